This design comes from an exercise in tuning for small area and a short achievable clock period on the open sky130 flow, not from production work. RTL that was checked went through simulation tests only; none was proved equivalent to the original. The runs stand in the order in which they began. Some may have run side by side, so a run need not build on the results above it, and the first need not be the original design. The series may have gaps, and a smaller design here may also do less where the tests do not look. Only the layout flow was run in runs 5, 6, 9 to 13, 19, 20, 29, 30 and 33; the RTL was not checked for function there.

**flow/run.sh**
```bash
#!/bin/bash
# synth_recipe.tcl (not shown) runs the flow's synth.tcl, then flattens the netlist and writes it again
# the make line also repeats each setting of config.mk as NAME=value (left out here)
make -C /OpenROAD-flow-scripts/flow DESIGN_CONFIG=/design/flow/config.mk WORK_HOME=/design/flow/orfs CLKGATE_MAP_FILE= SYNTH_SCRIPT=/design/flow/synth_recipe.tcl finish
```
**flow/config.mk**
```make
export PLATFORM = sky130hd
export DESIGN_NAME = fp_logarithm
export DESIGN_NICKNAME = fp_logarithm
export VERILOG_FILES = /design/flow/design.v
export SDC_FILE = /design/flow/constraint.sdc
export NUM_CORES = 4
export LEC_CHECK = 0
export CAP_MARGIN = 20
export CORE_MARGIN = 2
export CORE_UTILIZATION = 40
export SLEW_MARGIN = 20
```
**flow/constraint.sdc**
```tcl
create_clock -name core_clock -period 16.0 [get_ports {clk}]
set_input_delay 3.2000 -clock core_clock [delete_from_list [all_inputs] [get_ports {clk}]]
set_output_delay 3.2000 -clock core_clock [all_outputs]
set_load 0.01 [all_outputs]
```
**flow/design.v**
```verilog
`timescale 1ns / 1ps
	module int_to_float(output [31:0] flt_value,  input [31:0] int_value);
    integer i;
    reg [7:0] exp;
    reg [22:0] mantissa;
    assign flt_value = {int_value[31], exp, mantissa};
    always @* begin
        exp = 0;
        mantissa = 0;
        if(int_value != 32'b0) begin
            for(i = 0; i < 32; i = i + 1)
                if(int_value[i]) exp = i;
            if(exp > 23)
                mantissa = int_value >> (exp - 23);
            else if(exp < 23)
                mantissa = int_value << (23 - exp);
            else
                mantissa = int_value;
            exp = exp + 127;
        end
    end
endmodule
`timescale 1ns / 1ps
module fp_multiplier(input [32-1:0]  fp_input1,
            input [32-1:0]  fp_input2,
            input 			 clock,
            input 	  		 enable,
            output [32-1:0] fp_output,
            output 		    fp_exception
    );
wire [2*32+-2*8-1:0]result_man;
main_multiplier_fpu_test m1(.a({1'b1,fp_input1[32-2-8:0]}),.b({1'b1,fp_input2[32-2-8:0]}),.clk(clock),.c_reg(result_man));
wire overflow_exception;
wire underflow_exception;
reg [8-1:0]result_exp;
reg [8-1:0]out_exp;
reg [32-8-2:0] out_man;
reg [32-2:0] out_res;
reg out_inf;
reg out_zero;
reg out_nan;
reg out_inf_fw_1;
reg out_zero_fw_1;
reg out_nan_fw_1;
reg out_inf_fw_2;
reg out_zero_fw_2;
reg out_nan_fw_2;
reg do_norm;
reg overflow_exception_1;
reg underflow_exception_1;
reg overflow_exception_1_fw;
reg underflow_exception_1_fw;
reg overflow_exception_2;
reg norm_done;
reg exp_adj_done;
reg output_sign;
reg output_sign_fw_1;
reg output_sign_fw_2;
always @(posedge clock)
begin	
  if (enable)
  begin
    output_sign <= fp_input1[32-1] ^ fp_input2[32-1];   
    if (fp_input1[32-2:0] == 31'h7f800000 && fp_input2[32-2:0] == 31'b0)
    begin
      out_nan  <= 1;   
      out_zero <= 0; 
      out_inf  <= 0; 
      do_norm	<= 0;
    end	
    else if(fp_input2[32-2:0] == 31'h7f800000 && fp_input1[32-2:0] == 31'b0)
    begin
      out_nan  <= 1;   
      out_zero <= 0; 
      out_inf  <= 0; 
      do_norm	<= 0;
    end
    else if(fp_input1[32-2:0] == 31'h7f800000 || fp_input2[32-2:0] == 31'h7f800000)
    begin
      out_inf  <= 1;   
      out_zero <= 0;
      out_nan  <= 0;
      do_norm	<= 0;
    end			
    else if(fp_input1[32-2:0] == 31'b0 || fp_input2[32-2:0] == 31'b0)
    begin
      out_zero <= 1;   
      out_inf  <= 0;  
      out_nan  <= 0;
      do_norm	<= 0;
    end	
    else
    begin		
      out_inf  	<= 0;  
      out_zero 	<= 0;
      out_nan		<= 0;
      do_norm		<= 1;
      result_exp  <= fp_input1[32-2:32-1-8] + fp_input2[32-2:32-1-8] - 7'd127;						
    end
  end
  else
  begin
    out_zero      <= out_zero;
    out_nan		  <= out_nan;
    out_inf		  <= out_inf;
    result_exp	  <= result_exp;
    output_sign	  <= output_sign;		
    do_norm 		  <= do_norm;
  end
end
always @(posedge clock)
begin
  norm_done  	  			 <= 0;
  out_man	     			 <= 0;
  overflow_exception_1  <= 0;
  underflow_exception_1 <= 0;
  out_zero_fw_1 			 <= out_zero;
  out_nan_fw_1  			 <= out_nan;
  out_inf_fw_1  			 <= out_inf;
  output_sign_fw_1		 <= output_sign;
  if(do_norm)
  begin
    if (result_exp > 254)
    begin
      overflow_exception_1 	<= 1;   
      underflow_exception_1 	<= 0;
    end
    else if (result_exp < 1)
    begin
      underflow_exception_1 	<= 1;
      overflow_exception_1 	<= 0;
    end
    else
    begin
      if(result_man[2*32+-2*8-1])
      begin
        out_exp <= result_exp + 1'b1;  
        out_man <= result_man [2*32+-2*8-2 : 2*32+-2*8-2 -(32-8-2)];  
        norm_done  <= 1;
      end
      else if (result_man[2*32+-2*8-2])
      begin
        out_exp <= result_exp;  
        out_man <= result_man [2*32+-2*8-3 : 2*32+-2*8-3 -(32-8-2)];
        norm_done  <= 1;
      end		
      else
        out_man <= 23'b0;
    end
  end
end
always @(posedge clock)
begin
  exp_adj_done 				 <= 0;
  overflow_exception_2 	 <= 0;
  out_res						 <= 0;
  overflow_exception_1_fw  <= overflow_exception_1;
  underflow_exception_1_fw <= underflow_exception_1;
  out_zero_fw_2 			 	 <= out_zero_fw_1;
  out_nan_fw_2  			 	 <= out_nan_fw_1;
  out_inf_fw_2  			 	 <= out_inf_fw_1;
  output_sign_fw_2		 	 <= output_sign_fw_1;
  if(norm_done)
  begin		
    if (out_exp > 254)
      overflow_exception_2 <= 1;
    else
    begin
      exp_adj_done <= 1;
      out_res      <= {out_exp,out_man};
    end
  end
end
assign fp_output[32-1]     = output_sign_fw_2;
assign fp_output[32-2:0]   = exp_adj_done ? out_res : underflow_exception ? 31'b0: overflow_exception ? 31'h7f800000 : out_nan_fw_2 ? 31'h7f800001 : 31'b0;
assign overflow_exception  = overflow_exception_1_fw || overflow_exception_2 || out_inf_fw_2;
assign underflow_exception = underflow_exception_1_fw || out_zero_fw_2;
assign fp_exception        = overflow_exception || underflow_exception;
endmodule
module main_multiplier_fpu_test(
 input [23:0]	a,
 input [23:0] 	b,
 input 			clk,
 input 			en,
 output reg [47:0] 	c_reg
    );
  reg [23:0]  a_reg;
  reg [23:0]  b_reg;
  wire [47:0] c ; 
  always @(posedge clk) begin
    a_reg <= a ; 
    b_reg <= b ; 
    c_reg <= c ; 
    end 
  multiplier_fpu_test mul(
            .a(a_reg), 
            .b(b_reg), 
            .c(c),
            .clk(clk)
            );
endmodule
module multiplier_fpu_test(
 input [23:0] 	a,
 input [23:0]	b,
 input 			clk,
 output reg [47:0] 	c
    );
   wire [47:0]	c0;
   wire [47:0]	c1;
   wire [47:0]	c2;
   wire [47:0]	c3;
   wire [47:0]	c4;
   wire [47:0]	c5;
   wire [47:0]	c6;
   wire [47:0]	c7;
   wire [47:0]	c8;
   wire [47:0]	c9;
   wire [47:0]	c10;
   wire [47:0]	c11;
   wire [47:0]	c12;
   reg [47:0]	d0;
   reg [47:0]	d1;
   reg [47:0]	d2;
   reg [47:0]	d3;
   reg [47:0]	d4;
   reg [47:0]	d5;
   reg [47:0]	d6;
   reg [47:0]	d7;
   reg [47:0]	d8;
   reg [47:0]	d9;
   reg [47:0]	d10;
   reg [47:0]	d11;
   reg [47:0]	d12;
   mini_multiplier_fpu_test mmul0(
                .a(a),
                .b({b[1:0],1'b0}),
                .c(c0)
                );
   mini_multiplier_fpu_test mmul1(
                .a(a),
                .b(b[3:1]),
                .c(c1)
                );
   mini_multiplier_fpu_test mmul2(
                .a(a),
                .b(b[5:3]),
                .c(c2)
                );							
   mini_multiplier_fpu_test mmul3(
                .a(a),
                .b(b[7:5]),
                .c(c3)
                );
   mini_multiplier_fpu_test mmul4(
                .a(a),
                .b(b[9:7]),
                .c(c4)
                );
   mini_multiplier_fpu_test mmul5(
                .a(a),
                .b(b[11:9]),
                .c(c5)
                );
    mini_multiplier_fpu_test mmul6(
                .a(a),
                .b(b[13:11]),
                .c(c6)
                );
    mini_multiplier_fpu_test mmul7(
                .a(a),
                .b(b[15:13]),
                .c(c7)
                );
    mini_multiplier_fpu_test mmul8(
                .a(a),
                .b(b[17:15]),
                .c(c8)
                );
    mini_multiplier_fpu_test mmul9(
                .a(a),
                .b(b[19:17]),
                .c(c9)
                );
    mini_multiplier_fpu_test mmul10(
                .a(a),
                .b(b[21:19]),
                .c(c10)
                );
    mini_multiplier_fpu_test mmul11(
                .a(a),
                .b(b[23:21]),
                .c(c11)
                );
   mini_multiplier_fpu_test mmul12(
                .a(a),
                .b({2'b0,b[23]}),
                .c(c12)
                );
   always @( posedge clk) begin
    d0 <= c0 ;
    d1 <= {c1[45:0],2'b0} ;
    d2 <= {c2[43:0],4'b0} ;
    d3 <= {c3[41:0],6'b0} ;
    d4 <= {c4[39:0],8'b0} ;
    d5 <= {c5[37:0],10'b0} ;
    d6 <= {c6[35:0],12'b0} ;
    d7 <= {c7[33:0],14'b0} ;
    d8 <= {c8[31:0],16'b0} ;
    d9 <= {c9[29:0],18'b0} ;
    d10 <= {c10[27:0],20'b0} ;
    d11 <= {c11[25:0],22'b0} ;	
    d12 <= {c12[23:0],24'b0} ;	
   end
   reg [47:0] c_temp1, c_temp2, c_temp3, c_temp4, c_temp5, c_temp6, c_temp7, c_temp9, c_temp10, c_temp11, c_temp12; 
   always @(*) begin
    c_temp1 = d0 + d1 ; 
    c_temp2 = d2 + d3 ; 
    c_temp3 = d4 + d5 ; 
    c_temp4 = d6 + d7 ;
    c_temp5 = d8 + d9 ; 
    c_temp6 = d10 + d11 ; 		
    c_temp9 = c_temp1 + c_temp2 ;
    c_temp10 = c_temp3 + c_temp4 ;
    c_temp11 = c_temp5 + c_temp6 ;		
    c_temp12 = c_temp9 + c_temp10;
    c_temp7 = d12 + c_temp11;
    c = c_temp12 + c_temp7;
   end
endmodule
module mini_multiplier_fpu_test(
  input [23:0]	a,
  input [2:0] 	b,
  output reg [47:0] 		c
    );
  always @(*) begin
    case (b)
      3'b000 : c <= 1'b0 ; 
      3'b010 : c <= {{24{1'b0}},a} ; 
      3'b100 : c <= ~{{23{1'b0}},a,1'b0} + 48'b1 ;
      3'b110 : c <= ~{{24{1'b0}},a} + 48'b1 ; 
      3'b001 : c <= {{24{1'b0}},a} ;
      3'b011 : c <= {{23{1'b0}},a,1'b0} ; 
      3'b101 : c <= ~{{24{1'b0}},a} + 48'b1 ;
      3'b111 : c <= 1'b0 ;  			
    endcase
  end 
endmodule
`timescale 1ns / 1ps
module fp_adder(a,b,clk,out);
input[31:0]a,b;
input clk;
output [31:0]out;
wire [7:0]e1,e2,ex,ey,exy,ex1,ey1,ex2,ex3;
wire s1,s2,s,s3,sr,sn,s4,sx1,sy1,sn1,sn2,sn3,sn4,sr1,sr2,sn5,sn6;
wire [23:0]m1,m2,mx,my,mxy,mx1,my1;
wire [24:0]mxy1,mxy2;
assign s1=a[31];
assign s2=b[31];
assign e1=a[30:23];
assign e2=b[30:23];
assign m1[23]=1'b1;
assign m2[23]=1'b1;
assign m1[22:0]=a[22:0];
assign m2[22:0]=b[22:0];
cmpshift as(e1[7:0],e2[7:0],s1,s2,m1[23:0],m2[23:0],clk,ex,ey,mx,my,s,sx1,sy1);
buffer1 buff1(ex,ey,sx1,sy1,mx,my,s,clk,ex1,ey1,mx1,my1,sn,sn1,sn2);
faddsub as1(mx1,my1,sn1,sn2,sn,ex1,clk,mxy1,ex2,sn3,sn4,s3,sr1);
buffer2 buff2(mxy1,s3,sr1,ex2,sn3,sn4,clk,mxy2,ex3,sn5,sn6,s4,sr2);
normalized as2(mxy2,sr2,sn5,sn6,s4,clk,ex3,sr,exy,mxy);
assign out={sr,exy,mxy[22:0]};
endmodule
module buffer2(mxy1,s3,sr1,ex,sn3,sn4,clk,mxy2,ex3,sn5,sn6,s4,sr2);
input [24:0]mxy1;
input s3,clk,sr1,sn3,sn4;
input [7:0]ex;
output reg[24:0]mxy2;
output reg[7:0]ex3;
output reg s4,sn5,sn6,sr2;
always@(posedge clk)
begin
sr2<=sr1;
sn5<=sn3;
sn6<=sn4;
ex3<=ex;
mxy2<=mxy1;
s4<=s3;
end
endmodule
module buffer1(ex,ey,sx1,sy1,mx,my,s,clk,ex1,ey1,mx1,my1,sn,sn1,sn2);
input [7:0]ex,ey;
input [23:0]mx,my;
input s,clk,sx1,sy1;
output reg [7:0]ex1,ey1;
output reg [23:0]mx1,my1;
output reg sn,sn1,sn2;
always@(posedge clk)
begin
sn1<=sx1;
sn2<=sy1;
ex1<=ex;
ey1<=ey;
mx1<=mx;
my1<=my;
sn<=s;
end
endmodule
module normalized(mxy1,s,s1,s2,s3,clk,ex,sr,exy,mxy);
input[24:0]mxy1;
input s,s1,s2,s3,clk;
input[7:0]ex;
output reg sr;
output reg[7:0]exy;
output reg[23:0]mxy;
reg [24:0]mxy2;
reg [23:0]mxy_t;
reg [7:0]exy_t;
always@(posedge clk)
begin
sr<=s?s1^(mxy1[24]&s3):s2^(mxy1[24]&s3);
mxy2=(mxy1[24]&s3)?~mxy1+25'b1:mxy1;
mxy_t=mxy2[24:1];
exy_t=ex;
repeat(24)
begin
if(mxy_t[23]==1'b0)
begin
mxy_t=mxy_t<<1'b1;
exy_t=exy_t-8'b1;
end
end
mxy<=mxy_t;
exy<=exy_t;
end
endmodule
module faddsub(a,b,s1,s2,sn,ex1,clk,out,ex2,sn3,sn4,s,sr1);  
input [23:0]a,b;
input[7:0]ex1;
input s1,s2,clk,sn;
output reg [23:0]ex2;
output reg[24:0]out;
output reg s,sn3,sn4,sr1;
always@(posedge clk)
begin
ex2<=ex1;
sr1<=sn;
sn3<=s1;
sn4<=s2;
s<=s1^s2;
if(s1^s2)
begin
out<=a-b;
end
else
begin
out<=a+b;
end
end
endmodule
module cmpshift(e1,e2,s1,s2,m1,m2,clk,ex,ey,mx,my,s,sx1,sy1);  
input [7:0]e1,e2;
input [23:0]m1,m2;
input clk,s1,s2;
output reg[7:0]ex,ey;
output reg[23:0]mx,my;
output reg s,sx1,sy1;
reg [7:0]diff;
always@(posedge clk)
begin
sx1<=s1;
sy1<=s2;
if(e1==e2)
begin
ex<=e1+8'b1;
ey<=e2+8'b1;
mx<=m1;
my<=m2;
s<=1'b1;
end
else if(e1>e2)
begin
diff=e1-e2;
ex<=e1+8'b1;
ey<=e1+8'b1;
mx<=m1;
my<=m2>>diff;
s<=1'b1;
end
else
begin
diff=e2-e1;
ex<=e2+8'b1;
ey<=e2+8'b1;
mx<=m2;
my<=m1>>diff;
s<=1'b0;
end
end
endmodule
`timescale 1ns / 1ps
module fp_logarithm(in_val, clk, ln_output,rst);
input[31:0] in_val;
input clk,rst;
output[31:0] ln_output;
wire[31:0] frac, frac_by_2, add_1,log_mant,exp_ln2, mant_flt, exp_flt;
reg[31:0] frac_pipe1,frac_by_2_pipe1, add_pipe1, log_mant_pipe1, exp_ext, exp_ln2_pipe1,mant_ext,exp_flt_val;
reg[22:0] mant;
reg[7:0] exp,exp_val;
reg s;
int_to_float itf1(.int_value(mant_ext), .flt_value(mant_flt));
int_to_float itf2(.int_value(exp_ext), .flt_value(exp_flt));
fp_multiplier 	fpm1(.fp_input1(mant_flt), 		.fp_input2(32'h34000000),  .clock(clk), .enable(1'b1), .fp_output(frac)		);
fp_multiplier 	fpm2(.fp_input1(frac_pipe1), 		.fp_input2(32'hbf000000),  .clock(clk), .enable(1'b1), .fp_output(frac_by_2));
fp_adder 		fpa1(.a(frac_by_2_pipe1),.b(32'h3f800000),  .clk(clk), .out(add_1)	);
fp_multiplier 	fpm3(.fp_input1(frac_pipe1), 		.fp_input2(add_pipe1),	   .clock(clk), .enable(1'b1), .fp_output(log_mant)	);
fp_multiplier	fpm4(.fp_input1(exp_flt_val),			.fp_input2(32'h3f317218),  .clock(clk), .enable(1'b1),.fp_output(exp_ln2));
fp_adder			fpa2(.a(exp_ln2_pipe1),	.b(log_mant_pipe1),.clk(clk),.out(ln_output));
always@(posedge clk)
begin
mant<=in_val[22:0];
exp <=in_val[30:23] -127;
if(exp[7]==1'b1)
begin
exp_val<=-exp;
s=1'b1;end
else
begin
exp_val<=exp;
s=1'b0;
end
exp_ext[7:0]<= exp_val;
exp_ext[31:8]<={24{exp_val[7]}};
exp_flt_val<={s,exp_flt[30:0]};
mant_ext<={8'h00,mant};
frac_pipe1<=frac;
frac_by_2_pipe1<=frac_by_2;
add_pipe1<=add_1;
log_mant_pipe1<=log_mant;
exp_ln2_pipe1<=exp_ln2;
end
endmodule
```
==> results.cfg, run 1 <==
[timing]
hold_violations = 0
finalSetupViolCount = 0
worst_pin_slew_ns = 1.28
timing.fmax_ghz = 0.0663
maxSlewViolCount = 0
post-route-min-period_ns = 15.08
fin_skew_ns = 0.0784
relSlewSlack_pct = 14.1
min_period_over_period_pct = 94.3

[finish]
top_regs = add_pipe1: 32 flops, exp_ln2_pipe1: 32 flops, log_mant_pipe1: 32 flops
regArea_um2 = 33800
multi_input_area_um2 = 54300
fin_nets = 11000
area_growth_syn_to_layout_pct = 11.4
final_cell_mix = dfxtp_1 (1573), nor2_1 (807), inv_1 (781), nand2_1 (781), a21oi_1 (566)
fillers = 22060
stdcell_area_um2 = 104000
layout_commonest_cell = dfxtp_1
drive_gt1_share_pct = 8.37

[cts]
numCtsBuffers = 174
cts_max_path_buffers = 3
root_buffer = clkbuf_16
tritoncts = yes
clock_latency_ns = 0.88
htree_levels = 4
cts_sinks = 1655
clk_pin_slew_ns = 0.06

[floorplanning]
die_w_um = 486
start_util_pct = 40.3
fp-row-count = 176
die_area_um2 = 236000
io_pins = 66
fp.coreArea_um2 = 231000
die_h_um = 486

[yosys]
synth_cell_types = 128
synth_nets = 11116
synthArstFlopShare_pct = 0
ys_seq_elements = 1655
yosysWarnings = 12
synthesis.area_um2 = 93000
synth-edff-count = 64
syn_inst = 10183
avgSynthCellArea_um2 = 9.13
synthTopCellsByArea = dfxtp_1 (34%), fa_1 (9.9%), ha_1 (5.9%)
synth_top_area_share_pct = 34.3
yosysSeqAreaShare_pct = 36.3
synth_top_flop_cell = dfxtp_1
yosysTopAreaCell = dfxtp_1

[critical_path]
end_kind = register
crit_type = register to register
crit_slowest_cell = or4_1
worstPathRequired_ns = 16.68
critPathLaunchType = register
cpPeakStageDelay_ns = 0.53
path_max_fanout = 5
cp-startpoint = fpa1.buff2.mxy2[0]
critPathMostFrequentCell = ha_1
r2r-start = fpa1.buff2.mxy2[0]
crit_arrival_ns = 15.76

[placed_design]
hpwl_mm = 207
numPortBuffers = 63
placed_area_um2 = 97100
gp_congestion = 0.934

[drt]
viasPerCell = 5.64
drtIter0Drc = 7279
drc = 0
routedWlPerCell_um = 21.3
drt-total-wl_mm = 283
dr.pass1.iters = 8
dr_total_vias = 74713
ant_nets = 0

[grt]
grtUsageMet1_pct = 30.1
grt_use_total_pct = 23.4
grt_pass1_vias = 73956
grtUsageMet3_pct = 4.82
grt_busiest_layer = met2
antenna_found_initial = 11
grt_pass1_wl_mm = 435
grt-ovfl-total = 0
grt_max_degree = 75
use_met2_pct = 38.4

[run]
cap_violations = 0

[run_status]
outcome = finished clean

[min_path]
hold_path_startpoint = fpa2.as1.out[19]
min-delay-path-class = register to register
-- per-layer routing --
metal  vias up  share of wire [%]
met4         8                4.4
met1     36043                 42
li1      35069                  -
met2      2860                 46
met5         -              0.021
met3       733                7.5
-- repair_timing --
action / CTS / global route
buffers inserted: 0 / 11
hold endpoints to repair: 0 / 0
resized for setup: 0 / 35
setup endpoints to repair: 0 / 7
hold buffers: 0 / 0
-- logic make-up after synthesis --
logic type                 share of synthesized area [%]
other                                            0.00403
muxes                                               3.01
adders and majority gates                           16.0
xor gates and xnor gates                            6.29
and+or+nand+nor                                     15.4
buffers and inverters                               5.76
DFF                                                 36.3
AOI/OAI and AO/OA                                   17.2
-- final cells by class --
type	count	share of cell area, %
inverter	792	2.87
clock inverter	78	1.08
timing repair buffer	322	2.49
multi-input combinational	7122	52.4
antenna	7	0.0169
clock buffer	243	4.85
sequential	1655	32.6
tap	3026	3.66
-- critical path, delay by kind of cell (launching register included) --
| kind | cells | cell delay [ns] |
|---|---|---|
| and+or+nand+nor | 24 | 3.29 |
| adders and majority gates | 20 | 5.73 |
| muxes | 8 | 1.58 |
| AOI/OAI and AO/OA | 18 | 3.15 |
| buffers and inverters | 7 | 0.58 |
| xor gates and xnor gates | 2 | 0.28 |
| DFF | 1 | 0.32 |
-- Yosys cell counts (all sizes together), types with 249 or more instances --
master and instances:
dfxtp 1591, nor2 820, inv 784, nand2 784, a21oi 574, o21ai 571, clkbuf 497, fa 458
ha 441, xnor2 383, and2 321, nor3 249
-- worst paths after layout --
path | to | slack [ns] | depth (start not counted)
min reg2reg | fpa2.buff2.mxy2[19] | 0.28 | 0
min | fpa2.buff2.mxy2[19] | 0.28 | 0
max reg2reg | fpa1.as2.exy[7] | 0.92 | 79
max | fpa1.as2.exy[7] | 0.92 | 79
-- stage by stage --
step	cells	utilization (%)	hold slack, ns	worst slack [ns]	setup TNS, ns
after detailed placement	12906	42.1	0.312	0.271	0
final	13245	44.9	0.283	0.916	0
after global placement	12906	42.1	0.309	0.205	0
after global routing	13240	44.9	0.296	-0.110	-0.110
after CTS	13227	44.8	0.286	0.0766	0
after floorplan	10183	-	0.310	0.201	0
Power of run 1 is not shown: default switching activity piles up to over one toggle a cycle in this logic, so the estimate is an artifact.
==> run 2, diff against run 1 <==
==> flow/design.v (replaced) <==
`timescale 1ns / 1ps
module fp_logarithm(in_val, clk, ln_output, rst);
input  [31:0] in_val;
input         clk, rst;
output [31:0] ln_output;
localparam [20:0] K8 = 21'h162E43;    
reg [22:0] cM;
reg [7:0]  cE;
reg [3:0]  st;
reg signed [29:0] acc;
reg [31:0] outr;
reg        a2d;
reg [2:0]  h;
reg        nz1, two1, neg1, nz2, two2, neg2, holdr;
assign ln_output = outr;
always @(posedge clk) begin
  cM <= in_val[22:0];
  cE <= in_val[30:23];
  st <= st + 4'd1;
end
wire e127c = (cE == 8'd127);
wire subc  = ~cE[7] & ~(&cE[6:0]);           
wire [6:0] ev = subc ? ~cE[6:0] : (cE[6:0] + 7'd1);
reg  [2:0] msbev;
always @* begin
  casez (ev)
    7'b1??????: msbev = 3'd6;
    7'b01?????: msbev = 3'd5;
    7'b001????: msbev = 3'd4;
    7'b0001???: msbev = 3'd3;
    7'b00001??: msbev = 3'd2;
    7'b000001?: msbev = 3'd1;
    default:    msbev = 3'd0;
  endcase
end
wire [6:0] evn   = ev << (3'd6 - msbev);
wire       ovfc  = (evn >= 7'd93);
reg e127, e255, sub, ovf;
reg [2:0] delta;
always @(posedge clk) begin
  e127  <= e127c;
  e255  <= (cE == 8'd255);
  sub   <= subc;
  ovf   <= ovfc;
  delta <= msbev + {2'b0, ovfc};
end
wire [3:0]  ns   = st + 4'd1;
wire [24:0] mext = {1'b0, cM, 1'b0};
wire [8:0]  eext = {1'b0, evn, 1'b0};
reg  [4:0]  win;
reg         hnext;
always @* begin
  win = 5'd0;
  hnext = 1'b0;
  case (ns)
    4'd0: win = mext[4:0];
    4'd1: begin win = mext[8:4];   hnext = e127 & (cM[22:3]  == 20'd0); end
    4'd2: begin win = mext[12:8];  hnext = e127 & (cM[22:7]  == 16'd0); end
    4'd3: begin win = mext[16:12]; hnext = e127 & (cM[22:11] == 12'd0); end
    4'd4: begin win = mext[20:16]; hnext = e127 & (cM[22:15] == 8'd0);  end
    4'd5: begin win = mext[24:20]; hnext = e127 & (cM[22:19] == 4'd0);  end
    4'd11: win = e127 ? 5'd0 : eext[4:0];
    4'd12: win = e127 ? 5'd0 : eext[8:4];
    default: win = 5'd0;
  endcase
  if (hnext) win = 5'd0;
end
always @(posedge clk) begin
  nz1  <= ~((win[2] & win[1] & win[0]) | ~(win[2] | win[1] | win[0]));
  two1 <= (win[2] & ~win[1] & ~win[0]) | (~win[2] & win[1] & win[0]);
  neg1 <= win[2] & ~(win[1] & win[0]);
  nz2  <= ~((win[4] & win[3] & win[2]) | ~(win[4] | win[3] | win[2]));
  two2 <= (win[4] & ~win[3] & ~win[2]) | (~win[4] & win[3] & win[2]);
  neg2 <= win[4] & ~(win[3] & win[2]);
  holdr <= hnext;
end
wire isQ  = (st <= 4'd5);
wire isPA = (st == 4'd11);
wire isPB = (st == 4'd12);
wire isAl = (st >= 4'd6) & (st <= 4'd10);
wire c1   = isQ & ~cM[1];
reg [28:0] X;
always @* begin
  if (isQ)       X = {1'b1, ~cM[22:2], 7'b0};
  else if (isPA) X = ovf ? {8'b0, K8} : {7'b0, K8, 1'b0};
  else if (isPB) X = ovf ? {4'b0, K8, 4'b0} : {3'b0, K8, 5'b0};
  else           X = 29'd0;
end
wire [33:0] lowm = isQ ? 34'h7F : (isPB ? 34'hF : 34'h0);
wire [29:0] c1v  = {22'd0, c1, 7'd0};
wire [29:0] base1 = two1 ? ({X, 1'b0} | c1v) : (nz1 ? {1'b0, X} : 30'd0);
wire [29:0] base2 = two2 ? ({X, 1'b0} | c1v) : (nz2 ? {1'b0, X} : 30'd0);
wire [33:0] r1 = neg1 ? ({4'hF, ~base1} & ~lowm) : {4'h0, base1};
wire [33:0] r2 = neg2 ? ({4'hF, ~base2} & ~lowm) : {4'h0, base2};
wire a1 = nz1 & (neg1 ^ c1);
wire a2 = nz2 & (neg2 ^ c1);
wire [33:0] ex_a1 = isQ ? ({33'd0, a1} << 7) : (isPB ? ({33'd0, a1} << 4) : {33'd0, a1});
wire [33:0] ex_a2 = isPB ? ({33'd0, a2d} << 2) : ({33'd0, a2d} << 5);
wire [33:0] r2s = {r2[31:0], 2'b00} | ex_a1 | ex_a2;
wire mask = isPA & ~e127;
wire [29:0] acc_in = (st == 4'd0) ? 30'd0 :
                     mask ? {acc[29:4] ^ {26{sub}}, {4{sub}}} : acc;
wire cin = mask & sub;
wire [33:0] sum = {{4{acc_in[29]}}, acc_in} + r1 + r2s + {33'd0, cin};
wire ge24 = |acc[29:24];
reg [1:0] shs;  
always @* begin
  shs = 2'd0;
  if (isQ) shs = holdr ? 2'd0 : 2'd2;
  else if (isAl) begin
    if (e127) shs = (st != 4'd6 && ge24) ? 2'd1 : 2'd0;
    else case (st)
      4'd6: shs = delta[2] ? 2'd2 : 2'd0;
      4'd7, 4'd8: shs = delta[1] ? 2'd1 : 2'd0;
      4'd9: shs = delta[0] ? 2'd1 : 2'd0;
      default: shs = 2'd0;
    endcase
  end
  else if (isPB) shs = e127 ? 2'd0 : 2'd2;
end
always @(posedge clk) begin
  case (shs)
    2'd2:    acc <= sum[33:4];
    2'd1:    acc <= sum[30:1];
    default: acc <= sum[29:0];
  endcase
  a2d <= ((isQ & ~holdr) | isPA) ? a2 : 1'b0;
  if (st == 4'd0) h <= 3'd0;
  else if (isAl & e127 & (shs == 2'd1)) h <= h + 3'd1;
end
wire [24:0] xv = acc[24:0];
reg  [22:0] field;
reg  [1:0]  pofs;  
always @* begin
  if (xv[24])      begin field = xv[23:1];                  pofs = 2'd3; end
  else if (xv[23]) begin field = {xv[22:1], 1'b0};          pofs = 2'd2; end
  else if (xv[22]) begin field = {xv[21:1], 2'b00};         pofs = 2'd1; end
  else             begin field = {xv[20:1], 3'b000};        pofs = 2'd0; end
end
wire [2:0] z = {2'b0, cM[22:3] == 20'd0} + {2'b0, cM[22:7] == 16'd0} + {2'b0, cM[22:11] == 12'd0}
             + {2'b0, cM[22:15] == 8'd0} + {2'b0, cM[22:19] == 4'd0};
wire [7:0] expo = e127 ? (8'd120 - {3'b0, z, 2'b00} + {5'b0, h} + {6'b0, pofs})
                       : (8'd124 + {5'b0, delta} + {6'b0, pofs});
always @(posedge clk) begin
  if (st == 4'd13) begin
    if (e255)                    outr <= 32'hcf317216;
    else if (e127 && cM == 23'd0) outr <= 32'h00800000;
    else                         outr <= {sub, expo, field};
  end
end
endmodule
==> results.cfg, run 2 <==
[timing]
setup_tns_ns = 0
worst_pin_slew_ns = 0.997
hold_ws_ns = 0.534
relSlewSlack_pct = 33.5
rsz0062_at_grt = no
maxSlewViolCount = 0
post-route-min-period_ns = 6.28
finalSetupViolCount = 0
min_period_over_period_pct = 39.3
fin_skew_ns = 0.0111
hold_violations = 0
timing.fmax_ghz = 0.159

[finish]
largest_reg_flops = 32
area_growth_syn_to_layout_pct = 13.3
fin_util_pct = 46.1
top_regs = outr: 32 flops, acc: 30 flops, cM: 23 flops
largest-register = outr
fillers = 2604
final_cell_mix = nor2_1 (124), nand2_1 (121), a21oi_1 (109), inv_1 (87), dfxtp_1 (82)
drive_gt1_share_pct = 5.22
layout_commonest_cell = nor2_1
stdcell_area_um2 = 12000
fin_nets = 1458

[cts]
htree_levels = 4
numCtsBuffers = 17
cts_resized = 0
clock_latency_ns = 0.43
root_buffer = clkbuf_16
clk_pin_slew_ns = 0.06
postCtsSetupBuffers = 0
tritoncts = yes
hold_buffers = 0
cts_sinks = 115
cts_max_path_buffers = 2

[yosys]
synth-edff-count = 32
yosysWarnings = 1
synthesis.area_um2 = 10600
yosysSeqAreaShare_pct = 24.8
synth_cell_types = 83
synth_top_flop_cell = dfxtp_1
synthTopCellsByArea = dfxtp_1 (16%), edfxtp_1 (9.1%), ha_1 (7.1%)
synth_nets = 1444
netlist_top_cells_count = nor2_1 (124), nand2_1 (121), a21oi_1 (109)
ys_seq_elements = 115
synthArstFlopShare_pct = 0
synth_top_area_share_pct = 15.7
avgSynthCellArea_um2 = 8.04
yosysMostFrequentCell = nor2_1
syn_inst = 1314
yosysTopAreaCell = dfxtp_1

[floorplanning]
start_util_pct = 40.7
fp-row-count = 59
die_h_um = 167
fp.coreArea_um2 = 26000
io_pins = 66
die_w_um = 167
die_area_um2 = 27700

[drt]
viasPerCell = 5.74
dr_total_vias = 9618
drc = 0
ant_nets = 0
drtIter0Drc = 769
routedWlPerCell_um = 17.8
dr.pass1.iters = 5
drt-total-wl_mm = 29.9

[placed_design]
hpwl_mm = 22.9
gp_congestion = 0.932
placed_area_um2 = 11400
numPortBuffers = 63

[critical_path]
worstPathRequired_ns = 16.26
reg2reg_slack_ns = 9.72
r2r-end = acc[28]
critPathLaunchType = register
crit_arrival_ns = 6.55
crit_type = register to register
path_max_fanout = 31
critPathCapture = acc[28]
r2r-start = st[1]
rr_worst_depth = 20
cp-startpoint = st[1]
end_kind = register

[grt]
grt_use_total_pct = 21.2
grt_pass1_vias = 8974
grt-ovfl-total = 0
antenna_found_initial = 1
grt_max_degree = 50
grt_pass1_wl_mm = 47.5

[min_path]
min-delay-path-class = register to register

[run_status]
outcome = finished clean

[run]
cap_violations = 0
run 2: final cells by class:
cell class	count	area, µm²	share of cell area [%]
well taps	335	419	3.50
clock buffers	22	489	4.08
inverters	88	330	2.76
diodes	1	2.50	0.0209
clock inverters	10	95.1	0.794
flip-flops and latches	115	2620	21.9
repair buffers	77	736	6.14
multi-input cells	1029	7280	60.8
run 2: cell families (layout without fill, tap and decap cells):
logic type | Yosys count | count (layout) | share of synthesized area, %
mux | 35 | 35 | 3.31
fa+ha+maj | 96 | 96 | 13.9
xor+xnor | 107 | 107 | 8.94
buf+inv | 170 | 197 | 6.27
other cells | 0 | 1 | 0
flops | 115 | 115 | 24.8
simple gates | 391 | 391 | 17.5
compound gates | 400 | 400 | 25.2
run 2: critical path, stage by stage (launching register included):
cell	delay [ns]
dfxtp_1	0.44
ha_1	0.37
nor2b_1	0.29
nand2_1	0.28
nor2_1	0.47
nand2_1	0.10
buf_4	0.29
xnor2_1	0.35
nand2_1	0.11
fa_1	0.51
inv_1	0.04
ha_1	0.42
and4_1	0.27
and2_0	0.32
nand3_1	0.20
o32a_1	0.36
o21ai_0	0.26
o21ai_0	0.34
mux2i_1	0.19
a221oi_1	0.34
a22oi_1	0.15
run 2: per-layer routing:
layer / GRT usage, % / vias up / wire [µm]
li1: - / 4715 / -
met1: 28.8 / 4494 / 13600
met2: 33.6 / 370 / 13200
met3: 4.02 / 39 / 2150
met4: 7.72 / 0 / 903
met5: 0 / - / 0
run 2: worst min path at each step:
stage          cells past startpoint  endpoint   from  slack [ns]
6_report                           1     st[0]  st[0]        0.53
5_1_grt                            2      h[1]   h[1]        0.56
4_1_cts                            2      h[2]   h[2]        0.53
3_5_place_dp                       2      h[2]   h[2]        0.52
3_3_place_gp                       2      h[2]   h[2]        0.50
2_1_floorplan                      1     st[0]  st[0]        0.48
run 2: per-stage QoR:
stage,setup WS (ns),instances
6_report,9.72,1677
4_1_cts,9.74,1676
2_1_floorplan,10.92,1314
5_1_grt,9.22,1676
3_3_place_gp,9.84,1644
3_5_place_dp,9.77,1644
Power of run 2 is not shown: the default activity estimate is doubtful for this run.
==> run 3, diff against run 2 <==
--- a/flow/design.v
+++ b/flow/design.v
@@ -75,8 +75,12 @@
   holdr <= hnext;
 end
-wire isQ  = (st <= 4'd5);
-wire isPA = (st == 4'd11);
-wire isPB = (st == 4'd12);
-wire isAl = (st >= 4'd6) & (st <= 4'd10);
+reg isQ, isPA, isPB, isS0, isOut;
+always @(posedge clk) begin
+  isQ   <= (ns <= 4'd5);
+  isPA  <= (ns == 4'd11);
+  isPB  <= (ns == 4'd12);
+  isS0  <= (ns == 4'd0);
+  isOut <= (ns == 4'd13);
+end
 wire c1   = isQ & ~cM[1];
 reg [28:0] X;
@@ -99,24 +103,30 @@
 wire [33:0] r2s = {r2[31:0], 2'b00} | ex_a1 | ex_a2;
 wire mask = isPA & ~e127;
-wire [29:0] acc_in = (st == 4'd0) ? 30'd0 :
+wire [29:0] acc_in = isS0 ? 30'd0 :
                      mask ? {acc[29:4] ^ {26{sub}}, {4{sub}}} : acc;
 wire cin = mask & sub;
-wire [33:0] sum = {{4{acc_in[29]}}, acc_in} + r1 + r2s + {33'd0, cin};
+wire [33:0] opa = {{4{acc_in[29]}}, acc_in};
+wire [33:0] csa_s = opa ^ r1 ^ r2s;
+wire [33:0] csa_c = {(opa[32:0] & r1[32:0]) | (opa[32:0] & r2s[32:0]) | (r1[32:0] & r2s[32:0]), 1'b0};
+wire [33:0] sum = csa_s + csa_c + {33'd0, cin};
+reg [1:0] shn, shr;
+reg e127al;
+always @* begin
+  shn = 2'd0;
+  if (ns <= 4'd5) shn = hnext ? 2'd0 : 2'd2;
+  else if (~e127) case (ns)
+    4'd6:  shn = delta[2] ? 2'd2 : 2'd0;
+    4'd7, 4'd8: shn = delta[1] ? 2'd1 : 2'd0;
+    4'd9:  shn = delta[0] ? 2'd1 : 2'd0;
+    4'd12: shn = 2'd2;
+    default: shn = 2'd0;
+  endcase
+end
+always @(posedge clk) begin
+  shr    <= shn;
+  e127al <= e127 & (ns >= 4'd7) & (ns <= 4'd10);
+end
 wire ge24 = |acc[29:24];
-reg [1:0] shs;  
-always @* begin
-  shs = 2'd0;
-  if (isQ) shs = holdr ? 2'd0 : 2'd2;
-  else if (isAl) begin
-    if (e127) shs = (st != 4'd6 && ge24) ? 2'd1 : 2'd0;
-    else case (st)
-      4'd6: shs = delta[2] ? 2'd2 : 2'd0;
-      4'd7, 4'd8: shs = delta[1] ? 2'd1 : 2'd0;
-      4'd9: shs = delta[0] ? 2'd1 : 2'd0;
-      default: shs = 2'd0;
-    endcase
-  end
-  else if (isPB) shs = e127 ? 2'd0 : 2'd2;
-end
+wire [1:0] shs = e127al ? {1'b0, ge24} : shr;
 always @(posedge clk) begin
   case (shs)
@@ -126,6 +136,6 @@
   endcase
   a2d <= ((isQ & ~holdr) | isPA) ? a2 : 1'b0;
-  if (st == 4'd0) h <= 3'd0;
-  else if (isAl & e127 & (shs == 2'd1)) h <= h + 3'd1;
+  if (isS0) h <= 3'd0;
+  else if (e127al & ge24) h <= h + 3'd1;
 end
 wire [24:0] xv = acc[24:0];
@@ -143,5 +153,5 @@
                        : (8'd124 + {5'b0, delta} + {6'b0, pofs});
 always @(posedge clk) begin
-  if (st == 4'd13) begin
+  if (isOut) begin
     if (e255)                    outr <= 32'hcf317216;
     else if (e127 && cM == 23'd0) outr <= 32'h00800000;
--- a/flow/config.mk
+++ b/flow/config.mk
@@ -6,6 +6,7 @@
 export NUM_CORES = 4
 export LEC_CHECK = 0
+export ABC_AREA = 1
 export CAP_MARGIN = 20
 export CORE_MARGIN = 2
-export CORE_UTILIZATION = 40
+export CORE_UTILIZATION = 65
 export SLEW_MARGIN = 20
==> results.cfg, run 3 <==
[placed_design]
numPortBuffers = 63
placed_area_um2 = 11300
gp_congestion = 1.03
hpwl_mm = 23.2
pre_cts_ws_ns = 11.02

[timing]
fin_skew_ns = 0.0170
rsz0062_at_grt = no
setup_tns_ns = 0
timing.fmax_ghz = 0.196
finalSetupViolCount = 0
min_period_over_period_pct = 31.8
worst_pin_slew_ns = 0.940
relSlewSlack_pct = 37.1
fin_ws_ns = 10.91
hold_violations = 0
post-route-min-period_ns = 5.09
maxSlewViolCount = 0

[grt]
grt_use_total_pct = 35.2
antenna_found_initial = 0
grt_pass1_vias = 9065
grt_max_degree = 53
grt_pass1_wl_mm = 46.5
grt-ovfl-total = 0

[cts]
numCtsBuffers = 17
cts_resized = 0
clk_pin_slew_ns = 0.06
postCtsSetupBuffers = 0
htree_levels = 4
cts_sinks = 123
tritoncts = yes
root_buffer = clkbuf_16
clock_latency_ns = 0.43
cts_max_path_buffers = 2
hold_buffers = 0

[finish]
multi_input_area_um2 = 6750
drive_gt1_share_pct = 5.33
fillers = 1263
stdcell_area_um2 = 11800
fin_nets = 1653
n_antenna_cell = 0
top_regs = outr: 32 flops, acc: 30 flops, cM: 23 flops
largest-register = outr
fin_util_pct = 74.7
regArea_um2 = 2780
layout_commonest_cell = nand2_1
largest_reg_flops = 32
final_cell_mix = nand2_1 (282), inv_1 (191), nor2_1 (130), o21ai_0 (104), a21oi_1 (101)
area_growth_syn_to_layout_pct = 12.9

[critical_path]
crit_arrival_ns = 5.31
end_kind = register
cp-startpoint = neg1
worstPathRequired_ns = 16.22
path_max_fanout = 22
critPathLaunchType = register
crit_type = register to register
r2r-start = neg1

[yosys]
synth_top_flop_cell = dfxtp_1
syn_inst = 1482
yosysSeqAreaShare_pct = 26.6
synth-edff-count = 32
netlist_top_cells_count = nand2_1 (282), inv_1 (191), nor2_1 (130)
yosysWarnings = 1
synthesis.area_um2 = 10500
ys_seq_elements = 123
synth_top_area_share_pct = 17.4
yosysMostFrequentCell = nand2_1
synthTopCellsByArea = dfxtp_1 (17%), nand2_1 (10%), edfxtp_1 (9.2%)
avgSynthCellArea_um2 = 7.07
yosysTopAreaCell = dfxtp_1
synthArstFlopShare_pct = 0
synth_cell_types = 51
synth_nets = 1610

[drt]
highest_layer = met4
met2_length_mm = 14.3
m1WireLength_mm = 12.4
dr_wl_met3_mm = 2.49
drt-total-wl_mm = 30.3
dr.pass1.iters = 6
routedWlPerCell_um = 17.3
drc = 0
viasPerCell = 6.06
dr_total_vias = 10637
drtIter0Drc = 1339
ant_nets = 0

[floorplanning]
start_util_pct = 66.2
die_w_um = 131
die_h_um = 131
die_area_um2 = 17200
io_pins = 66
fp.coreArea_um2 = 15800
fp-row-count = 46

[run]
cap_violations = 0

[min_path]
min-delay-path-class = register to register
hold_path_startpoint = holdr

[run_status]
outcome = finished clean
## run 3: through the flow
| stage | hold slack (ns) | std cells |
|---|---|---|
| 6_report | 0.462 | 1754 |
| 5_1_grt | 0.494 | 1754 |
| 2_1_floorplan | 0.406 | 1482 |
| 4_1_cts | 0.446 | 1754 |
| 3_5_place_dp | 0.431 | 1722 |
| 3_3_place_gp | 0.415 | 1722 |
## run 3: critical path: stages (launching register included)
cell	delay (ns)
dfxtp_1	0.32
buf_4	0.32
clkinv_1	0.64
nor2_1	0.37
inv_1	0.11
nand2_1	0.07
o21ai_0	0.11
fa_1	0.53
inv_1	0.04
ha_1	0.34
nand2_1	0.12
nand3_1	0.12
a21oi_1	0.22
o21ai_1	0.16
nand2_1	0.09
nand2_1	0.12
a21boi_1	0.27
o21ai_0	0.17
or2_2	0.32
nand3_1	0.08
nand2_1	0.06
nand2_1	0.05
o21ai_0	0.22
## run 3: final cells by class
class                      count  share of cell area, %
clock buffer                  19                   3.84
multi-input combinational   1106                   57.0
clock inverter                13                  0.889
sequential                   123                   23.5
timing repair buffer          72                   5.90
inverter                     205                   6.53
tap                          216                   2.28
## run 3: path summary, 6_finish.rpt
path | endpoint | cells after the start | slack [ns]
setup / recovery | acc[23] | 22 | 10.91
hold / removal | a2d | 1 | 0.46
setup reg to reg | acc[23] | 22 | 10.91
hold reg to reg | a2d | 1 | 0.46
## run 3: cells by family after synthesis
| family | share of synthesized area, % |
|---|---|
| xor gates and xnor gates | 6.70 |
| and+or+nand+nor | 24.1 |
| adders and majority gates | 13.8 |
| AOI/OAI and AO/OA | 19.7 |
| buffers and inverters | 9.09 |
| DFF | 26.6 |
## run 3: layer usage
metal,vias to the layer above,global-route usage (%)
li1,5084,-
met1,4857,46.6
met2,606,57.4
met3,90,5.66
met4,0,14.3
met5,-,0
Power of run 3 is not shown: the default activity estimate is doubtful for this run.
==> run 4, diff against run 3 <==
--- a/flow/config.mk
+++ b/flow/config.mk
@@ -9,4 +9,4 @@
 export CAP_MARGIN = 20
 export CORE_MARGIN = 2
-export CORE_UTILIZATION = 65
+export CORE_UTILIZATION = 40
 export SLEW_MARGIN = 20
==> results.cfg, run 4 <==
[timing]
min_period_over_period_pct = 32.7
worst_pin_slew_ns = 0.998
setup_tns_ns = 0
finalSetupViolCount = 0
timing.fmax_ghz = 0.191
hold_ws_ns = 0.438
fin_skew_ns = 0.0112
hold_violations = 0
post-route-min-period_ns = 5.23
relSlewSlack_pct = 33.3
maxSlewViolCount = 0
rsz0062_at_grt = no

[floorplanning]
die_w_um = 166
io_pins = 66
start_util_pct = 40.4
die_area_um2 = 27500
fp-row-count = 59
fp.coreArea_um2 = 25900
die_h_um = 166

[critical_path]
crit_type = register to register
end_kind = register
critPathLaunchType = register
worstPathRequired_ns = 16.31
path_max_fanout = 22
crit_arrival_ns = 5.54

[finish]
area_growth_syn_to_layout_pct = 14.4
fin_util_pct = 46.3
top_regs = outr: 32 flops, acc: 30 flops, cM: 23 flops
drive_gt1_share_pct = 5.52
largest_reg_flops = 32
layout_commonest_cell = nand2_1
fin_nets = 1655
final_cell_mix = nand2_1 (282), inv_1 (191), nor2_1 (130), o21ai_0 (104), a21oi_1 (101)
largest-register = outr

[drt]
drc = 0
routedWlPerCell_um = 16.8
dr_total_vias = 10037
ant_nets = 0
drt-total-wl_mm = 31.6
drtIter0Drc = 734
viasPerCell = 5.35
dr.pass1.iters = 5

[grt]
grt_use_total_pct = 22.8
grt_max_degree = 44
grt_pass1_vias = 9408
antenna_found_initial = 0
grt-ovfl-total = 0
grt_pass1_wl_mm = 50.0

[placed_design]
hpwl_mm = 25.2
gp_congestion = 0.962
numPortBuffers = 63

[yosys]
synth-edff-count = 32
yosysSeqAreaShare_pct = 26.6
synth_cell_types = 51
netlist_top_cells_count = nand2_1 (282), inv_1 (191), nor2_1 (130)
synthTopCellsByArea = dfxtp_1 (17%), nand2_1 (10%), edfxtp_1 (9.2%)
synthesis.area_um2 = 10500
yosysWarnings = 1
synthArstFlopShare_pct = 0
yosysMostFrequentCell = nand2_1
yosysTopAreaCell = dfxtp_1
synth_nets = 1610
ys_seq_elements = 123
synth_top_flop_cell = dfxtp_1
avgSynthCellArea_um2 = 7.07
synth_top_area_share_pct = 17.4
syn_inst = 1482

[run_status]
outcome = finished clean

[cts]
clk_pin_slew_ns = 0.07
cts_sinks = 123
root_buffer = clkbuf_16
postCtsSetupBuffers = 0
htree_levels = 4
clock_latency_ns = 0.44
cts_max_path_buffers = 2
numCtsBuffers = 17
tritoncts = yes
hold_buffers = 0
cts_resized = 0

[run]
cap_violations = 0

[min_path]
min-delay-path-class = register to register
==> run 4: cell count changes in the layout (fill, tap and decap cells not counted), sizes merged <==
cell / change
diode: +1
buf: +2
clkbuf: -2
clkinv: +2
==> run 4: path summary, 6_finish.rpt <==
kind,startpoint,endpoint,slack (ns),cells past startpoint
setup reg to reg,isQ,acc[21],10.77,17
setup / recovery,isQ,acc[21],10.77,17
hold / removal,holdr,a2d,0.44,1
hold reg to reg,holdr,a2d,0.44,1
==> run 4: through the flow <==
stage                     instance area [µm²]  setup slack (ns)  std cells
final                                   12000             10.77       1876
after global routing                    12000             10.36       1875
after CTS                               12000             10.83       1875
after detailed placement                11400             10.86       1843
after global placement                  11400             10.87       1843
after floorplan                         10500             12.06       1482
==> run 4: kinds of logic after synthesis <==
family	after synthesis	synth area share (%)
flops	123	26.6
fa+ha+maj	94	13.8
xor+xnor	78	6.70
compound gates	358	19.7
simple gates	576	24.1
buf+inv	253	9.09
==> run 4: area by class of cell <==
cell class | instances | area, µm²
clock inverters | 15 | 128
clock buffers | 17 | 425
repair buffers | 74 | 713
fillers | 2605 | 13900
flip-flops and latches | 123 | 2780
inverters | 205 | 772
diodes | 1 | 2.50
multi-input cells | 1106 | 6750
well taps | 335 | 419
==> run 4: routing by layer <==
| layer | up-vias | share of wire (%) | global-route usage [%] |
|---|---|---|---|
| met1 | 4538 | 47 | 31.5 |
| met3 | 52 | 5.9 | 2.81 |
| li1 | 5087 | - | - |
| met4 | 0 | 2.0 | 6.77 |
| met5 | - | 0 | 0 |
| met2 | 360 | 45 | 37.4 |
==> run 4: critical path, stage by stage (launching register included) <==
cell      delay, ns
dfxtp_1        0.84
inv_1          0.39
o21ai_0        0.66
o22ai_1        0.18
xor2_1         0.21
fa_1           0.49
inv_1          0.04
ha_1           0.34
nand2_1        0.16
inv_1          0.05
a21oi_1        0.22
a21boi_0       0.35
nand2_1        0.14
a21oi_1        0.27
o21ai_0        0.20
or2_2          0.35
a21oi_1        0.14
a31oi_1        0.06
Power of run 4 is not shown: the default activity estimate is doubtful for this run.
==> run 5, diff against run 4 <==
--- a/flow/design.v
+++ b/flow/design.v
@@ -8,5 +8,5 @@
 reg [7:0]  cE;
 reg [3:0]  st;
-reg signed [29:0] acc;
+reg [33:0] accr;    
 reg [31:0] outr;
 reg        a2d;
@@ -103,6 +103,6 @@
 wire [33:0] r2s = {r2[31:0], 2'b00} | ex_a1 | ex_a2;
 wire mask = isPA & ~e127;
-wire [29:0] acc_in = isS0 ? 30'd0 :
-                     mask ? {acc[29:4] ^ {26{sub}}, {4{sub}}} : acc;
+wire [29:0] acc = ({30{sel4}} & accr[33:4]) | ({30{sel1}} & accr[30:1]) | ({30{sel0}} & accr[29:0]);
+wire [29:0] acc_in = {acc[29:4] ^ {26{xsub}}, lowf ? {4{sub}} : acc[3:0]};
 wire cin = mask & sub;
 wire [33:0] opa = {{4{acc_in[29]}}, acc_in};
@@ -129,10 +129,12 @@
 wire ge24 = |acc[29:24];
 wire [1:0] shs = e127al ? {1'b0, ge24} : shr;
+reg sel4, sel1, sel0, xsub, lowf;
 always @(posedge clk) begin
-  case (shs)
-    2'd2:    acc <= sum[33:4];
-    2'd1:    acc <= sum[30:1];
-    default: acc <= sum[29:0];
-  endcase
+  accr <= sum;
+  sel4 <= (shs == 2'd2) & (ns != 4'd0);
+  sel1 <= (shs == 2'd1) & (ns != 4'd0);
+  sel0 <= (shs == 2'd0) & (ns != 4'd0);
+  xsub <= (ns == 4'd11) & ~e127 & sub;
+  lowf <= (ns == 4'd11) & ~e127;
   a2d <= ((isQ & ~holdr) | isPA) ? a2 : 1'b0;
   if (isS0) h <= 3'd0;
--- a/flow/config.mk
+++ b/flow/config.mk
@@ -9,4 +9,4 @@
 export CAP_MARGIN = 20
 export CORE_MARGIN = 2
-export CORE_UTILIZATION = 40
+export CORE_UTILIZATION = 65
 export SLEW_MARGIN = 20
==> results.cfg, run 5 <==
[run_status]
outcome = finished clean

[critical_path]
crit_buf_inv = 2
end_kind = register
critPathMostFrequentCell = a21oi_1
worstPathRequired_ns = 16.32
r2r-start = isQ
crit_slowest_cell = dfxtp_1
cp_top_family = compound AO/OA/AOI/OAI gates
path_max_fanout = 24
worstPathCellList = inv_1 -> nand2_1 -> nor2_1 -> a21oi_1 -> o22ai_1 -> xor2_1 -> fa_1 -> ha_1 -> nand2_1 -> inv_1 -> nand3_1 -> nor2_1 -> a21oi_1 -> o21ai_0 -> nand2_1 -> a21oi_1 -> a21oi_1 -> xnor2_1
critPathLaunchType = register
cpPeakStageDelay_ns = 0.71
crit_type = register to register
crit_arrival_ns = 5.52
cp-startpoint = isQ

[finish]
largest_reg_flops = 34
layout_commonest_cell = nand2_1
fillers = 1254
multi_input_area_um2 = 6410
largest-register = accr
area_growth_syn_to_layout_pct = 13.7
drive_gt1_share_pct = 5.51
fin_nets = 1547
n_antenna_cell = 0
regArea_um2 = 2970
top_regs = accr: 34 flops, outr: 32 flops, cM: 23 flops
final_cell_mix = nand2_1 (252), inv_1 (188), a21oi_1 (99), xor2_1 (98), dfxtp_1 (98)

[cts]
clk_pin_slew_ns = 0.06
postCtsSetupBuffers = 0
clock_latency_ns = 0.44
hold_buffers = 0
tritoncts = yes
root_buffer = clkbuf_16
numCtsBuffers = 17
cts_sinks = 132
cts_resized = 0
cts_max_path_buffers = 2
htree_levels = 4

[grt]
grt-ovfl-total = 0
grtUsageMet3_pct = 7.59
grt_max_degree = 36
use_met2_pct = 55.8
grtUsageMet1_pct = 46.7
antenna_found_initial = 0
grt_use_total_pct = 34.9
grt_busiest_layer = met2
grt_pass1_wl_mm = 45.6
grt_pass1_vias = 9160

[yosys]
synthArstFlopShare_pct = 0
synth_top_area_share_pct = 19.4
netlist_top_cells_count = nand2_1 (252), inv_1 (188), dfxtp_1 (100)
avgSynthCellArea_um2 = 7.46
syn_inst = 1380
synth_top_flop_cell = dfxtp_1
yosysTopAreaCell = dfxtp_1
yosysMostFrequentCell = nand2_1
yosysSeqAreaShare_pct = 28.8
ys_seq_elements = 132
synthesis.area_um2 = 10300
synth_cell_types = 51
synth_nets = 1506
synth-edff-count = 32
synthTopCellsByArea = dfxtp_1 (19%), edfxtp_1 (9.3%), nand2_1 (9.2%)
yosysWarnings = 1

[timing]
hold_violations = 0
fin_skew_ns = 0.0103
maxSlewViolCount = 0
worst_pin_slew_ns = 1.04
rsz0062_at_grt = no
timing.fmax_ghz = 0.193
min_period_over_period_pct = 32.5
finalSetupViolCount = 0
relSlewSlack_pct = 30.4
setup_tns_ns = 0
post-route-min-period_ns = 5.19

[drt]
drt-total-wl_mm = 28.6
drtIter0Drc = 1075
drc = 0
dr.pass1.iters = 7
dr_total_vias = 9828
ant_nets = 0
viasPerCell = 5.96
routedWlPerCell_um = 17.3

[min_path]
hold_path_startpoint = holdr
min-delay-path-class = register to register

[placed_design]
hpwl_mm = 21.5
numPortBuffers = 63
gp_congestion = 0.948

[floorplanning]
die_w_um = 130
start_util_pct = 65.8
fp.coreArea_um2 = 15700
die_area_um2 = 16900
die_h_um = 130
io_pins = 66
fp-row-count = 46

[run]
cap_violations = 0
## run 5: metrics by stage
stage / hold slack, ns / setup WS, ns / std cells / util [%] / area (µm²)
floorplan: 0.406 / 12.19 / 1380 / - / 10300
global placement: 0.419 / 11.20 / 1618 / 70.7 / 11100
detailed placement: 0.424 / 11.16 / 1618 / 70.7 / 11100
CTS: 0.431 / 11.07 / 1650 / 74.8 / 11700
global route: 0.461 / 10.52 / 1650 / 74.8 / 11700
finish: 0.431 / 10.81 / 1650 / 74.8 / 11700
## run 5: worst register-to-register path, stage by stage, from the launching register on
cell and delay (ns):
dfxtp_1 0.71, inv_1 0.49, nand2_1 0.26, nor2_1 0.09, a21oi_1 0.33, o22ai_1 0.17
xor2_1 0.27, fa_1 0.45, ha_1 0.38, nand2_1 0.09, inv_1 0.08, nand3_1 0.08
nor2_1 0.15, a21oi_1 0.15, o21ai_0 0.43, nand2_1 0.12, a21oi_1 0.49, a21oi_1 0.18
xnor2_1 0.16
## run 5: worst paths after layout
path	slack (ns)	to	cells after the start
worst max-delay path	10.81	accr[32]	18
worst min-delay path	0.43	a2d	1
worst max register to register	10.81	accr[32]	18
worst min register to register	0.43	a2d	1
## run 5: per-layer routing
metal,wire (µm),up-vias
met1,12200,4556
met4,929,0
met5,0,-
li1,-,4688
met2,13200,519
met3,2370,65
## run 5: area by class of cell
cell class                 count  share of cell area [%]
multi-input combinational   1003                    54.8
sequential                   132                    25.3
inverter                     198                    6.35
timing repair buffer          69                    5.77
clock buffer                  18                    3.75
tap                          216                    2.31
clock inverter                14                    1.72
## run 5: logic make-up after synthesis
logic type / Yosys count / share of synthesized area [%]
flops: 132 / 28.8
buf+inv: 245 / 8.97
compound gates: 310 / 17.4
xor+xnor: 117 / 10.2
simple gates: 484 / 20.8
fa+ha+maj: 92 / 13.8
Power of run 5 is not shown: the default activity estimate is doubtful for this run.
==> run 6, diff against run 5 <==
--- a/flow/design.v
+++ b/flow/design.v
@@ -5,5 +5,7 @@
 output [31:0] ln_output;
 localparam [20:0] K8 = 21'h162E43;    
-reg [22:0] cM;
+reg [28:0] cX;     
+reg [1:0]  m10;    
+wire [22:0] cM = {~cX[27:7], m10};
 reg [7:0]  cE;
 reg [3:0]  st;
@@ -12,8 +14,9 @@
 reg        a2d;
 reg [2:0]  h;
-reg        nz1, two1, neg1, nz2, two2, neg2, holdr;
+reg        one1, two1, neg1, one2, two2, neg2, holdr;
+reg        one1n, two1n, neg1n, one2n, two2n, neg2n;
 assign ln_output = outr;
 always @(posedge clk) begin
-  cM <= in_val[22:0];
+  m10 <= in_val[1:0];
   cE <= in_val[30:23];
   st <= st + 4'd1;
@@ -46,4 +49,11 @@
 end
 wire [3:0]  ns   = st + 4'd1;
+wire ldPA = (ns == 4'd11);
+wire ldPB = (ns == 4'd12);
+always @(posedge clk) begin
+  if (ldPA)      cX <= ovf ? {8'b0, K8} : {7'b0, K8, 1'b0};
+  else if (ldPB) cX <= ovf ? {4'b0, K8, 4'b0} : {3'b0, K8, 5'b0};
+  else           cX <= {1'b1, ~in_val[22:2], 7'b0};
+end
 wire [24:0] mext = {1'b0, cM, 1'b0};
 wire [8:0]  eext = {1'b0, evn, 1'b0};
@@ -67,10 +77,16 @@
 end
 always @(posedge clk) begin
-  nz1  <= ~((win[2] & win[1] & win[0]) | ~(win[2] | win[1] | win[0]));
+  one1 <= win[1] ^ win[0];
   two1 <= (win[2] & ~win[1] & ~win[0]) | (~win[2] & win[1] & win[0]);
   neg1 <= win[2] & ~(win[1] & win[0]);
-  nz2  <= ~((win[4] & win[3] & win[2]) | ~(win[4] | win[3] | win[2]));
+  one2 <= win[3] ^ win[2];
   two2 <= (win[4] & ~win[3] & ~win[2]) | (~win[4] & win[3] & win[2]);
   neg2 <= win[4] & ~(win[3] & win[2]);
+  one1n <= ~(win[1] ^ win[0]);
+  two1n <= ~((win[2] & ~win[1] & ~win[0]) | (~win[2] & win[1] & win[0]));
+  neg1n <= ~(win[2] & ~(win[1] & win[0]));
+  one2n <= ~(win[3] ^ win[2]);
+  two2n <= ~((win[4] & ~win[3] & ~win[2]) | (~win[4] & win[3] & win[2]));
+  neg2n <= ~(win[4] & ~(win[3] & win[2]));
   holdr <= hnext;
 end
@@ -83,20 +99,20 @@
   isOut <= (ns == 4'd13);
 end
-wire c1   = isQ & ~cM[1];
-reg [28:0] X;
-always @* begin
-  if (isQ)       X = {1'b1, ~cM[22:2], 7'b0};
-  else if (isPA) X = ovf ? {8'b0, K8} : {7'b0, K8, 1'b0};
-  else if (isPB) X = ovf ? {4'b0, K8, 4'b0} : {3'b0, K8, 5'b0};
-  else           X = 29'd0;
-end
+wire c1 = isQ & ~m10[1];
+wire [28:0] X = cX;
 wire [33:0] lowm = isQ ? 34'h7F : (isPB ? 34'hF : 34'h0);
 wire [29:0] c1v  = {22'd0, c1, 7'd0};
-wire [29:0] base1 = two1 ? ({X, 1'b0} | c1v) : (nz1 ? {1'b0, X} : 30'd0);
-wire [29:0] base2 = two2 ? ({X, 1'b0} | c1v) : (nz2 ? {1'b0, X} : 30'd0);
-wire [33:0] r1 = neg1 ? ({4'hF, ~base1} & ~lowm) : {4'h0, base1};
-wire [33:0] r2 = neg2 ? ({4'hF, ~base2} & ~lowm) : {4'h0, base2};
-wire a1 = nz1 & (neg1 ^ c1);
-wire a2 = nz2 & (neg2 ^ c1);
+wire [29:0] one1v = {{15{~one1n}}, {15{one1}}};
+wire [29:0] two1v = {{15{~two1n}}, {15{two1}}};
+wire [29:0] neg1v = {{15{~neg1n}}, {15{neg1}}};
+wire [29:0] one2v = {{15{~one2n}}, {15{one2}}};
+wire [29:0] two2v = {{15{~two2n}}, {15{two2}}};
+wire [29:0] neg2v = {{15{~neg2n}}, {15{neg2}}};
+wire [29:0] base1 = (one1v & {1'b0, X}) | (two1v & ({X, 1'b0} | c1v));
+wire [29:0] base2 = (one2v & {1'b0, X}) | (two2v & ({X, 1'b0} | c1v));
+wire [33:0] r1 = {{4{~neg1n}}, base1 ^ (neg1v & ~lowm[29:0])};
+wire [33:0] r2 = {{4{~neg2n}}, base2 ^ (neg2v & ~lowm[29:0])};
+wire a1 = (one1 | two1) & (neg1 ^ c1);
+wire a2 = (one2 | two2) & (neg2 ^ c1);
 wire [33:0] ex_a1 = isQ ? ({33'd0, a1} << 7) : (isPB ? ({33'd0, a1} << 4) : {33'd0, a1});
 wire [33:0] ex_a2 = isPB ? ({33'd0, a2d} << 2) : ({33'd0, a2d} << 5);
@@ -108,6 +124,6 @@
 wire [33:0] opa = {{4{acc_in[29]}}, acc_in};
 wire [33:0] csa_s = opa ^ r1 ^ r2s;
-wire [33:0] csa_c = {(opa[32:0] & r1[32:0]) | (opa[32:0] & r2s[32:0]) | (r1[32:0] & r2s[32:0]), 1'b0};
-wire [33:0] sum = csa_s + csa_c + {33'd0, cin};
+wire [33:0] csa_c = {(opa[32:0] & r1[32:0]) | (opa[32:0] & r2s[32:0]) | (r1[32:0] & r2s[32:0]), cin};
+wire [33:0] sum = csa_s + csa_c;
 reg [1:0] shn, shr;
 reg e127al;
==> results.cfg, run 6 <==
[critical_path]
cpPeakStageDelay_ns = 1.07
crit_type = register to register
path_max_fanout = 30
critPathLaunchType = register
crit_arrival_ns = 5.07
crit_slowest_cell = dfxtp_1
worstPathCellList = nand2_1 -> nand3_1 -> o21ai_0 -> fa_1 -> inv_1 -> ha_1 -> nand3_1 -> nand2_1 -> a21oi_1 -> nor2_1 -> o22ai_1 -> o21ai_0 -> a21boi_0 -> o21ai_0 -> nand2_1 -> nand2_1 -> xor2_1
critPathMostFrequentCell = nand2_1
worstPathRequired_ns = 16.35
end_kind = register

[timing]
fin_skew_ns = 0.00975
maxSlewViolCount = 0
worst_pin_slew_ns = 1.14
hold_violations = 0
timing.fmax_ghz = 0.212
setup_tns_ns = 0
min_period_over_period_pct = 29.5
finalSetupViolCount = 0
post-route-min-period_ns = 4.72
relSlewSlack_pct = 24.2
rsz0062_at_grt = no

[floorplanning]
fp-row-count = 46
die_area_um2 = 17500
die_w_um = 132
start_util_pct = 67.0
fp.coreArea_um2 = 16000
io_pins = 66
die_h_um = 132

[cts]
hold_buffers = 0
cts_resized = 0
postCtsSetupBuffers = 0
cts_sinks = 144
root_buffer = clkbuf_16
cts_max_path_buffers = 2
clk_pin_slew_ns = 0.06
numCtsBuffers = 17
clock_latency_ns = 0.43
tritoncts = yes
htree_levels = 4

[drt]
drt-total-wl_mm = 26.5
viasPerCell = 5.70
routedWlPerCell_um = 15.4
dr_total_vias = 9804
drtIter0Drc = 837
drc = 0
dr.pass1.iters = 6
ant_nets = 0

[finish]
drive_gt1_share_pct = 5.32
layout_commonest_cell = nand2_1
largest_reg_flops = 34
final_cell_mix = nand2_1 (290), inv_1 (238), dfxtp_1 (111), xor2_1 (108), nor2_1 (96)
area_growth_syn_to_layout_pct = 12.8
largest-register = accr
top_regs = accr: 34 flops, outr: 32 flops, cX: 28 flops
fin_nets = 1619

[yosys]
synth_top_flop_cell = dfxtp_1
syn_inst = 1443
synth_cell_types = 55
synth_top_area_share_pct = 20.9
synthArstFlopShare_pct = 0
yosysSeqAreaShare_pct = 29.9
yosysMostFrequentCell = nand2_1
synthesis.area_um2 = 10700
avgSynthCellArea_um2 = 7.43
synthTopCellsByArea = dfxtp_1 (21%), nand2_1 (10%), edfxtp_1 (9.0%)
yosysTopAreaCell = dfxtp_1
netlist_top_cells_count = nand2_1 (290), inv_1 (238), dfxtp_1 (112)
yosysWarnings = 1
ys_seq_elements = 144
synth-edff-count = 32
synth_nets = 1571

[grt]
grt_pass1_wl_mm = 43.7
antenna_found_initial = 0
grt-ovfl-total = 0
grt_pass1_vias = 9103
grt_use_total_pct = 30.8
grt_max_degree = 33

[min_path]
min-delay-path-class = register to register

[placed_design]
gp_congestion = 0.942
hpwl_mm = 20.8
numPortBuffers = 63

[run]
cap_violations = 0

[run_status]
outcome = finished clean
## run 6: per-stage QoR
| stage | std cells | hold slack (ns) | util [%] | instance area, µm² | worst slack, ns |
|---|---|---|---|---|---|
| 5_1_grt | 1720 | 0.478 | 75.5 | 12100 | 10.96 |
| 6_report | 1721 | 0.457 | 75.5 | 12100 | 11.28 |
| 4_1_cts | 1720 | 0.448 | 75.5 | 12100 | 11.44 |
| 2_1_floorplan | 1443 | 0.413 | - | 10700 | 12.22 |
| 3_3_place_gp | 1688 | 0.439 | 71.9 | 11500 | 11.56 |
| 3_5_place_dp | 1688 | 0.440 | 71.9 | 11500 | 11.51 |
## run 6: kinds of logic after synthesis
kind of cell             after synthesis  synth area share, %
AND/OR/NAND/NOR                      523                 21.2
flip-flops                           144                 29.9
XOR/XNOR                             125                 10.5
adder cells (fa/ha/maj)               94                 13.5
AO/OA/AOI/OAI                        266                 14.6
buffers and inverters                291                 10.3
## run 6: worst paths after layout
path	slack, ns	end	from	cells past startpoint
worst min register to register	0.46	h[0]	isS0	1
worst max-delay path	11.28	accr[24]	sel4	17
worst min-delay path	0.46	h[0]	isS0	1
worst max register to register	11.28	accr[24]	sel4	17
## run 6: layer usage
| metal | track usage [%] | wire length, µm | vias to the layer above |
|---|---|---|---|
| li1 | - | - | 4785 |
| met1 | 39.5 | 11300 | 4485 |
| met2 | 51.4 | 12400 | 448 |
| met3 | 5.15 | 1880 | 86 |
| met4 | 12.8 | 942 | 0 |
| met5 | 0 | 0 | - |
## run 6: critical path, delay by kind of cell (launching register included)
kind / cells / cell delay, ns
AO/OA/AOI/OAI: 6 / 1.63
XOR/XNOR: 1 / 0.15
adder cells (fa/ha/maj): 2 / 0.90
buffers and inverters: 1 / 0.05
flip-flops: 1 / 1.07
AND/OR/NAND/NOR: 7 / 0.85
## run 6: layout make-up
| class | instances | area (µm²) |
|---|---|---|
| Sequential cell | 144 | 3200 |
| Clock inverter | 12 | 123 |
| Inverter | 253 | 955 |
| Fill cell | 1305 | 3920 |
| Clock buffer | 20 | 458 |
| Multi-Input combinational cell | 1008 | 6410 |
| Timing Repair Buffer | 67 | 661 |
| Tap cell | 216 | 270 |
| Antenna cell | 1 | 2.50 |
Power of run 6 is not shown: the default activity estimate is doubtful for this run.
==> run 7, diff against run 6 <==
--- a/flow/design.v
+++ b/flow/design.v
@@ -14,4 +14,5 @@
 reg        a2d;
 reg [2:0]  h;
+reg        sel4, sel1, sel0, sel4n, sel1n, sel0n, xsub, lowf;
 reg        one1, two1, neg1, one2, two2, neg2, holdr;
 reg        one1n, two1n, neg1n, one2n, two2n, neg2n;
@@ -119,5 +120,8 @@
 wire [33:0] r2s = {r2[31:0], 2'b00} | ex_a1 | ex_a2;
 wire mask = isPA & ~e127;
-wire [29:0] acc = ({30{sel4}} & accr[33:4]) | ({30{sel1}} & accr[30:1]) | ({30{sel0}} & accr[29:0]);
+wire [29:0] s4v = {{15{~sel4n}}, {15{sel4}}};
+wire [29:0] s1v = {{15{~sel1n}}, {15{sel1}}};
+wire [29:0] s0v = {{15{~sel0n}}, {15{sel0}}};
+wire [29:0] acc = (s4v & accr[33:4]) | (s1v & accr[30:1]) | (s0v & accr[29:0]);
 wire [29:0] acc_in = {acc[29:4] ^ {26{xsub}}, lowf ? {4{sub}} : acc[3:0]};
 wire cin = mask & sub;
@@ -145,5 +149,4 @@
 wire ge24 = |acc[29:24];
 wire [1:0] shs = e127al ? {1'b0, ge24} : shr;
-reg sel4, sel1, sel0, xsub, lowf;
 always @(posedge clk) begin
   accr <= sum;
@@ -151,4 +154,7 @@
   sel1 <= (shs == 2'd1) & (ns != 4'd0);
   sel0 <= (shs == 2'd0) & (ns != 4'd0);
+  sel4n <= ~((shs == 2'd2) & (ns != 4'd0));
+  sel1n <= ~((shs == 2'd1) & (ns != 4'd0));
+  sel0n <= ~((shs == 2'd0) & (ns != 4'd0));
   xsub <= (ns == 4'd11) & ~e127 & sub;
   lowf <= (ns == 4'd11) & ~e127;
==> results.cfg, run 7 <==
[critical_path]
worstPathCellList = clkdlybuf4s50_1
r2r-end = accr[32]
r2r-start = neg1
critPathLaunchType = register
crit_slowest_cell = clkdlybuf4s50_1
reg2reg_slack_ns = 11.73
end_kind = output pin
cpPeakStageDelay_ns = 0.54
cp_top_family = buffers and inverters
crit_type = register to output pin
crit_buf_inv = 1
worstPathRequired_ns = 12.80
rr_worst_depth = 18
path_max_fanout = 1
crit_arrival_ns = 1.31

[timing]
fin_skew_ns = 0.00954
min_period_over_period_pct = 28.2
relSlewSlack_pct = 36.3
finalSetupViolCount = 0
fin_ws_ns = 11.49
rsz0062_at_grt = no
timing.fmax_ghz = 0.222
maxSlewViolCount = 0
hold_violations = 0
setup_tns_ns = 0
post-route-min-period_ns = 4.51
worst_pin_slew_ns = 0.954

[floorplanning]
fp.coreArea_um2 = 16000
die_w_um = 132
start_util_pct = 67.0
io_pins = 66
die_h_um = 132
die_area_um2 = 17500
fp-row-count = 46

[grt]
grt_pass1_wl_mm = 44.2
grt_max_degree = 38
grt-ovfl-total = 0
grt_use_total_pct = 31.2
grt_pass1_vias = 9040
antenna_found_initial = 0

[drt]
dr_total_vias = 9842
routedWlPerCell_um = 15.8
drt-total-wl_mm = 26.9
drc = 0
drtIter0Drc = 976
viasPerCell = 5.78
dr.pass1.iters = 6
ant_nets = 0

[cts]
clock_latency_ns = 0.43
clk_pin_slew_ns = 0.06
numCtsBuffers = 17
root_buffer = clkbuf_16
cts_max_path_buffers = 2
hold_buffers = 0
htree_levels = 4
cts_sinks = 147
cts_resized = 0
tritoncts = yes
postCtsSetupBuffers = 0

[finish]
final_cell_mix = nand2_1 (269), inv_1 (214), dfxtp_1 (115), xor2_1 (103), nor2_1 (98)
top_regs = accr: 34 flops, outr: 32 flops, cX: 28 flops
stdcell_area_um2 = 12100
largest-register = accr
layout_commonest_cell = nand2_1
fin_nets = 1603
largest_reg_flops = 34
drive_gt1_share_pct = 5.24
n_antenna_cell = 0
area_growth_syn_to_layout_pct = 12.8

[yosys]
yosysMostFrequentCell = nand2_1
synth-edff-count = 32
avgSynthCellArea_um2 = 7.53
synthTopCellsByArea = dfxtp_1 (21%), nand2_1 (9.4%), edfxtp_1 (9.0%)
yosysWarnings = 1
syn_inst = 1424
synthesis.area_um2 = 10700
synth_top_flop_cell = dfxtp_1
synth_cell_types = 50
synth_top_area_share_pct = 21.5
netlist_top_cells_count = nand2_1 (269), inv_1 (214), dfxtp_1 (115)
synth_nets = 1552
yosysTopAreaCell = dfxtp_1
synthArstFlopShare_pct = 0
yosysSeqAreaShare_pct = 30.4
ys_seq_elements = 147

[placed_design]
placed_area_um2 = 11500
numPortBuffers = 63
gp_congestion = 0.955
pre_cts_ws_ns = 11.78
hpwl_mm = 21.3

[run]
cap_violations = 0

[min_path]
holdPathStages = 1
min-delay-path-class = register to register
hold_path_startpoint = isS0
min_to = h[0]

[run_status]
outcome = finished clean
-- run 7: layout make-up --
type | count | area, µm²
Clock buffer | 19 | 433
Clock inverter | 13 | 135
Fill cell | 1292 | 3910
Inverter | 226 | 850
Multi-Input combinational cell | 1016 | 6480
Sequential cell | 147 | 3260
Tap cell | 216 | 270
Timing Repair Buffer | 67 | 661
-- run 7: worst register-to-register path: cells and delay by family, from the launching register on --
| family | cells | cell delay, ns |
|---|---|---|
| buffers and inverters | 2 | 0.24 |
| AOI/OAI and AO/OA | 3 | 0.60 |
| and+or+nand+nor | 8 | 1.39 |
| DFF | 1 | 0.38 |
| xor gates and xnor gates | 2 | 0.36 |
| adders and majority gates | 3 | 1.21 |
-- run 7: cells by family (layout without fill, tap and decap cells) --
family	count (synthesis)	in the layout	synth area share, %
AND/OR/NAND/NOR	509	509	20.7
adder cells (fa/ha/maj)	94	94	13.5
flip-flops	147	147	30.4
buffers and inverters	261	325	9.17
AO/OA/AOI/OAI	288	288	15.6
XOR/XNOR	125	125	10.6
-- run 7: through the flow --
| step | std cells | util (%) | hold WS, ns |
|---|---|---|---|
| 3_3_place_gp | 1672 | 72.0 | 0.436 |
| 4_1_cts | 1704 | 75.6 | 0.456 |
| 2_1_floorplan | 1424 | - | 0.413 |
| 5_1_grt | 1704 | 75.6 | 0.501 |
| 6_report | 1704 | 75.6 | 0.458 |
| 3_5_place_dp | 1672 | 72.0 | 0.441 |
-- run 7: worst max-delay path by stage --
stage          startpoint            end  slack, ns  cells after the start
3_5_place_dp         neg1       accr[32]      11.78                     18
6_report         outr[20]  ln_output[20]      11.49                      1
4_1_cts          outr[20]  ln_output[20]      11.46                      1
3_3_place_gp         neg1       accr[28]      11.84                     18
2_1_floorplan     outr[0]   ln_output[0]      12.41                      0
5_1_grt              neg1       accr[28]      11.39                     18
-- run 7: layer usage --
layer	routed length, µm	share of wire [%]	vias up	track usage, %
li1	-	-	4806	-
met1	11700	43	4511	42.3
met2	12300	46	466	50.5
met3	2220	8.2	59	6.00
met4	666	2.5	0	10.3
met5	0	0	-	0
Power of run 7 is not shown: the default activity estimate is doubtful for this run.
==> run 8, diff against run 7 <==
==> flow/flow/run.sh (new file) <==
#!/bin/bash
set -e
ls -la > files.log 2>&1
cp standard.sh standard_sh.copy.log 2>/dev/null || true
export BUFFER_PORTS_ARGS="-buffer_cell sky130_fd_sc_hd__buf_2"
bash standard.sh > standard.log 2>&1
==> flow/standard.sh (new file) <==
#!/bin/bash
# synth_recipe.tcl (not shown) runs the flow's synth.tcl, then flattens the netlist and writes it again
# the make line also repeats each setting of config.mk as NAME=value (left out here)
make -C /OpenROAD-flow-scripts/flow DESIGN_CONFIG=/design/flow/config.mk WORK_HOME=/design/flow/orfs CLKGATE_MAP_FILE= SYNTH_SCRIPT=/design/flow/synth_recipe.tcl "${@:-finish}"
removed: flow/run.sh
==> results.cfg, run 8 <==
[finish]
stdcell_count = 1704
fin_nets = 1603
layout_commonest_cell = nand2_1
fin_util_pct = 74.2
fillers = 1303
largest_reg_flops = 34
drive_gt1_share_pct = 9.74
n_antenna_cell = 0
area_growth_syn_to_layout_pct = 10.8
stdcell_area_um2 = 11900
final_cell_mix = nand2_1 (269), inv_1 (214), dfxtp_1 (115), xor2_1 (103), nor2_1 (98)
top_regs = accr: 34 flops, outr: 32 flops, cX: 28 flops
largest-register = accr

[floorplanning]
fp.coreArea_um2 = 16000
fp-row-count = 46
die_area_um2 = 17500
die_h_um = 132
start_util_pct = 67.0
io_pins = 66
die_w_um = 132

[drt]
drc = 0
drtIter0Drc = 785
dr_total_vias = 9725
viasPerCell = 5.71
routedWlPerCell_um = 15.8
ant_nets = 0
drt-total-wl_mm = 26.9
dr.pass1.iters = 5

[timing]
timing.fmax_ghz = 0.236
post-route-min-period_ns = 4.24
worst_pin_slew_ns = 1.03
relSlewSlack_pct = 31.2
setup_tns_ns = 0
finalSetupViolCount = 0
rsz0062_at_grt = no
fin_skew_ns = 0.0107
maxSlewViolCount = 0
hold_violations = 0
min_period_over_period_pct = 26.5

[grt]
antenna_found_initial = 0
grt-ovfl-total = 0
grt_pass1_wl_mm = 44.1
grt_pass1_vias = 9082
grt_max_degree = 38
grt_use_total_pct = 31.5

[yosys]
netlist_top_cells_count = nand2_1 (269), inv_1 (214), dfxtp_1 (115)
yosysSeqAreaShare_pct = 30.4
syn_inst = 1424
synth_cell_types = 50
synth_top_flop_cell = dfxtp_1
yosysWarnings = 1
synthesis.area_um2 = 10700
avgSynthCellArea_um2 = 7.53
synth_top_area_share_pct = 21.5
synth_nets = 1552
synth-edff-count = 32
ys_seq_elements = 147
yosysMostFrequentCell = nand2_1
synthTopCellsByArea = dfxtp_1 (21%), nand2_1 (9.4%), edfxtp_1 (9.0%)
yosysTopAreaCell = dfxtp_1
synthArstFlopShare_pct = 0

[critical_path]
cpPeakStageDelay_ns = 0.52
r2r-start = neg1
path_max_fanout = 9
r2r-end = accr[32]
end_kind = register
rr_worst_depth = 18
critPathLaunchType = register
critPathMostFrequentCell = nand2_1
crit_slowest_cell = fa_1
crit_type = register to register
reg2reg_slack_ns = 11.76
worstPathRequired_ns = 16.32
worstPathCellList = inv_2 -> nor2_1 -> nand2_1 -> xor2_1 -> fa_1 -> ha_1 -> inv_1 -> fa_1 -> o21ai_0 -> a21o_1 -> nand2_1 -> nand2_1 -> nand3_1 -> nand2_1 -> nand3_1 -> nand3_1 -> a31oi_1 -> xor2_1
crit_arrival_ns = 4.56

[min_path]
holdPathStages = 1
hold_path_startpoint = isS0
min_to = h[1]
min-delay-path-class = register to register

[cts]
numCtsBuffers = 17
cts_sinks = 147
cts_resized = 0
cts_max_path_buffers = 2
root_buffer = clkbuf_16
htree_levels = 4
postCtsSetupBuffers = 0
clock_latency_ns = 0.44
hold_buffers = 0
tritoncts = yes
clk_pin_slew_ns = 0.06

[placed_design]
gp_congestion = 0.944
numPlacedInstances = 1672
hpwl_mm = 21.3
placed_area_um2 = 11200
numPortBuffers = 63

[run_status]
outcome = finished clean

[run]
cap_violations = 0
-- run 8: cell count changes in the layout (fill, tap and decap cells not counted), sizes merged --
| cell | change |
|---|---|
| buf | +63 |
| clkdlybuf4s50 | -63 |
| clkinv | -3 |
| inv | +3 |
| bufinv | +2 |
| clkinvlp | -2 |
-- run 8: worst max path at each step --
stage,slack [ns],cells past startpoint,startpoint,endpoint
floorplan,12.41,0,outr[0],ln_output[0]
global placement,11.84,18,neg1,accr[32]
detailed placement,11.80,18,neg1,accr[32]
CTS,11.81,1,outr[22],ln_output[22]
global route,11.50,18,neg1,accr[32]
finish,11.76,18,neg1,accr[32]
-- run 8: critical path, delay by kind of cell (launching register included) --
kind	cells	cell delay (ns)
xor gates and xnor gates	2	0.36
buffers and inverters	2	0.22
DFF	1	0.37
and+or+nand+nor	8	1.41
AOI/OAI and AO/OA	3	0.58
adders and majority gates	3	1.18
-- run 8: cell type report --
type | instances | area (µm²) | area share, %
inverters | 226 | 850 | 7.16
well taps | 216 | 270 | 2.28
flip-flops and latches | 147 | 3260 | 27.5
multi-input cells | 1016 | 6480 | 54.6
clock inverters | 13 | 191 | 1.61
clock buffers | 19 | 475 | 4.00
repair buffers | 67 | 345 | 2.91
-- run 8: cells by family after synthesis --
logic type               count (synthesis)  synth area share [%]
XOR/XNOR                               125                  10.6
AND/OR/NAND/NOR                        509                  20.7
adder cells (fa/ha/maj)                 94                  13.5
buffers and inverters                  261                  9.17
AO/OA/AOI/OAI                          288                  15.6
flip-flops                             147                  30.4
-- run 8: per-stage QoR --
| stage | worst slack (ns) | hold slack, ns |
|---|---|---|
| after floorplan | 12.41 | 0.413 |
| after global placement | 11.84 | 0.436 |
| after detailed placement | 11.80 | 0.469 |
| after CTS | 11.81 | 0.482 |
| after global routing | 11.50 | 0.505 |
| final | 11.76 | 0.477 |
-- run 8: routing by layer --
layer / vias to the layer above / share of wire [%] / track usage, %
li1: 4811 / - / -
met5: - / 0 / 0
met4: 0 / 2.4 / 11.5
met2: 374 / 45 / 50.9
met3: 42 / 7.2 / 5.15
met1: 4498 / 45 / 42.6
Power of run 8 is not shown: the default activity estimate is doubtful for this run.
==> run 9, diff against run 8 <==
--- a/flow/design.v
+++ b/flow/design.v
@@ -15,6 +15,8 @@
 reg [2:0]  h;
 reg        sel4, sel1, sel0, sel4n, sel1n, sel0n, xsub, lowf;
-reg        one1, two1, neg1, one2, two2, neg2, holdr;
-reg        one1n, two1n, neg1n, one2n, two2n, neg2n;
+reg        holdr;
+reg        p1l, q1l, n1l, m1l, p2l, q2l, n2l, m2l;
+reg        p1h, q1h, n1h, m1h, p2h, q2h, n2h, m2h;    
+reg        neg1, neg2;
 assign ln_output = outr;
 always @(posedge clk) begin
@@ -78,16 +80,14 @@
 end
 always @(posedge clk) begin
-  one1 <= win[1] ^ win[0];
-  two1 <= (win[2] & ~win[1] & ~win[0]) | (~win[2] & win[1] & win[0]);
+  p1l <= ~win[2] & (win[1] ^ win[0]);  p1h <= ~(~win[2] & (win[1] ^ win[0]));
+  q1l <= ~win[2] & win[1] & win[0];    q1h <= ~(~win[2] & win[1] & win[0]);
+  n1l <= win[2] & (win[1] ^ win[0]);   n1h <= ~(win[2] & (win[1] ^ win[0]));
+  m1l <= win[2] & ~win[1] & ~win[0];   m1h <= ~(win[2] & ~win[1] & ~win[0]);
+  p2l <= ~win[4] & (win[3] ^ win[2]);  p2h <= ~(~win[4] & (win[3] ^ win[2]));
+  q2l <= ~win[4] & win[3] & win[2];    q2h <= ~(~win[4] & win[3] & win[2]);
+  n2l <= win[4] & (win[3] ^ win[2]);   n2h <= ~(win[4] & (win[3] ^ win[2]));
+  m2l <= win[4] & ~win[3] & ~win[2];   m2h <= ~(win[4] & ~win[3] & ~win[2]);
   neg1 <= win[2] & ~(win[1] & win[0]);
-  one2 <= win[3] ^ win[2];
-  two2 <= (win[4] & ~win[3] & ~win[2]) | (~win[4] & win[3] & win[2]);
   neg2 <= win[4] & ~(win[3] & win[2]);
-  one1n <= ~(win[1] ^ win[0]);
-  two1n <= ~((win[2] & ~win[1] & ~win[0]) | (~win[2] & win[1] & win[0]));
-  neg1n <= ~(win[2] & ~(win[1] & win[0]));
-  one2n <= ~(win[3] ^ win[2]);
-  two2n <= ~((win[4] & ~win[3] & ~win[2]) | (~win[4] & win[3] & win[2]));
-  neg2n <= ~(win[4] & ~(win[3] & win[2]));
   holdr <= hnext;
 end
@@ -100,20 +100,29 @@
   isOut <= (ns == 4'd13);
 end
-wire c1 = isQ & ~m10[1];
+reg c1, lm_a, lm_b;    
+always @(posedge clk) begin
+  c1   <= (ns <= 4'd5) & ~m10[1];
+  lm_a <= (ns <= 4'd5) | (ns == 4'd12);
+  lm_b <= (ns <= 4'd5);
+end
 wire [28:0] X = cX;
-wire [33:0] lowm = isQ ? 34'h7F : (isPB ? 34'hF : 34'h0);
+wire [33:0] lowm = {27'd0, {3{lm_b}}, {4{lm_a}}};
 wire [29:0] c1v  = {22'd0, c1, 7'd0};
-wire [29:0] one1v = {{15{~one1n}}, {15{one1}}};
-wire [29:0] two1v = {{15{~two1n}}, {15{two1}}};
-wire [29:0] neg1v = {{15{~neg1n}}, {15{neg1}}};
-wire [29:0] one2v = {{15{~one2n}}, {15{one2}}};
-wire [29:0] two2v = {{15{~two2n}}, {15{two2}}};
-wire [29:0] neg2v = {{15{~neg2n}}, {15{neg2}}};
-wire [29:0] base1 = (one1v & {1'b0, X}) | (two1v & ({X, 1'b0} | c1v));
-wire [29:0] base2 = (one2v & {1'b0, X}) | (two2v & ({X, 1'b0} | c1v));
-wire [33:0] r1 = {{4{~neg1n}}, base1 ^ (neg1v & ~lowm[29:0])};
-wire [33:0] r2 = {{4{~neg2n}}, base2 ^ (neg2v & ~lowm[29:0])};
-wire a1 = (one1 | two1) & (neg1 ^ c1);
-wire a2 = (one2 | two2) & (neg2 ^ c1);
+wire [29:0] p1v = {{15{~p1h}}, {15{p1l}}};
+wire [29:0] q1v = {{15{~q1h}}, {15{q1l}}};
+wire [29:0] n1v = {{15{~n1h}}, {15{n1l}}};
+wire [29:0] m1v = {{15{~m1h}}, {15{m1l}}};
+wire [29:0] p2v = {{15{~p2h}}, {15{p2l}}};
+wire [29:0] q2v = {{15{~q2h}}, {15{q2l}}};
+wire [29:0] n2v = {{15{~n2h}}, {15{n2l}}};
+wire [29:0] m2v = {{15{~m2h}}, {15{m2l}}};
+wire [29:0] X1  = {1'b0, X};
+wire [29:0] X2  = {X, 1'b0} | c1v;
+wire [29:0] nX1 = ~X1 & ~lowm[29:0];
+wire [29:0] nX2 = ~X2 & ~lowm[29:0];
+wire [33:0] r1 = {{4{neg1}}, (p1v & X1) | (q1v & X2) | (n1v & nX1) | (m1v & nX2)};
+wire [33:0] r2 = {{4{neg2}}, (p2v & X1) | (q2v & X2) | (n2v & nX1) | (m2v & nX2)};
+wire a1 = ((p1l | q1l) & c1) | ((n1l | m1l) & ~c1);
+wire a2 = ((p2l | q2l) & c1) | ((n2l | m2l) & ~c1);
 wire [33:0] ex_a1 = isQ ? ({33'd0, a1} << 7) : (isPB ? ({33'd0, a1} << 4) : {33'd0, a1});
 wire [33:0] ex_a2 = isPB ? ({33'd0, a2d} << 2) : ({33'd0, a2d} << 5);
==> results.cfg, run 9 <==
[run_status]
outcome = finished clean

[yosys]
avgSynthCellArea_um2 = 7.64
synthTopCellsByArea = dfxtp_1 (23%), edfxtp_1 (8.8%), nand2_1 (7.1%)
syn_inst = 1430
synth_top_flop_cell = dfxtp_1
yosysTopAreaCell = dfxtp_1
synth_nets = 1558
synthArstFlopShare_pct = 0
synth_cell_types = 61
ys_seq_elements = 155
synthesis.area_um2 = 10900
yosysWarnings = 1
yosysSeqAreaShare_pct = 31.3
synth_top_area_share_pct = 22.5
synth-edff-count = 32
yosysMostFrequentCell = nand2_1
netlist_top_cells_count = nand2_1 (206), inv_1 (187), nor2_1 (134)

[cts]
clk_pin_slew_ns = 0.07
cts_sinks = 155
cts_resized = 0
cts_max_path_buffers = 2
numCtsBuffers = 17
clock_latency_ns = 0.44
htree_levels = 4
root_buffer = clkbuf_16
postCtsSetupBuffers = 0
hold_buffers = 0
tritoncts = yes

[timing]
worst_pin_slew_ns = 1.10
post-route-min-period_ns = 4.56
fin_skew_ns = 0.0131
maxSlewViolCount = 0
finalSetupViolCount = 0
timing.fmax_ghz = 0.219
min_period_over_period_pct = 28.5
setup_tns_ns = 0
hold_violations = 0
relSlewSlack_pct = 25.9
rsz0062_at_grt = no

[critical_path]
crit_type = register to register
crit_slowest_cell = fa_1
end_kind = register
cp_num_cells = 19
cpPeakStageDelay_ns = 0.56
cp_top_family = compound AO/OA/AOI/OAI gates
crit_arrival_ns = 4.92
path_max_fanout = 13
worstPathCellList = inv_1 -> nand3_1 -> o31ai_1 -> nor3_1 -> fa_1 -> ha_1 -> inv_1 -> fa_1 -> nand3b_1 -> nand2_1 -> a21oi_1 -> o21ai_0 -> a21boi_0 -> inv_1 -> nand2_1 -> nand2_1 -> a21boi_0 -> o21ai_0 -> xor2_1
rr_worst_depth = 19
critPathCapture = accr[24]
cp-startpoint = p1l
r2r-start = p1l
worstPathRequired_ns = 16.36
reg2reg_slack_ns = 11.44
critPathLaunchType = register
crit_buf_inv = 3
r2r-end = accr[24]

[floorplanning]
fp-row-count = 47
start_util_pct = 66.1
die_h_um = 134
die_area_um2 = 17900
fp.coreArea_um2 = 16500
die_w_um = 134
io_pins = 66

[finish]
layout_commonest_cell = nand2_1
multi_input_area_um2 = 6590
fin_nets = 1607
regArea_um2 = 3420
area_growth_syn_to_layout_pct = 10.2
largest-register = accr
top_regs = accr: 34 flops, outr: 32 flops, cX: 28 flops
drive_gt1_share_pct = 10.8
largest_reg_flops = 34
fillers = 1335
final_cell_mix = nand2_1 (206), inv_1 (187), nor2_1 (134), dfxtp_1 (123), o21ai_0 (109)
n_antenna_cell = 0

[run]
cap_violations = 0

[drt]
routedWlPerCell_um = 17.3
drc = 0
dr.pass1.iters = 9
dr_total_vias = 10254
ant_nets = 0
drtIter0Drc = 1239
viasPerCell = 5.99
drt-total-wl_mm = 29.7

[min_path]
min-delay-path-class = register to register

[grt]
grt_pass1_wl_mm = 47.5
grt_pass1_vias = 9357
grt_use_total_pct = 33.8
antenna_found_initial = 0
grt_max_degree = 38
grt-ovfl-total = 0

[placed_design]
gp_congestion = 0.986
numPortBuffers = 63
hpwl_mm = 22.8
## run 9: cell types whose count changed after synthesis, sizes merged, moves of 7 or more
cell    delta
nor2      +38
o21ai     +24
nand3      -7
xor2      -55
a221oi    +17
a21oi     +29
inv       -21
nand2     -58
dfxtp      +8
## run 9: kinds of logic (layout without fill, tap and decap cells)
logic type	Yosys count	count (layout)	share of synthesized area, %
buf+inv	245	307	8.48
xor+xnor	68	68	5.76
simple gates	481	481	19.9
fa+ha+maj	94	94	13.2
compound gates	387	387	21.3
flops	155	155	31.3
## run 9: how the worst min path moves through the flow
stage,start,end,slack (ns),cells after the start
global route,isS0,h[0],0.47,1
global placement,isS0,h[0],0.44,1
finish,isS0,h[0],0.45,1
floorplan,isS0,h[0],0.41,1
detailed placement,isS0,h[0],0.45,1
CTS,isS0,h[0],0.45,1
## run 9: cell type report
| class | count | area share, % |
|---|---|---|
| well taps | 220 | 2.29 |
| repair buffers | 67 | 2.87 |
| flip-flops and latches | 155 | 28.4 |
| clock buffers | 17 | 3.53 |
| multi-input cells | 1030 | 54.7 |
| clock inverters | 15 | 1.65 |
| inverters | 208 | 6.50 |
## run 9: layer usage
metal / vias up / track usage [%] / wire length (µm)
met2: 511 / 53.8 / 13500
met4: 0 / 14.0 / 1050
li1: 4992 / - / -
met1: 4680 / 46.5 / 12900
met5: - / 0 / 0
met3: 71 / 4.98 / 2220
## run 9: stage by stage
step | std cells | cell area (µm²) | util, % | setup WS (ns) | hold WS [ns]
floorplan | 1430 | 10900 | - | 12.28 | 0.413
global route | 1712 | 12000 | 72.9 | 11.19 | 0.475
detailed placement | 1680 | 11400 | 69.1 | 11.61 | 0.446
global placement | 1680 | 11400 | 69.1 | 11.63 | 0.441
CTS | 1712 | 12000 | 72.9 | 11.58 | 0.449
finish | 1712 | 12000 | 72.9 | 11.44 | 0.453
Power of run 9 is not shown: the default activity estimate is doubtful for this run.
==> run 10, diff against run 9 <==
--- a/flow/design.v
+++ b/flow/design.v
@@ -10,13 +10,11 @@
 reg [7:0]  cE;
 reg [3:0]  st;
-reg [33:0] accr;    
+reg [32:0] accr;    
 reg [31:0] outr;
 reg        a2d;
 reg [2:0]  h;
 reg        sel4, sel1, sel0, sel4n, sel1n, sel0n, xsub, lowf;
-reg        holdr;
-reg        p1l, q1l, n1l, m1l, p2l, q2l, n2l, m2l;
-reg        p1h, q1h, n1h, m1h, p2h, q2h, n2h, m2h;    
-reg        neg1, neg2;
+reg        one1, two1, neg1, one2, two2, neg2, holdr;
+reg        one1n, two1n, neg1n, one2n, two2n, neg2n;
 assign ln_output = outr;
 always @(posedge clk) begin
@@ -80,14 +78,16 @@
 end
 always @(posedge clk) begin
-  p1l <= ~win[2] & (win[1] ^ win[0]);  p1h <= ~(~win[2] & (win[1] ^ win[0]));
-  q1l <= ~win[2] & win[1] & win[0];    q1h <= ~(~win[2] & win[1] & win[0]);
-  n1l <= win[2] & (win[1] ^ win[0]);   n1h <= ~(win[2] & (win[1] ^ win[0]));
-  m1l <= win[2] & ~win[1] & ~win[0];   m1h <= ~(win[2] & ~win[1] & ~win[0]);
-  p2l <= ~win[4] & (win[3] ^ win[2]);  p2h <= ~(~win[4] & (win[3] ^ win[2]));
-  q2l <= ~win[4] & win[3] & win[2];    q2h <= ~(~win[4] & win[3] & win[2]);
-  n2l <= win[4] & (win[3] ^ win[2]);   n2h <= ~(win[4] & (win[3] ^ win[2]));
-  m2l <= win[4] & ~win[3] & ~win[2];   m2h <= ~(win[4] & ~win[3] & ~win[2]);
+  one1 <= win[1] ^ win[0];
+  two1 <= (win[2] & ~win[1] & ~win[0]) | (~win[2] & win[1] & win[0]);
   neg1 <= win[2] & ~(win[1] & win[0]);
+  one2 <= win[3] ^ win[2];
+  two2 <= (win[4] & ~win[3] & ~win[2]) | (~win[4] & win[3] & win[2]);
   neg2 <= win[4] & ~(win[3] & win[2]);
+  one1n <= ~(win[1] ^ win[0]);
+  two1n <= ~((win[2] & ~win[1] & ~win[0]) | (~win[2] & win[1] & win[0]));
+  neg1n <= ~(win[2] & ~(win[1] & win[0]));
+  one2n <= ~(win[3] ^ win[2]);
+  two2n <= ~((win[4] & ~win[3] & ~win[2]) | (~win[4] & win[3] & win[2]));
+  neg2n <= ~(win[4] & ~(win[3] & win[2]));
   holdr <= hnext;
 end
@@ -100,43 +100,34 @@
   isOut <= (ns == 4'd13);
 end
-reg c1, lm_a, lm_b;    
-always @(posedge clk) begin
-  c1   <= (ns <= 4'd5) & ~m10[1];
-  lm_a <= (ns <= 4'd5) | (ns == 4'd12);
-  lm_b <= (ns <= 4'd5);
-end
+wire c1 = isQ & ~m10[1];
 wire [28:0] X = cX;
-wire [33:0] lowm = {27'd0, {3{lm_b}}, {4{lm_a}}};
+wire [32:0] lowm = isQ ? 33'h7F : (isPB ? 33'hF : 33'h0);
 wire [29:0] c1v  = {22'd0, c1, 7'd0};
-wire [29:0] p1v = {{15{~p1h}}, {15{p1l}}};
-wire [29:0] q1v = {{15{~q1h}}, {15{q1l}}};
-wire [29:0] n1v = {{15{~n1h}}, {15{n1l}}};
-wire [29:0] m1v = {{15{~m1h}}, {15{m1l}}};
-wire [29:0] p2v = {{15{~p2h}}, {15{p2l}}};
-wire [29:0] q2v = {{15{~q2h}}, {15{q2l}}};
-wire [29:0] n2v = {{15{~n2h}}, {15{n2l}}};
-wire [29:0] m2v = {{15{~m2h}}, {15{m2l}}};
-wire [29:0] X1  = {1'b0, X};
-wire [29:0] X2  = {X, 1'b0} | c1v;
-wire [29:0] nX1 = ~X1 & ~lowm[29:0];
-wire [29:0] nX2 = ~X2 & ~lowm[29:0];
-wire [33:0] r1 = {{4{neg1}}, (p1v & X1) | (q1v & X2) | (n1v & nX1) | (m1v & nX2)};
-wire [33:0] r2 = {{4{neg2}}, (p2v & X1) | (q2v & X2) | (n2v & nX1) | (m2v & nX2)};
-wire a1 = ((p1l | q1l) & c1) | ((n1l | m1l) & ~c1);
-wire a2 = ((p2l | q2l) & c1) | ((n2l | m2l) & ~c1);
-wire [33:0] ex_a1 = isQ ? ({33'd0, a1} << 7) : (isPB ? ({33'd0, a1} << 4) : {33'd0, a1});
-wire [33:0] ex_a2 = isPB ? ({33'd0, a2d} << 2) : ({33'd0, a2d} << 5);
-wire [33:0] r2s = {r2[31:0], 2'b00} | ex_a1 | ex_a2;
+wire [29:0] one1v = {{15{~one1n}}, {15{one1}}};
+wire [29:0] two1v = {{15{~two1n}}, {15{two1}}};
+wire [29:0] neg1v = {{15{~neg1n}}, {15{neg1}}};
+wire [29:0] one2v = {{15{~one2n}}, {15{one2}}};
+wire [29:0] two2v = {{15{~two2n}}, {15{two2}}};
+wire [29:0] neg2v = {{15{~neg2n}}, {15{neg2}}};
+wire [29:0] base1 = (one1v & {1'b0, X}) | (two1v & ({X, 1'b0} | c1v));
+wire [29:0] base2 = (one2v & {1'b0, X}) | (two2v & ({X, 1'b0} | c1v));
+wire [32:0] r1 = {{3{~neg1n}}, base1 ^ (neg1v & ~lowm[29:0])};
+wire [32:0] r2 = {{3{~neg2n}}, base2 ^ (neg2v & ~lowm[29:0])};
+wire a1 = (one1 | two1) & (neg1 ^ c1);
+wire a2 = (one2 | two2) & (neg2 ^ c1);
+wire [32:0] ex_a1 = isQ ? ({32'd0, a1} << 7) : (isPB ? ({32'd0, a1} << 4) : {32'd0, a1});
+wire [32:0] ex_a2 = isPB ? ({32'd0, a2d} << 2) : ({32'd0, a2d} << 5);
+wire [32:0] r2s = {r2[30:0], 2'b00} | ex_a1 | ex_a2;
 wire mask = isPA & ~e127;
 wire [29:0] s4v = {{15{~sel4n}}, {15{sel4}}};
 wire [29:0] s1v = {{15{~sel1n}}, {15{sel1}}};
 wire [29:0] s0v = {{15{~sel0n}}, {15{sel0}}};
-wire [29:0] acc = (s4v & accr[33:4]) | (s1v & accr[30:1]) | (s0v & accr[29:0]);
+wire [29:0] acc = (s4v & {accr[32], accr[32:4]}) | (s1v & accr[30:1]) | (s0v & accr[29:0]);
 wire [29:0] acc_in = {acc[29:4] ^ {26{xsub}}, lowf ? {4{sub}} : acc[3:0]};
 wire cin = mask & sub;
-wire [33:0] opa = {{4{acc_in[29]}}, acc_in};
-wire [33:0] csa_s = opa ^ r1 ^ r2s;
-wire [33:0] csa_c = {(opa[32:0] & r1[32:0]) | (opa[32:0] & r2s[32:0]) | (r1[32:0] & r2s[32:0]), cin};
-wire [33:0] sum = csa_s + csa_c;
+wire [32:0] opa = {{3{acc_in[29]}}, acc_in};
+wire [32:0] csa_s = opa ^ r1 ^ r2s;
+wire [32:0] csa_c = {(opa[31:0] & r1[31:0]) | (opa[31:0] & r2s[31:0]) | (r1[31:0] & r2s[31:0]), cin};
+wire [32:0] sum = csa_s + csa_c;
 reg [1:0] shn, shr;
 reg e127al;
==> results.cfg, run 10 <==
[run_status]
outcome = finished clean

[grt]
grt_pass1_vias = 8922
grt_max_degree = 33
antenna_found_initial = 0
grt_use_total_pct = 31.3
grt-ovfl-total = 0
grt_pass1_wl_mm = 44.0

[finish]
top_regs = accr: 33 flops, outr: 32 flops, cX: 28 flops
n_antenna_cell = 0
area_growth_syn_to_layout_pct = 9.66
largest-register = accr
final_cell_mix = nand2_1 (240), inv_1 (231), dfxtp_1 (114), xor2_1 (103), nor2_1 (91)
fin_nets = 1589
drive_gt1_share_pct = 10.8
layout_commonest_cell = nand2_1
largest_reg_flops = 33

[critical_path]
path_max_fanout = 9
crit_type = register to register
crit_arrival_ns = 4.81
worstPathCellList = inv_1 -> nand2_1 -> inv_1 -> nor3_1 -> xor2_1 -> fa_1 -> inv_1 -> ha_1 -> nand2_1 -> nor4_1 -> nand3_1 -> nand3_1 -> nand2_1 -> nand2_1 -> a31oi_1 -> o21ai_0 -> xor2_1
crit_buf_inv = 3
crit_slowest_cell = nor3_1
r2r-end = accr[28]
critPathCapture = accr[28]
cp_top_family = simple AND/OR/NAND/NOR gates
end_kind = register
r2r-start = sel0n
cpPeakStageDelay_ns = 0.73
reg2reg_slack_ns = 11.54
rr_worst_depth = 17
critPathMostFrequentCell = nand2_1
cp_num_cells = 17
cp-startpoint = sel0n
worstPathRequired_ns = 16.36
critPathLaunchType = register

[placed_design]
gp_congestion = 0.955
hpwl_mm = 21.2
numPortBuffers = 63

[min_path]
hold_path_startpoint = isS0
min-delay-path-class = register to register

[yosys]
netlist_top_cells_count = nand2_1 (240), inv_1 (230), dfxtp_1 (114)
synthTopCellsByArea = dfxtp_1 (21%), edfxtp_1 (9.0%), xor2_1 (8.4%)
synth_top_area_share_pct = 21.3
synth_top_flop_cell = dfxtp_1
synthMuxAreaShare_pct = 0
yosysSeqAreaShare_pct = 30.2
yosysMostFrequentCell = nand2_1
avgSynthCellArea_um2 = 7.58
synthesis.area_um2 = 10700
synth-edff-count = 32
yosysTopAreaCell = dfxtp_1
syn_inst = 1416
synth_fa_ha_area_share_pct = 13.3
ys_seq_elements = 146
synthArstFlopShare_pct = 0
yosysWarnings = 1
synth_xor_area_share_pct = 10.2
synth_nets = 1543
synth_top_family_by_area = simple AND/OR/NAND/NOR gates
synth_compound_area_share_pct = 15.7
synth_cell_types = 53
synthSimpleGateAreaFrac_pct = 20.3

[floorplanning]
fp.coreArea_um2 = 16000
die_area_um2 = 17600
die_w_um = 133
die_h_um = 133
start_util_pct = 67.1
io_pins = 66
fp-row-count = 46

[cts]
tritoncts = yes
hold_buffers = 0
clock_latency_ns = 0.43
clk_pin_slew_ns = 0.06
htree_levels = 4
numCtsBuffers = 17
cts_resized = 0
root_buffer = clkbuf_16
cts_max_path_buffers = 2
postCtsSetupBuffers = 0
cts_sinks = 146

[drt]
dr.pass1.iters = 9
viasPerCell = 5.70
drt-total-wl_mm = 27.4
drc = 0
drtIter0Drc = 1011
dr_total_vias = 9645
ant_nets = 0
routedWlPerCell_um = 16.2

[timing]
min_period_over_period_pct = 27.9
setup_tns_ns = 0
fin_skew_ns = 0.00938
maxSlewViolCount = 0
relSlewSlack_pct = 35.0
timing.fmax_ghz = 0.224
rsz0062_at_grt = no
worst_pin_slew_ns = 0.968
finalSetupViolCount = 0
hold_violations = 0
post-route-min-period_ns = 4.46

[run]
cap_violations = 0
run 10: routing by layer:
layer	wire [µm]	GRT usage (%)
met5	0	0
met4	1110	13.5
met3	1910	4.56
met2	12200	49.1
met1	12200	43.2
run 10: cell families after synthesis:
family / count (synthesis)
AOI/OAI and AO/OA: 285
xor gates and xnor gates: 124
adders and majority gates: 93
and+or+nand+nor: 479
DFF: 146
buffers and inverters: 289
run 10: layout make-up:
| cell class | count | area, µm² |
|---|---|---|
| well taps | 216 | 270 |
| inverters | 249 | 937 |
| clock buffers | 19 | 464 |
| fillers | 1295 | 4230 |
| clock inverters | 13 | 118 |
| flip-flops and latches | 146 | 3240 |
| repair buffers | 67 | 345 |
| multi-input cells | 981 | 6390 |
run 10: how the worst min path moves through the flow:
stage,endpoint,slack [ns],depth (start not counted)
finish,h[0],0.44,1
global route,h[0],0.48,1
floorplan,h[0],0.41,1
global placement,h[0],0.43,1
CTS,h[0],0.44,1
detailed placement,h[0],0.43,1
run 10: stage by stage:
stage / util, % / std cells / setup WS, ns / hold WS, ns / instance area, µm²
final: 73.6 / 1691 / 11.54 / 0.438 / 11800
after global routing: 73.6 / 1691 / 11.34 / 0.478 / 11800
after CTS: 73.6 / 1691 / 11.68 / 0.440 / 11800
after detailed placement: 69.9 / 1659 / 11.71 / 0.435 / 11200
after global placement: 69.9 / 1659 / 11.75 / 0.432 / 11200
after floorplan: - / 1416 / 12.35 / 0.413 / 10700
Power of run 10 is not shown: the default activity estimate is doubtful for this run.
==> run 11, diff against run 10 <==
--- a/flow/design.v
+++ b/flow/design.v
@@ -14,5 +14,5 @@
 reg        a2d;
 reg [2:0]  h;
-reg        sel4, sel1, sel0, sel4n, sel1n, sel0n, xsub, lowf;
+reg        sel4, sel1, s0p, s0x, sel4n, sel1n, s0pn, s0xn, s0q, fsub;
 reg        one1, two1, neg1, one2, two2, neg2, holdr;
 reg        one1n, two1n, neg1n, one2n, two2n, neg2n;
@@ -122,7 +122,9 @@
 wire [29:0] s4v = {{15{~sel4n}}, {15{sel4}}};
 wire [29:0] s1v = {{15{~sel1n}}, {15{sel1}}};
-wire [29:0] s0v = {{15{~sel0n}}, {15{sel0}}};
-wire [29:0] acc = (s4v & {accr[32], accr[32:4]}) | (s1v & accr[30:1]) | (s0v & accr[29:0]);
-wire [29:0] acc_in = {acc[29:4] ^ {26{xsub}}, lowf ? {4{sub}} : acc[3:0]};
+wire [25:0] s0pv = {{11{~s0pn}}, {15{s0p}}};
+wire [25:0] s0xv = {{11{~s0xn}}, {15{s0x}}};
+wire [29:0] acc_sh = (s4v & {accr[32], accr[32:4]}) | (s1v & accr[30:1]);
+wire [29:0] acc_in = {acc_sh[29:4] | (s0pv & accr[29:4]) | (s0xv & ~accr[29:4]),
+                      acc_sh[3:0]  | ({4{s0q}} & accr[3:0]) | {4{fsub}}};
 wire cin = mask & sub;
 wire [32:0] opa = {{3{acc_in[29]}}, acc_in};
@@ -147,5 +149,5 @@
   e127al <= e127 & (ns >= 4'd7) & (ns <= 4'd10);
 end
-wire ge24 = |acc[29:24];
+wire ge24 = sel1 ? |accr[30:25] : |accr[29:24];
 wire [1:0] shs = e127al ? {1'b0, ge24} : shr;
 always @(posedge clk) begin
@@ -153,15 +155,17 @@
   sel4 <= (shs == 2'd2) & (ns != 4'd0);
   sel1 <= (shs == 2'd1) & (ns != 4'd0);
-  sel0 <= (shs == 2'd0) & (ns != 4'd0);
+  s0p  <= (shs == 2'd0) & (ns != 4'd0) & ~((ns == 4'd11) & ~e127 & sub);
+  s0x  <= (ns == 4'd11) & ~e127 & sub;
+  s0q  <= (shs == 2'd0) & (ns != 4'd0) & ~((ns == 4'd11) & ~e127);
+  fsub <= (ns == 4'd11) & ~e127 & sub;
   sel4n <= ~((shs == 2'd2) & (ns != 4'd0));
   sel1n <= ~((shs == 2'd1) & (ns != 4'd0));
-  sel0n <= ~((shs == 2'd0) & (ns != 4'd0));
-  xsub <= (ns == 4'd11) & ~e127 & sub;
-  lowf <= (ns == 4'd11) & ~e127;
+  s0pn <= ~((shs == 2'd0) & (ns != 4'd0) & ~((ns == 4'd11) & ~e127 & sub));
+  s0xn <= ~((ns == 4'd11) & ~e127 & sub);
   a2d <= ((isQ & ~holdr) | isPA) ? a2 : 1'b0;
   if (isS0) h <= 3'd0;
   else if (e127al & ge24) h <= h + 3'd1;
 end
-wire [24:0] xv = acc[24:0];
+wire [24:0] xv = e127 ? accr[24:0] : accr[28:4];
 reg  [22:0] field;
 reg  [1:0]  pofs;  
==> results.cfg, run 11 <==
[cts]
postCtsSetupBuffers = 0
cts_max_path_buffers = 2
cts_sinks = 147
hold_buffers = 0
tritoncts = yes
root_buffer = clkbuf_16
htree_levels = 4
numCtsBuffers = 17
cts_resized = 0
clock_latency_ns = 0.43
clk_pin_slew_ns = 0.06

[drt]
viasPerCell = 5.74
drt-total-wl_mm = 27.6
dr.pass1.iters = 5
drtIter0Drc = 907
dr_total_vias = 9943
drc = 0
ant_nets = 0
routedWlPerCell_um = 16.0

[floorplanning]
die_h_um = 133
die_w_um = 133
fp-row-count = 47
start_util_pct = 65.8
die_area_um2 = 17700
fp.coreArea_um2 = 16400
io_pins = 66

[critical_path]
path_max_fanout = 11
end_kind = register
reg2reg_slack_ns = 11.50
critPathLaunchType = register
worstPathRequired_ns = 16.35
crit_type = register to register
crit_arrival_ns = 4.86

[finish]
area_growth_syn_to_layout_pct = 9.09
layout_commonest_cell = inv_1
largest_reg_flops = 33
multi_input_area_um2 = 6390
final_cell_mix = inv_1 (249), nand2_1 (236), nor2_1 (117), dfxtp_1 (115), o21ai_0 (91)
n_antenna_cell = 0
largest-register = accr
regArea_um2 = 3260
drive_gt1_share_pct = 10.4
top_regs = accr: 33 flops, outr: 32 flops, cX: 28 flops
fin_nets = 1627
fillers = 1373

[grt]
grt-ovfl-total = 0
grt_pass1_wl_mm = 45.4
grt_pass1_vias = 9218
grt_max_degree = 55
antenna_found_initial = 1
grt_use_total_pct = 32.3

[yosys]
yosysTopAreaCell = dfxtp_1
yosysMostFrequentCell = inv_1
synth_top_flop_cell = dfxtp_1
synthTopCellsByArea = dfxtp_1 (21%), edfxtp_1 (8.9%), inv_1 (8.7%)
avgSynthCellArea_um2 = 7.41
synth_nets = 1584
syn_inst = 1457
synth_cell_types = 53
synthesis.area_um2 = 10800
synth_top_area_share_pct = 21.3
netlist_top_cells_count = inv_1 (249), nand2_1 (236), nor2_1 (117)
yosysSeqAreaShare_pct = 30.2
ys_seq_elements = 147
synthArstFlopShare_pct = 0
synth-edff-count = 32
yosysWarnings = 1

[run]
cap_violations = 0

[placed_design]
gp_congestion = 0.957
numPortBuffers = 63
hpwl_mm = 21.8

[timing]
setup_tns_ns = 0
post-route-min-period_ns = 4.50
relSlewSlack_pct = 24.1
maxSlewViolCount = 0
timing.fmax_ghz = 0.222
rsz0062_at_grt = no
min_period_over_period_pct = 28.1
fin_skew_ns = 0.0109
hold_violations = 0
worst_pin_slew_ns = 1.13
finalSetupViolCount = 0

[run_status]
outcome = finished clean

[min_path]
min-delay-path-class = register to register
==> run 11: path summary, 6_finish.rpt <==
kind,startpoint,depth (start not counted),end
worst max-delay path,sel1,18,accr[22]
worst min-delay path,st[0],1,st[0]
worst max register to register,sel1,18,accr[22]
worst min register to register,st[0],1,st[0]
==> run 11: cell type report <==
class	instances	share of cell area (%)
flip-flops and latches	147	27.7
repair buffers	66	2.87
inverters	263	8.40
well taps	220	2.34
clock buffers	20	3.79
multi-input cells	1005	54.2
clock inverters	12	0.701
==> run 11: layer usage <==
| layer | global-route usage, % | share of wire [%] | wire length, µm | vias up |
|---|---|---|---|---|
| met5 | 0 | 0.047 | 13 | - |
| met3 | 4.98 | 6.9 | 1900 | 63 |
| met2 | 51.6 | 46 | 12600 | 424 |
| li1 | - | - | - | 4900 |
| met1 | 44.0 | 45 | 12300 | 4554 |
| met4 | 12.8 | 2.9 | 814 | 2 |
==> run 11: cells by family after synthesis <==
group	Yosys count	synth area share, %
and+or+nand+nor	493	20.0
AOI/OAI and AO/OA	319	17.6
buffers and inverters	305	10.6
DFF	147	30.2
xor gates and xnor gates	100	8.32
adders and majority gates	93	13.2
==> run 11: critical path, cell delays in order (launching register included) <==
cell and delay [ns]:
dfxtp_1 0.48, inv_1 0.34, o22ai_1 0.20, a21oi_1 0.15, nand2_1 0.09, fa_1 0.56
ha_1 0.16, inv_1 0.06, fa_1 0.40, o21ai_0 0.34, nand2_1 0.10, nand3_1 0.12
nand2_1 0.06, nand2_1 0.21, a21oi_1 0.14, o21ai_0 0.34, a21oi_1 0.19, o21ai_0 0.29
xor2_1 0.17
==> run 11: stage by stage <==
| step | cells | utilization [%] | setup WS (ns) | hold WS [ns] | area (µm²) |
|---|---|---|---|---|---|
| after detailed placement | 1701 | 68.6 | 11.67 | 0.460 | 11300 |
| after floorplan | 1457 | - | 12.39 | 0.422 | 10800 |
| after CTS | 1733 | 71.8 | 11.58 | 0.471 | 11800 |
| final | 1733 | 71.8 | 11.50 | 0.474 | 11800 |
| after global routing | 1733 | 71.8 | 11.24 | 0.490 | 11800 |
| after global placement | 1701 | 68.6 | 11.71 | 0.452 | 11300 |
Power of run 11 is not shown: the default activity estimate is doubtful for this run.
==> run 12, diff against run 11 <==
--- a/flow/config.mk
+++ b/flow/config.mk
@@ -9,4 +9,5 @@
 export CAP_MARGIN = 20
 export CORE_MARGIN = 2
-export CORE_UTILIZATION = 65
+export CORE_UTILIZATION = 70
+export PLACE_DENSITY = 0.8
 export SLEW_MARGIN = 20
==> results.cfg, run 12 <==
[run_status]
outcome = finished clean

[grt]
grt-ovfl-total = 0
antenna_found_initial = 0
grt_pass1_vias = 9084
grt_use_total_pct = 34.6
grt_max_degree = 55
grt_pass1_wl_mm = 44.8

[finish]
multi_input_area_um2 = 6390
fin_nets = 1627
top_regs = accr: 33 flops, outr: 32 flops, cX: 28 flops
largest_reg_flops = 33
area_growth_syn_to_layout_pct = 9.56
regArea_um2 = 3260
layout_commonest_cell = inv_1
final_cell_mix = inv_1 (249), nand2_1 (236), nor2_1 (117), dfxtp_1 (115), o21ai_0 (91)
drive_gt1_share_pct = 10.5
n_antenna_cell = 0
fillers = 1160
largest-register = accr

[timing]
setup_tns_ns = 0
maxSlewViolCount = 0
worst_pin_slew_ns = 0.889
min_period_over_period_pct = 27.4
post-route-min-period_ns = 4.39
hold_violations = 0
fin_skew_ns = 0.00958
timing.fmax_ghz = 0.228
relSlewSlack_pct = 40.7
rsz0062_at_grt = no
finalSetupViolCount = 0

[yosys]
synth-edff-count = 32
synth_top_area_share_pct = 21.3
syn_inst = 1457
synthTopCellsByArea = dfxtp_1 (21%), edfxtp_1 (8.9%), inv_1 (8.7%)
ys_seq_elements = 147
yosysSeqAreaShare_pct = 30.2
yosysWarnings = 1
synthArstFlopShare_pct = 0
synthesis.area_um2 = 10800
synth_cell_types = 53
synth_nets = 1584
synth_top_flop_cell = dfxtp_1
yosysMostFrequentCell = inv_1
yosysTopAreaCell = dfxtp_1
avgSynthCellArea_um2 = 7.41
netlist_top_cells_count = inv_1 (249), nand2_1 (236), nor2_1 (117)

[critical_path]
worstPathRequired_ns = 16.36
path_max_fanout = 11
crit_arrival_ns = 4.75
end_kind = register
critPathLaunchType = register
crit_type = register to register

[cts]
hold_buffers = 0
numCtsBuffers = 17
postCtsSetupBuffers = 0
clk_pin_slew_ns = 0.07
htree_levels = 4
cts_resized = 0
cts_max_path_buffers = 2
cts_sinks = 147
tritoncts = yes
root_buffer = clkbuf_16
clock_latency_ns = 0.43

[drt]
dr_total_vias = 9997
routedWlPerCell_um = 16.4
drc = 0
dr_wl_met3_mm = 2.19
viasPerCell = 5.88
highest_layer = met4
drt-total-wl_mm = 27.8
met2_length_mm = 12.8
m1WireLength_mm = 11.9
ant_nets = 0
drtIter0Drc = 999
dr.pass1.iters = 6

[min_path]
min-delay-path-class = register to register

[floorplanning]
start_util_pct = 71.3
fp-row-count = 45
die_area_um2 = 16400
die_h_um = 128
io_pins = 66
fp.coreArea_um2 = 15100
die_w_um = 128

[placed_design]
gp_congestion = 1.04
numPortBuffers = 63
hpwl_mm = 21.7

[run]
cap_violations = 0
-- run 12: layer usage --
| layer | vias to the layer above | global-route usage [%] |
|---|---|---|
| met4 | 0 | 14.1 |
| met5 | - | 0 |
| met2 | 452 | 53.8 |
| met1 | 4580 | 48.0 |
| li1 | 4903 | - |
| met3 | 62 | 5.72 |
-- run 12: path summary, 6_finish.rpt --
path	startpoint	to	slack, ns	depth (start not counted)
setup reg to reg	sel1	accr[22]	11.61	18
hold / removal	st[0]	st[0]	0.49	1
setup / recovery	sel1	accr[22]	11.61	18
hold reg to reg	st[0]	st[0]	0.49	1
-- run 12: kinds of logic after synthesis --
kind of cell	after synthesis	synth area share, %
AND/OR/NAND/NOR	493	20.0
adder cells (fa/ha/maj)	93	13.2
flip-flops	147	30.2
XOR/XNOR	100	8.32
buffers and inverters	305	10.6
AO/OA/AOI/OAI	319	17.6
-- run 12: cell type report --
| cell class | instances | share of cell area, % |
|---|---|---|
| Tap cell | 188 | 1.99 |
| Multi-Input combinational cell | 1005 | 54.0 |
| Inverter | 263 | 8.36 |
| Sequential cell | 147 | 27.6 |
| Clock inverter | 13 | 1.46 |
| Clock buffer | 19 | 3.74 |
| Timing Repair Buffer | 66 | 2.85 |
-- run 12: worst max-delay path, cell delays in order, from the launching register on --
cell and delay [ns]:
dfxtp_1 0.46, inv_1 0.35, o22ai_1 0.19, a21oi_1 0.14, nand2_1 0.09, fa_1 0.55, ha_1 0.16, inv_1 0.06
fa_1 0.41, o21ai_0 0.33, nand2_1 0.09, nand3_1 0.12, nand2_1 0.06, nand2_1 0.21, a21oi_1 0.14, o21ai_0 0.32
a21oi_1 0.18, o21ai_0 0.28, xor2_1 0.17
-- run 12: per-stage QoR --
| step | hold slack [ns] | cell area [µm²] | setup slack, ns | util, % | std cells |
|---|---|---|---|---|---|
| floorplan | 0.422 | 10800 | 12.39 | - | 1457 |
| global placement | 0.454 | 11200 | 11.76 | 74.0 | 1669 |
| detailed placement | 0.462 | 11200 | 11.74 | 74.0 | 1669 |
| CTS | 0.477 | 11800 | 11.72 | 78.1 | 1701 |
| global route | 0.519 | 11800 | 11.36 | 78.1 | 1701 |
| finish | 0.492 | 11800 | 11.61 | 78.1 | 1701 |
Power of run 12 is not shown: the default activity estimate is doubtful for this run.
==> run 13, diff against run 12 <==
--- a/flow/config.mk
+++ b/flow/config.mk
@@ -9,5 +9,5 @@
 export CAP_MARGIN = 20
 export CORE_MARGIN = 2
-export CORE_UTILIZATION = 70
-export PLACE_DENSITY = 0.8
+export CORE_UTILIZATION = 65
+export GPL_TIMING_DRIVEN = 1
 export SLEW_MARGIN = 20
==> results.cfg, run 13 <==
[critical_path]
path_max_fanout = 11
critPathLaunchType = register
crit_buf_inv = 2
cpPeakStageDelay_ns = 0.56
crit_slowest_cell = fa_1
cp_top_family = compound AO/OA/AOI/OAI gates
critPathMostFrequentCell = nand2_1
end_kind = register
cp-startpoint = sel1
crit_arrival_ns = 4.86
reg2reg_slack_ns = 11.50
r2r-start = sel1
crit_type = register to register
worstPathCellList = inv_1 -> o22ai_1 -> a21oi_1 -> nand2_1 -> fa_1 -> ha_1 -> inv_1 -> fa_1 -> o21ai_0 -> nand2_1 -> nand3_1 -> nand2_1 -> nand2_1 -> a21oi_1 -> o21ai_0 -> a21oi_1 -> o21ai_0 -> xor2_1
worstPathRequired_ns = 16.35

[yosys]
ys_seq_elements = 147
synth_top_flop_cell = dfxtp_1
synthTopCellsByArea = dfxtp_1 (21%), edfxtp_1 (8.9%), inv_1 (8.7%)
yosysSeqAreaShare_pct = 30.2
netlist_top_cells_count = inv_1 (249), nand2_1 (236), nor2_1 (117)
synth_cell_types = 53
synth-edff-count = 32
synthArstFlopShare_pct = 0
yosysMostFrequentCell = inv_1
synth_nets = 1584
syn_inst = 1457
synth_top_area_share_pct = 21.3
yosysWarnings = 1
synthesis.area_um2 = 10800
avgSynthCellArea_um2 = 7.41
yosysTopAreaCell = dfxtp_1

[finish]
drive_gt1_share_pct = 10.4
fillers = 1373
area_growth_syn_to_layout_pct = 9.09
largest-register = accr
n_antenna_cell = 0
largest_reg_flops = 33
top_regs = accr: 33 flops, outr: 32 flops, cX: 28 flops
fin_nets = 1627
layout_commonest_cell = inv_1
final_cell_mix = inv_1 (249), nand2_1 (236), nor2_1 (117), dfxtp_1 (115), o21ai_0 (91)

[timing]
maxSlewViolCount = 0
setup_tns_ns = 0
worst_pin_slew_ns = 1.13
min_period_over_period_pct = 28.1
fin_skew_ns = 0.0109
relSlewSlack_pct = 24.1
post-route-min-period_ns = 4.50
timing.fmax_ghz = 0.222
hold_violations = 0
rsz0062_at_grt = no
finalSetupViolCount = 0

[cts]
root_buffer = clkbuf_16
clk_pin_slew_ns = 0.06
htree_levels = 4
cts_max_path_buffers = 2
cts_resized = 0
numCtsBuffers = 17
cts_sinks = 147
hold_buffers = 0
clock_latency_ns = 0.43
tritoncts = yes
postCtsSetupBuffers = 0

[min_path]
hold_path_startpoint = st[0]
min-delay-path-class = register to register

[grt]
grt_pass1_wl_mm = 45.4
grt-ovfl-total = 0
grt_use_total_pct = 32.3
grt_pass1_vias = 9218
antenna_found_initial = 1
grt_max_degree = 55

[drt]
viasPerCell = 5.74
drtIter0Drc = 907
routedWlPerCell_um = 16.0
dr.pass1.iters = 5
ant_nets = 0
drt-total-wl_mm = 27.6
drc = 0
dr_total_vias = 9943

[floorplanning]
fp-row-count = 47
io_pins = 66
die_area_um2 = 17700
start_util_pct = 65.8
die_h_um = 133
die_w_um = 133
fp.coreArea_um2 = 16400

[run_status]
outcome = finished clean

[placed_design]
numPortBuffers = 63
gp_congestion = 0.957
hpwl_mm = 21.8

[run]
cap_violations = 0
[run 13: cell counts after synthesis]
No cell type changed its count.
[run 13: worst reg2reg max path: stages (launching register included)]
cell and delay [ns]:
dfxtp_1 0.48, inv_1 0.35, o22ai_1 0.20, a21oi_1 0.15, nand2_1 0.09, fa_1 0.56, ha_1 0.16, inv_1 0.06
fa_1 0.40, o21ai_0 0.34, nand2_1 0.10, nand3_1 0.12, nand2_1 0.06, nand2_1 0.21, a21oi_1 0.15, o21ai_0 0.34
a21oi_1 0.19, o21ai_0 0.29, xor2_1 0.17
[run 13: path summary, 6_finish.rpt]
path,depth (start not counted),endpoint
max,18,accr[22]
min,1,st[0]
max reg2reg,18,accr[22]
min reg2reg,1,st[0]
[run 13: cell type report]
type                            count  area [µm²]  share of cell area [%]
Multi-Input combinational cell   1005        6390                    54.2
Sequential cell                   147        3260                    27.7
Inverter                          263         990                    8.40
Clock buffer                       20         447                    3.79
Timing Repair Buffer               66         338                    2.87
Tap cell                          220         275                    2.34
Clock inverter                     12        82.6                   0.701
[run 13: cell families after synthesis]
family	count (synthesis)	share of synthesized area [%]
AOI/OAI and AO/OA	319	17.6
xor gates and xnor gates	100	8.32
adders and majority gates	93	13.2
buffers and inverters	305	10.6
DFF	147	30.2
and+or+nand+nor	493	20.0
[run 13: metal layers]
metal | part of all wire [%] | up-vias | global-route usage, % | wire length [µm]
li1 | - | 4900 | - | -
met1 | 45 | 4554 | 44.0 | 12300
met2 | 46 | 424 | 51.6 | 12600
met3 | 6.9 | 63 | 4.98 | 1900
met4 | 2.9 | 2 | 12.8 | 814
met5 | 0.047 | - | 0 | 13
[run 13: through the flow]
step                      cell area (µm²)  hold WS [ns]  setup slack [ns]  cells  utilization (%)
after global routing                11800         0.490             11.24   1733             71.8
after floorplan                     10800         0.422             12.39   1457                -
after global placement              11300         0.452             11.71   1701             68.6
after detailed placement            11300         0.460             11.67   1701             68.6
final                               11800         0.474             11.50   1733             71.8
after CTS                           11800         0.471             11.58   1733             71.8
Power of run 13 is not shown: the default activity estimate is doubtful for this run.
==> run 14, diff against run 13 <==
==> flow/design.v: back to that of run 7 <==
==> results.cfg, run 14 <==
[yosys]
synth_top_area_share_pct = 21.5
synthTopCellsByArea = dfxtp_1 (21%), nand2_1 (9.4%), edfxtp_1 (9.0%)
yosysMostFrequentCell = nand2_1
netlist_top_cells_count = nand2_1 (269), inv_1 (214), dfxtp_1 (115)
synthesis.area_um2 = 10700
synthSimpleGateAreaFrac_pct = 20.7
yosysWarnings = 1
synth_compound_area_share_pct = 15.6
ys_seq_elements = 147
synth_top_family_by_area = simple AND/OR/NAND/NOR gates
synth-edff-count = 32
synthArstFlopShare_pct = 0
syn_inst = 1424
synth_fa_ha_area_share_pct = 13.5
synthMuxAreaShare_pct = 0
yosysTopAreaCell = dfxtp_1
avgSynthCellArea_um2 = 7.53
synth_xor_area_share_pct = 10.6
yosysSeqAreaShare_pct = 30.4
synth_cell_types = 50
synth_top_flop_cell = dfxtp_1
synth_nets = 1552

[cts]
postCtsSetupBuffers = 0
cts_max_path_buffers = 2
clock_latency_ns = 0.44
clk_pin_slew_ns = 0.06
numCtsBuffers = 17
hold_buffers = 0
tritoncts = yes
htree_levels = 4
cts_resized = 0
root_buffer = clkbuf_16
cts_sinks = 147

[timing]
post-route-min-period_ns = 4.24
setup_tns_ns = 0
worst_pin_slew_ns = 1.03
rsz0062_at_grt = no
hold_violations = 0
min_period_over_period_pct = 26.5
relSlewSlack_pct = 31.2
fin_skew_ns = 0.0107
finalSetupViolCount = 0
timing.fmax_ghz = 0.236
maxSlewViolCount = 0

[floorplanning]
start_util_pct = 67.0
fp.coreArea_um2 = 16000
die_area_um2 = 17500
io_pins = 66
die_w_um = 132
fp-row-count = 46
die_h_um = 132

[placed_design]
numPortBuffers = 63
gp_congestion = 0.944
hpwl_mm = 21.3
placed_area_um2 = 11200

[drt]
dr.pass1.iters = 5
drc = 0
drtIter0Drc = 785
routedWlPerCell_um = 15.8
dr_total_vias = 9725
ant_nets = 0
viasPerCell = 5.71
drt-total-wl_mm = 26.9

[critical_path]
crit_slowest_cell = fa_1
critPathMostFrequentCell = nand2_1
cp_top_family = simple AND/OR/NAND/NOR gates
crit_buf_inv = 2
crit_type = register to register
critPathLaunchType = register
worstPathRequired_ns = 16.32
cpPeakStageDelay_ns = 0.52
path_max_fanout = 9
worstPathCellList = inv_2 -> nor2_1 -> nand2_1 -> xor2_1 -> fa_1 -> ha_1 -> inv_1 -> fa_1 -> o21ai_0 -> a21o_1 -> nand2_1 -> nand2_1 -> nand3_1 -> nand2_1 -> nand3_1 -> nand3_1 -> a31oi_1 -> xor2_1
crit_arrival_ns = 4.56
end_kind = register

[finish]
layout_commonest_cell = nand2_1
largest-register = accr
fin_nets = 1603
drive_gt1_share_pct = 9.74
n_antenna_cell = 0
area_growth_syn_to_layout_pct = 10.8
final_cell_mix = nand2_1 (269), inv_1 (214), dfxtp_1 (115), xor2_1 (103), nor2_1 (98)
stdcell_area_um2 = 11900
largest_reg_flops = 34
fillers = 1303
top_regs = accr: 34 flops, outr: 32 flops, cX: 28 flops

[run_status]
outcome = finished clean

[grt]
grt_pass1_wl_mm = 44.1
grt_max_degree = 38
grt_pass1_vias = 9082
grt_use_total_pct = 31.5
antenna_found_initial = 0
grt-ovfl-total = 0

[run]
cap_violations = 0

[min_path]
min-delay-path-class = register to register
[run 14: cell count changes in the layout (fill, tap and decap cells not counted), sizes merged, moves of 3 or more]
cell	previous run	this run
nand2	257	281
inv	265	228
o211ai	10	15
clkinvlp	4	1
a221oi	10	2
a31oi	13	6
nand3	57	75
bufinv	0	4
a21oi	74	79
or2	5	2
nor2	126	105
o22ai	90	67
xor2	84	104
xnor2	16	21
[run 14: layout make-up]
cell class	instances	area, µm²	area share (%)
clock buffers	19	475	4.00
multi-input cells	1016	6480	54.6
flip-flops and latches	147	3260	27.5
well taps	216	270	2.28
clock inverters	13	191	1.61
repair buffers	67	345	2.91
inverters	226	850	7.16
[run 14: final timing paths]
kind / start / to / slack, ns / depth (start not counted)
max: neg1 / accr[32] / 11.76 / 18
min reg2reg: isS0 / h[1] / 0.48 / 1
max reg2reg: neg1 / accr[32] / 11.76 / 18
min: isS0 / h[1] / 0.48 / 1
[run 14: through the flow]
step	hold WS, ns	setup WS [ns]	cells	util (%)
2_1_floorplan	0.413	12.41	1424	-
3_3_place_gp	0.436	11.84	1672	70.0
3_5_place_dp	0.469	11.80	1672	70.0
4_1_cts	0.482	11.81	1704	74.2
5_1_grt	0.505	11.50	1704	74.2
6_report	0.477	11.76	1704	74.2
[run 14: logic make-up (layout without fill, tap and decap cells)]
| kind of cell | Yosys count | after routing |
|---|---|---|
| buffers and inverters | 261 | 325 |
| DFF | 147 | 147 |
| adders and majority gates | 94 | 94 |
| and+or+nand+nor | 509 | 509 |
| AOI/OAI and AO/OA | 288 | 288 |
| xor gates and xnor gates | 125 | 125 |
[run 14: metal layers]
layer	routed length (µm)	part of all wire [%]	track usage, %	vias up
met3	1930	7.2	5.15	42
met1	12100	45	42.6	4498
met5	0	0	0	-
met4	656	2.4	11.5	0
li1	-	-	-	4811
met2	12200	45	50.9	374
Power of run 14 is not shown: the default activity estimate is doubtful for this run.
==> run 15, diff against run 14 <==
--- a/flow/config.mk
+++ b/flow/config.mk
@@ -10,4 +10,3 @@
 export CORE_MARGIN = 2
 export CORE_UTILIZATION = 65
-export GPL_TIMING_DRIVEN = 1
-export SLEW_MARGIN = 20
+export SLEW_MARGIN = 70
==> results.cfg, run 15 <==
[critical_path]
worstPathCellList = inv_2 -> nor2_1 -> nand2_1 -> xor2_1 -> fa_1 -> ha_1 -> inv_1 -> fa_1 -> o21ai_0 -> a21o_1 -> nand2_1 -> nand2_1 -> nand3_1 -> nand2_1 -> nand3_1 -> nand3_1 -> a31oi_1 -> xor2_1
crit_buf_inv = 2
critPathLaunchType = register
worstPathRequired_ns = 16.33
end_kind = register
crit_arrival_ns = 4.56
cpPeakStageDelay_ns = 0.52
rr_worst_depth = 18
crit_slowest_cell = fa_1
cp_top_family = simple AND/OR/NAND/NOR gates
r2r-start = neg1
path_max_fanout = 9
r2r-end = accr[32]
crit_type = register to register
critPathMostFrequentCell = nand2_1
reg2reg_slack_ns = 11.77

[grt]
antenna_found_initial = 0
grt_pass1_wl_mm = 44.4
grt_pass1_vias = 9082
grt_max_degree = 38
grt-ovfl-total = 0
grt_use_total_pct = 31.6

[floorplanning]
die_area_um2 = 17500
die_w_um = 132
die_h_um = 132
fp.coreArea_um2 = 16000
start_util_pct = 67.0
io_pins = 66
fp-row-count = 46

[drt]
dr.pass1.iters = 5
drtIter0Drc = 793
drc = 0
routedWlPerCell_um = 15.9
drt-total-wl_mm = 27.2
ant_nets = 0
viasPerCell = 5.76
dr_total_vias = 9829

[placed_design]
numPortBuffers = 63
hpwl_mm = 21.2
gp_congestion = 0.944
numPlacedInstances = 1675

[finish]
layout_commonest_cell = nand2_1
largest_reg_flops = 34
fin_nets = 1606
n_antenna_cell = 0
largest-register = accr
drive_gt1_share_pct = 11.5
area_growth_syn_to_layout_pct = 11.4
final_cell_mix = nand2_1 (266), inv_1 (210), dfxtp_1 (104), xor2_1 (100), nor2_1 (97)
top_regs = accr: 34 flops, outr: 32 flops, cX: 28 flops
fin_util_pct = 74.6
stdcell_count = 1707

[timing]
hold_ws_ns = 0.478
timing.fmax_ghz = 0.236
post-route-min-period_ns = 4.23
min_period_over_period_pct = 26.5
worst_pin_slew_ns = 0.461
finalSetupViolCount = 0
relSlewSlack_pct = 69.2
hold_violations = 0
rsz0062_at_grt = no
fin_skew_ns = 0.0140
maxSlewViolCount = 0
setup_tns_ns = 0

[yosys]
yosysSeqAreaShare_pct = 30.4
netlist_top_cells_count = nand2_1 (269), inv_1 (214), dfxtp_1 (115)
synth_nets = 1552
synth_cell_types = 50
synthesis.area_um2 = 10700
yosysMostFrequentCell = nand2_1
synth_top_flop_cell = dfxtp_1
avgSynthCellArea_um2 = 7.53
synthArstFlopShare_pct = 0
synthTopCellsByArea = dfxtp_1 (21%), nand2_1 (9.4%), edfxtp_1 (9.0%)
ys_seq_elements = 147
synth_top_area_share_pct = 21.5
yosysWarnings = 1
yosysTopAreaCell = dfxtp_1
synth-edff-count = 32
syn_inst = 1424

[min_path]
min_to = h[2]
hold_path_startpoint = isS0
holdPathStages = 1
min-delay-path-class = register to register

[cts]
numCtsBuffers = 17
tritoncts = yes
postCtsSetupBuffers = 0
clk_pin_slew_ns = 0.07
htree_levels = 4
cts_sinks = 147
root_buffer = clkbuf_16
clock_latency_ns = 0.44
cts_max_path_buffers = 2
cts_resized = 0
hold_buffers = 0

[run_status]
outcome = finished clean

[run]
cap_violations = 0
## run 15: cell counts after synthesis
No cell type changed its count.
## run 15: per-layer routing
layer | global-route usage [%] | vias to the layer above | wire length [µm]
met3 | 5.00 | 54 | 2070
met2 | 52.8 | 455 | 12600
met5 | 0 | - | 0
met4 | 8.18 | 0 | 468
met1 | 42.8 | 4502 | 12000
li1 | - | 4818 | -
## run 15: per-stage QoR
step | cell area [µm²] | worst slack [ns]
floorplan | 10700 | 12.41
global placement | 11200 | 11.84
detailed placement | 11300 | 11.81
CTS | 11900 | 11.79
global route | 11900 | 11.42
finish | 11900 | 11.77
## run 15: logic make-up (layout without fill, tap and decap cells)
| logic type | after synthesis | after routing | synth area share (%) |
|---|---|---|---|
| flip-flops | 147 | 147 | 30.4 |
| XOR/XNOR | 125 | 125 | 10.6 |
| AO/OA/AOI/OAI | 288 | 288 | 15.6 |
| buffers and inverters | 261 | 328 | 9.17 |
| adder cells (fa/ha/maj) | 94 | 94 | 13.5 |
| AND/OR/NAND/NOR | 509 | 509 | 20.7 |
## run 15: worst max-delay path by stage
stage            start           end  slack, ns  cells past startpoint
6_report          neg1      accr[32]      11.77                     18
5_1_grt           neg1      accr[32]      11.42                     18
4_1_cts           neg1      accr[32]      11.79                     18
3_5_place_dp      neg1      accr[32]      11.81                     18
3_3_place_gp      neg1      accr[32]      11.84                     18
2_1_floorplan  outr[0]  ln_output[0]      12.41                      0
## run 15: layout make-up
type | count | area [µm²]
Clock buffer | 21 | 514
Sequential cell | 147 | 3280
Timing Repair Buffer | 70 | 359
Tap cell | 216 | 270
Fill cell | 1272 | 4060
Clock inverter | 11 | 131
Inverter | 226 | 852
Multi-Input combinational cell | 1016 | 6530
Power of run 15 is not shown: the default activity estimate is doubtful for this run.
==> run 16, diff against run 15 <==
--- a/flow/config.mk
+++ b/flow/config.mk
@@ -7,6 +7,6 @@
 export LEC_CHECK = 0
 export ABC_AREA = 1
-export CAP_MARGIN = 20
+export CAP_MARGIN = 50
 export CORE_MARGIN = 2
 export CORE_UTILIZATION = 65
-export SLEW_MARGIN = 70
+export SLEW_MARGIN = 85
==> results.cfg, run 16 <==
[critical_path]
cp-startpoint = neg2
rr_worst_depth = 24
critPathLaunchType = register
r2r-end = accr[23]
crit_arrival_ns = 5.73
cpPeakStageDelay_ns = 0.60
path_max_fanout = 10
end_kind = register
crit_buf_inv = 5
critPathMostFrequentCell = nand2_1
worstPathRequired_ns = 16.39
crit_slowest_cell = clkdlybuf4s50_1
cp_top_family = buffers and inverters
r2r-start = neg2
crit_type = register to register
worstPathCellList = inv_4 -> nor2_1 -> clkinv_1 -> nor2_4 -> xor2_2 -> a31oi_4 -> fa_1 -> inv_1 -> ha_1 -> nand2_1 -> o21ai_1 -> nand2_1 -> o211ai_1 -> clkdlybuf4s50_1 -> clkdlybuf4s50_1 -> a31oi_4 -> o21ai_2 -> nand2_1 -> nand2_1 -> nand2_1 -> nand2_1 -> nand2_1 -> a21o_1 -> nand2_1
reg2reg_slack_ns = 10.66

[min_path]
hold_path_startpoint = isS0
min-delay-path-class = register to register
holdPathStages = 1
min_to = h[2]

[cts]
postCtsSetupBuffers = 0
htree_levels = 4
cts_sinks = 147
clk_pin_slew_ns = 0.07
clock_latency_ns = 0.45
cts_resized = 0
hold_buffers = 0
cts_max_path_buffers = 2
root_buffer = clkbuf_16
numCtsBuffers = 17
tritoncts = yes

[finish]
fillers = 747
stdcell_area_um2 = 14200
fin_nets = 1664
layout_commonest_cell = nand2_1
largest-register = accr
top_regs = accr: 34 flops, outr: 32 flops, cX: 28 flops
final_cell_mix = nand2_1 (248), inv_1 (191), dfxtp_1 (95), nor2_1 (79), buf_2 (66)
largest_reg_flops = 34
area_growth_syn_to_layout_pct = 32.8
n_antenna_cell = 0
drive_gt1_share_pct = 28.3

[run]
cap_violations = 0

[drt]
dr.pass1.iters = 6
routedWlPerCell_um = 21.8
viasPerCell = 6.53
drc = 0
drt-total-wl_mm = 38.5
ant_nets = 0
dr_total_vias = 11521
drtIter0Drc = 1408

[yosys]
yosysWarnings = 1
yosysTopAreaCell = dfxtp_1
ys_seq_elements = 147
synth_cell_types = 50
syn_inst = 1424
synthArstFlopShare_pct = 0
synth_top_flop_cell = dfxtp_1
yosysSeqAreaShare_pct = 30.4
synthesis.area_um2 = 10700
synthTopCellsByArea = dfxtp_1 (21%), nand2_1 (9.4%), edfxtp_1 (9.0%)
netlist_top_cells_count = nand2_1 (269), inv_1 (214), dfxtp_1 (115)
synth_top_area_share_pct = 21.5
synth_nets = 1552
avgSynthCellArea_um2 = 7.53
yosysMostFrequentCell = nand2_1
synth-edff-count = 32

[timing]
timing.fmax_ghz = 0.187
rsz0062_at_grt = no
post-route-min-period_ns = 5.34
worst_pin_slew_ns = 0.326
relSlewSlack_pct = 78.1
setup_tns_ns = 0
hold_violations = 0
fin_skew_ns = 0.0164
finalSetupViolCount = 0
maxSlewViolCount = 0
min_period_over_period_pct = 33.4

[grt]
antenna_found_initial = 0
grt_pass1_vias = 10240
grt-ovfl-total = 0
grt_use_total_pct = 37.2
grt_max_degree = 38
grt_pass1_wl_mm = 51.8

[placed_design]
gp_congestion = 0.944
placed_area_um2 = 12900
hpwl_mm = 23.7
numPortBuffers = 63

[floorplanning]
die_h_um = 132
start_util_pct = 67.0
fp.coreArea_um2 = 16000
die_area_um2 = 17500
die_w_um = 132
io_pins = 66
fp-row-count = 46

[run_status]
outcome = finished clean
## run 16: cell counts after synthesis
No cell type changed its count.
## run 16: logic make-up (layout without fill, tap and decap cells)
kind of cell / after synthesis / after routing / synth area share [%]
XOR/XNOR: 125 / 125 / 10.6
adder cells (fa/ha/maj): 94 / 94 / 13.5
buffers and inverters: 261 / 386 / 9.17
flip-flops: 147 / 147 / 30.4
AND/OR/NAND/NOR: 509 / 509 / 20.7
AO/OA/AOI/OAI: 288 / 288 / 15.6
## run 16: layout make-up
| class | count | area, µm² | area share [%] |
|---|---|---|---|
| clock buffer | 21 | 514 | 3.61 |
| clock inverter | 11 | 156 | 1.10 |
| inverter | 226 | 893 | 6.28 |
| multi-input combinational | 1016 | 8160 | 57.3 |
| sequential | 147 | 3320 | 23.3 |
| tap | 216 | 270 | 1.90 |
| timing repair buffer | 128 | 917 | 6.44 |
## run 16: metal layers
layer | part of all wire (%) | GRT usage [%] | up-vias | wire [µm]
li1 | - | - | 4894 | -
met1 | 35 | 46.8 | 5324 | 13600
met2 | 46 | 61.7 | 1029 | 17800
met3 | 11 | 7.38 | 274 | 4430
met4 | 7.0 | 17.1 | 0 | 2680
met5 | 0 | 0 | - | 0
## run 16: worst max path at each step
stage                     slack (ns)           end  depth (start not counted)
after floorplan                12.41  ln_output[0]                          0
after global placement         11.84      accr[32]                         18
after detailed placement       11.38      accr[23]                         25
after CTS                      11.19      accr[23]                         25
after global routing           10.44      accr[23]                         24
final                          10.66      accr[23]                         24
## run 16: through the flow
stage | instances | util [%] | worst slack [ns] | hold slack, ns
after CTS | 1754 | 84.5 | 11.19 | 0.485
after detailed placement | 1722 | 80.3 | 11.38 | 0.462
final | 1765 | 89.0 | 10.66 | 0.482
after global routing | 1765 | 89.0 | 10.44 | 0.507
after floorplan | 1424 | - | 12.41 | 0.413
after global placement | 1672 | 70.0 | 11.84 | 0.436
## run 16: worst register-to-register path, stage by stage, from the launching register on
cell and delay (ns):
dfxtp_1 0.41, inv_4 0.13, nor2_1 0.23, clkinv_1 0.25
nor2_4 0.24, xor2_2 0.20, a31oi_4 0.05, fa_1 0.49
inv_1 0.05, ha_1 0.37, nand2_1 0.15, o21ai_1 0.22
nand2_1 0.14, o211ai_1 0.17, clkdlybuf4s50_1 0.60, clkdlybuf4s50_1 0.57
a31oi_4 0.07, o21ai_2 0.19, nand2_1 0.11, nand2_1 0.18
nand2_1 0.07, nand2_1 0.12, nand2_1 0.08, a21o_1 0.16
nand2_1 0.07
Power of run 16 is not shown: the default activity estimate is doubtful for this run.
==> run 17, diff against run 16 <==
--- a/flow/config.mk
+++ b/flow/config.mk
@@ -6,7 +6,6 @@
 export NUM_CORES = 4
 export LEC_CHECK = 0
-export ABC_AREA = 1
-export CAP_MARGIN = 50
+export CAP_MARGIN = 20
 export CORE_MARGIN = 2
 export CORE_UTILIZATION = 65
-export SLEW_MARGIN = 85
+export SLEW_MARGIN = 20
==> results.cfg, run 17 <==
[cts]
cts_sinks = 147
postCtsSetupBuffers = 0
root_buffer = clkbuf_16
htree_levels = 4
cts_resized = 0
cts_max_path_buffers = 2
numCtsBuffers = 17
hold_buffers = 0
clk_pin_slew_ns = 0.07
clock_latency_ns = 0.43
tritoncts = yes

[drt]
ant_nets = 0
met2_length_mm = 11.6
drt-total-wl_mm = 25.6
routedWlPerCell_um = 16.8
viasPerCell = 5.99
m1WireLength_mm = 11.6
dr_wl_met3_mm = 1.89
highest_layer = met4
drc = 0
dr_total_vias = 9130
drtIter0Drc = 755
dr.pass1.iters = 8

[finish]
largest-register = accr
top_regs = accr: 34 flops, outr: 32 flops, cX: 28 flops
final_cell_mix = inv_1 (125), dfxtp_1 (115), nand2_1 (100), nor2_1 (90), xnor2_1 (75)
layout_commonest_cell = inv_1
area_growth_syn_to_layout_pct = 9.43
n_antenna_cell = 0
largest_reg_flops = 34
fin_util_pct = 71.8
drive_gt1_share_pct = 9.59
fin_nets = 1419

[floorplanning]
fp.coreArea_um2 = 16400
io_pins = 66
die_h_um = 133
fp-row-count = 47
die_area_um2 = 17600
die_w_um = 133
start_util_pct = 65.6

[yosys]
synthArstFlopShare_pct = 0
avgSynthCellArea_um2 = 8.57
synthTopCellsByArea = dfxtp_1 (21%), edfxtp_1 (8.9%), ha_1 (6.7%)
synth_nets = 1384
yosysMostFrequentCell = inv_1
syn_inst = 1256
ys_seq_elements = 147
synth_top_flop_cell = dfxtp_1
synth_cell_types = 76
synth-edff-count = 32
synthesis.area_um2 = 10800
yosysSeqAreaShare_pct = 30.3
yosysTopAreaCell = dfxtp_1
yosysWarnings = 1
synth_top_area_share_pct = 21.4
netlist_top_cells_count = inv_1 (125), dfxtp_1 (115), nand2_1 (100)

[critical_path]
crit_buf_inv = 1
end_kind = register
cp_top_family = compound AO/OA/AOI/OAI gates
critPathLaunchType = register
path_max_fanout = 12
worstPathRequired_ns = 16.29
crit_slowest_cell = dfxtp_1
crit_type = register to register
cpPeakStageDelay_ns = 0.69
worstPathCellList = nor2b_1 -> nand2b_1 -> xnor2_1 -> fa_1 -> inv_1 -> ha_1 -> a21oi_1 -> o22ai_1 -> o22ai_1 -> o21ai_1 -> a31oi_1 -> o31a_1 -> o41ai_4 -> mux2i_1 -> a2111oi_1
reg2reg_slack_ns = 10.97
critPathMostFrequentCell = o22ai_1
crit_arrival_ns = 5.33

[placed_design]
hpwl_mm = 19.5
pre_cts_ws_ns = 10.98
numPortBuffers = 63
gp_congestion = 0.961

[min_path]
min-delay-path-class = register to register

[timing]
maxSlewViolCount = 0
worst_pin_slew_ns = 0.919
timing.fmax_ghz = 0.199
post-route-min-period_ns = 5.03
hold_ws_ns = 0.450
min_period_over_period_pct = 31.5
relSlewSlack_pct = 38.7
setup_tns_ns = 0
finalSetupViolCount = 0
fin_skew_ns = 0.00925
fin_ws_ns = 10.97
rsz0062_at_grt = no
hold_violations = 0

[run]
cap_violations = 0

[grt]
grt_max_degree = 44
grt_pass1_vias = 8193
antenna_found_initial = 0
grt-ovfl-total = 0
grt_pass1_wl_mm = 41.4
grt_use_total_pct = 29.4

[run_status]
outcome = finished clean
[run 17: metrics by stage]
stage | instance area [µm²] | std cells
3_5_place_dp | 11200 | 1492
3_3_place_gp | 11200 | 1492
5_1_grt | 11800 | 1524
4_1_cts | 11800 | 1524
2_1_floorplan | 10800 | 1256
6_report | 11800 | 1524
[run 17: kinds of logic after synthesis]
kind of cell	synth area share (%)
AO/OA/AOI/OAI	22.3
adder cells (fa/ha/maj)	13.4
multiplexers	2.56
XOR/XNOR	10.1
flip-flops	30.3
buffers and inverters	6.79
AND/OR/NAND/NOR	14.4
[run 17: cell type report]
class	count	area, µm²
multi-input combinational	922	6770
fill	1304	4630
sequential	147	3260
inverter	132	495
clock buffer	18	429
timing repair buffer	71	375
tap	220	275
clock inverter	14	170
[run 17: worst paths after layout]
| path | start | cells past startpoint | to |
|---|---|---|---|
| min reg2reg | isS0 | 1 | h[2] |
| max | neg2 | 15 | accr[33] |
| max reg2reg | neg2 | 15 | accr[33] |
| min | isS0 | 1 | h[2] |
[run 17: worst register-to-register path, cell delays in order (launching register included)]
cell and delay [ns]:
dfxtp_1 0.69, nor2b_1 0.47, nand2b_1 0.22, xnor2_1 0.20, fa_1 0.49, inv_1 0.04, ha_1 0.35, a21oi_1 0.09
o22ai_1 0.19, o22ai_1 0.15, o21ai_1 0.26, a31oi_1 0.23, o31a_1 0.45, o41ai_4 0.49, mux2i_1 0.14, a2111oi_1 0.45
[run 17: metal layers]
layer / vias up / track usage [%]
li1: 4521 / -
met1: 4231 / 40.2
met2: 342 / 47.2
met3: 36 / 6.21
met4: 0 / 8.96
met5: - / 0
Power of run 17 is not shown: the default activity estimate is doubtful for this run.
==> run 18, diff against run 17 <==
--- a/flow/config.mk
+++ b/flow/config.mk
@@ -6,6 +6,8 @@
 export NUM_CORES = 4
 export LEC_CHECK = 0
+export ABC_AREA = 1
 export CAP_MARGIN = 20
 export CORE_MARGIN = 2
-export CORE_UTILIZATION = 65
+export CORE_UTILIZATION = 70
+export PLACE_DENSITY = 0.8
 export SLEW_MARGIN = 20
==> results.cfg, run 18 <==
[run_status]
outcome = finished clean

[critical_path]
worstPathCellList = inv_2 -> nor2_1 -> nand2_1 -> xor2_1 -> fa_1 -> ha_1 -> inv_1 -> fa_1 -> o21ai_0 -> a21o_1 -> nand2_1 -> nand2_1 -> nand3_1 -> nand2_1 -> nand3_1 -> nand3_1 -> a31oi_1 -> xor2_1
path_max_fanout = 9
reg2reg_slack_ns = 11.69
critPathMostFrequentCell = nand2_1
end_kind = register
rr_worst_depth = 18
cpPeakStageDelay_ns = 0.52
crit_arrival_ns = 4.63
r2r-start = neg1
worstPathRequired_ns = 16.32
crit_slowest_cell = fa_1
r2r-end = accr[32]
crit_type = register to register
critPathLaunchType = register

[cts]
tritoncts = yes
cts_sinks = 147
cts_max_path_buffers = 2
numCtsBuffers = 17
root_buffer = clkbuf_16
clk_pin_slew_ns = 0.06
clock_latency_ns = 0.43
hold_buffers = 0
htree_levels = 4
cts_resized = 0
postCtsSetupBuffers = 0

[timing]
post-route-min-period_ns = 4.31
min_period_over_period_pct = 26.9
worst_pin_slew_ns = 0.972
finalSetupViolCount = 0
relSlewSlack_pct = 35.1
timing.fmax_ghz = 0.232
maxSlewViolCount = 0
hold_violations = 0
rsz0062_at_grt = no
fin_skew_ns = 0.00974
setup_tns_ns = 0

[finish]
drive_gt1_share_pct = 9.74
largest_reg_flops = 34
n_antenna_cell = 0
largest-register = accr
fin_nets = 1603
layout_commonest_cell = nand2_1
final_cell_mix = nand2_1 (269), inv_1 (214), dfxtp_1 (115), xor2_1 (103), nor2_1 (98)
fillers = 1122
area_growth_syn_to_layout_pct = 9.95
top_regs = accr: 34 flops, outr: 32 flops, cX: 28 flops

[floorplanning]
io_pins = 66
die_h_um = 128
die_area_um2 = 16300
die_w_um = 128
start_util_pct = 71.0
fp-row-count = 45
fp.coreArea_um2 = 15100

[yosys]
synthTopCellsByArea = dfxtp_1 (21%), nand2_1 (9.4%), edfxtp_1 (9.0%)
synth-edff-count = 32
yosysTopAreaCell = dfxtp_1
synth_top_flop_cell = dfxtp_1
synthesis.area_um2 = 10700
syn_inst = 1424
avgSynthCellArea_um2 = 7.53
netlist_top_cells_count = nand2_1 (269), inv_1 (214), dfxtp_1 (115)
yosysWarnings = 1
synth_nets = 1552
synthArstFlopShare_pct = 0
yosysMostFrequentCell = nand2_1
synth_top_area_share_pct = 21.5
ys_seq_elements = 147
synth_cell_types = 50
yosysSeqAreaShare_pct = 30.4

[grt]
antenna_found_initial = 0
grt_use_total_pct = 32.9
grt_max_degree = 38
grt_pass1_vias = 8996
grt_pass1_wl_mm = 42.6
grt-ovfl-total = 0

[drt]
dr_total_vias = 9702
routedWlPerCell_um = 15.6
drc = 0
ant_nets = 0
dr.pass1.iters = 6
drtIter0Drc = 802
viasPerCell = 5.79
drt-total-wl_mm = 26.2

[placed_design]
hpwl_mm = 20.8
numPortBuffers = 63
gp_congestion = 0.985

[min_path]
min-delay-path-class = register to register
min_to = h[0]
holdPathStages = 1
hold_path_startpoint = isS0

[run]
cap_violations = 0
-- run 18: cell count changes after synthesis, sizes merged, moves of 23 or more --
cell	before	now
nand3	19	75
xor2	49	104
inv	129	224
nand2	100	281
mux2i	26	0
o21ai	62	91
xnor2	75	21
a21o	28	3
o22ai	44	67
a22oi	26	1
-- run 18: layer usage --
| layer | vias up | routed length, µm | track usage [%] | part of all wire (%) |
|---|---|---|---|---|
| met2 | 431 | 12000 | 54.1 | 46 |
| li1 | 4811 | - | - | - |
| met3 | 55 | 2020 | 5.76 | 7.7 |
| met1 | 4405 | 11500 | 43.5 | 44 |
| met5 | - | 0 | 0 | 0 |
| met4 | 0 | 663 | 12.9 | 2.5 |
-- run 18: final cells by class --
type	instances	area [µm²]	share of cell area [%]
inverter	226	850	7.21
clock buffer	18	439	3.73
multi-input combinational	1016	6480	55.0
timing repair buffer	67	345	2.93
sequential	147	3260	27.7
tap	188	235	2.00
clock inverter	14	173	1.47
-- run 18: kinds of logic (layout without fill, tap and decap cells) --
| logic type | Yosys count | count (layout) | share of synthesized area (%) |
|---|---|---|---|
| AOI/OAI and AO/OA | 288 | 288 | 15.6 |
| and+or+nand+nor | 509 | 509 | 20.7 |
| buffers and inverters | 261 | 325 | 9.17 |
| DFF | 147 | 147 | 30.4 |
| xor gates and xnor gates | 125 | 125 | 10.6 |
| adders and majority gates | 94 | 94 | 13.5 |
-- run 18: metrics by stage --
step	area, µm²	util [%]	hold slack (ns)	setup slack [ns]	instances
after floorplan	10700	-	0.413	12.41	1424
after global placement	11200	74.0	0.438	11.84	1644
after detailed placement	11200	74.0	0.441	11.77	1644
after CTS	11800	78.1	0.450	11.76	1676
after global routing	11800	78.1	0.476	11.44	1676
final	11800	78.1	0.449	11.69	1676
-- run 18: worst max-delay path: cells and delay by family (launching register included) --
| family | cells | cell delay [ns] |
|---|---|---|
| and+or+nand+nor | 8 | 1.39 |
| AOI/OAI and AO/OA | 3 | 0.61 |
| xor gates and xnor gates | 2 | 0.38 |
| DFF | 1 | 0.38 |
| adders and majority gates | 3 | 1.21 |
| buffers and inverters | 2 | 0.24 |
-- run 18: how the worst max path moves through the flow --
stage | slack, ns | to | cells after the start | startpoint
floorplan | 12.41 | ln_output[0] | 0 | outr[0]
detailed placement | 11.77 | accr[32] | 18 | neg1
global route | 11.44 | accr[32] | 18 | neg1
CTS | 11.76 | accr[32] | 18 | neg1
finish | 11.69 | accr[32] | 18 | neg1
global placement | 11.84 | accr[32] | 18 | neg1
Power of run 18 is not shown: the default activity estimate is doubtful for this run.
==> run 19, diff against run 18 <==
--- a/flow/design.v
+++ b/flow/design.v
@@ -5,10 +5,10 @@
 output [31:0] ln_output;
 localparam [20:0] K8 = 21'h162E43;    
-reg [28:0] cX;     
+reg [27:0] cX;     
 reg [1:0]  m10;    
 wire [22:0] cM = {~cX[27:7], m10};
 reg [7:0]  cE;
 reg [3:0]  st;
-reg [33:0] accr;    
+reg [32:0] accr;    
 reg [31:0] outr;
 reg        a2d;
@@ -40,20 +40,16 @@
 wire [6:0] evn   = ev << (3'd6 - msbev);
 wire       ovfc  = (evn >= 7'd93);
-reg e127, e255, sub, ovf;
-reg [2:0] delta;
-always @(posedge clk) begin
-  e127  <= e127c;
-  e255  <= (cE == 8'd255);
-  sub   <= subc;
-  ovf   <= ovfc;
-  delta <= msbev + {2'b0, ovfc};
-end
+wire e127 = e127c;
+wire e255 = (cE == 8'd255);
+wire sub  = subc;
+wire ovf  = ovfc;
+wire [2:0] delta = msbev + {2'b0, ovfc};
 wire [3:0]  ns   = st + 4'd1;
 wire ldPA = (ns == 4'd11);
 wire ldPB = (ns == 4'd12);
 always @(posedge clk) begin
-  if (ldPA)      cX <= ovf ? {8'b0, K8} : {7'b0, K8, 1'b0};
-  else if (ldPB) cX <= ovf ? {4'b0, K8, 4'b0} : {3'b0, K8, 5'b0};
-  else           cX <= {1'b1, ~in_val[22:2], 7'b0};
+  if (ldPA)      cX <= ovf ? {7'b0, K8} : {6'b0, K8, 1'b0};
+  else if (ldPB) cX <= ovf ? {3'b0, K8, 4'b0} : {2'b0, K8, 5'b0};
+  else           cX <= {~in_val[22:2], 7'b0};
 end
 wire [24:0] mext = {1'b0, cM, 1'b0};
@@ -101,6 +97,6 @@
 end
 wire c1 = isQ & ~m10[1];
-wire [28:0] X = cX;
-wire [33:0] lowm = isQ ? 34'h7F : (isPB ? 34'hF : 34'h0);
+wire [28:0] X = {isQ, cX};
+wire [32:0] lowm = isQ ? 33'h7F : (isPB ? 33'hF : 33'h0);
 wire [29:0] c1v  = {22'd0, c1, 7'd0};
 wire [29:0] one1v = {{15{~one1n}}, {15{one1}}};
@@ -112,22 +108,22 @@
 wire [29:0] base1 = (one1v & {1'b0, X}) | (two1v & ({X, 1'b0} | c1v));
 wire [29:0] base2 = (one2v & {1'b0, X}) | (two2v & ({X, 1'b0} | c1v));
-wire [33:0] r1 = {{4{~neg1n}}, base1 ^ (neg1v & ~lowm[29:0])};
-wire [33:0] r2 = {{4{~neg2n}}, base2 ^ (neg2v & ~lowm[29:0])};
+wire [32:0] r1 = {{3{~neg1n}}, base1 ^ (neg1v & ~lowm[29:0])};
+wire [32:0] r2 = {{3{~neg2n}}, base2 ^ (neg2v & ~lowm[29:0])};
 wire a1 = (one1 | two1) & (neg1 ^ c1);
 wire a2 = (one2 | two2) & (neg2 ^ c1);
-wire [33:0] ex_a1 = isQ ? ({33'd0, a1} << 7) : (isPB ? ({33'd0, a1} << 4) : {33'd0, a1});
-wire [33:0] ex_a2 = isPB ? ({33'd0, a2d} << 2) : ({33'd0, a2d} << 5);
-wire [33:0] r2s = {r2[31:0], 2'b00} | ex_a1 | ex_a2;
+wire [32:0] ex_a1 = isQ ? ({32'd0, a1} << 7) : (isPB ? ({32'd0, a1} << 4) : {32'd0, a1});
+wire [32:0] ex_a2 = isPB ? ({32'd0, a2d} << 2) : ({32'd0, a2d} << 5);
+wire [32:0] r2s = {r2[30:0], 2'b00} | ex_a1 | ex_a2;
 wire mask = isPA & ~e127;
 wire [29:0] s4v = {{15{~sel4n}}, {15{sel4}}};
 wire [29:0] s1v = {{15{~sel1n}}, {15{sel1}}};
 wire [29:0] s0v = {{15{~sel0n}}, {15{sel0}}};
-wire [29:0] acc = (s4v & accr[33:4]) | (s1v & accr[30:1]) | (s0v & accr[29:0]);
-wire [29:0] acc_in = {acc[29:4] ^ {26{xsub}}, lowf ? {4{sub}} : acc[3:0]};
-wire cin = mask & sub;
-wire [33:0] opa = {{4{acc_in[29]}}, acc_in};
-wire [33:0] csa_s = opa ^ r1 ^ r2s;
-wire [33:0] csa_c = {(opa[32:0] & r1[32:0]) | (opa[32:0] & r2s[32:0]) | (r1[32:0] & r2s[32:0]), cin};
-wire [33:0] sum = csa_s + csa_c;
+wire [29:0] acc = (s4v & {accr[32], accr[32:4]}) | (s1v & accr[30:1]) | (s0v & accr[29:0]);
+wire [29:0] acc_in = {acc[29:4] ^ {26{xsub}}, lowf ? {4{xsub}} : acc[3:0]};
+wire cin = xsub;
+wire [32:0] opa = {{3{acc_in[29]}}, acc_in};
+wire [32:0] csa_s = opa ^ r1 ^ r2s;
+wire [32:0] csa_c = {(opa[31:0] & r1[31:0]) | (opa[31:0] & r2s[31:0]) | (r1[31:0] & r2s[31:0]), cin};
+wire [32:0] sum = csa_s + csa_c;
 reg [1:0] shn, shr;
 reg e127al;
@@ -176,9 +172,10 @@
 wire [7:0] expo = e127 ? (8'd120 - {3'b0, z, 2'b00} + {5'b0, h} + {6'b0, pofs})
                        : (8'd124 + {5'b0, delta} + {6'b0, pofs});
+always @(posedge clk) outr[31] <= sub | e255;    
 always @(posedge clk) begin
   if (isOut) begin
-    if (e255)                    outr <= 32'hcf317216;
-    else if (e127 && cM == 23'd0) outr <= 32'h00800000;
-    else                         outr <= {sub, expo, field};
+    if (e255)                    outr[30:0] <= 31'h4f317216;
+    else if (e127 && cM == 23'd0) outr[30:0] <= 31'h00800000;
+    else                         outr[30:0] <= {expo, field};
   end
 end
--- a/flow/config.mk
+++ b/flow/config.mk
@@ -9,5 +9,4 @@
 export CAP_MARGIN = 20
 export CORE_MARGIN = 2
-export CORE_UTILIZATION = 70
-export PLACE_DENSITY = 0.8
+export CORE_UTILIZATION = 65
 export SLEW_MARGIN = 20
==> results.cfg, run 19 <==
[cts]
clock_latency_ns = 0.43
numCtsBuffers = 17
hold_buffers = 0
htree_levels = 4
cts_sinks = 138
tritoncts = yes
postCtsSetupBuffers = 0
clk_pin_slew_ns = 0.06
cts_resized = 0
root_buffer = clkbuf_16
cts_max_path_buffers = 2

[placed_design]
numPlacedInstances = 1640
gp_congestion = 0.983
hpwl_mm = 21.3
numPortBuffers = 63

[critical_path]
reg2reg_slack_ns = 10.96
crit_arrival_ns = 5.20
path_max_fanout = 11
cp_top_family = adder cells
r2r-start = cE[0]
cp_num_cells = 26
end_kind = register
crit_type = register to register
critPathMostFrequentCell = ha_1
rr_worst_depth = 26
critPathLaunchType = register
r2r-end = outr[25]
crit_buf_inv = 4
cpPeakStageDelay_ns = 0.44
worstPathRequired_ns = 16.15
crit_slowest_cell = fa_1

[drt]
ant_nets = 0
dr_total_vias = 9597
viasPerCell = 5.74
dr.pass1.iters = 8
routedWlPerCell_um = 16.5
drtIter0Drc = 892
drc = 0
drt-total-wl_mm = 27.5

[yosys]
synth_nets = 1523
ys_seq_elements = 138
yosysTopAreaCell = dfxtp_1
synth_cell_types = 52
synthesis.area_um2 = 10600
synthTopCellsByArea = dfxtp_1 (20%), edfxtp_1 (8.8%), xor2_1 (8.4%)
netlist_top_cells_count = nand2_1 (233), inv_1 (214), dfxtp_1 (107)
synth_top_area_share_pct = 20.3
yosysWarnings = 1
syn_inst = 1397
yosysSeqAreaShare_pct = 29.1
avgSynthCellArea_um2 = 7.57
yosysMostFrequentCell = nand2_1
synth-edff-count = 31
synthArstFlopShare_pct = 0
synth_top_flop_cell = dfxtp_1

[finish]
largest-register = accr
largest_reg_flops = 33
fin_nets = 1569
layout_commonest_cell = nand2_1
fillers = 1315
stdcell_count = 1672
n_antenna_cell = 0
top_regs = accr: 33 flops, outr: 32 flops, cX: 27 flops
area_growth_syn_to_layout_pct = 10.4
final_cell_mix = nand2_1 (233), inv_1 (214), dfxtp_1 (107), xor2_1 (102), nor2_1 (89)
drive_gt1_share_pct = 11.7
regArea_um2 = 3070
multi_input_area_um2 = 6470

[floorplanning]
die_h_um = 132
io_pins = 66
die_area_um2 = 17300
die_w_um = 132
fp.coreArea_um2 = 15900
start_util_pct = 66.6
fp-row-count = 46

[timing]
post-route-min-period_ns = 5.04
maxSlewViolCount = 0
hold_violations = 0
worst_pin_slew_ns = 0.945
hold_ws_ns = 0.439
min_period_over_period_pct = 31.5
setup_tns_ns = 0
timing.fmax_ghz = 0.198
fin_skew_ns = 0.0100
relSlewSlack_pct = 36.9
finalSetupViolCount = 0
rsz0062_at_grt = no

[grt]
grt-ovfl-total = 0
grt_use_total_pct = 32.0
antenna_found_initial = 0
grt_pass1_vias = 8974
grt_max_degree = 32
grt_pass1_wl_mm = 44.5

[run]
cap_violations = 0

[min_path]
min-delay-path-class = register to register
min_to = h[0]
hold_path_startpoint = isS0
holdPathStages = 1

[run_status]
outcome = finished clean
[run 19: kinds of logic after synthesis]
kind of cell    Yosys count  synth area share, %
compound gates          296                 16.8
xor+xnor                124                 10.3
fa+ha+maj                92                 13.4
buf+inv                 274                 9.83
flops                   138                 29.1
simple gates            473                 20.7
[run 19: stage by stage]
stage	cell area (µm²)	worst slack (ns)	utilization, %
floorplan	10600	11.78	-
global placement	11000	11.06	69.5
detailed placement	11000	11.00	69.5
CTS	11700	10.97	73.5
global route	11700	10.48	73.5
finish	11700	10.96	73.5
[run 19: worst max path at each step]
stage                     start       end  slack [ns]
final                     cE[0]  outr[25]       10.96
after global routing      cE[0]  outr[27]       10.48
after CTS                 cE[0]  outr[25]       10.97
after detailed placement  cE[0]  outr[25]       11.00
after global placement    cE[0]  outr[25]       11.06
after floorplan           cE[0]  outr[25]       11.78
[run 19: area by class of cell]
| cell class | instances | share of cell area (%) |
|---|---|---|
| Timing Repair Buffer | 67 | 2.96 |
| Sequential cell | 138 | 26.3 |
| Clock buffer | 21 | 3.95 |
| Inverter | 234 | 7.55 |
| Tap cell | 216 | 2.32 |
| Clock inverter | 11 | 1.44 |
| Multi-Input combinational cell | 985 | 55.5 |
[run 19: routing by layer]
layer	global-route usage, %	share of wire (%)	vias up
li1	-	-	4737
met1	43.3	44	4381
met2	50.8	45	417
met3	5.48	7.0	62
met4	13.1	3.3	0
met5	0	0	-
Power of run 19 is not shown: the default activity estimate is doubtful for this run.
==> run 20, diff against run 19 <==
--- a/flow/config.mk
+++ b/flow/config.mk
@@ -9,4 +9,5 @@
 export CAP_MARGIN = 20
 export CORE_MARGIN = 2
-export CORE_UTILIZATION = 65
+export CORE_UTILIZATION = 70
+export PLACE_DENSITY = 0.8
 export SLEW_MARGIN = 20
==> results.cfg, run 20 <==
[yosys]
synth_compound_area_share_pct = 16.8
synth_top_flop_cell = dfxtp_1
yosysSeqAreaShare_pct = 29.1
synth_xor_area_share_pct = 10.3
syn_inst = 1397
synth_fa_ha_area_share_pct = 13.4
ys_seq_elements = 138
synthSimpleGateAreaFrac_pct = 20.7
synthArstFlopShare_pct = 0
yosysWarnings = 1
synth_cell_types = 52
avgSynthCellArea_um2 = 7.57
yosysMostFrequentCell = nand2_1
synth-edff-count = 31
synthTopCellsByArea = dfxtp_1 (20%), edfxtp_1 (8.8%), xor2_1 (8.4%)
yosysTopAreaCell = dfxtp_1
synthMuxAreaShare_pct = 0
synth_top_area_share_pct = 20.3
synth_nets = 1523
netlist_top_cells_count = nand2_1 (233), inv_1 (214), dfxtp_1 (107)
synth_top_family_by_area = simple AND/OR/NAND/NOR gates
synthesis.area_um2 = 10600

[floorplanning]
die_area_um2 = 16100
io_pins = 66
start_util_pct = 72.2
die_w_um = 127
fp.coreArea_um2 = 14600
fp-row-count = 44
die_h_um = 127

[cts]
tritoncts = yes
postCtsSetupBuffers = 0
root_buffer = clkbuf_16
clock_latency_ns = 0.43
cts_sinks = 138
cts_max_path_buffers = 2
hold_buffers = 0
htree_levels = 4
clk_pin_slew_ns = 0.06
cts_resized = 0
numCtsBuffers = 17

[timing]
relSlewSlack_pct = 35.9
setup_tns_ns = 0
finalSetupViolCount = 0
min_period_over_period_pct = 32.5
post-route-min-period_ns = 5.21
hold_violations = 0
maxSlewViolCount = 0
timing.fmax_ghz = 0.192
worst_pin_slew_ns = 0.954
rsz0062_at_grt = no
fin_skew_ns = 0.00832

[min_path]
min-delay-path-class = register to register

[critical_path]
critPathMostFrequentCell = ha_1
cpPeakStageDelay_ns = 0.46
critPathLaunchType = register
path_max_fanout = 11
worstPathRequired_ns = 16.15
crit_slowest_cell = fa_1
crit_arrival_ns = 5.36
end_kind = register
crit_type = register to register

[finish]
final_cell_mix = nand2_1 (233), inv_1 (214), dfxtp_1 (107), xor2_1 (102), nor2_1 (89)
fin_nets = 1570
top_regs = accr: 33 flops, outr: 32 flops, cX: 27 flops
area_growth_syn_to_layout_pct = 9.44
drive_gt1_share_pct = 11.7
largest-register = accr
layout_commonest_cell = nand2_1
n_antenna_cell = 0
fillers = 1065
largest_reg_flops = 33

[placed_design]
hpwl_mm = 21.2
numPortBuffers = 63
gp_congestion = 0.972

[drt]
ant_nets = 0
dr_total_vias = 9912
drc = 0
viasPerCell = 6.04
drtIter0Drc = 1047
dr.pass1.iters = 7
routedWlPerCell_um = 16.9
drt-total-wl_mm = 27.8

[run]
cap_violations = 0

[grt]
grt_use_total_pct = 35.1
grt_pass1_wl_mm = 44.9
grt_max_degree = 32
grt-ovfl-total = 0
grt_pass1_vias = 9297
antenna_found_initial = 0

[run_status]
outcome = finished clean
==> run 20: cell counts after synthesis <==
Identical to the previous run, type by type.
==> run 20: kinds of logic after synthesis <==
group                      Yosys count
and+or+nand+nor                    473
DFF                                138
adders and majority gates           92
xor gates and xnor gates           124
AOI/OAI and AO/OA                  296
buffers and inverters              274
==> run 20: worst max-delay path, delay by kind of cell, from the launching register on <==
kind            cells  cell delay [ns]
fa+ha+maj           6             1.94
buf+inv             4             0.51
flops               1             0.42
compound gates      4             0.59
simple gates       12             1.47
==> run 20: layout make-up <==
cell class / count / area (µm²) / share of cell area (%)
Timing Repair Buffer: 68 / 353 / 3.05
Tap cell: 184 / 230 / 1.99
Inverter: 234 / 881 / 7.61
Clock buffer: 21 / 472 / 4.08
Multi-Input combinational cell: 985 / 6470 / 55.9
Sequential cell: 138 / 3070 / 26.5
Clock inverter: 10 / 92.6 / 0.800
==> run 20: final timing paths <==
check / start / endpoint / slack, ns / cells past startpoint
setup / recovery: cE[0] / outr[25] / 10.79 / 26
setup reg to reg: cE[0] / outr[25] / 10.79 / 26
hold / removal: isS0 / h[0] / 0.46 / 1
hold reg to reg: isS0 / h[0] / 0.46 / 1
==> run 20: metal layers <==
| layer | track usage [%] | wire, µm | vias up |
|---|---|---|---|
| met1 | 45.2 | 11500 | 4569 |
| met5 | 0 | 0 | - |
| li1 | - | - | 4715 |
| met4 | 17.8 | 1350 | 0 |
| met3 | 6.66 | 2320 | 96 |
| met2 | 56.6 | 12600 | 532 |
==> run 20: stage by stage <==
step	hold WS [ns]	std cells	worst slack, ns	cell area [µm²]	util [%]
2_1_floorplan	0.413	1397	11.78	10600	-
3_3_place_gp	0.441	1609	11.07	11000	75.2
3_5_place_dp	0.447	1609	10.93	11000	75.2
4_1_cts	0.455	1640	10.85	11600	79.0
5_1_grt	0.484	1640	10.39	11600	79.0
6_report	0.461	1640	10.79	11600	79.0
Power of run 20 is not shown: the default activity estimate is doubtful for this run.
==> run 21, diff against run 20 <==
==> flow/design.v: back to that of run 7 <==
--- a/flow/config.mk
+++ b/flow/config.mk
@@ -9,5 +9,5 @@
 export CAP_MARGIN = 20
 export CORE_MARGIN = 2
-export CORE_UTILIZATION = 70
-export PLACE_DENSITY = 0.8
+export CORE_UTILIZATION = 60
+export PLACE_DENSITY = 0.6
 export SLEW_MARGIN = 20
==> results.cfg, run 21 <==
[run_status]
outcome = finished clean

[cts]
cts_sinks = 147
htree_levels = 4
tritoncts = yes
root_buffer = clkbuf_16
cts_max_path_buffers = 2
cts_resized = 0
numCtsBuffers = 17
clk_pin_slew_ns = 0.06
postCtsSetupBuffers = 0
hold_buffers = 0
clock_latency_ns = 0.43

[grt]
antenna_found_initial = 0
grt_pass1_wl_mm = 43.7
grt_pass1_vias = 8931
grt-ovfl-total = 0
grt_max_degree = 38
grt_use_total_pct = 29.7

[timing]
finalSetupViolCount = 0
setup_tns_ns = 0
hold_violations = 0
maxSlewViolCount = 0
fin_skew_ns = 0.00973
rsz0062_at_grt = no
post-route-min-period_ns = 4.33
worst_pin_slew_ns = 0.958
timing.fmax_ghz = 0.231
relSlewSlack_pct = 36.0
min_period_over_period_pct = 27.1

[finish]
largest_reg_flops = 34
area_growth_syn_to_layout_pct = 9.91
top_regs = accr: 34 flops, outr: 32 flops, cX: 28 flops
drive_gt1_share_pct = 9.61
fin_nets = 1603
fillers = 1533
layout_commonest_cell = nand2_1
largest-register = accr
final_cell_mix = nand2_1 (269), inv_1 (214), dfxtp_1 (115), xor2_1 (103), nor2_1 (98)
n_antenna_cell = 0

[yosys]
avgSynthCellArea_um2 = 7.53
netlist_top_cells_count = nand2_1 (269), inv_1 (214), dfxtp_1 (115)
synth_top_area_share_pct = 21.5
synthTopCellsByArea = dfxtp_1 (21%), nand2_1 (9.4%), edfxtp_1 (9.0%)
synth_top_flop_cell = dfxtp_1
yosysSeqAreaShare_pct = 30.4
yosysTopAreaCell = dfxtp_1
synthArstFlopShare_pct = 0
ys_seq_elements = 147
yosysMostFrequentCell = nand2_1
yosysWarnings = 1
synth-edff-count = 32
synth_cell_types = 50
synth_nets = 1552
syn_inst = 1424
synthesis.area_um2 = 10700

[floorplanning]
fp.coreArea_um2 = 17400
die_w_um = 138
io_pins = 66
die_h_um = 138
fp-row-count = 48
die_area_um2 = 18900
start_util_pct = 61.7

[critical_path]
crit_arrival_ns = 4.64
reg2reg_slack_ns = 11.67
path_max_fanout = 9
critPathLaunchType = register
critPathCapture = accr[32]
r2r-end = accr[32]
end_kind = register
worstPathRequired_ns = 16.32
r2r-start = neg1
cp-startpoint = neg1
rr_worst_depth = 18
crit_type = register to register

[drt]
ant_nets = 0
routedWlPerCell_um = 15.8
viasPerCell = 5.62
dr_total_vias = 9619
drtIter0Drc = 635
drc = 0
dr.pass1.iters = 7
drt-total-wl_mm = 27.1

[min_path]
min-delay-path-class = register to register
holdPathStages = 1

[placed_design]
gp_congestion = 0.936
hpwl_mm = 21.5
numPortBuffers = 63

[run]
cap_violations = 0
==> run 21: changes by cell type in the layout (fill, tap and decap cells not counted), moves of 7 or more <==
cell and delta:
nand2_1 +36, o21ai_0 +16, a211oi_1 -14, nor2_1 +9
dfxtp_1 +8, nor3_1 +8, inv_2 -7, nand2_2 -7
==> run 21: kinds of logic (layout without fill, tap and decap cells) <==
| group | Yosys count | after routing | synth area share (%) |
|---|---|---|---|
| simple gates | 509 | 509 | 20.7 |
| compound gates | 288 | 288 | 15.6 |
| buf+inv | 261 | 325 | 9.17 |
| flops | 147 | 147 | 30.4 |
| xor+xnor | 125 | 125 | 10.6 |
| fa+ha+maj | 94 | 94 | 13.5 |
==> run 21: worst max-delay path: stages (launching register included) <==
cell and delay, ns:
dfxtp_1 0.37, inv_2 0.13, nor2_1 0.37, nand2_1 0.24, xor2_1 0.22, fa_1 0.53, ha_1 0.25, inv_1 0.11
fa_1 0.40, o21ai_0 0.29, a21o_1 0.15, nand2_1 0.04, nand2_1 0.18, nand3_1 0.10, nand2_1 0.20, nand3_1 0.10
nand3_1 0.22, a31oi_1 0.14, xor2_1 0.16
==> run 21: metrics by stage <==
stage          hold slack, ns  area, µm²  std cells  setup WS (ns)  util [%]
2_1_floorplan           0.413      10700       1424          12.41         -
3_3_place_gp            0.442      11200       1681          11.74      64.6
6_report                0.443      11800       1713          11.67      67.9
4_1_cts                 0.445      11800       1713          11.71      67.9
5_1_grt                 0.478      11800       1713          11.41      67.9
3_5_place_dp            0.435      11200       1681          11.72      64.6
==> run 21: how the worst min path moves through the flow <==
stage	startpoint	endpoint	slack, ns
finish	isS0	h[0]	0.44
detailed placement	isS0	h[0]	0.44
global placement	isS0	h[0]	0.44
global route	isS0	h[2]	0.48
floorplan	isS0	h[0]	0.41
CTS	isS0	h[0]	0.44
==> run 21: area by class of cell <==
type	instances	area, µm²	share of cell area [%]
sequential	147	3260	27.7
clock buffer	21	460	3.91
multi-input combinational	1016	6480	55.0
timing repair buffer	67	345	2.93
inverter	226	850	7.21
clock inverter	11	101	0.860
tap	225	282	2.39
==> run 21: layer usage <==
| layer | share of wire (%) | GRT usage (%) | wire, µm |
|---|---|---|---|
| met1 | 46 | 40.2 | 12400 |
| met3 | 6.7 | 4.53 | 1800 |
| met5 | 0 | 0 | 0 |
| met4 | 2.7 | 11.1 | 743 |
| met2 | 45 | 48.1 | 12100 |
Power of run 21 is not shown: the default activity estimate is doubtful for this run.
==> run 22, diff against run 21 <==
--- a/flow/config.mk
+++ b/flow/config.mk
@@ -9,5 +9,5 @@
 export CAP_MARGIN = 20
 export CORE_MARGIN = 2
-export CORE_UTILIZATION = 60
-export PLACE_DENSITY = 0.6
+export CORE_UTILIZATION = 75
+export PLACE_DENSITY = 0.75
 export SLEW_MARGIN = 20
==> results.cfg, run 22 <==
[timing]
timing.fmax_ghz = 0.228
setup_tns_ns = 0
maxSlewViolCount = 0
fin_skew_ns = 0.0125
finalSetupViolCount = 0
rsz0062_at_grt = no
relSlewSlack_pct = 36.1
post-route-min-period_ns = 4.40
min_period_over_period_pct = 27.5
hold_violations = 0
worst_pin_slew_ns = 0.957

[drt]
routedWlPerCell_um = 17.7
ant_nets = 0
drt-total-wl_mm = 29.5
m1WireLength_mm = 11.7
drtIter0Drc = 1432
drc = 0
viasPerCell = 6.24
highest_layer = met4
dr_total_vias = 10412
met2_length_mm = 13.6
dr.pass1.iters = 7
dr_wl_met3_mm = 3.16

[yosys]
yosysSeqAreaShare_pct = 30.4
synth-edff-count = 32
synth_nets = 1552
synthesis.area_um2 = 10700
yosysTopAreaCell = dfxtp_1
syn_inst = 1424
synth_top_area_share_pct = 21.5
synthTopCellsByArea = dfxtp_1 (21%), nand2_1 (9.4%), edfxtp_1 (9.0%)
synthArstFlopShare_pct = 0
synth_cell_types = 50
synth_top_flop_cell = dfxtp_1
netlist_top_cells_count = nand2_1 (269), inv_1 (214), dfxtp_1 (115)
yosysWarnings = 1
ys_seq_elements = 147
yosysMostFrequentCell = nand2_1
avgSynthCellArea_um2 = 7.53

[grt]
grt_max_degree = 38
grt-ovfl-total = 0
antenna_found_initial = 0
grt_pass1_vias = 9545
grt_use_total_pct = 40.5
grt_pass1_wl_mm = 47.6

[critical_path]
cpPeakStageDelay_ns = 0.54
worstPathRequired_ns = 16.34
critPathMostFrequentCell = nand2_1
crit_slowest_cell = fa_1
worstPathCellList = inv_2 -> nor2_1 -> nand2_1 -> xor2_1 -> fa_1 -> ha_1 -> inv_1 -> fa_1 -> o21ai_0 -> a21o_1 -> nand2_1 -> nand2_1 -> nand3_1 -> nand2_1 -> nand3_1 -> nand3_1 -> a21oi_1 -> xnor2_1
crit_arrival_ns = 4.74
path_max_fanout = 9
crit_type = register to register
critPathLaunchType = register
crit_buf_inv = 2
end_kind = register
cp_top_family = simple AND/OR/NAND/NOR gates

[placed_design]
numPortBuffers = 63
gp_congestion = 0.985
hpwl_mm = 21.6

[finish]
fillers = 846
largest_reg_flops = 34
top_regs = accr: 34 flops, outr: 32 flops, cX: 28 flops
largest-register = accr
final_cell_mix = nand2_1 (269), inv_1 (214), dfxtp_1 (115), xor2_1 (103), nor2_1 (98)
fin_nets = 1603
area_growth_syn_to_layout_pct = 9.95
n_antenna_cell = 0
layout_commonest_cell = nand2_1
drive_gt1_share_pct = 9.74

[cts]
tritoncts = yes
clk_pin_slew_ns = 0.07
hold_buffers = 0
cts_max_path_buffers = 2
clock_latency_ns = 0.44
numCtsBuffers = 17
cts_sinks = 147
cts_resized = 0
postCtsSetupBuffers = 0
root_buffer = clkbuf_16
htree_levels = 4

[floorplanning]
fp-row-count = 43
start_util_pct = 76.9
io_pins = 66
die_area_um2 = 15300
die_w_um = 124
die_h_um = 124
fp.coreArea_um2 = 13900

[run_status]
outcome = finished clean

[min_path]
min-delay-path-class = register to register

[run]
cap_violations = 0
==> run 22: cell types whose count changed in the layout (fill, tap and decap cells not counted) <==
cell,delta
clkbuf_1,-2
clkbuf_8,+2
bufinv_16,+1
clkbuf_16,+1
clkinv_2,-1
clkinvlp_4,-1
inv_4,+1
inv_6,-1
==> run 22: cells by family (layout without fill, tap and decap cells) <==
family,after synthesis,after routing,share of synthesized area [%]
AND/OR/NAND/NOR,509,509,20.7
buffers and inverters,261,325,9.17
adder cells (fa/ha/maj),94,94,13.5
flip-flops,147,147,30.4
XOR/XNOR,125,125,10.6
AO/OA/AOI/OAI,288,288,15.6
==> run 22: path summary, 6_finish.rpt <==
check                           startpoint  endpoint  slack (ns)  cells after the start
worst max register to register        neg1  accr[28]       11.61                     18
worst max-delay path                  neg1  accr[28]       11.61                     18
worst min register to register        isS0      h[0]        0.48                      1
worst min-delay path                  isS0      h[0]        0.48                      1
==> run 22: cell type report <==
type | count | area, µm² | area share [%]
Multi-Input combinational cell | 1016 | 6480 | 55.0
Tap cell | 180 | 225 | 1.91
Timing Repair Buffer | 67 | 345 | 2.93
Clock buffer | 22 | 505 | 4.29
Clock inverter | 10 | 116 | 0.988
Inverter | 226 | 850 | 7.21
Sequential cell | 147 | 3260 | 27.7
==> run 22: metal layers <==
metal,up-vias,track usage (%)
met5,-,0
met4,0,16.3
met3,112,8.49
met2,737,66.0
met1,4760,52.4
li1,4803,-
==> run 22: worst reg2reg max path, stage by stage, from the launching register on <==
cell and delay, ns:
dfxtp_1 0.39, inv_2 0.13, nor2_1 0.35, nand2_1 0.24, xor2_1 0.21, fa_1 0.54, ha_1 0.27, inv_1 0.11
fa_1 0.42, o21ai_0 0.30, a21o_1 0.16, nand2_1 0.04, nand2_1 0.16, nand3_1 0.10, nand2_1 0.18, nand3_1 0.12
nand3_1 0.23, a21oi_1 0.12, xnor2_1 0.24
==> run 22: through the flow <==
step                cell area, µm²  hold WS, ns  instances  setup WS [ns]  util, %
global placement             11200        0.435       1636          11.85     80.1
CTS                          11800        0.466       1668          11.71     84.6
detailed placement           11200        0.436       1636          11.77     80.1
floorplan                    10700        0.413       1424          12.41        -
finish                       11800        0.477       1668          11.61     84.6
global route                 11800        0.487       1668          11.41     84.6
Power of run 22 is not shown: the default activity estimate is doubtful for this run.
==> run 23, diff against run 22 <==
--- a/flow/config.mk
+++ b/flow/config.mk
@@ -9,5 +9,5 @@
 export CAP_MARGIN = 20
 export CORE_MARGIN = 2
-export CORE_UTILIZATION = 75
-export PLACE_DENSITY = 0.75
+export CORE_UTILIZATION = 65
+export CTS_BUF_LIST = sky130_fd_sc_hd__clkbuf_8
 export SLEW_MARGIN = 20
==> results.cfg, run 23 <==
[yosys]
synthArstFlopShare_pct = 0
synth_nets = 1552
avgSynthCellArea_um2 = 7.53
ys_seq_elements = 147
synth_cell_types = 50
netlist_top_cells_count = nand2_1 (269), inv_1 (214), dfxtp_1 (115)
synthesis.area_um2 = 10700
yosysWarnings = 1
synth_top_flop_cell = dfxtp_1
synth_top_area_share_pct = 21.5
yosysTopAreaCell = dfxtp_1
synth-edff-count = 32
syn_inst = 1424
yosysMostFrequentCell = nand2_1
synthTopCellsByArea = dfxtp_1 (21%), nand2_1 (9.4%), edfxtp_1 (9.0%)
yosysSeqAreaShare_pct = 30.4

[cts]
postCtsSetupBuffers = 0
htree_levels = 4
clk_pin_slew_ns = 0.09
cts_max_path_buffers = 2
numCtsBuffers = 17
clock_latency_ns = 0.48
hold_buffers = 0
root_buffer = clkbuf_8
cts_sinks = 147
tritoncts = yes
cts_resized = 0

[timing]
hold_violations = 0
rsz0062_at_grt = no
fin_ws_ns = 11.74
finalSetupViolCount = 0
setup_tns_ns = 0
maxSlewViolCount = 0
worst_pin_slew_ns = 1.03
timing.fmax_ghz = 0.235
fin_skew_ns = 0.0114
post-route-min-period_ns = 4.26
min_period_over_period_pct = 26.6
relSlewSlack_pct = 31.2

[drt]
ant_nets = 0
dr.pass1.iters = 6
dr_total_vias = 9706
met2_length_mm = 12.0
viasPerCell = 5.70
drtIter0Drc = 891
highest_layer = met4
drt-total-wl_mm = 26.7
routedWlPerCell_um = 15.7
m1WireLength_mm = 11.8
drc = 0
dr_wl_met3_mm = 2.08

[critical_path]
critPathLaunchType = register
reg2reg_slack_ns = 11.74
worstPathRequired_ns = 16.37
end_kind = register
crit_type = register to register
path_max_fanout = 9
r2r-end = accr[32]
r2r-start = neg1
rr_worst_depth = 18
crit_arrival_ns = 4.63

[floorplanning]
start_util_pct = 67.0
io_pins = 66
fp.coreArea_um2 = 16000
die_h_um = 132
die_area_um2 = 17500
die_w_um = 132
fp-row-count = 46

[finish]
fillers = 1333
n_antenna_cell = 0
stdcell_area_um2 = 11700
fin_util_pct = 73.1
top_regs = accr: 34 flops, outr: 32 flops, cX: 28 flops
area_growth_syn_to_layout_pct = 9.10
largest-register = accr
final_cell_mix = nand2_1 (269), inv_1 (214), dfxtp_1 (115), xor2_1 (103), nor2_1 (98)
layout_commonest_cell = nand2_1
drive_gt1_share_pct = 9.74
largest_reg_flops = 34
fin_nets = 1603

[min_path]
min_to = h[0]
hold_path_startpoint = isS0
min-delay-path-class = register to register
holdPathStages = 1

[placed_design]
numPortBuffers = 63
hpwl_mm = 21.3
pre_cts_ws_ns = 11.80
placed_area_um2 = 11200
gp_congestion = 0.944

[run]
cap_violations = 0

[run_status]
outcome = finished clean

[grt]
grt_pass1_vias = 9076
grt_max_degree = 38
grt_pass1_wl_mm = 43.9
grt_use_total_pct = 31.3
antenna_found_initial = 0
grt-ovfl-total = 0
run 23: cell count changes in the layout (fill, tap and decap cells not counted):
cell	delta
clkinv_2	-1
inv_8	+1
bufinv_16	+4
clkbuf_16	-18
clkbuf_8	+13
clkinv_4	+1
run 23: cell type report:
type / count / area (µm²) / area share [%]
inverters: 226 / 850 / 7.27
clock inverters: 15 / 251 / 2.15
repair buffers: 67 / 345 / 2.95
well taps: 216 / 270 / 2.31
multi-input cells: 1016 / 6480 / 55.4
flip-flops and latches: 147 / 3260 / 27.9
clock buffers: 17 / 234 / 2.00
run 23: critical path, stage by stage, from the launching register on:
cell	delay [ns]
dfxtp_1	0.38
inv_2	0.13
nor2_1	0.34
nand2_1	0.23
xor2_1	0.21
fa_1	0.52
ha_1	0.25
inv_1	0.11
fa_1	0.42
o21ai_0	0.28
a21o_1	0.15
nand2_1	0.05
nand2_1	0.17
nand3_1	0.10
nand2_1	0.19
nand3_1	0.10
nand3_1	0.22
a31oi_1	0.14
xor2_1	0.15
run 23: worst max path at each step:
stage,from,endpoint,slack [ns],depth (start not counted)
after floorplan,outr[0],ln_output[0],12.41,0
after global placement,neg1,accr[32],11.84,18
after detailed placement,neg1,accr[32],11.80,18
after CTS,outr[22],ln_output[22],11.76,1
after global routing,neg1,accr[28],11.48,18
final,neg1,accr[32],11.74,18
run 23: per-stage QoR:
step	cells	hold WS, ns
6_report	1704	0.479
5_1_grt	1704	0.512
4_1_cts	1704	0.486
3_5_place_dp	1672	0.469
3_3_place_gp	1672	0.436
2_1_floorplan	1424	0.413
run 23: kinds of logic after synthesis:
| group | Yosys count | share of synthesized area (%) |
|---|---|---|
| and+or+nand+nor | 509 | 20.7 |
| DFF | 147 | 30.4 |
| xor gates and xnor gates | 125 | 10.6 |
| AOI/OAI and AO/OA | 288 | 15.6 |
| adders and majority gates | 94 | 13.5 |
| buffers and inverters | 261 | 9.17 |
run 23: per-layer routing:
layer / up-vias / global-route usage, %
met5: - / 0
met4: 0 / 12.0
met3: 55 / 5.61
met2: 392 / 50.1
met1: 4452 / 42.3
li1: 4807 / -
Power of run 23 is not shown: the default activity estimate is doubtful for this run.
==> run 24, diff against run 23 <==
--- a/flow/config.mk
+++ b/flow/config.mk
@@ -11,3 +11,4 @@
 export CORE_UTILIZATION = 65
 export CTS_BUF_LIST = sky130_fd_sc_hd__clkbuf_8
+export CTS_CLUSTER_SIZE = 24
 export SLEW_MARGIN = 20
==> results.cfg, run 24 <==
[run_status]
outcome = finished clean

[finish]
largest-register = accr
n_antenna_cell = 0
top_regs = accr: 34 flops, outr: 32 flops, cX: 28 flops
drive_gt1_share_pct = 9.74
stdcell_area_um2 = 11700
area_growth_syn_to_layout_pct = 9.10
fin_nets = 1603
regArea_um2 = 3260
layout_commonest_cell = nand2_1
largest_reg_flops = 34
fin_util_pct = 73.1
fillers = 1333
final_cell_mix = nand2_1 (269), inv_1 (214), dfxtp_1 (115), xor2_1 (103), nor2_1 (98)
multi_input_area_um2 = 6480

[floorplanning]
die_h_um = 132
io_pins = 66
start_util_pct = 67.0
fp.coreArea_um2 = 16000
die_area_um2 = 17500
fp-row-count = 46
die_w_um = 132

[run]
cap_violations = 0

[cts]
cts_resized = 0
tritoncts = yes
clk_pin_slew_ns = 0.09
numCtsBuffers = 17
htree_levels = 4
root_buffer = clkbuf_8
cts_max_path_buffers = 2
hold_buffers = 0
clock_latency_ns = 0.48
postCtsSetupBuffers = 0
cts_sinks = 147

[timing]
timing.fmax_ghz = 0.235
fin_skew_ns = 0.0114
setup_tns_ns = 0
min_period_over_period_pct = 26.6
rsz0062_at_grt = no
worst_pin_slew_ns = 1.03
hold_violations = 0
maxSlewViolCount = 0
fin_ws_ns = 11.74
post-route-min-period_ns = 4.26
relSlewSlack_pct = 31.2
finalSetupViolCount = 0

[drt]
ant_nets = 0
routedWlPerCell_um = 15.7
drtIter0Drc = 891
viasPerCell = 5.70
drt-total-wl_mm = 26.7
dr_total_vias = 9706
dr.pass1.iters = 6
drc = 0

[yosys]
synthesis.area_um2 = 10700
synth_cell_types = 50
yosysWarnings = 1
yosysTopAreaCell = dfxtp_1
avgSynthCellArea_um2 = 7.53
ys_seq_elements = 147
synth_top_area_share_pct = 21.5
synthTopCellsByArea = dfxtp_1 (21%), nand2_1 (9.4%), edfxtp_1 (9.0%)
yosysMostFrequentCell = nand2_1
synthArstFlopShare_pct = 0
synth_nets = 1552
synth_top_flop_cell = dfxtp_1
netlist_top_cells_count = nand2_1 (269), inv_1 (214), dfxtp_1 (115)
syn_inst = 1424
synth-edff-count = 32
yosysSeqAreaShare_pct = 30.4

[critical_path]
critPathLaunchType = register
end_kind = register
crit_type = register to register
crit_arrival_ns = 4.63
path_max_fanout = 9
rr_worst_depth = 18
worstPathRequired_ns = 16.37

[placed_design]
numPortBuffers = 63
hpwl_mm = 21.3
placed_area_um2 = 11200
pre_cts_ws_ns = 11.80
gp_congestion = 0.944

[min_path]
min-delay-path-class = register to register
holdPathStages = 1

[grt]
grt_pass1_vias = 9076
grt_pass1_wl_mm = 43.9
grt-ovfl-total = 0
grt_max_degree = 38
antenna_found_initial = 0
grt_use_total_pct = 31.3
==> run 24: cell counts after synthesis <==
Identical to the previous run, type by type.
==> run 24: cells by family (layout without fill, tap and decap cells) <==
family                   Yosys count  in the layout  share of synthesized area [%]
AND/OR/NAND/NOR                  509            509                           20.7
buffers and inverters            261            325                           9.17
flip-flops                       147            147                           30.4
adder cells (fa/ha/maj)           94             94                           13.5
XOR/XNOR                         125            125                           10.6
AO/OA/AOI/OAI                    288            288                           15.6
==> run 24: layer usage <==
metal,wire length [µm],GRT usage [%],part of all wire [%],up-vias
met2,12000,50.1,45,392
met1,11800,42.3,44,4452
met4,749,12.0,2.8,0
met3,2080,5.61,7.8,55
met5,0,0,0,-
li1,-,-,-,4807
==> run 24: worst paths after layout <==
kind / start / to / slack (ns)
worst max-delay path: neg1 / accr[32] / 11.74
worst min-delay path: isS0 / h[0] / 0.48
worst max register to register: neg1 / accr[32] / 11.74
worst min register to register: isS0 / h[0] / 0.48
==> run 24: per-stage QoR <==
step / cells / hold slack [ns]
CTS: 1704 / 0.486
finish: 1704 / 0.479
global route: 1704 / 0.512
global placement: 1672 / 0.436
detailed placement: 1672 / 0.469
floorplan: 1424 / 0.413
==> run 24: worst max-delay path: stages (launching register included) <==
cell,delay (ns)
dfxtp_1,0.38
inv_2,0.13
nor2_1,0.34
nand2_1,0.23
xor2_1,0.21
fa_1,0.52
ha_1,0.25
inv_1,0.11
fa_1,0.42
o21ai_0,0.28
a21o_1,0.15
nand2_1,0.05
nand2_1,0.17
nand3_1,0.10
nand2_1,0.19
nand3_1,0.10
nand3_1,0.22
a31oi_1,0.14
xor2_1,0.15
==> run 24: final cells by class <==
cell class | count | share of cell area, %
clock buffers | 17 | 2.00
repair buffers | 67 | 2.95
well taps | 216 | 2.31
flip-flops and latches | 147 | 27.9
multi-input cells | 1016 | 55.4
inverters | 226 | 7.27
clock inverters | 15 | 2.15
Power of run 24 is not shown: the default activity estimate is doubtful for this run.
==> run 25, diff against run 24 <==
--- a/flow/config.mk
+++ b/flow/config.mk
@@ -11,4 +11,4 @@
 export CORE_UTILIZATION = 65
 export CTS_BUF_LIST = sky130_fd_sc_hd__clkbuf_8
-export CTS_CLUSTER_SIZE = 24
+export CTS_CLUSTER_SIZE = 16
 export SLEW_MARGIN = 20
==> results.cfg, run 25 <==
[grt]
grt_pass1_wl_mm = 43.9
grt_max_degree = 38
antenna_found_initial = 0
grt_pass1_vias = 9076
grt-ovfl-total = 0
grt_use_total_pct = 31.3

[finish]
layout_commonest_cell = nand2_1
multi_input_area_um2 = 6480
stdcell_count = 1704
area_growth_syn_to_layout_pct = 9.10
n_antenna_cell = 0
largest-register = accr
final_cell_mix = nand2_1 (269), inv_1 (214), dfxtp_1 (115), xor2_1 (103), nor2_1 (98)
largest_reg_flops = 34
drive_gt1_share_pct = 9.74
fillers = 1333
regArea_um2 = 3260
stdcell_area_um2 = 11700
fin_nets = 1603
top_regs = accr: 34 flops, outr: 32 flops, cX: 28 flops

[cts]
root_buffer = clkbuf_8
cts_resized = 0
tritoncts = yes
clock_latency_ns = 0.48
numCtsBuffers = 17
cts_max_path_buffers = 2
hold_buffers = 0
clk_pin_slew_ns = 0.09
cts_sinks = 147
htree_levels = 4
postCtsSetupBuffers = 0

[yosys]
yosysMostFrequentCell = nand2_1
synth_cell_types = 50
ys_seq_elements = 147
avgSynthCellArea_um2 = 7.53
yosysWarnings = 1
syn_inst = 1424
synthTopCellsByArea = dfxtp_1 (21%), nand2_1 (9.4%), edfxtp_1 (9.0%)
synthSimpleGateAreaFrac_pct = 20.7
synth_compound_area_share_pct = 15.6
yosysTopAreaCell = dfxtp_1
yosysSeqAreaShare_pct = 30.4
synth_nets = 1552
synth-edff-count = 32
synth_fa_ha_area_share_pct = 13.5
synthMuxAreaShare_pct = 0
synth_top_area_share_pct = 21.5
synth_top_flop_cell = dfxtp_1
synthesis.area_um2 = 10700
synth_xor_area_share_pct = 10.6
synthArstFlopShare_pct = 0
synth_top_family_by_area = simple AND/OR/NAND/NOR gates
netlist_top_cells_count = nand2_1 (269), inv_1 (214), dfxtp_1 (115)

[floorplanning]
die_area_um2 = 17500
fp-row-count = 46
start_util_pct = 67.0
io_pins = 66
fp.coreArea_um2 = 16000
die_w_um = 132
die_h_um = 132

[drt]
viasPerCell = 5.70
dr.pass1.iters = 6
met2_length_mm = 12.0
routedWlPerCell_um = 15.7
m1WireLength_mm = 11.8
drt-total-wl_mm = 26.7
highest_layer = met4
dr_total_vias = 9706
ant_nets = 0
drtIter0Drc = 891
dr_wl_met3_mm = 2.08
drc = 0

[critical_path]
crit_type = register to register
crit_arrival_ns = 4.63
critPathLaunchType = register
worstPathRequired_ns = 16.37
end_kind = register
path_max_fanout = 9

[placed_design]
hpwl_mm = 21.3
numPortBuffers = 63
placed_area_um2 = 11200
gp_congestion = 0.944
numPlacedInstances = 1672

[timing]
min_period_over_period_pct = 26.6
fin_skew_ns = 0.0114
rsz0062_at_grt = no
setup_tns_ns = 0
worst_pin_slew_ns = 1.03
hold_ws_ns = 0.479
post-route-min-period_ns = 4.26
hold_violations = 0
timing.fmax_ghz = 0.235
relSlewSlack_pct = 31.2
maxSlewViolCount = 0
finalSetupViolCount = 0

[run]
cap_violations = 0

[min_path]
min-delay-path-class = register to register

[run_status]
outcome = finished clean
## run 25: cell counts after synthesis
Identical to the previous run, type by type.
## run 25: per-layer routing
layer	up-vias	global-route usage, %
met3	55	5.61
met4	0	12.0
met5	-	0
li1	4807	-
met1	4452	42.3
met2	392	50.1
## run 25: cell type report
type                       instances  share of cell area (%)
tap                              216                    2.31
timing repair buffer              67                    2.95
clock inverter                    15                    2.15
clock buffer                      17                    2.00
multi-input combinational       1016                    55.4
inverter                         226                    7.27
sequential                       147                    27.9
## run 25: critical path, stage by stage, from the launching register on
cell,delay [ns]
dfxtp_1,0.38
inv_2,0.13
nor2_1,0.34
nand2_1,0.23
xor2_1,0.21
fa_1,0.52
ha_1,0.25
inv_1,0.11
fa_1,0.42
o21ai_0,0.28
a21o_1,0.15
nand2_1,0.05
nand2_1,0.17
nand3_1,0.10
nand2_1,0.19
nand3_1,0.10
nand3_1,0.22
a31oi_1,0.14
xor2_1,0.15
## run 25: through the flow
step	utilization, %	worst slack (ns)
5_1_grt	73.1	11.48
2_1_floorplan	-	12.41
6_report	73.1	11.74
4_1_cts	73.1	11.76
3_5_place_dp	70.0	11.80
3_3_place_gp	70.0	11.84
## run 25: kinds of logic (layout without fill, tap and decap cells)
logic type | Yosys count | after routing
AO/OA/AOI/OAI | 288 | 288
XOR/XNOR | 125 | 125
adder cells (fa/ha/maj) | 94 | 94
buffers and inverters | 261 | 325
flip-flops | 147 | 147
AND/OR/NAND/NOR | 509 | 509
## run 25: path summary, 6_finish.rpt
path | startpoint | endpoint | slack, ns | cells after the start
setup / recovery | neg1 | accr[32] | 11.74 | 18
hold / removal | isS0 | h[0] | 0.48 | 1
setup reg to reg | neg1 | accr[32] | 11.74 | 18
hold reg to reg | isS0 | h[0] | 0.48 | 1
Power of run 25 is not shown: the default activity estimate is doubtful for this run.
==> run 26, diff against run 25 <==
==> flow/flow/run.sh (replaced) <==
#!/bin/bash
set -e
export BUFFER_PORTS_ARGS="-buffer_cell sky130_fd_sc_hd__buf_2"
export CTS_ARGS="-sink_clustering_enable -repair_clock_nets -buf_list sky130_fd_sc_hd__clkbuf_16 -dont_use_dummy_load"
bash standard.sh > standard.log 2>&1
--- a/flow/config.mk
+++ b/flow/config.mk
@@ -10,5 +10,3 @@
 export CORE_MARGIN = 2
 export CORE_UTILIZATION = 65
-export CTS_BUF_LIST = sky130_fd_sc_hd__clkbuf_8
-export CTS_CLUSTER_SIZE = 16
 export SLEW_MARGIN = 20
==> results.cfg, run 26 <==
[critical_path]
end_kind = register
cp_top_family = simple AND/OR/NAND/NOR gates
r2r-end = accr[32]
critPathMostFrequentCell = nand2_1
crit_type = register to register
worstPathRequired_ns = 16.30
worstPathCellList = inv_2 -> nor2_1 -> nand2_1 -> xor2_1 -> fa_1 -> ha_1 -> inv_1 -> fa_1 -> o21ai_0 -> a21o_1 -> nand2_1 -> nand2_1 -> nand3_1 -> nand2_1 -> nand3_1 -> nand3_1 -> a31oi_1 -> xor2_1
crit_arrival_ns = 4.56
path_max_fanout = 9
rr_worst_depth = 18
crit_buf_inv = 2
cpPeakStageDelay_ns = 0.52
critPathLaunchType = register
reg2reg_slack_ns = 11.74
crit_slowest_cell = fa_1
cp-startpoint = neg1
r2r-start = neg1

[placed_design]
gp_congestion = 0.944
hpwl_mm = 21.3
numPlacedInstances = 1672
placed_area_um2 = 11200
numPortBuffers = 63

[finish]
stdcell_area_um2 = 11600
largest-register = accr
n_antenna_cell = 0
top_regs = accr: 34 flops, outr: 32 flops, cX: 28 flops
drive_gt1_share_pct = 8.83
fillers = 1349
largest_reg_flops = 34
area_growth_syn_to_layout_pct = 8.54
fin_nets = 1603
stdcell_count = 1689
layout_commonest_cell = nand2_1
final_cell_mix = nand2_1 (269), inv_1 (214), dfxtp_1 (115), xor2_1 (103), nor2_1 (98)

[grt]
grt-ovfl-total = 0
grt_pass1_vias = 9072
grt_pass1_wl_mm = 44.2
grt_use_total_pct = 31.3
grt_max_degree = 38
antenna_found_initial = 0

[yosys]
synthArstFlopShare_pct = 0
synth-edff-count = 32
yosysWarnings = 1
synth_top_area_share_pct = 21.5
synth_nets = 1552
avgSynthCellArea_um2 = 7.53
syn_inst = 1424
synth_top_flop_cell = dfxtp_1
synth_cell_types = 50
yosysSeqAreaShare_pct = 30.4
synthTopCellsByArea = dfxtp_1 (21%), nand2_1 (9.4%), edfxtp_1 (9.0%)
netlist_top_cells_count = nand2_1 (269), inv_1 (214), dfxtp_1 (115)
ys_seq_elements = 147
synthesis.area_um2 = 10700
yosysMostFrequentCell = nand2_1
yosysTopAreaCell = dfxtp_1

[timing]
min_period_over_period_pct = 26.7
setup_tns_ns = 0
worst_pin_slew_ns = 1.02
fin_skew_ns = 0.0157
rsz0062_at_grt = no
post-route-min-period_ns = 4.27
maxSlewViolCount = 0
hold_violations = 0
timing.fmax_ghz = 0.234
relSlewSlack_pct = 31.7
finalSetupViolCount = 0

[min_path]
holdPathStages = 1
hold_path_startpoint = st[0]
min_to = st[0]
min-delay-path-class = register to register

[floorplanning]
die_h_um = 132
start_util_pct = 67.0
fp-row-count = 46
io_pins = 66
die_w_um = 132
die_area_um2 = 17500
fp.coreArea_um2 = 16000

[cts]
numCtsBuffers = 17
tritoncts = yes
hold_buffers = 0
postCtsSetupBuffers = 0
cts_sinks = 147
root_buffer = clkbuf_16
cts_max_path_buffers = 2
clk_pin_slew_ns = 0.05
clock_latency_ns = 0.43
cts_resized = 0
htree_levels = 4

[run]
cap_violations = 0

[drt]
ant_nets = 0
drt-total-wl_mm = 26.5
dr_total_vias = 9660
drtIter0Drc = 835
viasPerCell = 5.72
routedWlPerCell_um = 15.7
drc = 0
dr.pass1.iters = 8

[run_status]
outcome = finished clean
## run 26: cell counts after synthesis
No cell type changed its count.
## run 26: cells by family (layout without fill, tap and decap cells)
family / count (synthesis) / count (layout) / share of synthesized area [%]
AO/OA/AOI/OAI: 288 / 288 / 15.6
XOR/XNOR: 125 / 125 / 10.6
adder cells (fa/ha/maj): 94 / 94 / 13.5
buffers and inverters: 261 / 310 / 9.17
flip-flops: 147 / 147 / 30.4
AND/OR/NAND/NOR: 509 / 509 / 20.7
## run 26: layer usage
layer	share of wire [%]	up-vias	GRT usage, %	wire length, µm
met5	0	-	0	0
met3	7.6	41	5.84	2010
met1	45	4450	42.6	11900
met2	46	382	50.8	12100
met4	1.9	0	9.14	516
li1	-	4787	-	-
## run 26: final cells by class
class | count | area (µm²) | share of cell area [%]
repair buffers | 67 | 345 | 2.97
clock buffers | 17 | 425 | 3.66
well taps | 216 | 270 | 2.32
inverters | 226 | 850 | 7.30
multi-input cells | 1016 | 6480 | 55.7
flip-flops and latches | 147 | 3260 | 28.1
## run 26: how the worst max path moves through the flow
stage / to / slack [ns] / cells past startpoint
final: accr[32] / 11.74 / 18
after global routing: accr[32] / 11.48 / 18
after CTS: accr[32] / 11.80 / 18
after detailed placement: accr[32] / 11.80 / 18
after global placement: accr[32] / 11.84 / 18
after floorplan: ln_output[0] / 12.41 / 0
## run 26: stage by stage
stage          setup WS [ns]  hold WS (ns)  utilization, %
2_1_floorplan          12.41         0.413               -
3_3_place_gp           11.84         0.436            70.0
3_5_place_dp           11.80         0.469            70.0
4_1_cts                11.80         0.482            72.7
5_1_grt                11.48         0.512            72.7
6_report               11.74         0.481            72.7
Power of run 26 is not shown: the default activity estimate is doubtful for this run.
==> run 27, diff against run 26 <==
==> flow/flow/run.sh (replaced) <==
#!/bin/bash
set -e
export BUFFER_PORTS_ARGS="-buffer_cell sky130_fd_sc_hd__buf_2"
export CTS_ARGS="-sink_clustering_enable -repair_clock_nets -buf_list sky130_fd_sc_hd__clkbuf_8 -dont_use_dummy_load"
bash standard.sh > standard.log 2>&1
==> results.cfg, run 27 <==
[run_status]
outcome = finished clean

[grt]
grt_pass1_wl_mm = 43.6
grt_max_degree = 38
grt_use_total_pct = 31.0
grt_pass1_vias = 8930
grt-ovfl-total = 0
antenna_found_initial = 0

[min_path]
holdPathStages = 1
min_to = h[1]
hold_path_startpoint = isS0
min-delay-path-class = register to register

[timing]
fin_skew_ns = 0.0253
hold_violations = 0
worst_pin_slew_ns = 1.01
timing.fmax_ghz = 0.235
post-route-min-period_ns = 4.25
hold_ws_ns = 0.478
finalSetupViolCount = 0
maxSlewViolCount = 0
fin_ws_ns = 11.75
relSlewSlack_pct = 32.8
min_period_over_period_pct = 26.6
rsz0062_at_grt = no
setup_tns_ns = 0

[finish]
fin_util_pct = 71.5
n_antenna_cell = 0
top_regs = accr: 34 flops, outr: 32 flops, cX: 28 flops
drive_gt1_share_pct = 8.83
largest_reg_flops = 34
final_cell_mix = nand2_1 (269), inv_1 (214), dfxtp_1 (115), xor2_1 (103), nor2_1 (98)
area_growth_syn_to_layout_pct = 6.75
layout_commonest_cell = nand2_1
largest-register = accr
fin_nets = 1603

[yosys]
synth_top_area_share_pct = 21.5
avgSynthCellArea_um2 = 7.53
synthesis.area_um2 = 10700
netlist_top_cells_count = nand2_1 (269), inv_1 (214), dfxtp_1 (115)
yosysSeqAreaShare_pct = 30.4
ys_seq_elements = 147
synthArstFlopShare_pct = 0
synth_cell_types = 50
syn_inst = 1424
synthTopCellsByArea = dfxtp_1 (21%), nand2_1 (9.4%), edfxtp_1 (9.0%)
yosysMostFrequentCell = nand2_1
synth_nets = 1552
yosysWarnings = 1
synth_top_flop_cell = dfxtp_1
synth-edff-count = 32
yosysTopAreaCell = dfxtp_1

[cts]
clk_pin_slew_ns = 0.08
cts_resized = 0
cts_max_path_buffers = 2
tritoncts = yes
clock_latency_ns = 0.47
hold_buffers = 0
cts_sinks = 147
numCtsBuffers = 17
postCtsSetupBuffers = 0
root_buffer = clkbuf_8
htree_levels = 4

[critical_path]
path_max_fanout = 9
worstPathRequired_ns = 16.33
rr_worst_depth = 18
r2r-end = accr[32]
reg2reg_slack_ns = 11.75
end_kind = register
crit_arrival_ns = 4.58
critPathLaunchType = register
crit_type = register to register
r2r-start = neg1

[drt]
routedWlPerCell_um = 15.6
drtIter0Drc = 847
drc = 0
dr.pass1.iters = 6
viasPerCell = 5.71
dr_total_vias = 9639
ant_nets = 0
drt-total-wl_mm = 26.3

[floorplanning]
die_area_um2 = 17500
start_util_pct = 67.0
die_h_um = 132
fp-row-count = 46
die_w_um = 132
fp.coreArea_um2 = 16000
io_pins = 66

[placed_design]
hpwl_mm = 21.3
pre_cts_ws_ns = 11.80
gp_congestion = 0.944
numPortBuffers = 63

[run]
cap_violations = 0
==> run 27: cell count changes in the layout (fill, tap and decap cells not counted) <==
cell / before / now
clkbuf_8: 0 / 17
clkbuf_16: 17 / 0
==> run 27: final cells by class <==
class	instances	area, µm²
Multi-Input combinational cell	1016	6480
Fill cell	1373	4560
Sequential cell	147	3260
Inverter	226	850
Timing Repair Buffer	67	345
Tap cell	216	270
Clock buffer	17	234
==> run 27: critical path, stage by stage, from the launching register on <==
cell     delay (ns)
dfxtp_1        0.37
inv_2          0.13
nor2_1         0.35
nand2_1        0.23
xor2_1         0.21
fa_1           0.52
ha_1           0.25
inv_1          0.09
fa_1           0.41
o21ai_0        0.29
a21o_1         0.15
nand2_1        0.05
nand2_1        0.16
nand3_1        0.10
nand2_1        0.19
nand3_1        0.10
nand3_1        0.22
a31oi_1        0.14
xor2_1         0.15
==> run 27: worst max path at each step <==
stage,start,to,cells past startpoint
after global placement,neg1,accr[32],18
after floorplan,outr[0],ln_output[0],0
after CTS,outr[22],ln_output[22],1
after detailed placement,neg1,accr[32],18
after global routing,neg1,accr[32],18
final,neg1,accr[32],18
==> run 27: stage by stage <==
step | cells | area, µm²
after floorplan | 1424 | 10700
after global placement | 1672 | 11200
after detailed placement | 1672 | 11200
after CTS | 1689 | 11400
after global routing | 1689 | 11400
final | 1689 | 11400
==> run 27: layer usage <==
layer,part of all wire [%],track usage [%],vias up
li1,-,-,4788
met1,44,42.3,4430
met2,45,49.8,376
met3,8.1,5.50,45
met4,2.3,10.4,0
met5,0,0,-
==> run 27: kinds of logic after synthesis <==
group / count (synthesis) / synth area share [%]
and+or+nand+nor: 509 / 20.7
buffers and inverters: 261 / 9.17
adders and majority gates: 94 / 13.5
xor gates and xnor gates: 125 / 10.6
AOI/OAI and AO/OA: 288 / 15.6
DFF: 147 / 30.4
Power of run 27 is not shown: the default activity estimate is doubtful for this run.
==> run 28, diff against run 27 <==
==> flow/flow/run.sh (replaced) <==
#!/bin/bash
set -e
export BUFFER_PORTS_ARGS="-buffer_cell sky130_fd_sc_hd__buf_2"
export CTS_ARGS="-sink_clustering_enable -repair_clock_nets -buf_list {sky130_fd_sc_hd__clkbuf_4 sky130_fd_sc_hd__clkbuf_8} -dont_use_dummy_load"
bash standard.sh > standard.log 2>&1
==> results.cfg, run 28 <==
[run_status]
outcome = finished clean

[grt]
antenna_found_initial = 0
grt-ovfl-total = 0
grt_use_total_pct = 31.0
grt_pass1_vias = 8930
grt_max_degree = 38
grt_pass1_wl_mm = 43.6

[timing]
maxSlewViolCount = 0
worst_pin_slew_ns = 1.01
finalSetupViolCount = 0
min_period_over_period_pct = 26.6
timing.fmax_ghz = 0.235
setup_tns_ns = 0
hold_violations = 0
fin_skew_ns = 0.0253
post-route-min-period_ns = 4.25
rsz0062_at_grt = no
relSlewSlack_pct = 32.8

[finish]
largest-register = accr
final_cell_mix = nand2_1 (269), inv_1 (214), dfxtp_1 (115), xor2_1 (103), nor2_1 (98)
area_growth_syn_to_layout_pct = 6.75
top_regs = accr: 34 flops, outr: 32 flops, cX: 28 flops
fillers = 1373
largest_reg_flops = 34
fin_nets = 1603
multi_input_area_um2 = 6480
layout_commonest_cell = nand2_1
regArea_um2 = 3260
n_antenna_cell = 0
drive_gt1_share_pct = 8.83

[cts]
clock_latency_ns = 0.47
cts_max_path_buffers = 2
htree_levels = 4
postCtsSetupBuffers = 0
cts_resized = 0
clk_pin_slew_ns = 0.08
numCtsBuffers = 17
tritoncts = yes
hold_buffers = 0
root_buffer = clkbuf_8
cts_sinks = 147

[critical_path]
cpPeakStageDelay_ns = 0.52
crit_arrival_ns = 4.58
r2r-start = neg1
critPathLaunchType = register
path_max_fanout = 9
end_kind = register
worstPathCellList = inv_2 -> nor2_1 -> nand2_1 -> xor2_1 -> fa_1 -> ha_1 -> inv_1 -> fa_1 -> o21ai_0 -> a21o_1 -> nand2_1 -> nand2_1 -> nand3_1 -> nand2_1 -> nand3_1 -> nand3_1 -> a31oi_1 -> xor2_1
crit_type = register to register
rr_worst_depth = 18
crit_slowest_cell = fa_1
r2r-end = accr[32]
critPathMostFrequentCell = nand2_1
reg2reg_slack_ns = 11.75
worstPathRequired_ns = 16.33

[floorplanning]
die_w_um = 132
die_h_um = 132
fp-row-count = 46
io_pins = 66
start_util_pct = 67.0
die_area_um2 = 17500
fp.coreArea_um2 = 16000

[yosys]
synth_top_area_share_pct = 21.5
yosysWarnings = 1
ys_seq_elements = 147
synth-edff-count = 32
synth_nets = 1552
synth_top_flop_cell = dfxtp_1
netlist_top_cells_count = nand2_1 (269), inv_1 (214), dfxtp_1 (115)
synthArstFlopShare_pct = 0
synthTopCellsByArea = dfxtp_1 (21%), nand2_1 (9.4%), edfxtp_1 (9.0%)
yosysMostFrequentCell = nand2_1
synthesis.area_um2 = 10700
syn_inst = 1424
synth_cell_types = 50
yosysSeqAreaShare_pct = 30.4
yosysTopAreaCell = dfxtp_1
avgSynthCellArea_um2 = 7.53

[placed_design]
gp_congestion = 0.944
hpwl_mm = 21.3
numPortBuffers = 63

[min_path]
min_to = h[1]
hold_path_startpoint = isS0
min-delay-path-class = register to register
holdPathStages = 1

[drt]
ant_nets = 0
drt-total-wl_mm = 26.3
viasPerCell = 5.71
drtIter0Drc = 847
routedWlPerCell_um = 15.6
drc = 0
dr_total_vias = 9639
dr.pass1.iters = 6

[run]
cap_violations = 0
## run 28: layer usage
metal	track usage, %	vias up	share of wire (%)
met5	0	-	0
met4	10.4	0	2.3
met3	5.50	45	8.1
met2	49.8	376	45
met1	42.3	4430	44
li1	-	4788	-
## run 28: metrics by stage
stage,utilization (%),hold WS (ns),instance area [µm²],cells,worst slack [ns]
2_1_floorplan,-,0.413,10700,1424,12.41
3_3_place_gp,70.0,0.436,11200,1672,11.84
3_5_place_dp,70.0,0.469,11200,1672,11.80
4_1_cts,71.5,0.485,11400,1689,11.77
5_1_grt,71.5,0.516,11400,1689,11.49
6_report,71.5,0.478,11400,1689,11.75
## run 28: cell type report
cell class | instances | area share [%]
Multi-Input combinational cell | 1016 | 56.6
Sequential cell | 147 | 28.5
Inverter | 226 | 7.43
Timing Repair Buffer | 67 | 3.02
Tap cell | 216 | 2.36
Clock buffer | 17 | 2.05
## run 28: critical path: cells and delay by family, from the launching register on
kind,cells,cell delay (ns)
and+or+nand+nor,8,1.40
adders and majority gates,3,1.18
AOI/OAI and AO/OA,3,0.58
buffers and inverters,2,0.22
xor gates and xnor gates,2,0.36
DFF,1,0.37
## run 28: cell families after synthesis
logic type      Yosys count  synth area share, %
buf+inv                 261                 9.17
simple gates            509                 20.7
fa+ha+maj                94                 13.5
compound gates          288                 15.6
flops                   147                 30.4
xor+xnor                125                 10.6
## run 28: how the worst max path moves through the flow
stage | from | to | depth (start not counted)
after floorplan | outr[0] | ln_output[0] | 0
after global placement | neg1 | accr[32] | 18
after detailed placement | neg1 | accr[32] | 18
after CTS | outr[22] | ln_output[22] | 1
after global routing | neg1 | accr[32] | 18
final | neg1 | accr[32] | 18
Power of run 28 is not shown: the default activity estimate is doubtful for this run.
==> run 29, diff against run 28 <==
==> flow/design.v: back to that of run 11 <==
==> flow/flow/run.sh (replaced) <==
#!/bin/bash
set -e
export BUFFER_PORTS_ARGS="-buffer_cell sky130_fd_sc_hd__buf_2"
export CTS_ARGS="-sink_clustering_enable -repair_clock_nets -buf_list sky130_fd_sc_hd__clkbuf_8 -dont_use_dummy_load"
bash standard.sh > standard.log 2>&1
==> results.cfg, run 29 <==
[placed_design]
numPortBuffers = 63
hpwl_mm = 21.8
gp_congestion = 0.957
numPlacedInstances = 1701

[critical_path]
critPathLaunchType = register
rr_worst_depth = 18
worstPathRequired_ns = 16.37
path_max_fanout = 11
reg2reg_slack_ns = 11.60
worstPathCellList = inv_1 -> o22ai_1 -> a21oi_1 -> nand2_1 -> fa_1 -> ha_1 -> inv_1 -> fa_1 -> o21ai_0 -> nand2_1 -> nand3_1 -> nand2_1 -> nand2_1 -> a21oi_1 -> o21ai_0 -> a21oi_1 -> o21ai_0 -> xor2_1
r2r-end = accr[22]
crit_slowest_cell = fa_1
critPathMostFrequentCell = nand2_1
r2r-start = sel1
crit_type = register to register
crit_arrival_ns = 4.77
end_kind = register
cpPeakStageDelay_ns = 0.56

[timing]
relSlewSlack_pct = 26.9
rsz0062_at_grt = no
finalSetupViolCount = 0
post-route-min-period_ns = 4.40
worst_pin_slew_ns = 1.09
hold_ws_ns = 0.475
hold_violations = 0
setup_tns_ns = 0
timing.fmax_ghz = 0.227
maxSlewViolCount = 0
min_period_over_period_pct = 27.5
fin_skew_ns = 0.0264

[cts]
clock_latency_ns = 0.45
root_buffer = clkbuf_8
postCtsSetupBuffers = 0
cts_max_path_buffers = 2
clk_pin_slew_ns = 0.08
hold_buffers = 0
tritoncts = yes
numCtsBuffers = 17
cts_resized = 0
htree_levels = 4
cts_sinks = 147

[drt]
drt-total-wl_mm = 27.3
drc = 0
dr.pass1.iters = 5
drtIter0Drc = 872
viasPerCell = 5.74
routedWlPerCell_um = 15.9
ant_nets = 0
dr_total_vias = 9869

[min_path]
hold_path_startpoint = isS0
min_to = h[2]
holdPathStages = 1
min-delay-path-class = register to register

[finish]
stdcell_count = 1718
fin_nets = 1627
area_growth_syn_to_layout_pct = 6.36
top_regs = accr: 33 flops, outr: 32 flops, cX: 28 flops
layout_commonest_cell = inv_1
n_antenna_cell = 0
fillers = 1431
drive_gt1_share_pct = 9.61
largest-register = accr
largest_reg_flops = 33
final_cell_mix = inv_1 (249), nand2_1 (236), nor2_1 (117), dfxtp_1 (115), o21ai_0 (91)

[yosys]
synth_nets = 1584
synthTopCellsByArea = dfxtp_1 (21%), edfxtp_1 (8.9%), inv_1 (8.7%)
synthesis.area_um2 = 10800
ys_seq_elements = 147
syn_inst = 1457
yosysWarnings = 1
synth_cell_types = 53
netlist_top_cells_count = inv_1 (249), nand2_1 (236), nor2_1 (117)
yosysSeqAreaShare_pct = 30.2
yosysMostFrequentCell = inv_1
yosysTopAreaCell = dfxtp_1
avgSynthCellArea_um2 = 7.41
synth_top_flop_cell = dfxtp_1
synth-edff-count = 32
synthArstFlopShare_pct = 0
synth_top_area_share_pct = 21.3

[grt]
grt_use_total_pct = 31.6
grt-ovfl-total = 0
grt_pass1_vias = 9109
grt_pass1_wl_mm = 44.8
grt_max_degree = 55
antenna_found_initial = 0

[run]
cap_violations = 0

[floorplanning]
fp.coreArea_um2 = 16400
die_h_um = 133
start_util_pct = 65.8
die_area_um2 = 17700
die_w_um = 133
io_pins = 66
fp-row-count = 47

[run_status]
outcome = finished clean
-- run 29: worst max-delay path, delay by kind of cell (launching register included) --
family,cells,cell delay [ns]
buf+inv,2,0.39
simple gates,5,0.58
xor+xnor,1,0.16
compound gates,7,1.58
fa+ha+maj,3,1.12
flops,1,0.48
-- run 29: kinds of logic after synthesis --
family	count (synthesis)	share of synthesized area [%]
adders and majority gates	93	13.2
DFF	147	30.2
and+or+nand+nor	493	20.0
AOI/OAI and AO/OA	319	17.6
buffers and inverters	305	10.6
xor gates and xnor gates	100	8.32
-- run 29: metrics by stage --
stage | instance area (µm²) | setup WS, ns | utilization, %
2_1_floorplan | 10800 | 12.39 | -
3_5_place_dp | 11300 | 11.67 | 68.6
4_1_cts | 11500 | 11.64 | 70.0
3_3_place_gp | 11300 | 11.71 | 68.6
5_1_grt | 11500 | 11.27 | 70.0
6_report | 11500 | 11.60 | 70.0
-- run 29: area by class of cell --
class	instances	area (µm²)	area share, %
Sequential cell	147	3260	28.4
Multi-Input combinational cell	1005	6390	55.6
Inverter	263	990	8.61
Tap cell	220	275	2.40
Timing Repair Buffer	66	338	2.94
Clock buffer	17	234	2.04
-- run 29: worst max path at each step --
stage / from / to / cells after the start
2_1_floorplan: cX[27] / outr[27] / 18
3_3_place_gp: sel1 / accr[22] / 18
3_5_place_dp: sel1 / accr[22] / 18
4_1_cts: sel1 / accr[22] / 18
5_1_grt: sel1 / accr[22] / 18
6_report: sel1 / accr[22] / 18
-- run 29: metal layers --
layer	vias up	wire (µm)	GRT usage [%]
li1	4884	-	-
met1	4530	12300	44.2
met2	412	12500	51.0
met3	43	1840	4.83
met4	0	612	9.56
met5	-	0	0
Power of run 29 is not shown: the default activity estimate is doubtful for this run.
==> run 30, diff against run 29 <==
--- a/flow/design.v
+++ b/flow/design.v
@@ -14,5 +14,5 @@
 reg        a2d;
 reg [2:0]  h;
-reg        sel4, sel1, s0p, s0x, sel4n, sel1n, s0pn, s0xn, s0q, fsub;
+reg        sel4, sel1, sel0, sel4n, sel1n, sel0n, xsub, lowf;
 reg        one1, two1, neg1, one2, two2, neg2, holdr;
 reg        one1n, two1n, neg1n, one2n, two2n, neg2n;
@@ -122,9 +122,7 @@
 wire [29:0] s4v = {{15{~sel4n}}, {15{sel4}}};
 wire [29:0] s1v = {{15{~sel1n}}, {15{sel1}}};
-wire [25:0] s0pv = {{11{~s0pn}}, {15{s0p}}};
-wire [25:0] s0xv = {{11{~s0xn}}, {15{s0x}}};
-wire [29:0] acc_sh = (s4v & {accr[32], accr[32:4]}) | (s1v & accr[30:1]);
-wire [29:0] acc_in = {acc_sh[29:4] | (s0pv & accr[29:4]) | (s0xv & ~accr[29:4]),
-                      acc_sh[3:0]  | ({4{s0q}} & accr[3:0]) | {4{fsub}}};
+wire [29:0] s0v = {{15{~sel0n}}, {15{sel0}}};
+wire [29:0] acc = (s4v & {accr[32], accr[32:4]}) | (s1v & accr[30:1]) | (s0v & accr[29:0]);
+wire [29:0] acc_in = {acc[29:4] ^ {26{xsub}}, lowf ? {4{sub}} : acc[3:0]};
 wire cin = mask & sub;
 wire [32:0] opa = {{3{acc_in[29]}}, acc_in};
@@ -149,5 +147,5 @@
   e127al <= e127 & (ns >= 4'd7) & (ns <= 4'd10);
 end
-wire ge24 = sel1 ? |accr[30:25] : |accr[29:24];
+wire ge24 = |acc[29:24];
 wire [1:0] shs = e127al ? {1'b0, ge24} : shr;
 always @(posedge clk) begin
@@ -155,17 +153,15 @@
   sel4 <= (shs == 2'd2) & (ns != 4'd0);
   sel1 <= (shs == 2'd1) & (ns != 4'd0);
-  s0p  <= (shs == 2'd0) & (ns != 4'd0) & ~((ns == 4'd11) & ~e127 & sub);
-  s0x  <= (ns == 4'd11) & ~e127 & sub;
-  s0q  <= (shs == 2'd0) & (ns != 4'd0) & ~((ns == 4'd11) & ~e127);
-  fsub <= (ns == 4'd11) & ~e127 & sub;
+  sel0 <= (shs == 2'd0) & (ns != 4'd0);
   sel4n <= ~((shs == 2'd2) & (ns != 4'd0));
   sel1n <= ~((shs == 2'd1) & (ns != 4'd0));
-  s0pn <= ~((shs == 2'd0) & (ns != 4'd0) & ~((ns == 4'd11) & ~e127 & sub));
-  s0xn <= ~((ns == 4'd11) & ~e127 & sub);
+  sel0n <= ~((shs == 2'd0) & (ns != 4'd0));
+  xsub <= (ns == 4'd11) & ~e127 & sub;
+  lowf <= (ns == 4'd11) & ~e127;
   a2d <= ((isQ & ~holdr) | isPA) ? a2 : 1'b0;
   if (isS0) h <= 3'd0;
   else if (e127al & ge24) h <= h + 3'd1;
 end
-wire [24:0] xv = e127 ? accr[24:0] : accr[28:4];
+wire [24:0] xv = acc[24:0];
 reg  [22:0] field;
 reg  [1:0]  pofs;  
==> results.cfg, run 30 <==
[cts]
clk_pin_slew_ns = 0.07
cts_sinks = 146
cts_resized = 0
clock_latency_ns = 0.46
hold_buffers = 0
tritoncts = yes
postCtsSetupBuffers = 0
root_buffer = clkbuf_8
cts_max_path_buffers = 2
numCtsBuffers = 17
htree_levels = 4

[drt]
routedWlPerCell_um = 16.0
dr.pass1.iters = 8
dr_total_vias = 9466
ant_nets = 0
viasPerCell = 5.65
drc = 0
drt-total-wl_mm = 26.7
drtIter0Drc = 1040

[finish]
area_growth_syn_to_layout_pct = 6.42
largest_reg_flops = 33
final_cell_mix = nand2_1 (240), inv_1 (230), dfxtp_1 (114), xor2_1 (103), nor2_1 (91)
largest-register = accr
drive_gt1_share_pct = 9.93
n_antenna_cell = 0
top_regs = accr: 33 flops, outr: 32 flops, cX: 28 flops
fin_nets = 1589
stdcell_count = 1676
layout_commonest_cell = nand2_1

[floorplanning]
fp-row-count = 46
die_area_um2 = 17600
fp.coreArea_um2 = 16000
start_util_pct = 67.1
die_w_um = 133
die_h_um = 133
io_pins = 66

[yosys]
synthArstFlopShare_pct = 0
yosysWarnings = 1
avgSynthCellArea_um2 = 7.58
yosysTopAreaCell = dfxtp_1
synth_cell_types = 53
synth-edff-count = 32
yosysMostFrequentCell = nand2_1
synth_top_flop_cell = dfxtp_1
synth_top_area_share_pct = 21.3
syn_inst = 1416
synthTopCellsByArea = dfxtp_1 (21%), edfxtp_1 (9.0%), xor2_1 (8.4%)
synth_nets = 1543
yosysSeqAreaShare_pct = 30.2
ys_seq_elements = 146
synthesis.area_um2 = 10700
netlist_top_cells_count = nand2_1 (240), inv_1 (230), dfxtp_1 (114)

[timing]
min_period_over_period_pct = 27.9
timing.fmax_ghz = 0.224
post-route-min-period_ns = 4.46
relSlewSlack_pct = 33.6
rsz0062_at_grt = no
worst_pin_slew_ns = 0.988
fin_skew_ns = 0.0263
hold_violations = 0
finalSetupViolCount = 0
maxSlewViolCount = 0
setup_tns_ns = 0

[grt]
grt_pass1_vias = 8655
grt_use_total_pct = 30.7
antenna_found_initial = 0
grt-ovfl-total = 0
grt_pass1_wl_mm = 43.1
grt_max_degree = 33

[critical_path]
crit_buf_inv = 3
critPathMostFrequentCell = nand2_1
worstPathCellList = inv_1 -> nand2_1 -> inv_1 -> nor3_1 -> xor2_1 -> fa_1 -> inv_1 -> ha_1 -> nand2_1 -> nor4_1 -> nand3_1 -> nand3_1 -> nand2_1 -> nand2_1 -> a31oi_1 -> o21ai_0 -> xor2_1
path_max_fanout = 9
worstPathRequired_ns = 16.37
reg2reg_slack_ns = 11.54
crit_arrival_ns = 4.83
crit_type = register to register
r2r-end = accr[28]
crit_slowest_cell = nor3_1
cp_top_family = simple AND/OR/NAND/NOR gates
end_kind = register
rr_worst_depth = 17
cpPeakStageDelay_ns = 0.75
r2r-start = sel0n
critPathLaunchType = register

[placed_design]
numPortBuffers = 63
gp_congestion = 0.955
hpwl_mm = 21.2
numPlacedInstances = 1659

[run]
cap_violations = 0

[min_path]
holdPathStages = 1
hold_path_startpoint = isS0
min-delay-path-class = register to register
min_to = h[0]

[run_status]
outcome = finished clean
run 30: cell types whose count changed after synthesis, moves of 5 or more:
cell and change:
nand3_1 +15, a21oi_1 +11, xor2_1 +21, nand2_2 -5, o22ai_1 -24, clkbuf_1 -5
o21ai_0 -22, nor3_1 -8, a221oi_1 -5, xnor2_1 +5, a211oi_1 +9, inv_1 -19
nor2_1 -26, a31oi_1 -7
run 30: cells by family after synthesis:
kind of cell / count (synthesis) / share of synthesized area, %
adders and majority gates: 93 / 13.3
buffers and inverters: 289 / 10.3
AOI/OAI and AO/OA: 285 / 15.7
xor gates and xnor gates: 124 / 10.2
and+or+nand+nor: 479 / 20.3
DFF: 146 / 30.2
run 30: worst max-delay path by stage:
stage | endpoint | cells past startpoint | from | slack [ns]
after CTS | accr[28] | 17 | sel0n | 11.67
after detailed placement | accr[28] | 17 | sel0n | 11.71
final | accr[28] | 17 | sel0n | 11.54
after global routing | accr[28] | 17 | sel0n | 11.33
after floorplan | outr[27] | 16 | cX[24] | 12.35
after global placement | accr[28] | 17 | sel0n | 11.75
run 30: stage by stage:
stage / worst slack [ns] / util [%] / hold WS, ns / cell area, µm²
floorplan: 12.35 / - / 0.413 / 10700
global placement: 11.75 / 69.9 / 0.432 / 11200
detailed placement: 11.71 / 69.9 / 0.435 / 11200
CTS: 11.67 / 71.4 / 0.442 / 11400
global route: 11.33 / 71.4 / 0.480 / 11400
finish: 11.54 / 71.4 / 0.439 / 11400
run 30: final cells by class:
type	count	area [µm²]
fillers	1356	4580
flip-flops and latches	146	3240
multi-input cells	981	6390
inverters	249	937
repair buffers	67	345
well taps	216	270
clock buffers	17	234
run 30: worst reg2reg max path, cell delays in order, from the launching register on:
cell	delay, ns
dfxtp_1	0.52
inv_1	0.24
nand2_1	0.10
inv_1	0.05
nor3_1	0.75
xor2_1	0.19
fa_1	0.53
inv_1	0.04
ha_1	0.36
nand2_1	0.11
nor4_1	0.39
nand3_1	0.13
nand3_1	0.19
nand2_1	0.07
nand2_1	0.16
a31oi_1	0.17
o21ai_0	0.23
xor2_1	0.16
run 30: layer usage:
layer	wire, µm	vias to the layer above	GRT usage (%)
li1	-	4724	-
met1	12300	4300	43.2
met2	11800	389	48.0
met3	1670	53	4.25
met4	952	0	12.0
met5	0	-	0
Power of run 30 is not shown: the default activity estimate is doubtful for this run.
==> run 31, diff against run 30 <==
--- a/flow/design.v
+++ b/flow/design.v
@@ -10,5 +10,5 @@
 reg [7:0]  cE;
 reg [3:0]  st;
-reg [32:0] accr;    
+reg [33:0] accr;    
 reg [31:0] outr;
 reg        a2d;
@@ -21,5 +21,6 @@
   m10 <= in_val[1:0];
   cE <= in_val[30:23];
-  st <= st + 4'd1;
+  if (cE[0] == in_val[23]) st <= st + 4'd1;
+  else                     st <= 4'd0;
 end
 wire e127c = (cE == 8'd127);
@@ -102,5 +103,5 @@
 wire c1 = isQ & ~m10[1];
 wire [28:0] X = cX;
-wire [32:0] lowm = isQ ? 33'h7F : (isPB ? 33'hF : 33'h0);
+wire [33:0] lowm = isQ ? 34'h7F : (isPB ? 34'hF : 34'h0);
 wire [29:0] c1v  = {22'd0, c1, 7'd0};
 wire [29:0] one1v = {{15{~one1n}}, {15{one1}}};
@@ -112,22 +113,22 @@
 wire [29:0] base1 = (one1v & {1'b0, X}) | (two1v & ({X, 1'b0} | c1v));
 wire [29:0] base2 = (one2v & {1'b0, X}) | (two2v & ({X, 1'b0} | c1v));
-wire [32:0] r1 = {{3{~neg1n}}, base1 ^ (neg1v & ~lowm[29:0])};
-wire [32:0] r2 = {{3{~neg2n}}, base2 ^ (neg2v & ~lowm[29:0])};
+wire [33:0] r1 = {{4{~neg1n}}, base1 ^ (neg1v & ~lowm[29:0])};
+wire [33:0] r2 = {{4{~neg2n}}, base2 ^ (neg2v & ~lowm[29:0])};
 wire a1 = (one1 | two1) & (neg1 ^ c1);
 wire a2 = (one2 | two2) & (neg2 ^ c1);
-wire [32:0] ex_a1 = isQ ? ({32'd0, a1} << 7) : (isPB ? ({32'd0, a1} << 4) : {32'd0, a1});
-wire [32:0] ex_a2 = isPB ? ({32'd0, a2d} << 2) : ({32'd0, a2d} << 5);
-wire [32:0] r2s = {r2[30:0], 2'b00} | ex_a1 | ex_a2;
+wire [33:0] ex_a1 = isQ ? ({33'd0, a1} << 7) : (isPB ? ({33'd0, a1} << 4) : {33'd0, a1});
+wire [33:0] ex_a2 = isPB ? ({33'd0, a2d} << 2) : ({33'd0, a2d} << 5);
+wire [33:0] r2s = {r2[31:0], 2'b00} | ex_a1 | ex_a2;
 wire mask = isPA & ~e127;
 wire [29:0] s4v = {{15{~sel4n}}, {15{sel4}}};
 wire [29:0] s1v = {{15{~sel1n}}, {15{sel1}}};
 wire [29:0] s0v = {{15{~sel0n}}, {15{sel0}}};
-wire [29:0] acc = (s4v & {accr[32], accr[32:4]}) | (s1v & accr[30:1]) | (s0v & accr[29:0]);
+wire [29:0] acc = (s4v & accr[33:4]) | (s1v & accr[30:1]) | (s0v & accr[29:0]);
 wire [29:0] acc_in = {acc[29:4] ^ {26{xsub}}, lowf ? {4{sub}} : acc[3:0]};
 wire cin = mask & sub;
-wire [32:0] opa = {{3{acc_in[29]}}, acc_in};
-wire [32:0] csa_s = opa ^ r1 ^ r2s;
-wire [32:0] csa_c = {(opa[31:0] & r1[31:0]) | (opa[31:0] & r2s[31:0]) | (r1[31:0] & r2s[31:0]), cin};
-wire [32:0] sum = csa_s + csa_c;
+wire [33:0] opa = {{4{acc_in[29]}}, acc_in};
+wire [33:0] csa_s = opa ^ r1 ^ r2s;
+wire [33:0] csa_c = {(opa[32:0] & r1[32:0]) | (opa[32:0] & r2s[32:0]) | (r1[32:0] & r2s[32:0]), cin};
+wire [33:0] sum = csa_s + csa_c;
 reg [1:0] shn, shr;
 reg e127al;
==> results.cfg, run 31 <==
[run_status]
outcome = finished clean

[cts]
clk_pin_slew_ns = 0.08
cts_sinks = 147
numCtsBuffers = 17
root_buffer = clkbuf_8
postCtsSetupBuffers = 0
cts_resized = 0
clock_latency_ns = 0.44
tritoncts = yes
cts_max_path_buffers = 2
hold_buffers = 0
htree_levels = 4

[drt]
dr_total_vias = 9635
dr.pass1.iters = 8
drtIter0Drc = 777
routedWlPerCell_um = 15.5
viasPerCell = 5.66
drc = 0
ant_nets = 0
drt-total-wl_mm = 26.3

[critical_path]
reg2reg_slack_ns = 11.25
crit_buf_inv = 2
end_kind = register
critPathMostFrequentCell = nand2_1
r2r-end = accr[29]
worstPathRequired_ns = 16.30
cp_top_family = adder cells
crit_type = register to register
critPathLaunchType = register
worstPathCellList = inv_1 -> xor2_1 -> fa_1 -> inv_1 -> ha_1 -> nand2_1 -> nor2_1 -> nand2_1 -> o21ai_0 -> nand2_1 -> o21ai_0 -> nand3_1 -> nand2_1 -> a21oi_1 -> xnor2_1
crit_slowest_cell = dfxtp_1
rr_worst_depth = 15
path_max_fanout = 15
r2r-start = xsub
crit_arrival_ns = 5.05
cpPeakStageDelay_ns = 0.90

[yosys]
synth_cell_types = 52
synth_top_area_share_pct = 21.2
netlist_top_cells_count = nand2_1 (236), inv_1 (221), nor2_1 (120)
ys_seq_elements = 147
yosysSeqAreaShare_pct = 30.1
synth_top_flop_cell = dfxtp_1
yosysTopAreaCell = dfxtp_1
syn_inst = 1437
synthArstFlopShare_pct = 0
synthesis.area_um2 = 10800
synth_nets = 1565
avgSynthCellArea_um2 = 7.54
yosysMostFrequentCell = nand2_1
synthTopCellsByArea = dfxtp_1 (21%), edfxtp_1 (8.9%), xor2_1 (8.4%)
yosysWarnings = 1
synth-edff-count = 32

[run]
cap_violations = 0

[placed_design]
numPlacedInstances = 1686
hpwl_mm = 21.8
numPortBuffers = 63
gp_congestion = 0.947

[timing]
setup_tns_ns = 0
timing.fmax_ghz = 0.210
relSlewSlack_pct = 35.6
maxSlewViolCount = 0
fin_skew_ns = 0.0333
worst_pin_slew_ns = 0.964
hold_violations = 0
post-route-min-period_ns = 4.75
rsz0062_at_grt = no
min_period_over_period_pct = 29.7
finalSetupViolCount = 0

[finish]
layout_commonest_cell = nand2_1
stdcell_count = 1703
largest-register = accr
drive_gt1_share_pct = 8.97
area_growth_syn_to_layout_pct = 6.48
fin_nets = 1613
n_antenna_cell = 0
top_regs = accr: 34 flops, outr: 32 flops, cX: 28 flops
final_cell_mix = nand2_1 (236), inv_1 (221), nor2_1 (120), dfxtp_1 (115), xor2_1 (104)
largest_reg_flops = 34

[grt]
grt-ovfl-total = 0
grt_max_degree = 40
grt_pass1_vias = 8888
grt_pass1_wl_mm = 43.6
grt_use_total_pct = 30.8
antenna_found_initial = 0

[min_path]
holdPathStages = 1
min-delay-path-class = register to register
hold_path_startpoint = isS0
min_to = h[1]

[floorplanning]
die_h_um = 133
die_area_um2 = 17700
fp.coreArea_um2 = 16500
fp-row-count = 47
io_pins = 66
die_w_um = 133
start_util_pct = 65.8
[run 31: worst reg2reg max path, cell delays in order, from the launching register on]
cell and delay (ns):
dfxtp_1 0.90, inv_1 0.57, xor2_1 0.33, fa_1 0.56, inv_1 0.04, ha_1 0.36
nand2_1 0.13, nor2_1 0.16, nand2_1 0.11, o21ai_0 0.36, nand2_1 0.13, o21ai_0 0.45
nand3_1 0.13, nand2_1 0.16, a21oi_1 0.10, xnor2_1 0.15
[run 31: cells by family (layout without fill, tap and decap cells)]
group                      after synthesis  count (layout)  synth area share (%)
buffers and inverters                  274             320                  9.58
xor gates and xnor gates               126             126                  10.3
adders and majority gates               94              94                  13.3
and+or+nand+nor                        501             501                  20.6
AOI/OAI and AO/OA                      295             295                  16.1
DFF                                    147             147                  30.1
[run 31: layout make-up]
type	instances	area, µm²
clock buffer	17	234
fill	1384	4920
inverter	238	896
multi-input combinational	1016	6540
sequential	147	3260
tap	220	275
timing repair buffer	65	330
[run 31: worst max path at each step]
stage,startpoint,to,slack [ns],cells past startpoint
2_1_floorplan,in_val[23],st[2],12.26,3
3_3_place_gp,xsub,accr[29],11.36,15
3_5_place_dp,xsub,accr[29],11.35,15
4_1_cts,xsub,accr[29],11.32,15
5_1_grt,xsub,accr[29],10.93,15
6_report,xsub,accr[29],11.25,15
[run 31: through the flow]
step / instance area (µm²) / utilization [%] / setup slack, ns / hold WS, ns
CTS: 11500 / 70.1 / 11.32 / 0.468
finish: 11500 / 70.1 / 11.25 / 0.468
global route: 11500 / 70.1 / 10.93 / 0.514
global placement: 11300 / 68.7 / 11.36 / 0.442
floorplan: 10800 / - / 12.26 / 0.413
detailed placement: 11300 / 68.7 / 11.35 / 0.451
[run 31: metal layers]
metal  track usage [%]  share of wire, %  vias up
li1                  -                 -     4836
met1              43.0                46     4413
met2              49.6                46      347
met3              5.18               6.6       39
met4              8.87               1.8        0
met5                 0                 0        -
Power of run 31 is not shown: default switching activity piles up to over one toggle a cycle in this logic, so the estimate is an artifact.
==> run 32, diff against run 31 <==
--- a/flow/design.v
+++ b/flow/design.v
@@ -14,5 +14,5 @@
 reg        a2d;
 reg [2:0]  h;
-reg        sel4, sel1, sel0, sel4n, sel1n, sel0n, xsub, lowf;
+reg        sel4, sel1, sel0, sel4n, sel1n, sel0n, xsub, xsubn, lowf;
 reg        one1, two1, neg1, one2, two2, neg2, holdr;
 reg        one1n, two1n, neg1n, one2n, two2n, neg2n;
@@ -125,5 +125,5 @@
 wire [29:0] s0v = {{15{~sel0n}}, {15{sel0}}};
 wire [29:0] acc = (s4v & accr[33:4]) | (s1v & accr[30:1]) | (s0v & accr[29:0]);
-wire [29:0] acc_in = {acc[29:4] ^ {26{xsub}}, lowf ? {4{sub}} : acc[3:0]};
+wire [29:0] acc_in = {acc[29:4] ^ {{11{~xsubn}}, {15{xsub}}}, lowf ? {4{sub}} : acc[3:0]};
 wire cin = mask & sub;
 wire [33:0] opa = {{4{acc_in[29]}}, acc_in};
@@ -159,4 +159,5 @@
   sel0n <= ~((shs == 2'd0) & (ns != 4'd0));
   xsub <= (ns == 4'd11) & ~e127 & sub;
+  xsubn <= ~((ns == 4'd11) & ~e127 & sub);
   lowf <= (ns == 4'd11) & ~e127;
   a2d <= ((isQ & ~holdr) | isPA) ? a2 : 1'b0;
==> results.cfg, run 32 <==
[critical_path]
crit_arrival_ns = 4.89
critPathCapture = accr[33]
reg2reg_slack_ns = 11.45
rr_worst_depth = 17
cpPeakStageDelay_ns = 0.78
cp-startpoint = sel0n
end_kind = register
path_max_fanout = 10
r2r-start = sel0n
worstPathRequired_ns = 16.35
crit_type = register to register
r2r-end = accr[33]
crit_slowest_cell = nor3_1
worstPathCellList = inv_1 -> nand2_1 -> inv_1 -> nor3_1 -> xor2_1 -> fa_1 -> inv_1 -> ha_1 -> nand2_1 -> nor2_1 -> nand2_1 -> o21ai_0 -> a21oi_1 -> o21ai_0 -> a21oi_1 -> o21ai_0 -> xor2_1
critPathLaunchType = register

[grt]
grt_pass1_wl_mm = 43.8
grt_max_degree = 36
grt_pass1_vias = 8901
grt-ovfl-total = 0
grt_use_total_pct = 31.2
antenna_found_initial = 0

[finish]
largest-register = accr
fin_nets = 1625
regArea_um2 = 3280
layout_commonest_cell = nand2_1
fillers = 1467
multi_input_area_um2 = 6530
drive_gt1_share_pct = 9.30
largest_reg_flops = 34
stdcell_area_um2 = 11600
stdcell_count = 1715
area_growth_syn_to_layout_pct = 6.60
n_antenna_cell = 0
top_regs = accr: 34 flops, outr: 32 flops, cX: 28 flops
final_cell_mix = nand2_1 (253), inv_1 (229), dfxtp_1 (116), xor2_1 (103), nor2_1 (99)

[yosys]
yosysTopAreaCell = dfxtp_1
synthMuxAreaShare_pct = 0
synthArstFlopShare_pct = 0
synth_nets = 1577
yosysMostFrequentCell = nand2_1
yosysWarnings = 1
synthSimpleGateAreaFrac_pct = 20.7
syn_inst = 1449
synth_cell_types = 51
synth_xor_area_share_pct = 10.2
ys_seq_elements = 148
synthTopCellsByArea = dfxtp_1 (21%), edfxtp_1 (8.8%), nand2_1 (8.7%)
synth_top_flop_cell = dfxtp_1
avgSynthCellArea_um2 = 7.49
synth_fa_ha_area_share_pct = 13.3
yosysSeqAreaShare_pct = 30.2
synth_top_family_by_area = simple AND/OR/NAND/NOR gates
synth_compound_area_share_pct = 15.8
synthesis.area_um2 = 10900
synth-edff-count = 32
netlist_top_cells_count = nand2_1 (253), inv_1 (229), dfxtp_1 (116)
synth_top_area_share_pct = 21.4

[cts]
clk_pin_slew_ns = 0.08
hold_buffers = 0
root_buffer = clkbuf_8
cts_resized = 0
postCtsSetupBuffers = 0
numCtsBuffers = 17
cts_sinks = 148
tritoncts = yes
htree_levels = 4
cts_max_path_buffers = 2
clock_latency_ns = 0.46

[floorplanning]
die_area_um2 = 17800
start_util_pct = 65.9
die_w_um = 133
fp.coreArea_um2 = 16500
die_h_um = 133
io_pins = 66
fp-row-count = 47

[timing]
min_period_over_period_pct = 28.4
maxSlewViolCount = 0
worst_pin_slew_ns = 1.31
post-route-min-period_ns = 4.55
fin_skew_ns = 0.0281
rsz0062_at_grt = no
relSlewSlack_pct = 12.0
timing.fmax_ghz = 0.220
hold_violations = 0
setup_tns_ns = 0
finalSetupViolCount = 0

[placed_design]
placed_area_um2 = 11300
numPortBuffers = 63
hpwl_mm = 21.8
gp_congestion = 0.952
numPlacedInstances = 1698

[min_path]
min-delay-path-class = register to register

[drt]
dr_total_vias = 9642
dr.pass1.iters = 6
drt-total-wl_mm = 27.3
viasPerCell = 5.62
drc = 0
ant_nets = 0
routedWlPerCell_um = 15.9
drtIter0Drc = 776

[run_status]
outcome = finished clean

[run]
cap_violations = 0
[run 32: worst min-delay path by stage]
stage | from | end | slack, ns | depth (start not counted)
2_1_floorplan | isS0 | h[0] | 0.41 | 1
3_3_place_gp | isS0 | h[0] | 0.44 | 1
3_5_place_dp | isS0 | h[0] | 0.44 | 1
4_1_cts | isS0 | h[1] | 0.43 | 1
5_1_grt | isS0 | h[1] | 0.44 | 1
6_report | isS0 | h[1] | 0.43 | 1
[run 32: cells by family after synthesis]
family                   after synthesis
flip-flops                           148
XOR/XNOR                             126
AND/OR/NAND/NOR                      503
adder cells (fa/ha/maj)               94
buffers and inverters                278
AO/OA/AOI/OAI                        300
[run 32: worst max-delay path: cells and delay by family, from the launching register on]
kind            cells  cell delay (ns)
compound gates      5             1.04
xor+xnor            2             0.44
fa+ha+maj           2             0.93
buf+inv             3             0.29
flops               1             0.51
simple gates        5             1.24
[run 32: cell type report]
class	count	area share, %
clock buffer	17	2.02
sequential	148	28.4
multi-input combinational	1023	56.4
tap	220	2.38
inverter	239	7.82
timing repair buffer	68	3.05
[run 32: routing by layer]
metal / GRT usage, % / vias to the layer above / wire length, µm
met5: 0 / - / 0
met4: 14.8 / 0 / 1060
met3: 3.81 / 56 / 1910
met2: 46.8 / 373 / 11800
met1: 44.9 / 4373 / 12500
li1: - / 4840 / -
[run 32: through the flow]
step                setup WS, ns  util, %  hold WS (ns)
finish                     11.45     70.3         0.430
global route               11.10     70.3         0.437
CTS                        11.55     70.3         0.430
detailed placement         11.57     68.8         0.439
global placement           11.58     68.8         0.437
floorplan                  12.26        -         0.413
Power of run 32 is left out for the same reason.
==> run 33, diff against run 32 <==
--- a/flow/design.v
+++ b/flow/design.v
@@ -14,5 +14,5 @@
 reg        a2d;
 reg [2:0]  h;
-reg        sel4, sel1, sel0, sel4n, sel1n, sel0n, xsub, xsubn, lowf;
+reg        sel4, sel1, s0p, s0x, sel4n, sel1n, s0pn, s0xn, s0q, fsub;
 reg        one1, two1, neg1, one2, two2, neg2, holdr;
 reg        one1n, two1n, neg1n, one2n, two2n, neg2n;
@@ -123,7 +123,9 @@
 wire [29:0] s4v = {{15{~sel4n}}, {15{sel4}}};
 wire [29:0] s1v = {{15{~sel1n}}, {15{sel1}}};
-wire [29:0] s0v = {{15{~sel0n}}, {15{sel0}}};
-wire [29:0] acc = (s4v & accr[33:4]) | (s1v & accr[30:1]) | (s0v & accr[29:0]);
-wire [29:0] acc_in = {acc[29:4] ^ {{11{~xsubn}}, {15{xsub}}}, lowf ? {4{sub}} : acc[3:0]};
+wire [25:0] s0pv = {{11{~s0pn}}, {15{s0p}}};
+wire [25:0] s0xv = {{11{~s0xn}}, {15{s0x}}};
+wire [29:0] acc_sh = (s4v & accr[33:4]) | (s1v & accr[30:1]);
+wire [29:0] acc_in = {acc_sh[29:4] | (s0pv & accr[29:4]) | (s0xv & ~accr[29:4]),
+                      acc_sh[3:0]  | ({4{s0q}} & accr[3:0]) | {4{fsub}}};
 wire cin = mask & sub;
 wire [33:0] opa = {{4{acc_in[29]}}, acc_in};
@@ -148,5 +150,5 @@
   e127al <= e127 & (ns >= 4'd7) & (ns <= 4'd10);
 end
-wire ge24 = |acc[29:24];
+wire ge24 = sel1 ? |accr[30:25] : |accr[29:24];
 wire [1:0] shs = e127al ? {1'b0, ge24} : shr;
 always @(posedge clk) begin
@@ -154,16 +156,17 @@
   sel4 <= (shs == 2'd2) & (ns != 4'd0);
   sel1 <= (shs == 2'd1) & (ns != 4'd0);
-  sel0 <= (shs == 2'd0) & (ns != 4'd0);
+  s0p  <= (shs == 2'd0) & (ns != 4'd0) & ~((ns == 4'd11) & ~e127 & sub);
+  s0x  <= (ns == 4'd11) & ~e127 & sub;
+  s0q  <= (shs == 2'd0) & (ns != 4'd0) & ~((ns == 4'd11) & ~e127);
+  fsub <= (ns == 4'd11) & ~e127 & sub;
   sel4n <= ~((shs == 2'd2) & (ns != 4'd0));
   sel1n <= ~((shs == 2'd1) & (ns != 4'd0));
-  sel0n <= ~((shs == 2'd0) & (ns != 4'd0));
-  xsub <= (ns == 4'd11) & ~e127 & sub;
-  xsubn <= ~((ns == 4'd11) & ~e127 & sub);
-  lowf <= (ns == 4'd11) & ~e127;
+  s0pn <= ~((shs == 2'd0) & (ns != 4'd0) & ~((ns == 4'd11) & ~e127 & sub));
+  s0xn <= ~((ns == 4'd11) & ~e127 & sub);
   a2d <= ((isQ & ~holdr) | isPA) ? a2 : 1'b0;
   if (isS0) h <= 3'd0;
   else if (e127al & ge24) h <= h + 3'd1;
 end
-wire [24:0] xv = acc[24:0];
+wire [24:0] xv = e127 ? accr[24:0] : accr[28:4];
 reg  [22:0] field;
 reg  [1:0]  pofs;  
==> results.cfg, run 33 <==
[run_status]
outcome = finished clean

[placed_design]
placed_area_um2 = 11400
pre_cts_ws_ns = 11.58
numPortBuffers = 63
hpwl_mm = 23.0
gp_congestion = 0.996

[drt]
ant_nets = 0
drt-total-wl_mm = 29.0
routedWlPerCell_um = 16.6
viasPerCell = 5.85
drc = 0
dr_total_vias = 10203
dr.pass1.iters = 7
drtIter0Drc = 1038

[critical_path]
path_max_fanout = 11
crit_type = register to register
crit_buf_inv = 2
crit_slowest_cell = o21ai_0
worstPathCellList = inv_1 -> nor2_1 -> inv_1 -> or2_2 -> o311ai_0 -> fa_1 -> ha_1 -> nand2_1 -> o211ai_1 -> nor2_1 -> o21ai_1 -> a21oi_1 -> o21ai_0 -> nand3_1 -> nand2_1 -> xnor2_1
crit_arrival_ns = 4.89
worstPathRequired_ns = 16.38
end_kind = register
cpPeakStageDelay_ns = 0.54
critPathLaunchType = register
reg2reg_slack_ns = 11.50
cp_top_family = compound AO/OA/AOI/OAI gates

[cts]
cts_sinks = 148
htree_levels = 4
postCtsSetupBuffers = 0
cts_max_path_buffers = 2
hold_buffers = 0
root_buffer = clkbuf_8
cts_resized = 0
tritoncts = yes
clock_latency_ns = 0.46
clk_pin_slew_ns = 0.08
numCtsBuffers = 17

[yosys]
synth_top_flop_cell = dfxtp_1
synth_top_family_by_area = simple AND/OR/NAND/NOR gates
synth_compound_area_share_pct = 19.2
yosysSeqAreaShare_pct = 30.0
synth_fa_ha_area_share_pct = 13.2
syn_inst = 1477
yosysMostFrequentCell = inv_1
ys_seq_elements = 148
synthArstFlopShare_pct = 0
netlist_top_cells_count = inv_1 (255), nand2_1 (229), nor2_1 (122)
synthMuxAreaShare_pct = 0
synthesis.area_um2 = 10900
synth_cell_types = 55
avgSynthCellArea_um2 = 7.41
synth_nets = 1605
synthSimpleGateAreaFrac_pct = 19.3
yosysTopAreaCell = dfxtp_1
synth-edff-count = 32
yosysWarnings = 1
synthTopCellsByArea = dfxtp_1 (21%), edfxtp_1 (8.8%), inv_1 (8.8%)
synth_xor_area_share_pct = 7.76
synth_top_area_share_pct = 21.2

[timing]
timing.fmax_ghz = 0.222
maxSlewViolCount = 0
relSlewSlack_pct = 30.9
hold_ws_ns = 0.466
fin_skew_ns = 0.0292
fin_ws_ns = 11.50
rsz0062_at_grt = no
hold_violations = 0
post-route-min-period_ns = 4.50
min_period_over_period_pct = 28.1
finalSetupViolCount = 0
worst_pin_slew_ns = 1.01
setup_tns_ns = 0

[min_path]
min-delay-path-class = register to register

[floorplanning]
die_w_um = 134
fp.coreArea_um2 = 16500
io_pins = 66
die_h_um = 134
die_area_um2 = 17900
fp-row-count = 47
start_util_pct = 66.2

[grt]
grt_max_degree = 57
grt-ovfl-total = 0
antenna_found_initial = 0
grt_use_total_pct = 33.1
grt_pass1_vias = 9473
grt_pass1_wl_mm = 47.1

[run]
cap_violations = 0

[finish]
stdcell_area_um2 = 11700
largest-register = accr
n_antenna_cell = 0
largest_reg_flops = 34
fin_nets = 1654
drive_gt1_share_pct = 8.73
area_growth_syn_to_layout_pct = 6.54
final_cell_mix = inv_1 (255), nand2_1 (229), nor2_1 (122), dfxtp_1 (115), o21ai_0 (98)
top_regs = accr: 34 flops, outr: 32 flops, cX: 28 flops
layout_commonest_cell = inv_1
run 33: metrics by stage:
step,cells,utilization [%]
floorplan,1477,-
global placement,1727,69.1
detailed placement,1727,69.1
CTS,1744,70.5
global route,1744,70.5
finish,1744,70.5
run 33: path summary, 6_finish.rpt:
path / startpoint / to / depth (start not counted)
setup / recovery: neg2 / accr[33] / 16
hold reg to reg: isS0 / h[1] / 1
hold / removal: isS0 / h[1] / 1
setup reg to reg: neg2 / accr[33] / 16
run 33: kinds of logic after synthesis:
kind of cell             Yosys count
XOR/XNOR                          96
AND/OR/NAND/NOR                  483
buffers and inverters            306
adder cells (fa/ha/maj)           94
AO/OA/AOI/OAI                    350
flip-flops                       148
run 33: final cells by class:
type,count,area [µm²]
timing repair buffer,68,353
clock buffer,17,234
sequential,148,3280
tap,220,275
fill,1486,4870
multi-input combinational,1023,6500
inverter,268,1010
run 33: layer usage:
metal / share of wire [%] / vias up / track usage, %
li1: - / 4993 / -
met1: 44 / 4685 / 46.0
met3: 7.4 / 72 / 4.95
met4: 3.1 / 0 / 12.4
met2: 45 / 453 / 52.3
met5: 0 / - / 0
Power of run 33 is left out for the same reason.

[separate check: timing with driven ports]
In the flow no input, the clock included, has a driving cell. The finished layouts below were timed again as built, in two steps. Step 1 (the two cells are an assumption about what drives the block):
set clk [get_ports {clk}]
set_driving_cell -lib_cell sky130_fd_sc_hd__clkbuf_16 $clk
set_driving_cell -lib_cell sky130_fd_sc_hd__buf_2 [delete_from_list [all_inputs] $clk]
Step 2, shift: input delay + t, output delay - t, t = (earliest + latest rising clock arrival at the registers) / 2. This alone moves slack from input paths to output paths. a / b / c = ideal / step 1 / step 2; a / b = the first two.
run | t (ns) | setup WS [ns] | cell pins on the clock port's net
run 1 | 0.915 | 0.916 / 0.916 / 0.916 | 1
run 2 | 0.472 | 9.716 / 9.716 / 9.716 | 1
run 3 | 0.469 | 10.910 / 10.910 / 10.910 | 1
run 4 | 0.484 | 10.769 / 10.769 / 10.769 | 1
run 5 | 0.479 | 10.807 / 10.807 / 10.807 | 1
run 6 | 0.469 | 11.278 / 11.278 / 11.278 | 1
run 7 | 0.470 | 11.487 / 11.441 / 11.728 | 1
run 8 | 0.476 | 11.758 / 11.758 / 11.758 | 1
run 9 | 0.481 | 11.440 / 11.440 / 11.440 | 1
run 10 | 0.467 | 11.542 / 11.542 / 11.542 | 1
run 11 | 0.472 | 11.498 / 11.498 / 11.498 | 1
run 12 | 0.472 | 11.614 / 11.614 / 11.614 | 1
run 13 | 0.472 | 11.498 / 11.498 / 11.498 | 1
run 14 | 0.476 | 11.758 / 11.758 / 11.758 | 1
run 15 | 0.481 | 11.767 / 11.767 / 11.767 | 1
run 16 | 0.492 | 10.655 / 10.655 / 10.655 | 1
run 17 | 0.472 | 10.967 / 10.967 / 10.967 | 1
run 18 | 0.474 | 11.688 / 11.688 / 11.688 | 1
run 19 | 0.470 | 10.957 / 10.957 / 10.957 | 1
run 20 | 0.470 | 10.793 / 10.793 / 10.793 | 1
run 21 | 0.472 | 11.671 / 11.671 / 11.671 | 1
run 22 | 0.475 | 11.605 / 11.605 / 11.605 | 1
run 23 | 0.518 | 11.743 / 11.743 / 11.743 | 1
run 24 | 0.518 | 11.743 / 11.743 / 11.743 | 1
run 25 | 0.518 | 11.743 / 11.743 / 11.743 | 1
run 26 | 0.466 | 11.735 / 11.735 / 11.735 | 1
run 27 | 0.492 | 11.750 / 11.750 / 11.750 | 1
run 28 | 0.492 | 11.750 / 11.750 / 11.750 | 1
run 29 | 0.485 | 11.600 / 11.600 / 11.600 | 1
run 30 | 0.484 | 11.539 / 11.539 / 11.539 | 1
run 31 | 0.464 | 11.248 / 11.249 / 11.249 | 1
run 32 | 0.485 | 11.455 / 11.455 / 11.455 | 1
run 33 | 0.486 | 11.499 / 11.499 / 11.499 | 1
After both steps setup and hold are still met in every run listed.
